What follows belongs to an exercise in optimizing a design on an open flow for small area, a short achievable clock period and few clock cycles; a production flow would make more cautious choices.
Function was checked by simulation only, so behaviour that the tests miss may differ from the original.
Runs are listed by start time; runs that overlapped did not see each other's results, and the first one shown may already differ from the original design.
The series may have gaps, and a smaller design here may also do less where the tests do not look.
Power figures rest on the tool's default switching activity, not on a simulated workload.

===== design/flow/config.mk =====
export PLATFORM = sky130hd
export DESIGN_NAME = gpu_block
export DESIGN_NICKNAME = gpu_block
export VERILOG_FILES = /design/flow/design.v
export SDC_FILE = /design/flow/constraint.sdc
export NUM_CORES = 4
export LEC_CHECK = 0
export CAP_MARGIN = 20
export CORE_MARGIN = 2
export CORE_UTILIZATION = 40
export PLACE_DENSITY = 0.6
export SLEW_MARGIN = 20

===== design/flow/run.sh =====
#!/bin/bash
# synth_recipe.tcl (not shown) runs the flow's synth.tcl, then flattens the netlist and writes it again
# the make line also repeats each setting of config.mk as NAME=value (left out here)
make -C /OpenROAD-flow-scripts/flow DESIGN_CONFIG=/design/flow/config.mk WORK_HOME=/design/flow/orfs CLKGATE_MAP_FILE= SYNTH_SCRIPT=/design/flow/synth_recipe.tcl finish

===== design/flow/constraint.sdc =====
create_clock -name core_clock -period 9.5 [get_ports {clk}]
set_input_delay 1.9000 -clock core_clock [delete_from_list [all_inputs] [get_ports {clk}]]
set_output_delay 1.9000 -clock core_clock [all_outputs]
set_load 0.01 [all_outputs]

===== design/flow/design.v =====
module gpu_storage_register (
    input  wire         clk,
    input  wire         rst,
    input  wire         read_frame,
    input  wire [2:0]   control_in,
    input  wire [23:0]  color_in,
    input  wire [767:0] vertices_in,
    input  wire [7:0]   num_vertices_in,
    output wire [2:0]   control,
    output wire [23:0]  color,
    output wire [767:0] vertices,
    output wire [7:0]   num_vertices
);
    reg [2:0]   control_reg;
    reg [23:0]  color_reg;
    reg [767:0] vertices_reg;
    reg [7:0]   num_vertices_reg;
    always @(posedge clk or posedge rst) begin
        if (rst) begin
            control_reg      <= 3'b0;
            color_reg        <= 24'b0;
            vertices_reg     <= 768'b0;
            num_vertices_reg <= 8'b0;
        end else if (read_frame) begin
            control_reg      <= control_in;
            color_reg        <= color_in;
            vertices_reg     <= vertices_in;
            num_vertices_reg <= num_vertices_in;
        end
    end
    assign control      = control_reg;
    assign color        = color_reg;
    assign vertices     = vertices_reg;
    assign num_vertices = num_vertices_reg;
endmodule
module gpu_controller (
    input  wire       clk,
    input  wire       rst,
    input  wire       read_frame,
    input  wire [2:0] control,
    input  wire       pixel_ready,
    input  wire       data_read,
    input  wire       valid,
    input  wire       done1,
    input  wire       done2,
    output reg        start,
    output reg        data_ready,
    output reg        computation_done,
    output reg        next_pixel,
    output reg        strobe_fill,
    output reg        read_input,
    output reg        new_data,
    output reg        mode
);
    localparam IDLE      = 4'd0,
               READ      = 4'd1,
               BRANCH    = 4'd2,
               DRLN      = 4'd3,
               CHKERRL   = 4'd4,
               TR        = 4'd5,
               WAI1      = 4'd6,
               PIXELFILL = 4'd7,
               STROBE    = 4'd8,
               WAITERR   = 4'd9,
               CHKERR    = 4'd10,
               WAI2      = 4'd11,
               MWAI2     = 4'd12;
    reg [3:0] state, nextstate;
    always @(posedge clk or posedge rst) begin
        if (rst) state <= IDLE;
        else     state <= nextstate;
    end
    always @(*) begin
        nextstate = state;
        case (state)
            IDLE:      if (read_frame) nextstate = READ;
            READ:      nextstate = BRANCH;
            BRANCH:    if (control == 3'b001)      nextstate = DRLN;
                       else if (control == 3'b100) nextstate = STROBE;
                       else                        nextstate = PIXELFILL;
            DRLN:      if (done1)            nextstate = IDLE;
                       else if (pixel_ready) nextstate = CHKERRL;
            CHKERRL:   nextstate = valid ? TR : DRLN;
            TR:        if (data_read) nextstate = WAI1;
            WAI1:      nextstate = done1 ? IDLE : DRLN;
            PIXELFILL: nextstate = STROBE;
            STROBE:    nextstate = WAITERR;
            WAITERR:   nextstate = CHKERR;
            CHKERR:    nextstate = valid ? WAI2 : STROBE;
            WAI2:      if (data_read) nextstate = MWAI2;
            MWAI2:     if (done2 || control == 3'b011 || control == 3'b100) nextstate = IDLE;
                       else                                                  nextstate = STROBE;
            default:   nextstate = IDLE;
        endcase
    end
    always @(*) begin
        start            = 1'b0;
        data_ready       = 1'b0;
        computation_done = 1'b0;
        next_pixel       = 1'b0;
        strobe_fill      = 1'b0;
        read_input       = 1'b0;
        new_data         = 1'b0;
        mode             = 1'b0;
        case (state)
            IDLE:      computation_done = 1'b1;
            READ:      read_input = 1'b1;
            BRANCH:    start = (control == 3'b001);
            DRLN:      next_pixel = 1'b1;
            TR:        data_ready = 1'b1;
            PIXELFILL: begin new_data = 1'b1; mode = 1'b1; end
            STROBE:    begin strobe_fill = 1'b1; mode = 1'b1; end
            WAITERR:   mode = 1'b1;
            CHKERR:    mode = 1'b1;
            WAI2:      begin data_ready = 1'b1; mode = 1'b1; end
            MWAI2:     mode = 1'b1;
            default:   ;
        endcase
    end
endmodule
module sequencer (
    input  wire        clk,
    input  wire        rst,
    input  wire        start,
    input  wire        continue_in,
    input  wire        line_drawn,
    input  wire [7:0]  num_vertices,
    input  wire [15:0] connection,
    output reg         next_line,
    output reg         sequence_drawn,
    output wire [3:0]  addr
);
    localparam IDLE = 3'd0, FIND = 3'd1, FINDDONE = 3'd2, NLINE = 3'd3, DRAW = 3'd4, DONE = 3'd5;
    reg [2:0]  state, nextstate;
    reg [4:0]  count_reg;
    reg [15:0] mask_reg;
    reg        count_enable;
    wire       match_found;
    always @(posedge clk or posedge rst) begin
        if (rst) begin
            count_reg <= 5'b0;
            state     <= IDLE;
            mask_reg  <= 16'b0;
        end else begin
            state <= nextstate;
            if (start || continue_in) begin
                count_reg <= 5'b0;
                mask_reg  <= 16'h0001;
            end else if (count_enable) begin
                count_reg <= count_reg + 5'd1;
                mask_reg  <= {mask_reg[14:0], 1'b0};
            end
        end
    end
    always @(*) begin
        nextstate = state;
        case (state)
            IDLE:     if (start || continue_in) nextstate = FIND;
            FIND:     if (count_reg == num_vertices[4:0]) nextstate = DONE;
                      else if (match_found)               nextstate = NLINE;
                      else                                nextstate = FINDDONE;
            FINDDONE: nextstate = FIND;
            NLINE:    nextstate = DRAW;
            DRAW:     if (line_drawn) nextstate = FINDDONE;
            DONE:     nextstate = IDLE;
            default:  nextstate = IDLE;
        endcase
    end
    always @(*) begin
        next_line      = (state == NLINE);
        sequence_drawn = (state == DONE);
        count_enable   = (state == FINDDONE);
    end
    assign addr = count_reg[3:0];
    assign match_found = |(connection[7:0] & mask_reg[7:0]);
endmodule
module gpu_timer (
    input  wire       clk,
    input  wire       rst,
    input  wire       start,
    input  wire       sequence_drawn,
    input  wire [7:0] num_vertices,
    output reg        continue_out,
    output wire       done1,
    output wire [3:0] count
);
    reg  [4:0] count_reg;
    wire [4:0] count_inc = count_reg + 5'd1;
    always @(posedge clk or posedge rst) begin
        if (rst) begin
            count_reg    <= 5'b0;
            continue_out <= 1'b0;
        end else begin
            continue_out <= 1'b0;
            if (start)
                count_reg <= 5'b0;
            else if (count_reg == num_vertices[4:0])
                count_reg <= 5'b0;
            else if (sequence_drawn) begin
                count_reg <= count_inc;
                continue_out <= (count_inc != num_vertices[4:0]);
            end
        end
    end
    assign count = count_reg[3:0];
    assign done1 = (count_reg == num_vertices[4:0]);
endmodule
module coord_selector (
    input  wire         clk,
    input  wire         rst,
    input  wire         start,
    input  wire         continue_in,
    input  wire         line_drawn,
    input  wire [3:0]   count,
    input  wire [7:0]   num_vertices,
    input  wire [767:0] vertices,
    output wire [63:0]  two_points,
    output wire         next_line,
    output wire         sequence_drawn
);
    wire [3:0]  addr;
    wire [47:0] vtx [0:15];
    genvar k;
    generate
        for (k = 0; k < 16; k = k + 1) begin : g_vtx
            assign vtx[k] = vertices[767-48*k -: 48];
        end
    endgenerate
    wire [15:0] connection = vtx[count][47:32];
    wire [31:0] coord1     = vtx[count][31:0];
    wire [31:0] coord2     = vtx[addr][31:0];
    sequencer seq1 (
        .clk            (clk),
        .rst            (rst),
        .start          (start),
        .continue_in    (continue_in),
        .line_drawn     (line_drawn),
        .num_vertices   (num_vertices),
        .connection     (connection),
        .next_line      (next_line),
        .sequence_drawn (sequence_drawn),
        .addr           (addr)
    );
    assign two_points = {coord1, coord2};
endmodule
module line_alg_controller (
    input  wire       clk,
    input  wire       rst,
    input  wire       small_slope,
    input  wire       positive_slope,
    input  wire       next_line,
    input  wire       next_pixel,
    input  wire [7:0] status,
    output reg        load,
    output reg        strobe,
    output reg        read_data,
    output reg        line_drawn,
    output reg        pixel_ready,
    output reg  [3:0] enable
);
    localparam RSTIDLE = 5'd0,  LDRAWN = 5'd1,  IDLE = 5'd2,  IDLE2 = 5'd3,
               READ    = 5'd4,  READ2  = 5'd5,  BRANCH = 5'd6,
               NEL     = 5'd7,  NLP    = 5'd8,  NLW  = 5'd9,
               NES     = 5'd10, NSP    = 5'd11, NSW  = 5'd12,
               POL     = 5'd13, PLP    = 5'd14, PLW  = 5'd15,
               POS     = 5'd16, PSP    = 5'd17, PSW  = 5'd18;
    wire pos_small_pixel_rdy = status[0];
    wire pos_small_line_done = status[1];
    wire pos_large_pixel_rdy = status[2];
    wire pos_large_line_done = status[3];
    wire neg_small_pixel_rdy = status[4];
    wire neg_small_line_done = status[5];
    wire neg_large_pixel_rdy = status[6];
    wire neg_large_line_done = status[7];
    reg [4:0] state, nextstate;
    always @(posedge clk or posedge rst) begin
        if (rst) state <= RSTIDLE;
        else     state <= nextstate;
    end
    always @(*) begin
        nextstate = state;
        case (state)
            RSTIDLE: if (next_line) nextstate = IDLE2;
            LDRAWN:  nextstate = IDLE;
            IDLE:    if (next_line) nextstate = IDLE2;
            IDLE2:   nextstate = READ;
            READ:    nextstate = READ2;
            READ2:   nextstate = BRANCH;
            BRANCH:  if (positive_slope) nextstate = small_slope ? PSP : PLP;
                     else                nextstate = small_slope ? NSP : NLP;
            POS:     if (next_pixel) nextstate = pos_small_line_done ? LDRAWN : PSP;
            PSP:     if (pos_small_pixel_rdy) nextstate = PSW;
            PSW:     nextstate = POS;
            POL:     if (next_pixel) nextstate = pos_large_line_done ? LDRAWN : PLP;
            PLP:     if (pos_large_pixel_rdy) nextstate = PLW;
            PLW:     nextstate = POL;
            NES:     if (next_pixel) nextstate = neg_small_line_done ? LDRAWN : NSP;
            NSP:     if (neg_small_pixel_rdy) nextstate = NSW;
            NSW:     nextstate = NES;
            NEL:     if (next_pixel) nextstate = neg_large_line_done ? LDRAWN : NLP;
            NLP:     if (neg_large_pixel_rdy) nextstate = NLW;
            NLW:     nextstate = NEL;
            default: nextstate = RSTIDLE;
        endcase
    end
    always @(*) begin
        line_drawn  = 1'b0;
        pixel_ready = 1'b0;
        load        = 1'b0;
        strobe      = 1'b0;
        enable      = 4'b0000;
        read_data   = 1'b0;
        case (state)
            LDRAWN: line_drawn = 1'b1;
            READ:   read_data = 1'b1;
            READ2:  read_data = 1'b1;
            BRANCH: load = 1'b1;
            POS:    enable = 4'b0001;
            PSP:    begin strobe = 1'b1; enable = 4'b0001; end
            PSW:    begin pixel_ready = 1'b1; enable = 4'b0001; end
            POL:    enable = 4'b0010;
            PLP:    begin strobe = 1'b1; enable = 4'b0010; end
            PLW:    begin pixel_ready = 1'b1; enable = 4'b0010; end
            NES:    enable = 4'b0100;
            NSP:    begin strobe = 1'b1; enable = 4'b0100; end
            NSW:    begin pixel_ready = 1'b1; enable = 4'b0100; end
            NEL:    enable = 4'b1000;
            NLP:    begin strobe = 1'b1; enable = 4'b1000; end
            NLW:    begin pixel_ready = 1'b1; enable = 4'b1000; end
            default: ;
        endcase
    end
endmodule
module initial_calc (
    input  wire        clk,
    input  wire        rst,
    input  wire        read_data,
    input  wire [15:0] x1,
    input  wire [15:0] x2,
    input  wire [15:0] y1,
    input  wire [15:0] y2,
    output wire [15:0] xi,
    output wire [15:0] xf,
    output wire [15:0] yi,
    output wire [15:0] yf,
    output wire [15:0] dx,
    output wire [15:0] dy,
    output wire        positive_slope,
    output wire        small_slope
);
    reg [15:0] dx_reg, dy_reg, xi_reg, xf_reg, yi_reg, yf_reg;
    reg        small_slope_reg, positive_slope_reg;
    reg [15:0] dx_nxt, dy_nxt, xi_nxt, xf_nxt, yi_nxt, yf_nxt;
    reg        small_slope_nxt;
    wire       positive_slope_nxt;
    wire y1equaly2   = (y1 == y2);
    wire x1equalx2   = (x1 == x2);
    wire y1lessy2    = ($signed(y1) < $signed(y2));
    wire x1lessx2    = ($signed(x1) < $signed(x2));
    wire y1greatery2 = !y1lessy2 && !y1equaly2;
    wire x1greaterx2 = !x1lessx2 && !x1equalx2;
    wire x2greaterx1 = x1lessx2 && !x1equalx2;
    wire [15:0] absdx = dx_reg[15] ? (16'd0 - dx_reg) : dx_reg;
    wire [15:0] absdy = dy_reg[15] ? (16'd0 - dy_reg) : dy_reg;
    wire absdxgreaterabsdy = ($signed(absdx) >= $signed(absdy));
    assign positive_slope_nxt = (($signed(dx_reg) > 0) && ($signed(dy_reg) > 0)) ||
                                (($signed(dx_reg) < 0) && ($signed(dy_reg) < 0));
    always @(posedge clk or posedge rst) begin
        if (rst) begin
            dx_reg <= 16'b0;
            dy_reg <= 16'b0;
            xi_reg <= 16'b0;
            xf_reg <= 16'b0;
            yi_reg <= 16'b0;
            yf_reg <= 16'b0;
            positive_slope_reg <= 1'b0;
            small_slope_reg    <= 1'b0;
        end else begin
            dx_reg <= dx_nxt;
            dy_reg <= dy_nxt;
            xi_reg <= xi_nxt;
            xf_reg <= xf_nxt;
            yi_reg <= yi_nxt;
            yf_reg <= yf_nxt;
            positive_slope_reg <= positive_slope_nxt;
            small_slope_reg    <= small_slope_nxt;
        end
    end
    always @(*) begin
        xi_nxt = xi_reg;
        xf_nxt = xf_reg;
        yi_nxt = yi_reg;
        yf_nxt = yf_reg;
        small_slope_nxt = small_slope_reg;
        if (read_data) begin
            if (x1lessx2) begin xi_nxt = x1; xf_nxt = x2; end
            else          begin xi_nxt = x2; xf_nxt = x1; end
            if (y1lessy2) begin yi_nxt = y1; yf_nxt = y2; end
            else          begin yi_nxt = y2; yf_nxt = y1; end
            if (!positive_slope_nxt) begin
                if (absdxgreaterabsdy) begin
                    if (y1greatery2) begin yi_nxt = y1; yf_nxt = y2; end
                    else             begin yi_nxt = y2; yf_nxt = y1; end
                end else begin
                    if (x1greaterx2) begin xi_nxt = x1; xf_nxt = x2; end
                    else             begin xi_nxt = x2; xf_nxt = x1; end
                end
            end
            small_slope_nxt = absdxgreaterabsdy;
        end
    end
    always @(*) begin
        dx_nxt = dx_reg;
        dy_nxt = dy_reg;
        if (read_data) begin
            if (x2greaterx1 || (x1equalx2 && y1greatery2)) begin
                dx_nxt = x2 - x1;
                dy_nxt = y2 - y1;
            end else begin
                dx_nxt = x1 - x2;
                dy_nxt = y1 - y2;
            end
        end
    end
    assign positive_slope = positive_slope_reg;
    assign small_slope    = small_slope_reg;
    assign xi = xi_reg;
    assign xf = xf_reg;
    assign yi = yi_reg;
    assign yf = yf_reg;
    assign dx = dx_reg;
    assign dy = dy_reg;
endmodule
module positive_small_slope (
    input  wire        clk,
    input  wire        rst,
    input  wire        strobe,
    input  wire        load,
    input  wire        enable,
    input  wire [15:0] dx,
    input  wire [15:0] dy,
    input  wire [15:0] xi,
    input  wire [15:0] xf,
    input  wire [15:0] yi,
    input  wire [15:0] yf,
    output wire        pixel_done,
    output wire        line_done,
    output wire [15:0] x,
    output wire [15:0] y
);
    reg  [15:0] x_reg, y_reg, eps_reg, eps_plus_dy_reg;
    reg         wait_load_reg;
    reg  [15:0] x_nxt, y_nxt, eps_nxt, eps_plus_dy_nxt;
    wire        enstrobe = enable && strobe;
    wire [15:0] epsdy_min_dx     = eps_plus_dy_reg - dx;
    wire [15:0] epsdy_shift_left = {eps_plus_dy_reg[14:0], 1'b0};
    always @(posedge clk or posedge rst) begin
        if (rst) begin
            x_reg           <= 16'b0;
            y_reg           <= 16'b0;
            eps_reg         <= 16'b0;
            eps_plus_dy_reg <= 16'b0;
            wait_load_reg   <= 1'b0;
        end else begin
            x_reg           <= x_nxt;
            y_reg           <= y_nxt;
            eps_reg         <= eps_nxt;
            eps_plus_dy_reg <= eps_plus_dy_nxt;
            if (load)          wait_load_reg <= 1'b1;
            else if (enstrobe) wait_load_reg <= !wait_load_reg;
        end
    end
    always @(*) begin
        eps_plus_dy_nxt = eps_plus_dy_reg;
        if (!wait_load_reg) eps_plus_dy_nxt = eps_reg + dy;
        if (load)           eps_plus_dy_nxt = dy;
    end
    always @(*) begin
        x_nxt   = x_reg;
        y_nxt   = y_reg;
        eps_nxt = eps_reg;
        if (enstrobe) begin
            if (!wait_load_reg && (x_reg < xf))
                x_nxt = x_reg + 16'd1;
            if ((epsdy_shift_left >= dx) && !eps_plus_dy_reg[15]) begin
                eps_nxt = epsdy_min_dx;
                if (!wait_load_reg) y_nxt = y_reg + 16'd1;
            end else begin
                eps_nxt = eps_plus_dy_reg;
            end
        end
        if (load) begin
            x_nxt   = xi;
            y_nxt   = yi;
            eps_nxt = 16'b0;
        end
    end
    assign line_done  = (x_reg == xf);
    assign pixel_done = !wait_load_reg;
    assign x = x_reg;
    assign y = y_reg;
endmodule
module negative_small_slope (
    input  wire        clk,
    input  wire        rst,
    input  wire        strobe,
    input  wire        load,
    input  wire        enable,
    input  wire [15:0] dx,
    input  wire [15:0] dy,
    input  wire [15:0] xi,
    input  wire [15:0] xf,
    input  wire [15:0] yi,
    input  wire [15:0] yf,
    output wire        pixel_done,
    output wire        line_done,
    output wire [15:0] x,
    output wire [15:0] y
);
    reg  [15:0] x_reg, y_reg, eps_reg, eps_plus_dy_reg;
    reg         wait_load_reg;
    reg  [15:0] x_nxt, y_nxt, eps_nxt, eps_plus_dy_nxt;
    wire        enstrobe = enable && strobe;
    wire [15:0] epsdy_plus_dx    = eps_plus_dy_reg + dx;
    wire [15:0] epsdy_shift_left = {eps_plus_dy_reg[14:0], 1'b0};
    wire [15:0] neg_dx           = 16'd0 - dx;
    always @(posedge clk or posedge rst) begin
        if (rst) begin
            x_reg           <= 16'b0;
            y_reg           <= 16'b0;
            eps_reg         <= 16'b0;
            eps_plus_dy_reg <= 16'b0;
            wait_load_reg   <= 1'b0;
        end else begin
            x_reg           <= x_nxt;
            y_reg           <= y_nxt;
            eps_reg         <= eps_nxt;
            eps_plus_dy_reg <= eps_plus_dy_nxt;
            if (load)          wait_load_reg <= 1'b1;
            else if (enstrobe) wait_load_reg <= !wait_load_reg;
        end
    end
    always @(*) begin
        eps_plus_dy_nxt = eps_plus_dy_reg;
        if (!wait_load_reg) eps_plus_dy_nxt = eps_reg + dy;
        if (load)           eps_plus_dy_nxt = dy;
    end
    always @(*) begin
        x_nxt   = x_reg;
        y_nxt   = y_reg;
        eps_nxt = eps_reg;
        if (enstrobe) begin
            if (!wait_load_reg && ($signed(x_reg) < $signed(xf)))
                x_nxt = x_reg + 16'd1;
            if ($signed(epsdy_shift_left) <= $signed(neg_dx)) begin
                eps_nxt = epsdy_plus_dx;
                if (!wait_load_reg) y_nxt = y_reg - 16'd1;
            end else begin
                eps_nxt = eps_plus_dy_reg;
            end
        end
        if (load) begin
            x_nxt   = xi;
            y_nxt   = yi;
            eps_nxt = 16'b0;
        end
    end
    assign line_done  = (x_reg == xf);
    assign pixel_done = !wait_load_reg;
    assign x = x_reg;
    assign y = y_reg;
endmodule
module line_draw_algorithm (
    input  wire        clk,
    input  wire        rst,
    input  wire        next_line,
    input  wire        next_pixel,
    input  wire [63:0] twopoints,
    output wire        pixel_ready,
    output wire        line_drawn,
    output wire [31:0] line_coord
);
    wire [15:0] xps, xpl, xns, xnl, yps, ypl, yns, ynl;
    wire [3:0]  enable;
    wire [7:0]  status;
    wire        read_data, strobe, load;
    wire [15:0] xi, xf, yi, yf, dx, dy;
    wire        positive_slope, small_slope;
    wire [15:0] x1 = twopoints[63:48];
    wire [15:0] y1 = twopoints[47:32];
    wire [15:0] x2 = twopoints[31:16];
    wire [15:0] y2 = twopoints[15:0];
    wire [15:0] negdx = 16'd0 - dx;
    wire [15:0] negdy = 16'd0 - dy;
    positive_small_slope pos_small_slope (
        .clk(clk), .rst(rst), .strobe(strobe), .load(load), .enable(enable[0]),
        .dx(dx), .dy(dy), .xi(xi), .xf(xf), .yi(yi), .yf(yf),
        .pixel_done(status[0]), .line_done(status[1]), .x(xps), .y(yps)
    );
    positive_small_slope pos_large_slope (
        .clk(clk), .rst(rst), .strobe(strobe), .load(load), .enable(enable[1]),
        .dx(dy), .dy(dx), .xi(yi), .xf(yf), .yi(xi), .yf(xf),
        .pixel_done(status[2]), .line_done(status[3]), .x(ypl), .y(xpl)
    );
    negative_small_slope neg_small_slope (
        .clk(clk), .rst(rst), .strobe(strobe), .load(load), .enable(enable[2]),
        .dx(dx), .dy(dy), .xi(xi), .xf(xf), .yi(yi), .yf(yf),
        .pixel_done(status[4]), .line_done(status[5]), .x(xns), .y(yns)
    );
    negative_small_slope neg_large_slope (
        .clk(clk), .rst(rst), .strobe(strobe), .load(load), .enable(enable[3]),
        .dx(negdy), .dy(negdx), .xi(yi), .xf(yf), .yi(xi), .yf(xf),
        .pixel_done(status[6]), .line_done(status[7]), .x(ynl), .y(xnl)
    );
    line_alg_controller line_alg_cntr (
        .clk(clk), .rst(rst),
        .small_slope(small_slope), .positive_slope(positive_slope),
        .next_line(next_line), .next_pixel(next_pixel), .status(status),
        .load(load), .strobe(strobe), .read_data(read_data),
        .line_drawn(line_drawn), .pixel_ready(pixel_ready), .enable(enable)
    );
    initial_calc init_calc (
        .clk(clk), .rst(rst), .read_data(read_data),
        .x1(x1), .x2(x2), .y1(y1), .y2(y2),
        .xi(xi), .xf(xf), .yi(yi), .yf(yf), .dx(dx), .dy(dy),
        .positive_slope(positive_slope), .small_slope(small_slope)
    );
    wire [15:0] x_l = (enable == 4'b0001) ? xps :
                      (enable == 4'b0010) ? xpl :
                      (enable == 4'b0100) ? xns :
                      (enable == 4'b1000) ? xnl : 16'b0;
    wire [15:0] y_l = (enable == 4'b0001) ? yps :
                      (enable == 4'b0010) ? ypl :
                      (enable == 4'b0100) ? yns :
                      (enable == 4'b1000) ? ynl : 16'b0;
    assign line_coord = {x_l, y_l};
endmodule
module pixel_fill (
    input  wire        clk,
    input  wire        rst,
    input  wire        strobe_fill,
    input  wire        new_data,
    input  wire [15:0] xi,
    input  wire [15:0] yi,
    input  wire [15:0] w,
    input  wire [15:0] h,
    output wire        done2,
    output wire [15:0] x,
    output wire [15:0] y
);
    reg [15:0] countx_reg, county_reg;
    reg        strobe_d;
    wire       y_pulse = (countx_reg == w) && strobe_d;
    always @(posedge clk or posedge rst) begin
        if (rst) begin
            countx_reg <= 16'b0;
            county_reg <= 16'b0;
            strobe_d   <= 1'b0;
        end else begin
            strobe_d <= strobe_fill;
            if (new_data)         countx_reg <= xi;
            else if (strobe_fill) countx_reg <= countx_reg + 16'd1;
            else if (y_pulse)     countx_reg <= 16'b0;
            if (new_data)         county_reg <= yi;
            else if (y_pulse)     county_reg <= county_reg + 16'd1;
        end
    end
    assign x     = countx_reg;
    assign y     = county_reg;
    assign done2 = (county_reg == h);
endmodule
module coord_to_address (
    input  wire [31:0] fill_coord,
    input  wire [31:0] line_coord,
    input  wire        mode,
    output wire        valid_address,
    output wire [19:0] address
);
    wire [15:0] x_fill = fill_coord[31:16];
    wire [15:0] y_fill = fill_coord[15:0];
    wire [15:0] x_line = line_coord[31:16];
    wire [15:0] y_line = line_coord[15:0];
    wire x_fill_valid = !x_fill[15] && ($signed(x_fill) <= $signed(16'h02D0));
    wire y_fill_valid = !y_fill[15] && ($signed(y_fill) <= $signed(16'h01E0));
    wire x_line_valid = !x_line[15] && ($signed(x_line) <= $signed(16'h02D0));
    wire y_line_valid = !y_line[15] && ($signed(y_line) <= $signed(16'h01E0));
    wire [19:0] fill_addr = y_fill[15:0] * 20'd480 + {{4{x_fill[15]}}, x_fill};
    wire [19:0] line_addr = y_line[15:0] * 20'd480 + {{4{x_line[15]}}, x_line};
    assign valid_address = mode ? (x_fill_valid && y_fill_valid) : (x_line_valid && y_line_valid);
    assign address       = mode ? fill_addr : line_addr;
endmodule
module drawlogic_block (
    input  wire         clk,
    input  wire         rst,
    input  wire         start,
    input  wire         new_data,
    input  wire         strobe_fill,
    input  wire         next_pixel,
    input  wire [7:0]   num_vertices,
    input  wire [767:0] vertices,
    output wire         done1,
    output wire         done2,
    output wire         pixel_ready,
    output wire [31:0]  fill_coord,
    output wire [31:0]  line_coord
);
    wire [15:0] xi = vertices[767:752];
    wire [15:0] yi = vertices[751:736];
    wire [15:0] w  = vertices[735:720];
    wire [15:0] h  = vertices[719:704];
    wire [15:0] x, y;
    wire        sequence_drawn, line_drawn, next_line, continue_sig;
    wire [3:0]  count;
    wire [63:0] two_points;
    pixel_fill drw_pixel_fill (
        .clk(clk), .rst(rst), .strobe_fill(strobe_fill), .new_data(new_data),
        .xi(xi), .yi(yi), .w(w), .h(h), .done2(done2), .x(x), .y(y)
    );
    gpu_timer drw_gpu_timer (
        .clk(clk), .rst(rst), .start(start), .sequence_drawn(sequence_drawn),
        .num_vertices(num_vertices), .continue_out(continue_sig), .done1(done1), .count(count)
    );
    line_draw_algorithm drw_line_draw_algorithm (
        .clk(clk), .rst(rst), .next_line(next_line), .next_pixel(next_pixel),
        .twopoints(two_points), .pixel_ready(pixel_ready), .line_drawn(line_drawn),
        .line_coord(line_coord)
    );
    coord_selector drw_coord_selector (
        .clk(clk), .rst(rst), .start(start), .continue_in(continue_sig),
        .line_drawn(line_drawn), .count(count), .num_vertices(num_vertices),
        .vertices(vertices), .two_points(two_points), .next_line(next_line),
        .sequence_drawn(sequence_drawn)
    );
    assign fill_coord = {x, y};
endmodule
module gpu_block (
    input  wire         clk,
    input  wire         rst,
    input  wire         read_frame,
    input  wire         pixel_done,
    input  wire [2:0]   control_in,
    input  wire [7:0]   num_vertices_in,
    input  wire [23:0]  color_in,
    input  wire [767:0] vertices_in,
    output wire         computation_done,
    output wire         pixel_ready,
    output wire [23:0]  data_in,
    output wire [19:0]  address_in
);
    wire [2:0]   control;
    wire [23:0]  color;
    wire [767:0] vertices;
    wire [7:0]   num_vertices;
    wire         valid, done1, done2, start, data_ready, next_pixel;
    wire         strobe_fill, read_input, new_data, mode;
    wire [31:0]  fill_coord, line_coord;
    wire [19:0]  address;
    gpu_storage_register COMstorage_register (
        .clk(clk), .rst(rst), .read_frame(read_frame),
        .control_in(control_in), .color_in(color_in), .vertices_in(vertices_in),
        .num_vertices_in(num_vertices_in),
        .control(control), .color(color), .vertices(vertices), .num_vertices(num_vertices)
    );
    gpu_controller COMgpu_controller (
        .clk(clk), .rst(rst), .read_frame(read_frame), .control(control),
        .pixel_ready(data_ready), .data_read(pixel_done), .valid(valid),
        .done1(done1), .done2(done2),
        .start(start), .data_ready(pixel_ready), .computation_done(computation_done),
        .next_pixel(next_pixel), .strobe_fill(strobe_fill), .read_input(read_input),
        .new_data(new_data), .mode(mode)
    );
    drawlogic_block COMdrawlogic_block (
        .clk(clk), .rst(rst), .start(start), .new_data(new_data),
        .strobe_fill(strobe_fill), .next_pixel(next_pixel),
        .num_vertices(num_vertices), .vertices(vertices),
        .done1(done1), .done2(done2), .pixel_ready(data_ready),
        .fill_coord(fill_coord), .line_coord(line_coord)
    );
    coord_to_address COMcoord_to_address (
        .fill_coord(fill_coord), .line_coord(line_coord), .mode(mode),
        .valid_address(valid), .address(address)
    );
    assign data_in    = color;
    assign address_in = address;
endmodule

==> impl_metrics.env, run 1 <==
export IMPL_grt_use_total_pct=32.8
export IMPL_grt_pass1_vias=62900
export IMPL_synth_cell_area_um2=71700
export IMPL_period_needed_ps=9020
export IMPL_timing_critical_path_max_delay_family="compound AO/OA/AOI/OAI gates"
export IMPL_worst_path_max_delay_cell="sky130_fd_sc_hd__clkdlybuf4s50_1"
export IMPL_multi_input_comb_area_um2=41200
export IMPL_die_width_um=427
export IMPL_tritoncts_clock_tree="yes"
export IMPL_crit_fanout=17
export IMPL_layout_cell_area_non_filler_um2=86300
export IMPL_floorplan_io_pins=853
export IMPL_floorplan_die_area_um2=183000
export IMPL_finish_net_count=9094
export IMPL_cap_viol_max_count=0
export IMPL_post_route_cells_drive_above_1_share_pct=14.7
export IMPL_detailroute_via_count=64400
export IMPL_cts_reportedPaths_clkPinSlew_ps=60
export IMPL_critPathBufInv=4
export IMPL_placement_rows=155
export IMPL_synth_enable_flop_cells=0
export IMPL_start_kind="register"
export IMPL_post_drt_via_cell_ratio=6.24
export IMPL_worstSetupPathType="reg -> out"
export IMPL_skew_final_ps=45.8
export IMPL_power_static_leakage_nw=36.6
export IMPL_synth_async_sr_flop_share_pct=100
export IMPL_synth_area_per_cell_um2=9.91
export IMPL_achievable_frequency_mhz=111
export IMPL_weighted_congestion_at_the_end_of_routability_driven_global_placement=0.980
export IMPL_synthCells=7239
export IMPL_post_route_drc_count=0
export IMPL_placement_cell_area_um2=81500
export IMPL_cts_buffers=133
export IMPL_number_of_antenna_violations_at_the_first_check_in_global_routing=114
export IMPL_crit_path_cell_trace="ha_2, nor4bb_4, buf_4, or2_1, buf_4, a221o_2, xor2_1, xnor2_1, fa_1, inv_1, ha_1, nor2b_1, o31a_1, o211ai_1, a21oi_1, a2111o_1, xor2_1, ha_1, a21o_1, a31o_2, xnor2_1, mux2i_1, clkdlybuf4s50_1"
export IMPL_clk_latency_ps=830
export IMPL_yosysTopAreaCellShare_pct=38.6
export IMPL_worst_setup_path_end_kind="output pin"
export IMPL_slowest_delay_ps=610
export IMPL_timing_critical_path_arrival_ps=7120
export IMPL_min_path_type="reg -> reg"
export IMPL_floorplan_initialDensity_pct=40.2
export IMPL_maximum_number_of_pins_on_one_net_before_global_route_repair=188
export IMPL_tightestPinTransition_ps=1280
export IMPL_finalWorstSetupSlack_ps=475
export IMPL_clockRootBuffer="sky130_fd_sc_hd__clkbuf_16"
export IMPL_worst_slew_margin_rel_pct=14.7
export IMPL_clock_path_buffers=3
export IMPL_pre_cts_ws_ps=712
export IMPL_h_tree_depth=4
export IMPL_final_min_period_over_clock_period_pct=95.0
export IMPL_ys_warn_count=10
export IMPL_yosys_top_cells_area="sky130_fd_sc_hd__dfrtp_1 (39%), sky130_fd_sc_hd__mux2_2 (11%), sky130_fd_sc_hd__ha_1 (7.4%)"
export IMPL_cts_sinks=1106
export IMPL_dr_pass1_iters=10
export IMPL_syn_to_final_growth_pct=20.3
export IMPL_run_status="timing/DRC/antenna clean"
export IMPL_hold_worst_slack_ps=472
export IMPL_post_drt_wl_per_cell_um=29.7
export IMPL_finalSetupViolations=0
export IMPL_synth_most_common_cell="sky130_fd_sc_hd__dfrtp_1"
export IMPL_synth_sequential_area_ratio_pct=38.6
export IMPL_antenna_violating_nets_post_route=0
export IMPL_vdd_drop_max_uv=496
export IMPL_floorplan_core_area_um2=178000
export IMPL_initialDrtViolationCount=7917
export IMPL_finalWirelength_um=307000
export IMPL_fillers=16500
export IMPL_netlist_top_cell_by_area="sky130_fd_sc_hd__dfrtp_1"
export IMPL_unique_masters_post_synth=115
export IMPL_timing_max_transition_violations_final=0
export IMPL_p_per_area_nw_per_um2=417
export IMPL_ys_ff_latch=1106
export IMPL_hpwlAfterDp_um=229000
export IMPL_grt_pass1_wl_um=439000
export IMPL_critical_path_required_ps=7600
export IMPL_io_buffer_count=737
export IMPL_area_sequential_um2=27700
export IMPL_final_hold_violation_count=0
export IMPL_synth_top_cells_by_count="sky130_fd_sc_hd__dfrtp_1 (1106), sky130_fd_sc_hd__mux2_2 (701), sky130_fd_sc_hd__nor2_1 (434)"
export IMPL_grt_remaining_overflow=0
export IMPL_postCtsHoldBufs=0
export IMPL_die_h_um=427
export IMPL_postSynth_topFlopCell="sky130_fd_sc_hd__dfrtp_1"
==> report_power, final <==
part	internal (W)	total, W	switching, W
registers	0.00576	0.00735	0.00159
clock network	0.00305	0.00532	0.00227
logic	0.00937	0.0233	0.0140
==> kinds of logic (layout without fill, tap and decap cells) <==
logic type                 after synthesis  count (layout)  synth area share, %
AOI/OAI and AO/OA                     1880            1880                 18.2
xor gates and xnor gates               355             355                 4.34
adders and majority gates              485             485                 9.04
buffers and inverters                  754            1425                 4.15
DFF                                   1106            1106                 38.6
muxes                                  808             808                 12.5
other                                    0              65                    0
and+or+nand+nor                       1851            1851                 13.2
==> routing by layer <==
layer	vias to the layer above	share of wire [%]	wire length, µm	global-route usage, %
met5	-	0.14	431	0
li1	28100	-	-	-
met3	897	10	30900	9.19
met2	3501	45	137000	50.8
met1	31800	39	118000	41.2
met4	56	6.4	19600	18.2
==> layout make-up <==
| cell class | instances | share of cell area [%] |
|---|---|---|
| tap | 2355 | 3.42 |
| multi-input combinational | 5379 | 47.8 |
| sequential | 1106 | 32.1 |
| antenna | 65 | 0.189 |
| clock buffer | 191 | 4.36 |
| clock inverter | 50 | 0.851 |
| inverter | 314 | 1.37 |
| timing repair buffer | 870 | 9.94 |
==> worst paths after layout <==
path	slack, ps	start	to	cells after the start
worst min-delay path	470	COMstorage_register.vertices_reg[763]	COMdrawlogic_block.drw_pixel_fill.countx_reg[11]	2
worst min register to register	470	COMstorage_register.vertices_reg[763]	COMdrawlogic_block.drw_pixel_fill.countx_reg[11]	2
worst max register to register	2220	COMdrawlogic_block.drw_gpu_timer.count_reg[2]	register	18
worst max-delay path	480	register	address_in[18]	23
max in group asynchronous	6070	rst	COMstorage_register.vertices_reg[505]	5
min in group asynchronous	1540	rst	COMstorage_register.vertices_reg[389]	2
==> layout by cell type, fill, tap and decap left out, drive strengths merged, types with 33 or more instances in the layout <==
| master | n |
|---|---|
| nand3 | 212 |
| buf | 134 |
| nand4 | 125 |
| clkdlybuf4s50 | 734 |
| mux2 | 703 |
| o31ai | 39 |
| ha | 427 |
| nand2 | 401 |
| xnor2 | 249 |
| xor2 | 106 |
| inv | 318 |
| diode | 65 |
| a221o | 42 |
| a22oi | 270 |
| nor2b | 56 |
| o21a | 50 |
| nor2 | 439 |
| a21oi | 387 |
| clkbuf | 191 |
| a222oi | 65 |
| a211oi | 64 |
| and3 | 142 |
| o21ai | 357 |
| mux2i | 105 |
| o211ai | 33 |
| clkinv | 35 |
| a21o | 104 |
| dfrtp | 1106 |
| nor3 | 163 |
| fa | 56 |
| a221oi | 96 |
| a22o | 96 |
| nand2b | 42 |
| or3 | 65 |
| a31oi | 59 |
==> per-stage QoR <==
step | std cells | power, W | setup TNS, ps | util [%]
floorplan | 7239 | 0.0233 | -8472970 | -
global placement | 10000 | 0.0299 | 0 | 45.7
detailed placement | 10000 | 0.0302 | 0 | 45.7
CTS | 10300 | 0.0357 | 0 | 48.2
global route | 10300 | 0.0385 | -8.55 | 48.4
finish | 10300 | 0.0360 | 0 | 48.4
==> worst reg2reg max path: cells and delay by family (launching register included) <==
| kind | cells | cell delay [ps] |
|---|---|---|
| multiplexers | 1 | 510 |
| flip-flops | 1 | 380 |
| buffers and inverters | 3 | 940 |
| adder cells (fa/ha/maj) | 1 | 420 |
| AO/OA/AOI/OAI | 8 | 2280 |
| AND/OR/NAND/NOR | 5 | 2630 |
==> what timing repair did <==
action,CTS,global route
resized for setup,8,7
setup endpoints to repair,2,5
pin swaps,1,0
setup buffers,1,4
Testbench counts, summed over its fixed seeds: cycles 861,451.
==> run 2: changes to the inputs <==
==> design/flow/design.v (replaced) <==
module gpu_block (
    input  wire         clk,
    input  wire         rst,
    input  wire         read_frame,
    input  wire         pixel_done,
    input  wire [2:0]   control_in,
    input  wire [7:0]   num_vertices_in,
    input  wire [23:0]  color_in,
    input  wire [767:0] vertices_in,
    output wire         computation_done,
    output wire         pixel_ready,
    output wire [23:0]  data_in,
    output wire [19:0]  address_in
);
    localparam S_IDLE  = 4'd0,
               S_START = 4'd1,
               S_VTX   = 4'd2,
               S_L1    = 4'd3,
               S_L2    = 4'd4,
               S_L3    = 4'd5,
               S_L4    = 4'd6,
               S_STEP  = 4'd7,
               S_FSTEP = 4'd8,
               S_FIN   = 4'd9;
    reg [3:0] state;
    reg [175:0] vxs, vys;      
    reg [127:0] vcs;           
    reg [1:0]   v0c_hi;        
    reg         v1c_hi;        
    reg [23:0]  color;
    reg [2:0]   ctl;
    reg [4:0]   nv;
    integer k;
    always @(posedge clk) begin
        if (state == S_IDLE) begin
            for (k = 0; k < 16; k = k + 1) begin
                vcs[8*k +: 8]  <= vertices_in[752-48*k +: 8];
                vxs[11*k +: 11] <= vertices_in[736-48*k +: 11];
                vys[11*k +: 11] <= vertices_in[720-48*k +: 11];
            end
            v0c_hi <= vertices_in[761:760];
            v1c_hi <= vertices_in[712];
            color  <= color_in;
            ctl    <= control_in;
            nv     <= num_vertices_in[4:0];
        end
    end
    wire        lmode      = (ctl == 3'b001);
    wire        first_only = (ctl == 3'b011) || (ctl == 3'b100);
    wire [9:0]  f_xi = {v0c_hi, vcs[7:0]};
    wire [8:0]  f_yi = vxs[8:0];
    wire [9:0]  f_w  = vys[9:0];
    wire [8:0]  f_h  = {v1c_hi, vcs[15:8]};
    reg  [4:0]  i;             
    reg  [7:0]  rem;           
    reg  [2:0]  jreg;          
    reg  [10:0] x1, y1;        
    wire [3:0]  sel  = (state == S_VTX) ? i[3:0] : {1'b0, jreg};
    wire [10:0] sx   = vxs[11*sel +: 11];
    wire [10:0] sy   = vys[11*sel +: 11];
    wire [7:0]  sc   = vcs[8*sel +: 8];
    wire [7:0]  jmask;
    genvar g;
    generate
        for (g = 0; g < 8; g = g + 1) begin : g_jm
            assign jmask[g] = (nv > g);
        end
    endgenerate
    function [2:0] lowbit;
        input [7:0] m;
        begin
            casez (m)
                8'b???????1: lowbit = 3'd0;
                8'b??????10: lowbit = 3'd1;
                8'b?????100: lowbit = 3'd2;
                8'b????1000: lowbit = 3'd3;
                8'b???10000: lowbit = 3'd4;
                8'b??100000: lowbit = 3'd5;
                8'b?1000000: lowbit = 3'd6;
                default:     lowbit = 3'd7;
            endcase
        end
    endfunction
    wire [7:0]  vtx_m    = sc & jmask;
    wire [7:0]  rem_next = rem & ~(8'd1 << jreg);
    wire [4:0]  i_inc    = i + 5'd1;
    wire        last_i   = (i_inc == nv);
    reg  signed [11:0] lx, ly;     
    reg  signed [11:0] u;          
    reg  [10:0] k1;                
    reg  signed [11:0] k2;         
    reg  [10:0] r;                 
    reg  [10:0] tdx, tdy;          
    reg         negx, negy, zx, zy;
    reg         sm, s, minc, cand;
    wire signed [11:0] ddx = {1'b0, lx[10:0]} - {1'b0, x1};
    wire signed [11:0] ddy = {1'b0, ly[10:0]} - {1'b0, y1};
    wire [11:0] adx = ddx[11] ? -ddx : ddx;
    wire [11:0] ady = ddy[11] ? -ddy : ddy;
    wire        is_small  = (tdx >= tdy);
    wire        pos    = !zx && !zy && (negx == negy);
    wire [10:0] xmin   = negx ? lx[10:0] : x1;
    wire [10:0] xmax   = negx ? x1 : lx[10:0];
    wire [10:0] ymin   = negy ? ly[10:0] : y1;
    wire [10:0] ymax   = negy ? y1 : ly[10:0];
    wire [10:0] dmaj   = sm ? tdx : tdy;
    wire        c      = !u[11];
    reg  [9:0]  fx;
    reg  [8:0]  fy;
    wire [9:0]  fx1    = fx + 10'd1;
    wire        fvalid = (fx <= 10'd720) && (fy <= 9'd480);
    wire        lvalid = !lx[11] && !ly[11] && (lx <= 12'sd720) && (ly <= 12'sd480);
    wire        fterm  = cand && fvalid && (first_only || (fy == f_h));
    reg         out_valid;
    reg  [17:0] out_addr;
    wire        adv = !out_valid || pixel_done;
    wire [9:0]  ax = lmode ? lx[9:0] : fx;
    wire [8:0]  ay = lmode ? ly[8:0] : fy;
    wire [12:0] ahi = {ay, 4'b0} - {4'b0, ay} + {8'b0, ax[9:5]};
    wire [17:0] addr_calc = {ahi, ax[4:0]};
    always @(posedge clk or posedge rst) begin
        if (rst) begin
            out_valid <= 1'b0;
        end else if (adv) begin
            out_valid <= cand && (((state == S_STEP) && lvalid) ||
                                  ((state == S_FSTEP) && fvalid));
        end
    end
    always @(posedge clk) begin
        if (adv) out_addr <= addr_calc;
    end
    always @(posedge clk or posedge rst) begin
        if (rst) begin
            state <= S_IDLE;
            cand  <= 1'b0;
            fx    <= 10'd0;
            fy    <= 9'd0;
        end else begin
            case (state)
                S_IDLE: if (read_frame) state <= S_START;
                S_START: begin
                    cand <= 1'b0;
                    if (lmode) begin
                        state <= (nv == 5'd0) ? S_FIN : S_VTX;
                    end else begin
                        if (ctl != 3'b100) begin
                            fx <= f_xi;
                            fy <= f_yi;
                        end
                        state <= S_FSTEP;
                    end
                end
                S_VTX: begin
                    if (vtx_m != 8'd0)  state <= S_L1;
                    else if (last_i)    state <= S_FIN;
                end
                S_L1: state <= S_L2;
                S_L2: state <= S_L3;
                S_L3: state <= S_L4;
                S_L4: state <= S_STEP;
                S_STEP: if (adv) begin
                    if (r != 11'd0) begin
                        cand <= 1'b1;
                    end else begin
                        cand <= 1'b0;
                        if (rem != 8'd0)  state <= S_L1;
                        else if (last_i)  state <= S_FIN;
                        else              state <= S_VTX;
                    end
                end
                S_FSTEP: if (adv) begin
                    if (fterm) begin
                        state <= S_FIN;
                    end else begin
                        cand <= 1'b1;
                        if (fx1 == f_w) begin
                            fx <= 10'd0;
                            fy <= fy + 9'd1;
                        end else begin
                            fx <= fx1;
                        end
                    end
                end
                S_FIN: if (adv) state <= S_IDLE;
                default: state <= S_IDLE;
            endcase
        end
    end
    always @(posedge clk) begin
        case (state)
            S_START: i <= 5'd0;
            S_VTX: begin
                x1   <= sx;
                y1   <= sy;
                rem  <= vtx_m;
                jreg <= lowbit(vtx_m);
                if (vtx_m == 8'd0) i <= i_inc;
            end
            S_L1: begin
                lx   <= {1'b0, sx};
                ly   <= {1'b0, sy};
                rem  <= rem_next;
                jreg <= lowbit(rem_next);
            end
            S_L2: begin
                tdx  <= adx[10:0];
                tdy  <= ady[10:0];
                negx <= ddx[11];
                negy <= ddy[11];
                zx   <= (ddx == 12'sd0);
                zy   <= (ddy == 12'sd0);
            end
            S_L3: begin
                sm   <= is_small;
                s    <= pos;
                minc <= is_small ? (tdx != 11'd0) : (tdy != 11'd0);
                k1   <= is_small ? tdy : tdx;
                k2   <= is_small ? ({1'b0, tdy} - {1'b0, tdx}) : ({1'b0, tdx} - {1'b0, tdy});
                r    <= is_small ? ((tdx == 11'd0) ? 11'd1 : tdx) : tdy;
                lx   <= {1'b0, (is_small || pos) ? xmin : xmax};
                ly   <= {1'b0, (!is_small || pos) ? ymin : ymax};
            end
            S_L4: begin
                u    <= {1'b0, k1} - {2'b0, dmaj[10:1]} - {11'b0, dmaj[0]};
            end
            S_STEP: if (adv && (r != 11'd0)) begin
                r <= r - 11'd1;
                u <= u + (c ? k2 : {1'b0, k1});
                if (sm) begin
                    if (minc) lx <= lx + 12'sd1;
                    if (c)    ly <= s ? ly + 12'sd1 : ly - 12'sd1;
                end else begin
                    if (minc) ly <= ly + 12'sd1;
                    if (c)    lx <= s ? lx + 12'sd1 : lx - 12'sd1;
                end
            end
            S_FIN: ;
            default: ;
        endcase
        if (state == S_STEP && adv && r == 11'd0) begin
            if (rem == 8'd0 && !last_i) i <= i_inc;
        end
    end
    assign computation_done = (state == S_IDLE);
    assign pixel_ready      = out_valid;
    assign data_in          = color;
    assign address_in       = {2'b00, out_addr};
endmodule
==> impl_metrics.env, run 2 <==
export IMPL_antenna_violating_nets_post_route=0
export IMPL_unique_masters_post_synth=74
export IMPL_post_synth_xor_area_fraction_pct=3.28
export IMPL_h_tree_depth=3
export IMPL_synth_most_common_cell="sky130_fd_sc_hd__edfxtp_1"
export IMPL_clock_path_buffers=3
export IMPL_placed_cells=4439
export IMPL_pre_cts_ws_ps=4070
export IMPL_floorplan_initialDensity_pct=40.2
export IMPL_post_route_drc_count=0
export IMPL_clk_latency_ps=670
export IMPL_worst_slew_margin_rel_pct=30.9
export IMPL_postCtsHoldBufs=0
export IMPL_grt_use_total_pct=25.7
export IMPL_worst_setup_path_end_kind="register"
export IMPL_synthesized_area_fraction_occupied_by_ao_oa_aoi_and_oai_cells_pct=8.32
export IMPL_largest_registers="vxs: 176 flops, vys: 176 flops, vcs: 128 flops"
export IMPL_min_to="s"
export IMPL_cts_reportedPaths_clkPinSlew_ps=60
export IMPL_synthCells=2910
export IMPL_final_hold_violation_count=0
export IMPL_cts_sinks=695
export IMPL_run_status="timing/DRC/antenna clean"
export IMPL_detailroute_via_count=24700
export IMPL_maximum_number_of_pins_on_one_net_before_global_route_repair=155
export IMPL_finalWorstSetupSlack_ps=4200
export IMPL_post_drt_wl_per_cell_um=24.3
export IMPL_clockRootBuffer="sky130_fd_sc_hd__clkbuf_16"
export IMPL_post_layout_nonfiller_instances=4612
export IMPL_hpwlAfterDp_um=83800
export IMPL_post_route_cells_drive_above_1_share_pct=5.54
export IMPL_post_drt_via_cell_ratio=5.36
export IMPL_io_buffer_count=562
export IMPL_initialDrtViolationCount=2397
export IMPL_synth_async_sr_flop_share_pct=3.60
export IMPL_grt_remaining_overflow=0
export IMPL_netlist_top_cell_by_area="sky130_fd_sc_hd__edfxtp_1"
export IMPL_syn_to_final_growth_pct=28.2
export IMPL_die_h_um=293
export IMPL_vdd_drop_max_uv=262
export IMPL_tightestPinTransition_ps=1040
export IMPL_r2r_cells=13
export IMPL_achievable_frequency_mhz=189
export IMPL_synth_area_per_cell_um2=11.5
export IMPL_die_width_um=293
export IMPL_floorplan_core_area_um2=83200
export IMPL_min_path_type="reg -> reg"
export IMPL_postSynth_topFlopCell="sky130_fd_sc_hd__edfxtp_1"
export IMPL_worstHoldStart="zx"
export IMPL_synth_sequential_area_ratio_pct=61.9
export IMPL_skew_final_ps=42.8
export IMPL_timing_max_transition_violations_final=0
export IMPL_period_needed_ps=5300
export IMPL_critical_path_required_ps=10020
export IMPL_p_per_area_nw_per_um2=344
export IMPL_reg2reg_from="state[1]"
export IMPL_finalSetupViolations=0
export IMPL_floorplan_die_area_um2=85900
export IMPL_utilization_pct=51.5
export IMPL_dr_pass1_iters=5
export IMPL_weighted_congestion_at_the_end_of_routability_driven_global_placement=0.870
export IMPL_synth_top_family_by_area="simple AND/OR/NAND/NOR gates"
export IMPL_finalWirelength_um=112000
export IMPL_grt_setup_unrepaired="no"
export IMPL_number_of_antenna_violations_at_the_first_check_in_global_routing=48
export IMPL_worstSetupPathType="reg -> reg"
export IMPL_post_synth_fa_ha_maj_area_fraction_pct=4.54
export IMPL_tritoncts_clock_tree="yes"
export IMPL_power_static_leakage_nw=15.8
export IMPL_mostFrequentLayoutCell="sky130_fd_sc_hd__edfxtp_1"
export IMPL_yosys_top_cells_area="sky130_fd_sc_hd__edfxtp_1 (60%), sky130_fd_sc_hd__nand2_1 (6.6%), sky130_fd_sc_hd__ha_1 (4.0%)"
export IMPL_ys_ff_latch=695
export IMPL_synth_cell_area_um2=33400
export IMPL_cap_viol_max_count=0
export IMPL_grt_pass1_vias=23900
export IMPL_final_min_period_over_clock_period_pct=55.8
export IMPL_synth_simple_gate_area_share_pct=15.6
export IMPL_grt_pass1_wl_um=160000
export IMPL_floorplan_io_pins=853
export IMPL_rr_endpoint="i[1]"
export IMPL_ys_warn_count=1
export IMPL_cts_buffers=79
export IMPL_timing_critical_path_arrival_ps=5820
export IMPL_total_power_w=0.0148
export IMPL_layout_cells_most_common_list="sky130_fd_sc_hd__edfxtp_1 (665), sky130_fd_sc_hd__nand2_1 (588), sky130_fd_sc_hd__clkdlybuf4s50_1 (562), sky130_fd_sc_hd__nand3_1 (231), sky130_fd_sc_hd__inv_1 (139)"
export IMPL_yosysTopAreaCellShare_pct=59.7
export IMPL_cts_post_setup_buffers_inserted=0
export IMPL_worst_hold_path_num_cells=1
export IMPL_synth_enable_flop_cells=665
export IMPL_placement_rows=106
export IMPL_finish_net_count=4363
export IMPL_reg2reg_slack_ps=4200
export IMPL_cts_resized=0
export IMPL_synth_mux_area_share_pct=3.01
export IMPL_crit_fanout=57
export IMPL_synth_top_cells_by_count="sky130_fd_sc_hd__edfxtp_1 (665), sky130_fd_sc_hd__nand2_1 (590), sky130_fd_sc_hd__nand3_1 (231)"
export IMPL_start_kind="register"
-- run 2: cell count changes after synthesis, sizes merged, moves of 174 or more --
cell,previous run,this run
dfrtp,1106,25
mux2,703,24
edfxtp,0,665
ha,427,107
nor2,439,122
a21oi,387,92
a22oi,270,0
o21ai,357,132
clkbuf,332,108
nand2,401,590
inv,313,139
-- run 2: critical path: stages (launching register included) --
cell and delay [ps]:
sky130_fd_sc_hd__dfrtp_2 340, sky130_fd_sc_hd__buf_4 490, sky130_fd_sc_hd__nor4b_4 310, sky130_fd_sc_hd__buf_4 540
sky130_fd_sc_hd__mux2i_4 800, sky130_fd_sc_hd__buf_4 680, sky130_fd_sc_hd__nor2_2 300, sky130_fd_sc_hd__a32oi_1 340
sky130_fd_sc_hd__a31oi_1 120, sky130_fd_sc_hd__nor2_1 300, sky130_fd_sc_hd__o21ai_0 280, sky130_fd_sc_hd__nand4_2 290
sky130_fd_sc_hd__nand2_1 130, sky130_fd_sc_hd__a21bo_1 200
-- run 2: worst max path at each step --
stage	start	end
floorplan	state[2]	computation_done
global placement	state[1]	i[1]
detailed placement	state[1]	i[1]
CTS	state[1]	i[1]
global route	state[1]	i[1]
finish	state[1]	i[1]
-- run 2: layout make-up --
type,count,area (µm²)
fillers,7297,40300
multi-input cells,1929,11700
inverters,140,526
flip-flops and latches,695,20700
repair buffers,595,5920
clock inverters,39,468
diodes,29,72.6
well taps,1080,1350
clock buffers,105,2090
-- run 2: power by group --
group          internal (W)  leakage (nW)  switching [W]  total (W)
combinational       0.00225          8.00        0.00397    0.00623
clock               0.00171          1.22        0.00130    0.00302
sequential          0.00490          6.53       0.000611    0.00551
total               0.00887          15.8        0.00589     0.0148
-- run 2: kinds of logic (layout without fill, tap and decap cells) --
family / Yosys count / after routing
mux: 92 / 92
fa+ha+maj: 116 / 116
xor+xnor: 125 / 125
simple gates: 1157 / 1157
other cells: 1 / 31
buf+inv: 287 / 879
compound gates: 437 / 437
flops: 695 / 695
-- run 2: per-layer routing --
metal	wire length [µm]	track usage (%)
met5	207	0
met4	3560	8.81
met3	9660	6.34
met2	51500	40.2
met1	47000	34.9
-- run 2: stage by stage --
| step | cell area [µm²] | hold WS [ps] | TNS (ps) |
|---|---|---|---|
| 6_report | 42800 | 568 | 0 |
| 2_1_floorplan | 33400 | 485 | -2048460 |
| 3_3_place_gp | 40200 | 548 | 0 |
| 5_1_grt | 42800 | 579 | 0 |
| 4_1_cts | 42800 | 564 | 0 |
| 3_5_place_dp | 40200 | 559 | 0 |
Testbench counts for the RTL of run 2, summed over its fixed seeds: cycles 148,238.
==> run 3: changes to the inputs <==
--- a/design/flow/design.v
+++ b/design/flow/design.v
@@ -17,10 +17,12 @@
                S_VTX   = 4'd2,
-               S_L1    = 4'd3,
-               S_L2    = 4'd4,
-               S_L3    = 4'd5,
-               S_L4    = 4'd6,
-               S_STEP  = 4'd7,
-               S_FSTEP = 4'd8,
-               S_FIN   = 4'd9;
+               S_VTX2  = 4'd3,
+               S_L1    = 4'd4,
+               S_L2    = 4'd5,
+               S_L3    = 4'd6,
+               S_L4    = 4'd7,
+               S_STEP  = 4'd8,
+               S_FSTEP = 4'd9,
+               S_FIN   = 4'd10;
     reg [3:0] state;
+    reg       idle;            
     reg [175:0] vxs, vys;      
@@ -34,3 +36,3 @@
     always @(posedge clk) begin
-        if (state == S_IDLE) begin
+        if (idle) begin
             for (k = 0; k < 16; k = k + 1) begin
@@ -55,5 +57,4 @@
     reg  [7:0]  rem;           
-    reg  [2:0]  jreg;          
+    reg  [3:0]  sel;           
     reg  [10:0] x1, y1;        
-    wire [3:0]  sel  = (state == S_VTX) ? i[3:0] : {1'b0, jreg};
     wire [10:0] sx   = vxs[11*sel +: 11];
@@ -83,4 +84,4 @@
     endfunction
-    wire [7:0]  vtx_m    = sc & jmask;
-    wire [7:0]  rem_next = rem & ~(8'd1 << jreg);
+    wire [2:0]  jnext    = lowbit(rem);
+    wire [7:0]  rem_next = rem & ~(8'd1 << jnext);
     wire [4:0]  i_inc    = i + 5'd1;
@@ -95,7 +96,9 @@
     reg         sm, s, minc, cand;
-    wire signed [11:0] ddx = {1'b0, lx[10:0]} - {1'b0, x1};
-    wire signed [11:0] ddy = {1'b0, ly[10:0]} - {1'b0, y1};
-    wire [11:0] adx = ddx[11] ? -ddx : ddx;
-    wire [11:0] ady = ddy[11] ? -ddy : ddy;
-    wire        is_small  = (tdx >= tdy);
+    wire [11:0] pdx = {1'b0, lx[10:0]} - {1'b0, x1};
+    wire [11:0] ndx = {1'b0, x1} - {1'b0, lx[10:0]};
+    wire [11:0] pdy = {1'b0, ly[10:0]} - {1'b0, y1};
+    wire [11:0] ndy = {1'b0, y1} - {1'b0, ly[10:0]};
+    wire [11:0] dxy = {1'b0, tdx} - {1'b0, tdy};
+    wire [11:0] dyx = {1'b0, tdy} - {1'b0, tdx};
+    wire        is_small = !dxy[11];
     wire        pos    = !zx && !zy && (negx == negy);
@@ -107,2 +110,8 @@
     wire        c      = !u[11];
+    wire signed [11:0] u_k1 = u + {1'b0, k1};
+    wire signed [11:0] u_k2 = u + k2;
+    wire signed [11:0] lx_inc = lx + 12'sd1;
+    wire signed [11:0] ly_inc = ly + 12'sd1;
+    wire signed [11:0] lx_min = s ? lx_inc : lx - 12'sd1;
+    wire signed [11:0] ly_min = s ? ly_inc : ly - 12'sd1;
     reg  [9:0]  fx;
@@ -134,2 +143,3 @@
             state <= S_IDLE;
+            idle  <= 1'b1;
             cand  <= 1'b0;
@@ -139,3 +149,6 @@
             case (state)
-                S_IDLE: if (read_frame) state <= S_START;
+                S_IDLE: if (read_frame) begin
+                    state <= S_START;
+                    idle  <= 1'b0;
+                end
                 S_START: begin
@@ -152,5 +165,7 @@
                 end
-                S_VTX: begin
-                    if (vtx_m != 8'd0)  state <= S_L1;
-                    else if (last_i)    state <= S_FIN;
+                S_VTX: state <= S_VTX2;
+                S_VTX2: begin
+                    if (rem != 8'd0)  state <= S_L1;
+                    else if (last_i)  state <= S_FIN;
+                    else              state <= S_VTX;
                 end
@@ -165,5 +180,3 @@
                         cand <= 1'b0;
-                        if (rem != 8'd0)  state <= S_L1;
-                        else if (last_i)  state <= S_FIN;
-                        else              state <= S_VTX;
+                        state <= S_VTX2;
                     end
@@ -183,4 +196,10 @@
                 end
-                S_FIN: if (adv) state <= S_IDLE;
-                default: state <= S_IDLE;
+                S_FIN: if (adv) begin
+                    state <= S_IDLE;
+                    idle  <= 1'b1;
+                end
+                default: begin
+                    state <= S_IDLE;
+                    idle  <= 1'b1;
+                end
             endcase
@@ -190,9 +209,19 @@
         case (state)
-            S_START: i <= 5'd0;
+            S_START: begin
+                i   <= 5'd0;
+                sel <= 4'd0;
+            end
             S_VTX: begin
-                x1   <= sx;
-                y1   <= sy;
-                rem  <= vtx_m;
-                jreg <= lowbit(vtx_m);
-                if (vtx_m == 8'd0) i <= i_inc;
+                x1  <= sx;
+                y1  <= sy;
+                rem <= sc & jmask;
+            end
+            S_VTX2: begin
+                if (rem != 8'd0) begin
+                    sel <= {1'b0, jnext};
+                    rem <= rem_next;
+                end else begin
+                    i   <= i_inc;
+                    sel <= i_inc[3:0];
+                end
             end
@@ -201,12 +230,10 @@
                 ly   <= {1'b0, sy};
-                rem  <= rem_next;
-                jreg <= lowbit(rem_next);
             end
             S_L2: begin
-                tdx  <= adx[10:0];
-                tdy  <= ady[10:0];
-                negx <= ddx[11];
-                negy <= ddy[11];
-                zx   <= (ddx == 12'sd0);
-                zy   <= (ddy == 12'sd0);
+                negx <= pdx[11];
+                negy <= pdy[11];
+                tdx  <= pdx[11] ? ndx[10:0] : pdx[10:0];
+                tdy  <= pdy[11] ? ndy[10:0] : pdy[10:0];
+                zx   <= (lx[10:0] == x1);
+                zy   <= (ly[10:0] == y1);
             end
@@ -215,5 +242,5 @@
                 s    <= pos;
-                minc <= is_small ? (tdx != 11'd0) : (tdy != 11'd0);
+                minc <= is_small ? (tdx != 11'd0) : 1'b1;
                 k1   <= is_small ? tdy : tdx;
-                k2   <= is_small ? ({1'b0, tdy} - {1'b0, tdx}) : ({1'b0, tdx} - {1'b0, tdy});
+                k2   <= is_small ? dyx : dxy;
                 r    <= is_small ? ((tdx == 11'd0) ? 11'd1 : tdx) : tdy;
@@ -227,19 +254,15 @@
                 r <= r - 11'd1;
-                u <= u + (c ? k2 : {1'b0, k1});
+                u <= c ? u_k2 : u_k1;
                 if (sm) begin
-                    if (minc) lx <= lx + 12'sd1;
-                    if (c)    ly <= s ? ly + 12'sd1 : ly - 12'sd1;
+                    if (minc) lx <= lx_inc;
+                    if (c)    ly <= ly_min;
                 end else begin
-                    if (minc) ly <= ly + 12'sd1;
-                    if (c)    lx <= s ? lx + 12'sd1 : lx - 12'sd1;
-                end
-            end
-            S_FIN: ;
+                    ly <= ly_inc;
+                    if (c)    lx <= lx_min;
+                end
+            end
             default: ;
         endcase
-        if (state == S_STEP && adv && r == 11'd0) begin
-            if (rem == 8'd0 && !last_i) i <= i_inc;
-        end
-    end
-    assign computation_done = (state == S_IDLE);
+    end
+    assign computation_done = idle;
     assign pixel_ready      = out_valid;
==> impl_metrics.env, run 3 <==
export IMPL_critical_path_required_ps=7600
export IMPL_clockRootBuffer="sky130_fd_sc_hd__clkbuf_16"
export IMPL_run_status="timing/DRC/antenna clean"
export IMPL_synth_most_common_cell="sky130_fd_sc_hd__edfxtp_1"
export IMPL_share_clk_of_total_power_pct=22.1
export IMPL_clock_path_buffers=3
export IMPL_weighted_congestion_at_the_end_of_routability_driven_global_placement=0.889
export IMPL_power_share_switching_pct=35.9
export IMPL_tightestPinTransition_ps=1080
export IMPL_global_routing_met3_resource_utilization_pct=5.80
export IMPL_share_comb_of_total_power_pct=37.6
export IMPL_ys_warn_count=1
export IMPL_setup_tns_ps=0
export IMPL_finalWirelength_um=106000
export IMPL_floorplan_io_pins=853
export IMPL_io_buffer_count=562
export IMPL_initialDrtViolationCount=1850
export IMPL_dr_pass1_iters=7
export IMPL_grt_busiest_layer="met2"
export IMPL_worst_setup_path_end_kind="output pin"
export IMPL_final_hold_violation_count=0
export IMPL_grt_pass1_vias=22400
export IMPL_worst_slew_margin_rel_pct=27.8
export IMPL_p_per_area_nw_per_um2=328
export IMPL_crit_path_cell_trace="clkdlybuf4s50_1"
export IMPL_timing_critical_path_max_delay_family="flip-flops"
export IMPL_synth_area_per_cell_um2=14.8
export IMPL_mostFrequentLayoutCell="sky130_fd_sc_hd__edfxtp_1"
export IMPL_floorplan_core_area_um2=82200
export IMPL_synth_sequential_area_ratio_pct=62.5
export IMPL_timing_max_transition_violations_final=0
export IMPL_maximum_number_of_pins_on_one_net_before_global_route_repair=184
export IMPL_postSynth_topFlopCell="sky130_fd_sc_hd__edfxtp_1"
export IMPL_cts_resized=0
export IMPL_cell_internal_power_w=0.00900
export IMPL_hold_worst_slack_ps=580
export IMPL_unique_masters_post_synth=82
export IMPL_net_switching_power_of_the_design_w=0.00503
export IMPL_number_of_antenna_violations_at_the_first_check_in_global_routing=43
export IMPL_globalRouteMet2Util_pct=39.9
export IMPL_post_route_drc_count=0
export IMPL_floorplan_initialDensity_pct=40.5
export IMPL_synth_top_cells_by_count="sky130_fd_sc_hd__edfxtp_1 (671), sky130_fd_sc_hd__mux4_2 (149), sky130_fd_sc_hd__inv_1 (140)"
export IMPL_worstSetupPathType="reg -> out"
export IMPL_layout_cells_most_common_list="sky130_fd_sc_hd__edfxtp_1 (671), sky130_fd_sc_hd__clkdlybuf4s50_1 (562), sky130_fd_sc_hd__mux4_2 (149), sky130_fd_sc_hd__inv_1 (139), sky130_fd_sc_hd__ha_1 (135)"
export IMPL_timing_critical_path_arrival_ps=2350
export IMPL_h_tree_depth=3
export IMPL_synthCells=2252
export IMPL_finish_net_count=3777
export IMPL_ys_ff_latch=697
export IMPL_cts_reportedPaths_clkPinSlew_ps=60
export IMPL_cts_sinks=697
export IMPL_skew_final_ps=52.6
export IMPL_grt_met1_usage_pct=32.9
export IMPL_syn_to_final_growth_pct=28.6
export IMPL_critPathBufInv=1
export IMPL_synth_async_sr_flop_share_pct=3.73
export IMPL_yosysTopAreaCellShare_pct=60.6
export IMPL_netlist_top_cell_by_area="sky130_fd_sc_hd__edfxtp_1"
export IMPL_placed_cells=3811
export IMPL_postCtsHoldBufs=0
export IMPL_yosys_top_cells_area="sky130_fd_sc_hd__edfxtp_1 (61%), sky130_fd_sc_hd__mux4_2 (10%), sky130_fd_sc_hd__ha_1 (5.1%)"
export IMPL_cts_buffers=80
export IMPL_die_h_um=292
export IMPL_period_needed_ps=4250
export IMPL_slowest_delay_ps=1040
export IMPL_worst_path_max_delay_cell="sky130_fd_sc_hd__dfstp_4"
export IMPL_floorplan_die_area_um2=85500
export IMPL_vdd_drop_max_uv=262
export IMPL_largest_registers="vxs: 176 flops, vys: 176 flops, vcs: 128 flops"
export IMPL_achievable_frequency_mhz=235
export IMPL_post_layout_nonfiller_instances=3974
export IMPL_crit_fanout=40
export IMPL_min_path_type="reg -> reg"
export IMPL_post_drt_via_cell_ratio=5.53
export IMPL_synth_enable_flop_cells=671
export IMPL_cts_post_setup_buffers_inserted=0
export IMPL_hpwlAfterDp_um=81300
export IMPL_grt_setup_unrepaired="no"
export IMPL_tritoncts_clock_tree="yes"
export IMPL_start_kind="register"
export IMPL_grt_use_total_pct=24.6
export IMPL_antenna_violating_nets_post_route=0
export IMPL_final_min_period_over_clock_period_pct=44.7
export IMPL_detailroute_via_count=22000
export IMPL_post_drt_wl_per_cell_um=26.7
export IMPL_share_seq_of_total_power_pct=40.3
export IMPL_die_width_um=292
export IMPL_clk_latency_ps=670
export IMPL_grt_pass1_wl_um=151000
export IMPL_post_route_cells_drive_above_1_share_pct=11.1
export IMPL_synth_cell_area_um2=33300
export IMPL_grt_remaining_overflow=0
export IMPL_placement_rows=105
export IMPL_cap_viol_max_count=0
export IMPL_power_static_leakage_nw=15.4
export IMPL_finalSetupViolations=0
run 3: cell count changes after synthesis, moves of 17 or more:
cell                       before  now
sky130_fd_sc_hd__a22oi_1        0   17
sky130_fd_sc_hd__a311oi_1      46    2
sky130_fd_sc_hd__a31oi_1       47   17
sky130_fd_sc_hd__and3_1        38   10
sky130_fd_sc_hd__clkbuf_1     108   64
sky130_fd_sc_hd__ha_1         107  135
sky130_fd_sc_hd__mux2i_1       63   33
sky130_fd_sc_hd__mux4_2         4  149
sky130_fd_sc_hd__nand2_1      590  112
sky130_fd_sc_hd__nand3_1      231   31
run 3: power groups by stage:
stage	logic [W]	clock network (W)	registers, W
CTS	0.00532	0.00316	0.00565
global route	0.00578	0.00327	0.00574
global placement	0.00519	0	0.00566
floorplan	0.00341	0	0.00578
finish	0.00528	0.00310	0.00565
detailed placement	0.00530	0	0.00569
run 3: routing by layer:
layer	up-vias	wire, µm
met5	-	186
li1	9876	-
met4	30	3190
met1	10900	43400
met3	199	9140
met2	916	50200
run 3: cell families (layout without fill, tap and decap cells):
family	count (synthesis)	after routing	share of synthesized area [%]
adder cells (fa/ha/maj)	147	147	5.80
AND/OR/NAND/NOR	448	448	6.53
buffers and inverters	238	871	2.79
other	1	20	0.0113
flip-flops	697	697	62.5
XOR/XNOR	122	122	3.21
multiplexers	190	190	11.3
AO/OA/AOI/OAI	409	409	7.79
run 3: worst min-delay path, cell delays in order (launching register included):
cell	delay, ps
sky130_fd_sc_hd__edfxtp_1	410
sky130_fd_sc_hd__nand2_1	80
sky130_fd_sc_hd__nand3_1	80
run 3: worst paths after layout:
kind	from	end	slack, ps	cells after the start
max	idle	computation_done	5250	1
min reg2reg	vxs[8]	fy[8]	580	2
min in group asynchronous	rst	out_valid	1630	2
max in group asynchronous	rst	state[2]	7420	2
min	vxs[8]	fy[8]	580	2
max reg2reg	ctl[2]	out_addr[16]	5480	16
run 3: layout make-up:
cell class,count,area (µm²)
Antenna cell,18,45.0
Clock buffer,102,2150
Clock inverter,43,482
Fill cell,6808,39500
Inverter,141,529
Multi-Input combinational cell,1318,11600
Sequential cell,697,20800
Tap cell,1070,1340
Timing Repair Buffer,585,5840
run 3: through the flow:
step                      setup WS (ps)  power (W)  cell area (µm²)  util, %
after global placement             5080     0.0109            40100     48.8
after global routing               5170     0.0148            42700     52.0
after detailed placement           5050     0.0110            40100     48.8
after CTS                          5180     0.0141            42700     52.0
final                              5250     0.0140            42800     52.0
after floorplan                    1240    0.00918            33300        -
Testbench counts for the RTL of run 3, summed over its fixed seeds: cycles 149,243.
==> run 4: changes to the inputs <==
==> design/flow/flow/run.sh (new file) <==
#!/bin/bash
# Standard layout, but with the smallest plain buffer as every port's buffer
# instead of the delay-buffer cell buffer_ports picks by default.
set -euo pipefail
export BUFFER_PORTS_ARGS="-buffer_cell sky130_fd_sc_hd__buf_1"
bash standard.sh > standard.log 2>&1
==> design/flow/standard.sh (new file) <==
#!/bin/bash
# synth_recipe.tcl (not shown) runs the flow's synth.tcl, then flattens the netlist and writes it again
# the make line also repeats each setting of config.mk as NAME=value (left out here)
make -C /OpenROAD-flow-scripts/flow DESIGN_CONFIG=/design/flow/config.mk WORK_HOME=/design/flow/orfs CLKGATE_MAP_FILE= SYNTH_SCRIPT=/design/flow/synth_recipe.tcl "${@:-finish}"
removed: design/flow/run.sh
==> impl_metrics.env, run 4 <==
export IMPL_post_synth_xor_area_fraction_pct=3.21
export IMPL_weighted_congestion_at_the_end_of_routability_driven_global_placement=0.926
export IMPL_tritoncts_clock_tree="yes"
export IMPL_achievable_frequency_mhz=243
export IMPL_die_h_um=292
export IMPL_synth_area_per_cell_um2=14.8
export IMPL_dr_pass1_iters=8
export IMPL_tightestPinTransition_ps=1020
export IMPL_largest_registers="vxs: 176 flops, vys: 176 flops, vcs: 128 flops"
export IMPL_synthCells=2252
export IMPL_skew_final_ps=51.6
export IMPL_p_per_area_nw_per_um2=351
export IMPL_synth_simple_gate_area_share_pct=6.53
export IMPL_timing_max_transition_violations_final=0
export IMPL_setup_tns_ps=0
export IMPL_cts_sinks=697
export IMPL_utilization_pct=47.8
export IMPL_antenna_violating_nets_post_route=0
export IMPL_grt_use_total_pct=23.7
export IMPL_maximum_number_of_pins_on_one_net_before_global_route_repair=213
export IMPL_ys_warn_count=1
export IMPL_pre_cts_ws_ps=5270
export IMPL_crit_fanout=31
export IMPL_hpwlAfterDp_um=78600
export IMPL_syn_to_final_growth_pct=18.2
export IMPL_post_drt_wl_per_cell_um=25.7
export IMPL_mostFrequentLayoutCell="sky130_fd_sc_hd__edfxtp_1"
export IMPL_period_needed_ps=4120
export IMPL_start_kind="register"
export IMPL_cts_buffers=77
export IMPL_initialDrtViolationCount=1979
export IMPL_floorplan_io_pins=853
export IMPL_cap_viol_max_count=0
export IMPL_grt_pass1_vias=22000
export IMPL_worstHoldStart="fx[1]"
export IMPL_yosysTopAreaCellShare_pct=60.6
export IMPL_synth_enable_flop_cells=671
export IMPL_synth_async_sr_flop_share_pct=3.73
export IMPL_clk_latency_ps=650
export IMPL_yosys_top_cells_area="sky130_fd_sc_hd__edfxtp_1 (61%), sky130_fd_sc_hd__mux4_2 (10%), sky130_fd_sc_hd__ha_1 (5.1%)"
export IMPL_finalWirelength_um=102000
export IMPL_clockRootBuffer="sky130_fd_sc_hd__clkbuf_16"
export IMPL_synth_most_common_cell="sky130_fd_sc_hd__edfxtp_1"
export IMPL_post_drt_via_cell_ratio=5.49
export IMPL_floorplan_initialDensity_pct=40.5
export IMPL_synth_top_family_by_area="multiplexers"
export IMPL_floorplan_die_area_um2=85500
export IMPL_reg2reg_from="ctl[2]"
export IMPL_placement_rows=105
export IMPL_critical_path_required_ps=9850
export IMPL_finish_net_count=3777
export IMPL_synthesized_area_fraction_occupied_by_ao_oa_aoi_and_oai_cells_pct=7.79
export IMPL_post_route_drc_count=0
export IMPL_cts_reportedPaths_clkPinSlew_ps=60
export IMPL_startpoint="ctl[2]"
export IMPL_layout_cells_most_common_list="sky130_fd_sc_hd__edfxtp_1 (671), sky130_fd_sc_hd__buf_1 (562), sky130_fd_sc_hd__mux4_2 (149), sky130_fd_sc_hd__inv_1 (139), sky130_fd_sc_hd__ha_1 (135)"
export IMPL_postSynth_topFlopCell="sky130_fd_sc_hd__edfxtp_1"
export IMPL_final_hold_violation_count=0
export IMPL_cts_resized=0
export IMPL_layout_cell_area_non_filler_um2=39300
export IMPL_floorplan_core_area_um2=82200
export IMPL_timing_critical_path_arrival_ps=4470
export IMPL_synth_sequential_area_ratio_pct=62.5
export IMPL_unique_masters_post_synth=82
export IMPL_grt_pass1_wl_um=147000
export IMPL_postCtsHoldBufs=0
export IMPL_synth_cell_area_um2=33300
export IMPL_finalSetupViolations=0
export IMPL_h_tree_depth=3
export IMPL_worst_setup_path_end_kind="register"
export IMPL_number_of_antenna_violations_at_the_first_check_in_global_routing=40
export IMPL_grt_remaining_overflow=0
export IMPL_cts_post_setup_buffers_inserted=0
export IMPL_post_route_cells_drive_above_1_share_pct=11.5
export IMPL_io_buffer_count=562
export IMPL_post_synth_fa_ha_maj_area_fraction_pct=5.80
export IMPL_power_static_leakage_nw=14.0
export IMPL_worst_slew_margin_rel_pct=31.8
export IMPL_synth_top_cells_by_count="sky130_fd_sc_hd__edfxtp_1 (671), sky130_fd_sc_hd__mux4_2 (149), sky130_fd_sc_hd__inv_1 (140)"
export IMPL_die_width_um=292
export IMPL_finalWorstSetupSlack_ps=5380
export IMPL_grt_setup_unrepaired="no"
export IMPL_run_status="timing/DRC/antenna clean"
export IMPL_worstSetupPathType="reg -> reg"
export IMPL_detailroute_via_count=21800
export IMPL_placement_cell_area_um2=36600
export IMPL_ys_ff_latch=697
export IMPL_min_path_type="reg -> reg"
export IMPL_synth_mux_area_share_pct=11.3
export IMPL_clock_path_buffers=3
export IMPL_final_min_period_over_clock_period_pct=43.4
export IMPL_vdd_drop_max_uv=207
export IMPL_netlist_top_cell_by_area="sky130_fd_sc_hd__edfxtp_1"
==> run 4: cell counts after synthesis <==
No cell type changed its count.
==> run 4: worst paths after layout <==
path	to	slack [ps]	depth (start not counted)
worst max-delay path	out_addr[16]	5380	16
worst min-delay path	fx[1]	560	2
worst max register to register	out_addr[16]	5380	16
worst min register to register	fx[1]	560	2
max in group asynchronous	state[0]	7740	2
min in group asynchronous	fy[3]	1310	2
==> run 4: worst max-delay path, stage by stage (launching register included) <==
cell and delay [ps]:
sky130_fd_sc_hd__edfxtp_1 430, sky130_fd_sc_hd__nor2_1 150, sky130_fd_sc_hd__and2_1 140, sky130_fd_sc_hd__buf_4 340
sky130_fd_sc_hd__nand2_1 100, sky130_fd_sc_hd__o21ai_0 250, sky130_fd_sc_hd__ha_1 350, sky130_fd_sc_hd__ha_1 220
sky130_fd_sc_hd__fa_1 400, sky130_fd_sc_hd__a21o_1 200, sky130_fd_sc_hd__a21oi_1 240, sky130_fd_sc_hd__o21bai_1 90
sky130_fd_sc_hd__a21oi_1 230, sky130_fd_sc_hd__o21ai_0 180, sky130_fd_sc_hd__a21o_1 210, sky130_fd_sc_hd__a21oi_1 190
sky130_fd_sc_hd__xnor2_1 90
==> run 4: final cells by class <==
| type | instances | area, µm² |
|---|---|---|
| clock buffers | 88 | 2000 |
| diodes | 16 | 40.0 |
| flip-flops and latches | 697 | 20800 |
| repair buffers | 588 | 2360 |
| well taps | 1070 | 1340 |
| fillers | 7204 | 42900 |
| inverters | 141 | 529 |
| multi-input cells | 1318 | 11600 |
| clock inverters | 55 | 666 |
==> run 4: report_power, final <==
part / leakage (nW) / internal [W] / switching, W / total (W)
logic: 5.80 / 0.00212 / 0.00290 / 0.00501
registers: 6.84 / 0.00486 / 0.000820 / 0.00568
clock network: 1.31 / 0.00181 / 0.00130 / 0.00312
==> run 4: kinds of logic (layout without fill, tap and decap cells) <==
| group | Yosys count | count (layout) |
|---|---|---|
| XOR/XNOR | 122 | 122 |
| buffers and inverters | 238 | 872 |
| flip-flops | 697 | 697 |
| other | 1 | 18 |
| AND/OR/NAND/NOR | 448 | 448 |
| AO/OA/AOI/OAI | 409 | 409 |
| multiplexers | 190 | 190 |
| adder cells (fa/ha/maj) | 147 | 147 |
==> run 4: per-layer routing <==
layer / vias up / global-route usage, % / wire (µm)
li1: 9863 / - / -
met1: 10900 / 32.3 / 43400
met2: 922 / 37.7 / 48000
met3: 166 / 5.71 / 7770
met4: 24 / 7.12 / 2890
met5: - / 0 / 152
==> run 4: stage by stage <==
| step | std cells | total power, W | hold slack, ps |
|---|---|---|---|
| 2_1_floorplan | 2253 | 0.00918 | 446 |
| 6_report | 3973 | 0.0138 | 564 |
| 5_1_grt | 3964 | 0.0146 | 585 |
| 3_3_place_gp | 3813 | 0.0106 | 549 |
| 3_5_place_dp | 3813 | 0.0107 | 552 |
| 4_1_cts | 3956 | 0.0139 | 565 |
==> run 5: changes to the inputs <==
--- a/design/flow/design.v
+++ b/design/flow/design.v
@@ -27,2 +27,3 @@
     reg       idle;            
+    reg       cdone;           
     reg [175:0] vxs, vys;      
@@ -33,2 +34,3 @@
     reg [2:0]   ctl;
+    reg         lmode, first_only, is_cont;
     reg [4:0]   nv;
@@ -46,2 +48,5 @@
             ctl    <= control_in;
+            lmode  <= (control_in == 3'b001);
+            first_only <= (control_in == 3'b011) || (control_in == 3'b100);
+            is_cont <= (control_in == 3'b100);
             nv     <= num_vertices_in[4:0];
@@ -49,4 +54,2 @@
     end
-    wire        lmode      = (ctl == 3'b001);
-    wire        first_only = (ctl == 3'b011) || (ctl == 3'b100);
     wire [9:0]  f_xi = {v0c_hi, vcs[7:0]};
@@ -144,2 +147,3 @@
             idle  <= 1'b1;
+            cdone <= 1'b1;
             cand  <= 1'b0;
@@ -152,2 +156,3 @@
                     idle  <= 1'b0;
+                    cdone <= 1'b0;
                 end
@@ -158,3 +163,3 @@
                     end else begin
-                        if (ctl != 3'b100) begin
+                        if (!is_cont) begin
                             fx <= f_xi;
@@ -199,2 +204,3 @@
                     idle  <= 1'b1;
+                    cdone <= 1'b1;
                 end
@@ -203,2 +209,3 @@
                     idle  <= 1'b1;
+                    cdone <= 1'b1;
                 end
@@ -266,3 +273,3 @@
     end
-    assign computation_done = idle;
+    assign computation_done = cdone;
     assign pixel_ready      = out_valid;
--- a/design/flow/config.mk
+++ b/design/flow/config.mk
@@ -10,2 +10,3 @@
 export CORE_UTILIZATION = 40
+export CTS_BUF_LIST = sky130_fd_sc_hd__clkbuf_8
 export PLACE_DENSITY = 0.6
==> impl_metrics.env, run 5 <==
export IMPL_run_status="timing/DRC/antenna clean"
export IMPL_cts_buffers=117
export IMPL_synth_top_cells_by_count="sky130_fd_sc_hd__edfxtp_1 (671), sky130_fd_sc_hd__mux4_2 (146), sky130_fd_sc_hd__inv_1 (145)"
export IMPL_vdd_drop_max_uv=249
export IMPL_die_width_um=293
export IMPL_synth_most_common_cell="sky130_fd_sc_hd__edfxtp_1"
export IMPL_clk_latency_ps=800
export IMPL_tritoncts_clock_tree="yes"
export IMPL_hpwlAfterDp_um=82000
export IMPL_antenna_violating_nets_post_route=0
export IMPL_initialDrtViolationCount=2074
export IMPL_synth_cell_area_um2=33300
export IMPL_layout_cells_most_common_list="sky130_fd_sc_hd__edfxtp_1 (671), sky130_fd_sc_hd__buf_1 (562), sky130_fd_sc_hd__inv_1 (178), sky130_fd_sc_hd__mux4_2 (146), sky130_fd_sc_hd__ha_1 (136)"
export IMPL_yosys_top_cells_area="sky130_fd_sc_hd__edfxtp_1 (60%), sky130_fd_sc_hd__mux4_2 (9.9%), sky130_fd_sc_hd__ha_1 (5.1%)"
export IMPL_synthCells=2254
export IMPL_ys_ff_latch=697
export IMPL_worstHoldStart="v0c_hi[1]"
export IMPL_finalWirelength_um=107000
export IMPL_final_hold_violation_count=0
export IMPL_fillers=7334
export IMPL_achievable_frequency_mhz=246
export IMPL_setup_tns_ps=0
export IMPL_worst_hold_path_num_cells=2
export IMPL_io_buffer_count=562
export IMPL_finalSetupViolations=0
export IMPL_cts_sinks=697
export IMPL_grt_use_total_pct=24.8
export IMPL_detailroute_via_count=22500
export IMPL_rr_endpoint="vys[58]"
export IMPL_largest_registers="vxs: 176 flops, vys: 176 flops, vcs: 128 flops"
export IMPL_floorplan_initialDensity_pct=40.5
export IMPL_worst_setup_path_end_kind="register"
export IMPL_synth_sequential_area_ratio_pct=62.4
export IMPL_min_to="fx[9]"
export IMPL_weighted_congestion_at_the_end_of_routability_driven_global_placement=0.910
export IMPL_period_needed_ps=4060
export IMPL_cts_reportedPaths_clkPinSlew_ps=70
export IMPL_floorplan_io_pins=853
export IMPL_skew_final_ps=79.6
export IMPL_crit_fanout=157
export IMPL_synth_enable_flop_cells=671
export IMPL_unique_masters_post_synth=80
export IMPL_post_drt_wl_per_cell_um=26.5
export IMPL_grt_pass1_vias=22500
export IMPL_netlist_top_cell_by_area="sky130_fd_sc_hd__edfxtp_1"
export IMPL_grt_pass1_wl_um=153000
export IMPL_yosysTopAreaCellShare_pct=60.4
export IMPL_dr_pass1_iters=6
export IMPL_postSynth_topFlopCell="sky130_fd_sc_hd__edfxtp_1"
export IMPL_p_per_area_nw_per_um2=341
export IMPL_grt_remaining_overflow=0
export IMPL_min_path_type="reg -> reg"
export IMPL_start_kind="register"
export IMPL_synth_async_sr_flop_share_pct=3.73
export IMPL_cts_resized=0
export IMPL_r2r_cells=3
export IMPL_placed_cells=3810
export IMPL_postCtsHoldBufs=0
export IMPL_synth_area_per_cell_um2=14.8
export IMPL_post_layout_nonfiller_instances=4037
export IMPL_clock_path_buffers=3
export IMPL_post_route_cells_drive_above_1_share_pct=11.9
export IMPL_power_static_leakage_nw=13.9
export IMPL_floorplan_core_area_um2=82200
export IMPL_final_min_period_over_clock_period_pct=42.7
export IMPL_post_drt_via_cell_ratio=5.58
export IMPL_syn_to_final_growth_pct=16.4
export IMPL_clockRootBuffer="sky130_fd_sc_hd__clkbuf_8"
export IMPL_timing_max_transition_violations_final=0
export IMPL_mostFrequentLayoutCell="sky130_fd_sc_hd__edfxtp_1"
export IMPL_reg2reg_from="cdone"
export IMPL_grt_setup_unrepaired="no"
export IMPL_die_h_um=293
export IMPL_worst_slew_margin_rel_pct=27.0
export IMPL_placement_rows=105
export IMPL_number_of_antenna_violations_at_the_first_check_in_global_routing=36
export IMPL_timing_critical_path_arrival_ps=4410
export IMPL_critical_path_required_ps=9850
export IMPL_h_tree_depth=3
export IMPL_post_route_drc_count=0
export IMPL_ys_warn_count=1
export IMPL_reg2reg_slack_ps=5440
export IMPL_tightestPinTransition_ps=1090
export IMPL_cap_viol_max_count=0
export IMPL_cts_post_setup_buffers_inserted=0
export IMPL_worstSetupPathType="reg -> reg"
export IMPL_floorplan_die_area_um2=85700
export IMPL_maximum_number_of_pins_on_one_net_before_global_route_repair=158
export IMPL_finish_net_count=3815
run 5: worst max-delay path by stage:
stage	startpoint	end
after detailed placement	pixel_done	ly[8]
after CTS	cdone	vys[58]
after floorplan	cdone	computation_done
final	cdone	vys[58]
after global placement	pixel_done	ly[8]
after global routing	cdone	vxs[59]
run 5: final cells by class:
class                   count  area (µm²)  area share, %
clock buffers             117        1610           4.15
flip-flops and latches    697       20800           53.6
clock inverters            92         579           1.49
well taps                1070        1340           3.45
repair buffers            586        2310           5.96
diodes                     17        42.5          0.110
multi-input cells        1312       11600           29.8
inverters                 146         548           1.41
run 5: logic make-up after synthesis:
kind of cell	Yosys count	synth area share, %
flops	697	62.4
buf+inv	246	3.00
other cells	1	0.0112
simple gates	401	5.74
mux	193	11.3
compound gates	439	8.34
fa+ha+maj	148	5.82
xor+xnor	129	3.39
run 5: power breakdown:
group | total [W] | switching (W) | leakage [nW] | internal (W)
logic | 0.00505 | 0.00299 | 5.84 | 0.00206
registers | 0.00563 | 0.000770 | 6.83 | 0.00486
clock network | 0.00257 | 0.00127 | 1.25 | 0.00130
run 5: worst max-delay path, stage by stage, from the launching register on:
cell and delay, ps:
sky130_fd_sc_hd__dfstp_4 980, sky130_fd_sc_hd__buf_12 690, sky130_fd_sc_hd__buf_4 880, sky130_fd_sc_hd__buf_4 880
run 5: metal layers:
layer | track usage (%) | vias up | routed length (µm)
li1 | - | 9946 | -
met1 | 36.2 | 11300 | 47500
met2 | 36.3 | 1110 | 46500
met3 | 7.11 | 169 | 10300
met4 | 6.94 | 22 | 2650
met5 | 0 | - | 147
run 5: through the flow:
| step | utilization, % | worst slack, ps | instance area [µm²] | power [W] | hold WS (ps) |
|---|---|---|---|---|---|
| 2_1_floorplan | - | 1240 | 33300 | 0.00914 | 522 |
| 5_1_grt | 47.2 | 5170 | 38800 | 0.0140 | 630 |
| 3_5_place_dp | 44.5 | 5030 | 36600 | 0.0107 | 562 |
| 4_1_cts | 47.1 | 5380 | 38800 | 0.0133 | 575 |
| 3_3_place_gp | 44.5 | 5100 | 36600 | 0.0106 | 575 |
| 6_report | 47.2 | 5440 | 38800 | 0.0132 | 580 |
Testbench counts for the RTL of run 5, summed over its fixed seeds: cycles 149,243.
==> run 6: changes to the inputs <==
==> design/flow/flow/run.sh (replaced) <==
#!/bin/bash
set -euo pipefail
export BUFFER_PORTS_ARGS="-buffer_cell sky130_fd_sc_hd__buf_1"
export SETUP_SLACK_MARGIN=6.0
bash standard.sh > standard.log 2>&1
--- a/design/flow/config.mk
+++ b/design/flow/config.mk
@@ -7,2 +7,3 @@
 export LEC_CHECK = 0
+export ABC_CLOCK_PERIOD_IN_PS = 3500
 export CAP_MARGIN = 20
==> impl_metrics.env, run 6 <==
export IMPL_min_path_type="reg -> reg"
export IMPL_synth_most_common_cell="sky130_fd_sc_hd__edfxtp_1"
export IMPL_hold_worst_slack_ps=608
export IMPL_hpwlAfterDp_um=82100
export IMPL_mostFrequentLayoutCell="sky130_fd_sc_hd__edfxtp_1"
export IMPL_io_buffer_count=562
export IMPL_die_h_um=293
export IMPL_share_comb_of_total_power_pct=38.4
export IMPL_worst_setup_path_end_kind="output pin"
export IMPL_timing_critical_path_arrival_ps=1580
export IMPL_setup_tns_ps=0
export IMPL_finalSetupViolations=0
export IMPL_post_drt_via_cell_ratio=5.53
export IMPL_r2r_cells=15
export IMPL_syn_to_final_growth_pct=18.4
export IMPL_final_hold_violation_count=0
export IMPL_floorplan_io_pins=853
export IMPL_ys_warn_count=1
export IMPL_achievable_frequency_mhz=287
export IMPL_floorplan_initialDensity_pct=40.5
export IMPL_synth_top_cells_by_count="sky130_fd_sc_hd__edfxtp_1 (671), sky130_fd_sc_hd__mux4_2 (146), sky130_fd_sc_hd__inv_1 (145)"
export IMPL_maximum_number_of_pins_on_one_net_before_global_route_repair=193
export IMPL_share_clk_of_total_power_pct=20.7
export IMPL_worst_hold_path_num_cells=2
export IMPL_h_tree_depth=3
export IMPL_placement_cell_area_um2=36600
export IMPL_rr_endpoint="out_addr[16]"
export IMPL_antenna_violating_nets_post_route=0
export IMPL_run_status="timing/DRC/antenna clean"
export IMPL_detailroute_via_count=22500
export IMPL_tightestPinTransition_ps=1090
export IMPL_vdd_drop_max_uv=338
export IMPL_synth_enable_flop_cells=671
export IMPL_grt_remaining_overflow=0
export IMPL_finalWirelength_um=109000
export IMPL_grt_pass1_wl_um=154000
export IMPL_critical_path_required_ps=7600
export IMPL_share_seq_of_total_power_pct=41.0
export IMPL_layout_cell_area_non_filler_um2=39500
export IMPL_cap_viol_max_count=0
export IMPL_net_switching_power_of_the_design_w=0.00514
export IMPL_initialDrtViolationCount=2105
export IMPL_worstSetupPathType="reg -> out"
export IMPL_timing_max_transition_violations_final=0
export IMPL_final_min_period_over_clock_period_pct=36.7
export IMPL_grt_use_total_pct=25.0
export IMPL_power_share_switching_pct=37.5
export IMPL_reg2reg_from="lmode"
export IMPL_post_drt_wl_per_cell_um=26.8
export IMPL_largest_registers="vxs: 176 flops, vys: 176 flops, vcs: 128 flops"
export IMPL_tritoncts_clock_tree="yes"
export IMPL_floorplan_die_area_um2=85700
export IMPL_critPathBufInv=1
export IMPL_p_per_area_nw_per_um2=347
export IMPL_postCtsHoldBufs=0
export IMPL_synth_cell_area_um2=33300
export IMPL_yosysTopAreaCellShare_pct=60.4
export IMPL_crit_path_cell_trace="buf_6"
export IMPL_placement_rows=105
export IMPL_weighted_congestion_at_the_end_of_routability_driven_global_placement=0.946
export IMPL_netlist_top_cell_by_area="sky130_fd_sc_hd__edfxtp_1"
export IMPL_cts_reportedPaths_clkPinSlew_ps=60
export IMPL_worst_slew_margin_rel_pct=27.2
export IMPL_layout_cells_most_common_list="sky130_fd_sc_hd__edfxtp_1 (671), sky130_fd_sc_hd__buf_1 (561), sky130_fd_sc_hd__inv_1 (170), sky130_fd_sc_hd__mux4_2 (146), sky130_fd_sc_hd__ha_1 (133)"
export IMPL_cts_sinks=697
export IMPL_slowest_delay_ps=660
export IMPL_synth_sequential_area_ratio_pct=62.4
export IMPL_clockRootBuffer="sky130_fd_sc_hd__clkbuf_8"
export IMPL_reg2reg_slack_ps=6070
export IMPL_grt_setup_unrepaired="yes"
export IMPL_die_width_um=293
export IMPL_postSynth_topFlopCell="sky130_fd_sc_hd__edfxtp_1"
export IMPL_yosys_top_cells_area="sky130_fd_sc_hd__edfxtp_1 (60%), sky130_fd_sc_hd__mux4_2 (9.9%), sky130_fd_sc_hd__ha_1 (5.1%)"
export IMPL_cts_buffers=115
export IMPL_skew_final_ps=50.9
export IMPL_clock_path_buffers=3
export IMPL_crit_fanout=3
export IMPL_synth_async_sr_flop_share_pct=3.73
export IMPL_worstHoldStart="fx[9]"
export IMPL_start_kind="register"
export IMPL_synth_area_per_cell_um2=14.8
export IMPL_finish_net_count=3839
export IMPL_period_needed_ps=3480
export IMPL_post_route_cells_drive_above_1_share_pct=13.6
export IMPL_worst_path_max_delay_cell="sky130_fd_sc_hd__dfstp_4"
export IMPL_utilization_pct=48.0
export IMPL_post_route_drc_count=0
export IMPL_grt_pass1_vias=22800
export IMPL_floorplan_core_area_um2=82200
export IMPL_min_to="fx[9]"
export IMPL_clk_latency_ps=790
export IMPL_unique_masters_post_synth=80
export IMPL_dr_pass1_iters=7
export IMPL_number_of_antenna_violations_at_the_first_check_in_global_routing=36
export IMPL_timing_critical_path_max_delay_family="flip-flops"
export IMPL_synthCells=2254
export IMPL_ys_ff_latch=697
export IMPL_cell_internal_power_w=0.00857
export IMPL_power_static_leakage_nw=14.2
## run 6: changes by cell type in the layout (fill, tap and decap cells not counted), sizes merged
cell	before	now
buf	586	609
bufinv	5	14
clkbuf	117	119
clkinv	45	52
clkinvlp	3	2
diode	17	15
inv	185	178
## run 6: cells by family (layout without fill, tap and decap cells)
logic type | Yosys count | after routing | synth area share (%)
flops | 697 | 697 | 62.4
fa+ha+maj | 148 | 148 | 5.82
buf+inv | 246 | 974 | 3.00
xor+xnor | 129 | 129 | 3.39
compound gates | 439 | 439 | 8.34
other cells | 1 | 17 | 0.0112
simple gates | 401 | 401 | 5.74
mux | 193 | 193 | 11.3
## run 6: worst max path at each step
stage	slack (ps)	end	startpoint	cells after the start
CTS	5950	computation_done	cdone	1
floorplan	4060	computation_done	cdone	0
global route	5900	k2[10]	tdx[9]	11
global placement	5470	ly[1]	pixel_done	7
finish	6020	computation_done	cdone	1
detailed placement	5380	ly[0]	pixel_done	7
## run 6: per-layer routing
metal	vias up	track usage [%]	part of all wire, %
li1	10000	-	-
met1	11200	35.2	43
met2	1002	36.7	43
met3	212	8.26	9.7
met4	32	7.58	3.2
met5	-	0	0.20
## run 6: metrics by stage
step | cells | power, W | worst slack (ps)
after floorplan | 2255 | 0.00900 | 4060
after global placement | 3811 | 0.0106 | 5470
after detailed placement | 3811 | 0.0107 | 5380
after CTS | 4037 | 0.0137 | 5950
after global routing | 4061 | 0.0145 | 5900
final | 4068 | 0.0137 | 6020
## run 6: what timing repair did
item                       in CTS  in global routing
gates resized for setup        20                 17
pin swaps                       1                  5
buffers inserted               10                 13
cloned                          0                  3
setup endpoints to repair      91                102
## run 6: power by group through the flow
| stage | logic, W | registers, W | clock network, W |
|---|---|---|---|
| 2_1_floorplan | 0.00338 | 0.00562 | 0 |
| 3_3_place_gp | 0.00491 | 0.00567 | 0 |
| 3_5_place_dp | 0.00499 | 0.00570 | 0 |
| 4_1_cts | 0.00515 | 0.00561 | 0.00289 |
| 5_1_grt | 0.00575 | 0.00569 | 0.00302 |
| 6_report | 0.00526 | 0.00562 | 0.00283 |
## run 6: final cells by class
type / count / area (µm²)
Multi-Input combinational cell: 1312 / 11700
Antenna cell: 15 / 37.5
Clock buffer: 116 / 1600
Timing Repair Buffer: 612 / 2630
Clock inverter: 100 / 851
Inverter: 146 / 548
Sequential cell: 697 / 20800
Fill cell: 7296 / 42800
Tap cell: 1070 / 1340
==> run 7: changes to the inputs <==
--- a/design/flow/design.v
+++ b/design/flow/design.v
@@ -16,5 +16,3 @@
                S_START = 4'd1,
-               S_VTX   = 4'd2,
-               S_VTX2  = 4'd3,
-               S_L1    = 4'd4,
+               S_LWAIT = 4'd2,
                S_L2    = 4'd5,
@@ -28,4 +26,3 @@
     reg       cdone;           
-    reg [175:0] vxs, vys;      
-    reg [127:0] vcs;           
+    reg [29:0]  ring [0:15];
     reg [1:0]   v0c_hi;        
@@ -38,8 +35,10 @@
     always @(posedge clk) begin
+        for (k = 0; k < 16; k = k + 1) begin
+            if (idle)
+                ring[k] <= {vertices_in[752-48*k +: 8], vertices_in[736-48*k +: 11],
+                            vertices_in[720-48*k +: 11]};
+            else
+                ring[k] <= ring[(k+1) % 16];
+        end
         if (idle) begin
-            for (k = 0; k < 16; k = k + 1) begin
-                vcs[8*k +: 8]  <= vertices_in[752-48*k +: 8];
-                vxs[11*k +: 11] <= vertices_in[736-48*k +: 11];
-                vys[11*k +: 11] <= vertices_in[720-48*k +: 11];
-            end
             v0c_hi <= vertices_in[761:760];
@@ -54,13 +53,17 @@
     end
-    wire [9:0]  f_xi = {v0c_hi, vcs[7:0]};
-    wire [8:0]  f_yi = vxs[8:0];
-    wire [9:0]  f_w  = vys[9:0];
-    wire [8:0]  f_h  = {v1c_hi, vcs[15:8]};
+    wire [29:0] ring0 = ring[0];
+    wire [29:0] ring1 = ring[1];
+    wire [9:0]  f_xi = {v0c_hi, ring0[29:22]};
+    wire [8:0]  f_yi = ring0[19:11];
+    wire [9:0]  f_w_in = ring0[9:0];
+    wire [8:0]  f_h_in = {v1c_hi, ring1[29:22]};
     reg  [4:0]  i;             
     reg  [7:0]  rem;           
-    reg  [3:0]  sel;           
     reg  [10:0] x1, y1;        
-    wire [10:0] sx   = vxs[11*sel +: 11];
-    wire [10:0] sy   = vys[11*sel +: 11];
-    wire [7:0]  sc   = vcs[8*sel +: 8];
+    reg  [3:0]  tv;            
+    reg         havev;         
+    reg         havej;         
+    reg         fin_l;         
+    wire [29:0] tap15 = ring[15];
+    wire [29:0] tap7  = ring[7];
     wire [7:0]  jmask;
@@ -91,2 +94,11 @@
     wire        last_i   = (i_inc == nv);
+    wire [3:0]  want  = havev ? {1'b0, jnext} : i[3:0];
+    wire        avail = (tv[2:0] == want[2:0]);
+    wire [29:0] tap   = (tv[3] == want[3]) ? tap15 : tap7;
+    wire [10:0] sx    = tap[21:11];
+    wire [10:0] sy    = tap[10:0];
+    wire [7:0]  vtx_m = tap[29:22] & jmask;
+    wire        fe    = (state == S_LWAIT) || (state == S_STEP);
+    wire        fetch_v = fe && !havev && !havej && !fin_l && avail;
+    wire        fetch_j = fe && havev && !havej && avail;
     reg  signed [11:0] lx, ly;     
@@ -99,6 +111,6 @@
     reg         sm, s, minc, cand;
-    wire [11:0] pdx = {1'b0, lx[10:0]} - {1'b0, x1};
-    wire [11:0] ndx = {1'b0, x1} - {1'b0, lx[10:0]};
-    wire [11:0] pdy = {1'b0, ly[10:0]} - {1'b0, y1};
-    wire [11:0] ndy = {1'b0, y1} - {1'b0, ly[10:0]};
+    wire [11:0] pdx = {1'b0, tdx} - {1'b0, x1};
+    wire [11:0] ndx = {1'b0, x1} - {1'b0, tdx};
+    wire [11:0] pdy = {1'b0, tdy} - {1'b0, y1};
+    wire [11:0] ndy = {1'b0, y1} - {1'b0, tdy};
     wire [11:0] dxy = {1'b0, tdx} - {1'b0, tdy};
@@ -124,2 +136,4 @@
     wire        lvalid = !lx[11] && !ly[11] && (lx <= 12'sd720) && (ly <= 12'sd480);
+    wire [9:0]  f_w    = k1[9:0];
+    wire [8:0]  f_h    = r[8:0];
     wire        fterm  = cand && fvalid && (first_only || (fy == f_h));
@@ -161,3 +175,3 @@
                     if (lmode) begin
-                        state <= (nv == 5'd0) ? S_FIN : S_VTX;
+                        state <= (nv == 5'd0) ? S_FIN : S_LWAIT;
                     end else begin
@@ -170,9 +184,6 @@
                 end
-                S_VTX: state <= S_VTX2;
-                S_VTX2: begin
-                    if (rem != 8'd0)  state <= S_L1;
-                    else if (last_i)  state <= S_FIN;
-                    else              state <= S_VTX;
-                end
-                S_L1: state <= S_L2;
+                S_LWAIT: begin
+                    if (havej)       state <= S_L2;
+                    else if (fin_l)  state <= S_FIN;
+                end
                 S_L2: state <= S_L3;
@@ -185,3 +196,5 @@
                         cand <= 1'b0;
-                        state <= S_VTX2;
+                        if (havej)       state <= S_L2;
+                        else if (fin_l)  state <= S_FIN;
+                        else             state <= S_LWAIT;
                     end
@@ -217,30 +230,12 @@
             S_START: begin
-                i   <= 5'd0;
-                sel <= 4'd0;
-            end
-            S_VTX: begin
-                x1  <= sx;
-                y1  <= sy;
-                rem <= sc & jmask;
-            end
-            S_VTX2: begin
-                if (rem != 8'd0) begin
-                    sel <= {1'b0, jnext};
-                    rem <= rem_next;
-                end else begin
-                    i   <= i_inc;
-                    sel <= i_inc[3:0];
-                end
-            end
-            S_L1: begin
-                lx   <= {1'b0, sx};
-                ly   <= {1'b0, sy};
+                k1[9:0] <= f_w_in;
+                r[8:0]  <= f_h_in;
             end
             S_L2: begin
+                lx   <= {1'b0, tdx};
+                ly   <= {1'b0, tdy};
                 negx <= pdx[11];
                 negy <= pdy[11];
-                tdx  <= pdx[11] ? ndx[10:0] : pdx[10:0];
-                tdy  <= pdy[11] ? ndy[10:0] : pdy[10:0];
-                zx   <= (lx[10:0] == x1);
-                zy   <= (ly[10:0] == y1);
+                zx   <= (tdx == x1);
+                zy   <= (tdy == y1);
             end
@@ -273,2 +268,32 @@
     end
+    always @(posedge clk) begin
+        tv <= idle ? 4'd15 : tv + 4'd1;
+        if (state == S_START) begin
+            i     <= 5'd0;
+            havev <= 1'b0;
+            havej <= 1'b0;
+            fin_l <= 1'b0;
+        end else if (state == S_L2) begin
+            havej <= 1'b0;
+            tdx   <= pdx[11] ? ndx[10:0] : pdx[10:0];
+            tdy   <= pdy[11] ? ndy[10:0] : pdy[10:0];
+        end else if (fetch_v) begin
+            x1 <= sx;
+            y1 <= sy;
+            rem <= vtx_m;
+            if (vtx_m != 8'd0) havev <= 1'b1;
+            else if (last_i)   fin_l <= 1'b1;
+            else               i <= i_inc;
+        end else if (fetch_j) begin
+            tdx   <= sx;
+            tdy   <= sy;
+            rem   <= rem_next;
+            havej <= 1'b1;
+            if (rem_next == 8'd0) begin
+                havev <= 1'b0;
+                if (last_i) fin_l <= 1'b1;
+                else        i <= i_inc;
+            end
+        end
+    end
     assign computation_done = cdone;
==> impl_metrics.env, run 7 <==
export IMPL_ys_ff_latch=700
export IMPL_grt_use_total_pct=23.6
export IMPL_post_route_drc_count=0
export IMPL_critPathBufInv=1
export IMPL_post_drt_via_cell_ratio=5.25
export IMPL_tritoncts_clock_tree="yes"
export IMPL_hpwlAfterDp_um=79700
export IMPL_synth_most_common_cell="sky130_fd_sc_hd__mux2_2"
export IMPL_skew_final_ps=87.0
export IMPL_tightestPinTransition_ps=1020
export IMPL_placement_rows=104
export IMPL_initialDrtViolationCount=1986
export IMPL_yosys_top_cells_area="sky130_fd_sc_hd__dfxtp_1 (30%), sky130_fd_sc_hd__mux2_2 (18%), sky130_fd_sc_hd__edfxtp_1 (17%)"
export IMPL_largest_registers="ring: 480 flops, color: 24 flops, out_addr: 18 flops"
export IMPL_startpoint="cdone"
export IMPL_finalWirelength_um=102000
export IMPL_die_h_um=289
export IMPL_synth_async_sr_flop_share_pct=3.71
export IMPL_pre_cts_ws_ps=5150
export IMPL_worst_slew_margin_rel_pct=32.0
export IMPL_registers_top_by_ff_count="ring"
export IMPL_share_seq_of_total_power_pct=44.2
export IMPL_floorplan_io_pins=853
export IMPL_io_buffer_count=562
export IMPL_grt_setup_unrepaired="no"
export IMPL_final_min_period_over_clock_period_pct=35.9
export IMPL_share_comb_of_total_power_pct=33.9
export IMPL_floorplan_core_area_um2=80500
export IMPL_cell_internal_power_w=0.00809
export IMPL_vdd_drop_max_uv=242
export IMPL_final_hold_violation_count=0
export IMPL_synth_cell_area_um2=32500
export IMPL_crit_path_depth=1
export IMPL_floorplan_initialDensity_pct=40.4
export IMPL_synthCells=2897
export IMPL_reg2reg_from="sm"
export IMPL_unique_masters_post_synth=95
export IMPL_start_kind="register"
export IMPL_post_route_cells_drive_above_1_share_pct=22.0
export IMPL_finish_net_count=4422
export IMPL_achievable_frequency_mhz=293
export IMPL_slowest_delay_ps=620
export IMPL_antenna_violating_nets_post_route=0
export IMPL_syn_to_final_growth_pct=17.8
export IMPL_p_per_area_nw_per_um2=320
export IMPL_weighted_congestion_at_the_end_of_routability_driven_global_placement=0.937
export IMPL_finalSetupViolations=0
export IMPL_min_path_type="reg -> reg"
export IMPL_synth_area_per_cell_um2=11.2
export IMPL_number_of_antenna_violations_at_the_first_check_in_global_routing=55
export IMPL_worst_setup_path_end_kind="output pin"
export IMPL_worstSetupEndpoint="computation_done"
export IMPL_worst_path_max_delay_cell="sky130_fd_sc_hd__dfstp_4"
export IMPL_mostFrequentLayoutCell="sky130_fd_sc_hd__buf_1"
export IMPL_crit_path_cell_trace="buf_4"
export IMPL_synth_top_cells_by_count="sky130_fd_sc_hd__mux2_2 (517), sky130_fd_sc_hd__dfxtp_1 (492), sky130_fd_sc_hd__edfxtp_1 (182)"
export IMPL_layout_cells_most_common_list="sky130_fd_sc_hd__buf_1 (561), sky130_fd_sc_hd__mux2_2 (517), sky130_fd_sc_hd__dfxtp_1 (492), sky130_fd_sc_hd__edfxtp_1 (182), sky130_fd_sc_hd__inv_1 (168)"
export IMPL_grt_remaining_overflow=0
export IMPL_r2r_cells=12
export IMPL_finalWorstSetupSlack_ps=6090
export IMPL_post_layout_nonfiller_instances=4645
export IMPL_netlist_top_cell_by_area="sky130_fd_sc_hd__dfxtp_1"
export IMPL_clk_latency_ps=770
export IMPL_reg2reg_slack_ps=6130
export IMPL_critical_path_required_ps=7600
export IMPL_placed_cells=4386
export IMPL_crit_fanout=2
export IMPL_timing_max_transition_violations_final=0
export IMPL_cts_buffers=116
export IMPL_fillers=7543
export IMPL_rr_endpoint="u[10]"
export IMPL_die_width_um=289
export IMPL_h_tree_depth=3
export IMPL_clock_path_buffers=3
export IMPL_synth_enable_flop_cells=182
export IMPL_run_status="timing/DRC/antenna clean"
export IMPL_share_clk_of_total_power_pct=22.0
export IMPL_grt_pass1_wl_um=146000
export IMPL_power_share_switching_pct=34.1
export IMPL_worstSetupPathType="reg -> out"
export IMPL_yosysTopAreaCellShare_pct=30.3
export IMPL_post_drt_wl_per_cell_um=22.1
export IMPL_maximum_number_of_pins_on_one_net_before_global_route_repair=185
export IMPL_dr_pass1_iters=6
export IMPL_utilization_pct=47.6
export IMPL_number_of_flip_flops_in_the_largest_register=480
export IMPL_ys_warn_count=2
export IMPL_timing_critical_path_arrival_ps=1510
export IMPL_period_needed_ps=3410
export IMPL_setup_tns_ps=0
export IMPL_grt_pass1_vias=22800
export IMPL_postCtsHoldBufs=0
export IMPL_net_switching_power_of_the_design_w=0.00419
export IMPL_cap_viol_max_count=0
export IMPL_clockRootBuffer="sky130_fd_sc_hd__clkbuf_8"
export IMPL_cts_sinks=700
export IMPL_detailroute_via_count=24400
export IMPL_postSynth_topFlopCell="sky130_fd_sc_hd__dfxtp_1"
export IMPL_floorplan_die_area_um2=83700
export IMPL_timing_critical_path_max_delay_family="flip-flops"
export IMPL_synth_sequential_area_ratio_pct=49.1
export IMPL_cts_reportedPaths_clkPinSlew_ps=70
export IMPL_power_static_leakage_nw=15.1
export IMPL_total_power_w=0.0123
## run 7: cell count changes after synthesis, moves of 24 or more
| cell | delta |
|---|---|
| sky130_fd_sc_hd__mux2_2 | +510 |
| sky130_fd_sc_hd__dfxtp_1 | +492 |
| sky130_fd_sc_hd__edfxtp_1 | -489 |
| sky130_fd_sc_hd__mux4_2 | -146 |
| sky130_fd_sc_hd__clkbuf_1 | +62 |
| sky130_fd_sc_hd__nor2_1 | +38 |
| sky130_fd_sc_hd__nand2_1 | +36 |
| sky130_fd_sc_hd__xnor2_1 | -24 |
## run 7: power by group through the flow
stage	logic, W	clock network, W	registers [W]
6_report	0.00416	0.00270	0.00542
4_1_cts	0.00415	0.00276	0.00542
3_3_place_gp	0.00395	0	0.00551
5_1_grt	0.00459	0.00289	0.00554
3_5_place_dp	0.00400	0	0.00552
2_1_floorplan	0.00328	0	0.00495
## run 7: metal layers
layer  track usage (%)  share of wire [%]  vias up
li1                  -                  -    11600
met1              33.7                 45    11500
met2              33.5                 42     1000
met3              7.02                9.9      172
met4              8.52                2.8       28
met5                 0               0.19        -
## run 7: stage by stage
step	area (µm²)	hold slack, ps
detailed placement	35600	440
global route	38300	452
floorplan	32600	433
global placement	35600	435
CTS	38100	434
finish	38300	422
## run 7: worst min-delay path by stage
stage                               to  slack [ps]  cells after the start    startpoint
final                      ring[7][21]         420                      1   ring[8][21]
after global routing      ring[11][20]         450                      1  ring[12][20]
after CTS                  ring[7][21]         430                      1   ring[8][21]
after detailed placement   ring[7][17]         440                      1   ring[8][17]
after global placement     ring[3][29]         440                      1   ring[4][29]
after floorplan                  tv[0]         430                      1         tv[0]
## run 7: cell type report
class                           instances  area, µm²  share of cell area [%]
Multi-Input combinational cell       1919      15600                    40.7
Sequential cell                       700      16000                    41.7
Clock buffer                          134       1840                    4.81
Inverter                              124        474                    1.24
Timing Repair Buffer                  604       2520                    6.57
Antenna cell                           24       60.1                   0.157
Clock inverter                         80        537                    1.40
Tap cell                             1060       1330                    3.46
## run 7: cells by family after synthesis
kind of cell | share of synthesized area, %
flip-flops | 49.1
AND/OR/NAND/NOR | 8.79
multiplexers | 19.6
AO/OA/AOI/OAI | 9.93
buffers and inverters | 3.36
adder cells (fa/ha/maj) | 6.11
XOR/XNOR | 3.16
other | 0.0115
## run 7: repair_timing
item / 4_1_cts / 5_1_grt
resized for setup: 14 / 18
endpoints found under the setup margin: 184 / 127
setup buffers: 11 / 10
pin swaps: 0 / 1
cloned: 0 / 0
Testbench counts for the RTL of run 7, summed over its fixed seeds: cycles 148,045.
==> run 8: changes to the inputs <==
--- a/design/flow/design.v
+++ b/design/flow/design.v
@@ -26,2 +26,3 @@
     reg       cdone;           
+    reg       ld;              
     reg [29:0]  ring [0:15];
@@ -36,3 +37,3 @@
         for (k = 0; k < 16; k = k + 1) begin
-            if (idle)
+            if (ld)
                 ring[k] <= {vertices_in[752-48*k +: 8], vertices_in[736-48*k +: 11],
@@ -162,2 +163,3 @@
             cdone <= 1'b1;
+            ld    <= 1'b1;
             cand  <= 1'b0;
@@ -171,2 +173,3 @@
                     cdone <= 1'b0;
+                    ld    <= 1'b0;
                 end
@@ -176,2 +179,3 @@
                         state <= (nv == 5'd0) ? S_FIN : S_LWAIT;
+                        ld    <= (nv == 5'd0);
                     end else begin
@@ -186,3 +190,6 @@
                     if (havej)       state <= S_L2;
-                    else if (fin_l)  state <= S_FIN;
+                    else if (fin_l) begin
+                        state <= S_FIN;
+                        ld    <= 1'b1;
+                    end
                 end
@@ -197,4 +204,6 @@
                         if (havej)       state <= S_L2;
-                        else if (fin_l)  state <= S_FIN;
-                        else             state <= S_LWAIT;
+                        else if (fin_l) begin
+                            state <= S_FIN;
+                            ld    <= 1'b1;
+                        end else         state <= S_LWAIT;
                     end
@@ -204,2 +213,3 @@
                         state <= S_FIN;
+                        ld    <= 1'b1;
                     end else begin
@@ -223,2 +233,3 @@
                     cdone <= 1'b1;
+                    ld    <= 1'b1;
                 end
==> design/flow/flow/run.sh (replaced) <==
#!/bin/bash
set -euo pipefail
export BUFFER_PORTS_ARGS="-buffer_cell sky130_fd_sc_hd__buf_1"
export SETUP_SLACK_MARGIN=6.3
bash standard.sh > standard.log 2>&1
==> impl_metrics.env, run 8 <==
export IMPL_p_per_area_nw_per_um2=331
export IMPL_post_synth_xor_area_fraction_pct=3.56
export IMPL_dr_pass1_iters=5
export IMPL_placement_rows=103
export IMPL_floorplan_core_area_um2=79000
export IMPL_timing_critical_path_max_delay_family="flip-flops"
export IMPL_h_tree_depth=3
export IMPL_synthCells=2807
export IMPL_syn_to_final_growth_pct=20.6
export IMPL_yosysTopAreaCellShare_pct=30.8
export IMPL_final_min_period_over_clock_period_pct=35.4
export IMPL_run_status="timing/DRC/antenna clean"
export IMPL_rr_endpoint="k2[10]"
export IMPL_crit_path_depth=1
export IMPL_post_drt_via_cell_ratio=5.24
export IMPL_postSynth_topFlopCell="sky130_fd_sc_hd__dfxtp_1"
export IMPL_worst_slew_margin_rel_pct=30.6
export IMPL_cts_buffers=119
export IMPL_cap_viol_max_count=0
export IMPL_clockRootBuffer="sky130_fd_sc_hd__clkbuf_8"
export IMPL_start_kind="register"
export IMPL_yosys_top_cells_area="sky130_fd_sc_hd__dfxtp_1 (31%), sky130_fd_sc_hd__mux2_2 (18%), sky130_fd_sc_hd__edfxtp_1 (17%)"
export IMPL_startpoint="cdone"
export IMPL_synth_async_sr_flop_share_pct=3.85
export IMPL_worstSetupEndpoint="computation_done"
export IMPL_layout_cells_most_common_list="sky130_fd_sc_hd__buf_1 (535), sky130_fd_sc_hd__mux2_2 (515), sky130_fd_sc_hd__dfxtp_1 (492), sky130_fd_sc_hd__edfxtp_1 (182), sky130_fd_sc_hd__inv_1 (160)"
export IMPL_dr_wl_met2_um=43700
export IMPL_registers_top_by_ff_count="ring"
export IMPL_synth_simple_gate_area_share_pct=7.67
export IMPL_die_h_um=287
export IMPL_number_of_antenna_violations_at_the_first_check_in_global_routing=47
export IMPL_timing_critical_path_arrival_ps=1460
export IMPL_period_needed_ps=3360
export IMPL_post_route_drc_count=0
export IMPL_synth_cell_area_um2=32000
export IMPL_synth_most_common_cell="sky130_fd_sc_hd__mux2_2"
export IMPL_antenna_violating_nets_post_route=0
export IMPL_post_drt_wl_per_cell_um=22.9
export IMPL_post_synth_fa_ha_maj_area_fraction_pct=6.15
export IMPL_mostFrequentLayoutCell="sky130_fd_sc_hd__buf_1"
export IMPL_highest_metal_layer_with_signal_wires="met5"
export IMPL_unique_masters_post_synth=91
export IMPL_finalWirelength_um=105000
export IMPL_layout_cell_area_non_filler_um2=38500
export IMPL_setup_tns_ps=0
export IMPL_post_route_cells_drive_above_1_share_pct=25.0
export IMPL_worstSetupPathType="reg -> out"
export IMPL_die_width_um=287
export IMPL_placed_cells=4298
export IMPL_skew_final_ps=85.3
export IMPL_grt_pass1_vias=23400
export IMPL_slowest_delay_ps=630
export IMPL_final_hold_violation_count=0
export IMPL_achievable_frequency_mhz=297
export IMPL_tritoncts_clock_tree="yes"
export IMPL_grt_remaining_overflow=0
export IMPL_finalWorstSetupSlack_ps=6140
export IMPL_synth_mux_area_share_pct=19.3
export IMPL_fillers=7391
export IMPL_pre_cts_ws_ps=5140
export IMPL_min_path_type="reg -> reg"
export IMPL_vdd_drop_max_uv=243
export IMPL_power_static_leakage_nw=15.1
export IMPL_r2r_cells=12
export IMPL_critical_path_required_ps=7600
export IMPL_hpwlAfterDp_um=80000
export IMPL_ys_warn_count=2
export IMPL_synth_top_cells_by_count="sky130_fd_sc_hd__mux2_2 (515), sky130_fd_sc_hd__dfxtp_1 (492), sky130_fd_sc_hd__edfxtp_1 (182)"
export IMPL_floorplan_initialDensity_pct=40.5
export IMPL_initialDrtViolationCount=1794
export IMPL_worst_path_max_delay_cell="sky130_fd_sc_hd__dfstp_4"
export IMPL_synth_enable_flop_cells=182
export IMPL_worst_setup_path_end_kind="output pin"
export IMPL_placement_cell_area_um2=35100
export IMPL_finish_net_count=4376
export IMPL_finalSetupViolations=0
export IMPL_ys_ff_latch=701
export IMPL_largest_registers="ring: 480 flops, color: 24 flops, out_addr: 18 flops"
export IMPL_floorplan_io_pins=853
export IMPL_cts_sinks=701
export IMPL_weighted_congestion_at_the_end_of_routability_driven_global_placement=0.922
export IMPL_reg2reg_from="tdx[1]"
export IMPL_m1WireLength_um=47000
export IMPL_crit_path_cell_trace="buf_6"
export IMPL_crit_fanout=2
export IMPL_grt_use_total_pct=24.6
export IMPL_grt_pass1_wl_um=149000
export IMPL_post_layout_nonfiller_instances=4574
export IMPL_tightestPinTransition_ps=1040
export IMPL_number_of_flip_flops_in_the_largest_register=480
export IMPL_synthesized_area_fraction_occupied_by_ao_oa_aoi_and_oai_cells_pct=9.96
export IMPL_clk_latency_ps=790
export IMPL_clock_path_buffers=3
export IMPL_met3WireLength_um=11600
export IMPL_critPathBufInv=1
export IMPL_io_buffer_count=562
export IMPL_synth_sequential_area_ratio_pct=50.0
export IMPL_synth_top_family_by_area="multiplexers"
export IMPL_floorplan_die_area_um2=82200
export IMPL_netlist_top_cell_by_area="sky130_fd_sc_hd__dfxtp_1"
export IMPL_timing_max_transition_violations_final=0
export IMPL_detailroute_via_count=24000
export IMPL_grt_setup_unrepaired="yes"
export IMPL_reg2reg_slack_ps=6370
export IMPL_cts_reportedPaths_clkPinSlew_ps=60
export IMPL_maximum_number_of_pins_on_one_net_before_global_route_repair=181
export IMPL_synth_area_per_cell_um2=11.4
==> run 8: cells by family (layout without fill, tap and decap cells) <==
kind of cell,count (synthesis),in the layout
flip-flops,701,701
AO/OA/AOI/OAI,509,509
XOR/XNOR,129,129
buffers and inverters,269,973
adder cells (fa/ha/maj),150,150
multiplexers,553,553
AND/OR/NAND/NOR,495,496
other,1,13
==> run 8: routing by layer <==
layer	GRT usage, %	vias to the layer above
met4	6.19	30
met5	0	-
met3	8.57	185
met1	34.6	11400
met2	35.8	1034
li1	-	11300
==> run 8: cell type report <==
| class | count | area [µm²] | share of cell area (%) |
|---|---|---|---|
| Antenna cell | 11 | 27.5 | 0.0714 |
| Clock buffer | 142 | 1950 | 5.07 |
| Clock inverter | 73 | 627 | 1.63 |
| Inverter | 134 | 507 | 1.31 |
| Multi-Input combinational cell | 1839 | 15300 | 39.7 |
| Sequential cell | 701 | 16000 | 41.5 |
| Tap cell | 1050 | 1310 | 3.41 |
| Timing Repair Buffer | 624 | 2790 | 7.24 |
==> run 8: through the flow <==
| stage | util [%] | power, W | hold slack [ps] |
|---|---|---|---|
| 2_1_floorplan | - | 0.00822 | 433 |
| 3_3_place_gp | 44.4 | 0.00956 | 437 |
| 3_5_place_dp | 44.4 | 0.00960 | 441 |
| 4_1_cts | 48.1 | 0.0126 | 423 |
| 5_1_grt | 48.8 | 0.0135 | 440 |
| 6_report | 48.8 | 0.0128 | 426 |
==> run 8: worst min path at each step <==
stage                            from          end  slack, ps  depth (start not counted)
after floorplan                 tv[0]        tv[0]        430                          1
after global placement    ring[11][1]  ring[10][1]        440                          1
after detailed placement  ring[9][28]  ring[8][28]        440                          1
after CTS                 ring[1][18]  ring[0][18]        420                          1
after global routing      ring[1][18]  ring[0][18]        440                          1
final                     ring[1][18]  ring[0][18]        430                          1
==> run 8: timing repair <==
action                     4_1_cts  5_1_grt
gates resized for setup         24       90
setup buffers                   26       21
pin swaps                        3       16
gates cloned                     1        2
hold buffers                     0        0
setup endpoints to repair      179      142
==> run 8: report_power, final <==
part / internal (W) / switching (W)
clock: 0.00157 / 0.00132
combinational: 0.00225 / 0.00204
sequential: 0.00455 / 0.00102
Testbench counts for the RTL of run 8, summed over its fixed seeds: cycles 148,045.
==> run 9: changes to the inputs <==
--- a/design/flow/config.mk
+++ b/design/flow/config.mk
@@ -11,3 +11,2 @@
 export CORE_UTILIZATION = 40
-export CTS_BUF_LIST = sky130_fd_sc_hd__clkbuf_8
 export PLACE_DENSITY = 0.6
==> impl_metrics.env, run 9 <==
export IMPL_run_status="timing/DRC/antenna clean"
export IMPL_vdd_drop_max_uv=240
export IMPL_slowest_delay_ps=650
export IMPL_grt_setup_unrepaired="yes"
export IMPL_maximum_number_of_pins_on_one_net_before_global_route_repair=181
export IMPL_period_needed_ps=3290
export IMPL_critPathBufInv=1
export IMPL_registers_top_by_ff_count="ring"
export IMPL_share_seq_of_total_power_pct=42.8
export IMPL_worstHoldStart="ring[11][28]"
export IMPL_initialDrtViolationCount=1811
export IMPL_grt_remaining_overflow=0
export IMPL_antenna_violating_nets_post_route=0
export IMPL_finalSetupViolations=0
export IMPL_h_tree_depth=3
export IMPL_number_of_antenna_violations_at_the_first_check_in_global_routing=44
export IMPL_clk_latency_ps=670
export IMPL_cap_viol_max_count=0
export IMPL_dr_pass1_iters=5
export IMPL_hpwlAfterDp_um=80000
export IMPL_clock_path_buffers=3
export IMPL_grt_use_total_pct=24.5
export IMPL_die_width_um=287
export IMPL_timing_critical_path_max_delay_family="flip-flops"
export IMPL_cts_sinks=701
export IMPL_p_per_area_nw_per_um2=337
export IMPL_finalWirelength_um=104000
export IMPL_floorplan_io_pins=853
export IMPL_synthCells=2807
export IMPL_finish_net_count=4334
export IMPL_worst_path_max_delay_cell="sky130_fd_sc_hd__dfstp_4"
export IMPL_dr_wl_met2_um=43000
export IMPL_synth_sequential_area_ratio_pct=50.0
export IMPL_final_min_period_over_clock_period_pct=34.6
export IMPL_yosysTopAreaCellShare_pct=30.8
export IMPL_mostFrequentLayoutCell="sky130_fd_sc_hd__buf_1"
export IMPL_power_static_leakage_nw=14.9
export IMPL_io_buffer_count=562
export IMPL_die_h_um=287
export IMPL_number_of_flip_flops_in_the_largest_register=480
export IMPL_post_drt_via_cell_ratio=5.25
export IMPL_post_drt_wl_per_cell_um=23.0
export IMPL_met3WireLength_um=12200
export IMPL_grt_pass1_vias=23100
export IMPL_reg2reg_from="tdy[7]"
export IMPL_postSynth_topFlopCell="sky130_fd_sc_hd__dfxtp_1"
export IMPL_synth_async_sr_flop_share_pct=3.85
export IMPL_placement_cell_area_um2=35100
export IMPL_crit_fanout=5
export IMPL_ys_warn_count=2
export IMPL_share_comb_of_total_power_pct=33.0
export IMPL_critical_path_required_ps=7600
export IMPL_highest_metal_layer_with_signal_wires="met5"
export IMPL_cts_reportedPaths_clkPinSlew_ps=60
export IMPL_timing_critical_path_arrival_ps=1390
export IMPL_layout_cell_area_non_filler_um2=38600
export IMPL_synth_top_cells_by_count="sky130_fd_sc_hd__mux2_2 (515), sky130_fd_sc_hd__dfxtp_1 (492), sky130_fd_sc_hd__edfxtp_1 (182)"
export IMPL_clockRootBuffer="sky130_fd_sc_hd__clkbuf_16"
export IMPL_largest_registers="ring: 480 flops, color: 24 flops, out_addr: 18 flops"
export IMPL_unique_masters_post_synth=91
export IMPL_achievable_frequency_mhz=304
export IMPL_power_share_switching_pct=33.8
export IMPL_detailroute_via_count=23700
export IMPL_synth_area_per_cell_um2=11.4
export IMPL_weighted_congestion_at_the_end_of_routability_driven_global_placement=0.922
export IMPL_setup_tns_ps=0
export IMPL_tightestPinTransition_ps=1080
export IMPL_layout_cells_most_common_list="sky130_fd_sc_hd__buf_1 (561), sky130_fd_sc_hd__mux2_2 (515), sky130_fd_sc_hd__dfxtp_1 (492), sky130_fd_sc_hd__edfxtp_1 (182), sky130_fd_sc_hd__nor2_1 (147)"
export IMPL_total_power_w=0.0130
export IMPL_cell_internal_power_w=0.00861
export IMPL_start_kind="register"
export IMPL_ys_ff_latch=701
export IMPL_floorplan_initialDensity_pct=40.5
export IMPL_synth_enable_flop_cells=182
export IMPL_net_switching_power_of_the_design_w=0.00439
export IMPL_tritoncts_clock_tree="yes"
export IMPL_worstSetupPathType="reg -> out"
export IMPL_yosys_top_cells_area="sky130_fd_sc_hd__dfxtp_1 (31%), sky130_fd_sc_hd__mux2_2 (18%), sky130_fd_sc_hd__edfxtp_1 (17%)"
export IMPL_grt_pass1_wl_um=149000
export IMPL_skew_final_ps=70.6
export IMPL_worst_setup_path_end_kind="output pin"
export IMPL_m1WireLength_um=45900
export IMPL_timing_max_transition_violations_final=0
export IMPL_post_route_drc_count=0
export IMPL_floorplan_die_area_um2=82200
export IMPL_syn_to_final_growth_pct=20.8
export IMPL_floorplan_core_area_um2=79000
export IMPL_cts_buffers=79
export IMPL_startpoint="cdone"
export IMPL_crit_path_cell_trace="buf_6"
export IMPL_placement_rows=103
export IMPL_synth_most_common_cell="sky130_fd_sc_hd__mux2_2"
export IMPL_final_hold_violation_count=0
export IMPL_synth_cell_area_um2=32000
export IMPL_netlist_top_cell_by_area="sky130_fd_sc_hd__dfxtp_1"
export IMPL_post_route_cells_drive_above_1_share_pct=23.3
export IMPL_worst_slew_margin_rel_pct=27.8
export IMPL_min_path_type="reg -> reg"
export IMPL_share_clk_of_total_power_pct=24.2
-- run 9: cell counts after synthesis --
No cell type changed its count.
-- run 9: path summary, 6_finish.rpt --
path | endpoint | slack, ps | cells after the start
max | computation_done | 6210 | 1
min | ring[10][28] | 440 | 1
max reg2reg | k2[10] | 6340 | 11
min reg2reg | ring[10][28] | 440 | 1
max in group asynchronous | ld | 7840 | 3
min in group asynchronous | fx[9] | 1310 | 3
-- run 9: final cells by class --
cell class / count / area [µm²]
fill: 7357 / 40400
sequential: 701 / 16000
multi-input combinational: 1838 / 15300
timing repair buffer: 623 / 2730
clock buffer: 115 / 2280
tap: 1050 / 1310
inverter: 134 / 507
clock inverter: 33 / 438
antenna: 15 / 37.5
-- run 9: metrics by stage --
| step | hold slack (ps) | instances | utilization (%) | setup slack [ps] |
|---|---|---|---|---|
| after floorplan | 433 | 2808 | - | 6320 |
| after global placement | 437 | 4298 | 44.4 | 5150 |
| after detailed placement | 441 | 4298 | 44.4 | 5140 |
| after CTS | 438 | 4470 | 48.2 | 5910 |
| after global routing | 453 | 4497 | 48.8 | 6170 |
| final | 440 | 4509 | 48.9 | 6210 |
-- run 9: worst register-to-register path, stage by stage, from the launching register on --
cell	delay [ps]
sky130_fd_sc_hd__edfxtp_1	470
sky130_fd_sc_hd__buf_4	190
sky130_fd_sc_hd__ha_2	400
sky130_fd_sc_hd__nand4_1	170
sky130_fd_sc_hd__a21oi_1	170
sky130_fd_sc_hd__o21ai_1	120
sky130_fd_sc_hd__nand2b_4	220
sky130_fd_sc_hd__buf_12	270
sky130_fd_sc_hd__mux2_2	370
sky130_fd_sc_hd__a21oi_1	250
sky130_fd_sc_hd__o21ai_1	120
sky130_fd_sc_hd__xor2_1	150
-- run 9: timing repair --
item                                    4_1_cts  5_1_grt
setup buffers                                23       23
hold buffers                                  0        0
endpoints found under the setup margin      153       79
endpoints found under the hold margin         0        0
resized for setup                            25       63
pin swaps                                     3       14
cloned                                        1        0
-- run 9: power by group through the flow --
stage,logic (W),clock network (W),registers (W)
after global placement,0.00392,0,0.00563
after detailed placement,0.00396,0,0.00564
after floorplan,0.00325,0,0.00497
after CTS,0.00407,0.00321,0.00559
after global routing,0.00469,0.00333,0.00570
final,0.00428,0.00315,0.00557
-- run 9: metal layers --
metal  vias to the layer above  GRT usage [%]
met2                       992           35.5
li1                      11300              -
met1                     11300           35.1
met3                       168           8.24
met5                         -              0
met4                        28           5.64
-- run 9: kinds of logic (layout without fill, tap and decap cells) --
family,Yosys count,after routing,synth area share (%)
and+or+nand+nor,495,495,7.67
AOI/OAI and AO/OA,509,509,9.96
other,1,17,0.0117
buffers and inverters,269,905,3.27
xor gates and xnor gates,129,129,3.56
muxes,553,553,19.3
adders and majority gates,150,150,6.15
DFF,701,701,50.0
==> run 10: changes to the inputs <==
--- a/design/flow/design.v
+++ b/design/flow/design.v
@@ -25,4 +25,5 @@
     reg       idle;            
-    reg       cdone;           
+    reg       busy;            
     reg       ld;              
+    reg       ld_n;            
     reg [29:0]  ring [0:15];
@@ -37,7 +38,5 @@
         for (k = 0; k < 16; k = k + 1) begin
-            if (ld)
-                ring[k] <= {vertices_in[752-48*k +: 8], vertices_in[736-48*k +: 11],
-                            vertices_in[720-48*k +: 11]};
-            else
-                ring[k] <= ring[(k+1) % 16];
+            ring[k] <= ~(({vertices_in[752-48*k +: 8], vertices_in[736-48*k +: 11],
+                           vertices_in[720-48*k +: 11]} & {30{ld}}) |
+                         (ring[(k+1) % 16] & {30{ld_n}}));
         end
@@ -54,4 +53,4 @@
     end
-    wire [29:0] ring0 = ring[0];
-    wire [29:0] ring1 = ring[1];
+    wire [29:0] ring0 = ~ring[0];      
+    wire [29:0] ring1 = ~ring[1];
     wire [9:0]  f_xi = {v0c_hi, ring0[29:22]};
@@ -97,3 +96,3 @@
     wire        avail = (tv[2:0] == want[2:0]);
-    wire [29:0] tap   = (tv[3] == want[3]) ? tap15 : tap7;
+    wire [29:0] tap   = ((tv[3] == want[3]) ? tap15 : tap7) ^ {30{tv[0]}};
     wire [10:0] sx    = tap[21:11];
@@ -162,4 +161,5 @@
             idle  <= 1'b1;
-            cdone <= 1'b1;
+            busy  <= 1'b0;
             ld    <= 1'b1;
+            ld_n  <= 1'b0;
             cand  <= 1'b0;
@@ -172,4 +172,5 @@
                     idle  <= 1'b0;
-                    cdone <= 1'b0;
+                    busy  <= 1'b1;
                     ld    <= 1'b0;
+                    ld_n  <= 1'b1;
                 end
@@ -180,2 +181,3 @@
                         ld    <= (nv == 5'd0);
+                        ld_n  <= !((nv == 5'd0));
                     end else begin
@@ -193,2 +195,3 @@
                         ld    <= 1'b1;
+                        ld_n  <= 1'b0;
                     end
@@ -207,2 +210,3 @@
                             ld    <= 1'b1;
+                            ld_n  <= 1'b0;
                         end else         state <= S_LWAIT;
@@ -214,2 +218,3 @@
                         ld    <= 1'b1;
+                        ld_n  <= 1'b0;
                     end else begin
@@ -227,3 +232,3 @@
                     idle  <= 1'b1;
-                    cdone <= 1'b1;
+                    busy  <= 1'b0;
                 end
@@ -232,4 +237,5 @@
                     idle  <= 1'b1;
-                    cdone <= 1'b1;
+                    busy  <= 1'b0;
                     ld    <= 1'b1;
+                    ld_n  <= 1'b0;
                 end
@@ -309,3 +315,3 @@
     end
-    assign computation_done = cdone;
+    assign computation_done = !busy;
     assign pixel_ready      = out_valid;
==> design/flow/flow/run.sh (replaced) <==
#!/bin/bash
set -euo pipefail
export BUFFER_PORTS_ARGS="-buffer_cell sky130_fd_sc_hd__buf_1"
export SETUP_SLACK_MARGIN=6.45
bash standard.sh > standard.log 2>&1
==> impl_metrics.env, run 10 <==
export IMPL_run_status="timing/DRC/antenna clean"
export IMPL_reg2reg_from="tdx[1]"
export IMPL_timing_max_transition_violations_final=0
export IMPL_final_min_period_over_clock_period_pct=33.4
export IMPL_vdd_drop_max_uv=276
export IMPL_grt_pass1_wl_um=164000
export IMPL_placement_rows=101
export IMPL_synth_enable_flop_cells=182
export IMPL_floorplan_die_area_um2=79000
export IMPL_postSynth_topFlopCell="sky130_fd_sc_hd__dfxtp_1"
export IMPL_clk_latency_ps=670
export IMPL_tritoncts_clock_tree="yes"
export IMPL_cts_buffers=76
export IMPL_start_kind="register"
export IMPL_yosys_top_cells_area="sky130_fd_sc_hd__dfxtp_1 (32%), sky130_fd_sc_hd__edfxtp_1 (18%), sky130_fd_sc_hd__a22oi_1 (12%)"
export IMPL_cts_sinks=703
export IMPL_grt_pass1_vias=24300
export IMPL_power_share_switching_pct=38.6
export IMPL_ys_warn_count=2
export IMPL_tightestPinTransition_ps=1050
export IMPL_period_needed_ps=3170
export IMPL_synth_top_cells_by_count="sky130_fd_sc_hd__a22oi_1 (504), sky130_fd_sc_hd__dfxtp_1 (492), sky130_fd_sc_hd__edfxtp_1 (182)"
export IMPL_skew_final_ps=58.3
export IMPL_io_buffer_count=562
export IMPL_achievable_frequency_mhz=315
export IMPL_unique_masters_post_synth=89
export IMPL_finalSetupViolations=0
export IMPL_synth_cell_area_um2=30700
export IMPL_share_clk_of_total_power_pct=22.9
export IMPL_worst_setup_path_end_kind="register"
export IMPL_synth_sequential_area_ratio_pct=52.2
export IMPL_cell_internal_power_w=0.00815
export IMPL_pre_cts_ws_ps=5320
export IMPL_grt_remaining_overflow=0
export IMPL_synth_most_common_cell="sky130_fd_sc_hd__a22oi_1"
export IMPL_netlist_top_cell_by_area="sky130_fd_sc_hd__dfxtp_1"
export IMPL_r2r_cells=12
export IMPL_power_static_leakage_nw=14.8
export IMPL_maximum_number_of_pins_on_one_net_before_global_route_repair=187
export IMPL_finish_net_count=4444
export IMPL_min_path_type="reg -> reg"
export IMPL_dr_pass1_iters=6
export IMPL_registers_top_by_ff_count="ring"
export IMPL_hold_worst_slack_ps=400
export IMPL_worstSetupPathType="reg -> reg"
export IMPL_die_h_um=281
export IMPL_finalWorstSetupSlack_ps=6330
export IMPL_h_tree_depth=3
export IMPL_timing_critical_path_arrival_ps=3560
export IMPL_yosysTopAreaCellShare_pct=32.1
export IMPL_final_hold_violation_count=0
export IMPL_largest_registers="ring: 480 flops, color: 24 flops, out_addr: 18 flops"
export IMPL_critical_path_required_ps=9890
export IMPL_worst_slew_margin_rel_pct=30.1
export IMPL_setup_tns_ps=0
export IMPL_hpwlAfterDp_um=87300
export IMPL_detailroute_via_count=26000
export IMPL_post_drt_via_cell_ratio=5.66
export IMPL_clockRootBuffer="sky130_fd_sc_hd__clkbuf_16"
export IMPL_startpoint="tdx[1]"
export IMPL_crit_fanout=6
export IMPL_grt_use_total_pct=28.6
export IMPL_clock_path_buffers=3
export IMPL_synth_async_sr_flop_share_pct=4.13
export IMPL_floorplan_initialDensity_pct=40.4
export IMPL_share_seq_of_total_power_pct=44.2
export IMPL_net_switching_power_of_the_design_w=0.00513
export IMPL_synth_area_per_cell_um2=10.5
export IMPL_antenna_violating_nets_post_route=0
export IMPL_number_of_antenna_violations_at_the_first_check_in_global_routing=35
export IMPL_mostFrequentLayoutCell="sky130_fd_sc_hd__buf_1"
export IMPL_number_of_flip_flops_in_the_largest_register=480
export IMPL_finalWirelength_um=118000
export IMPL_initialDrtViolationCount=2705
export IMPL_post_route_drc_count=0
export IMPL_die_width_um=281
export IMPL_weighted_congestion_at_the_end_of_routability_driven_global_placement=0.962
export IMPL_post_route_cells_drive_above_1_share_pct=12.3
export IMPL_cap_viol_max_count=0
export IMPL_worst_hold_path_num_cells=1
export IMPL_floorplan_io_pins=853
export IMPL_worstHoldStart="ring[14][10]"
export IMPL_post_drt_wl_per_cell_um=25.8
export IMPL_layout_cells_most_common_list="sky130_fd_sc_hd__buf_1 (523), sky130_fd_sc_hd__a22oi_1 (503), sky130_fd_sc_hd__dfxtp_1 (489), sky130_fd_sc_hd__edfxtp_1 (182), sky130_fd_sc_hd__nand2_1 (167)"
export IMPL_floorplan_core_area_um2=75900
export IMPL_ys_ff_latch=703
export IMPL_cts_reportedPaths_clkPinSlew_ps=60
export IMPL_share_comb_of_total_power_pct=32.9
export IMPL_syn_to_final_growth_pct=23.8
export IMPL_grt_setup_unrepaired="yes"
export IMPL_p_per_area_nw_per_um2=349
export IMPL_synthCells=2922
==> run 10: cell count changes after synthesis, moves of 23 or more <==
cell	change
sky130_fd_sc_hd__nand2_1	+45
sky130_fd_sc_hd__mux2_2	-498
sky130_fd_sc_hd__mux2i_1	+23
sky130_fd_sc_hd__nor2_1	-37
sky130_fd_sc_hd__clkbuf_1	+56
sky130_fd_sc_hd__a22oi_1	+477
==> run 10: cell type report <==
| type | instances | area [µm²] |
|---|---|---|
| fillers | 7016 | 37900 |
| flip-flops and latches | 703 | 16100 |
| multi-input cells | 1889 | 14100 |
| repair buffers | 677 | 3330 |
| clock buffers | 107 | 2260 |
| well taps | 1030 | 1290 |
| inverters | 139 | 549 |
| clock inverters | 32 | 354 |
| diodes | 17 | 42.5 |
| repair inverters | 1 | 8.76 |
==> run 10: final timing paths <==
check	endpoint	slack [ps]
min reg2reg	ring[13][10]	400
max	tdx[3]	6330
min	ring[13][10]	400
max reg2reg	tdx[3]	6330
max in group asynchronous	fx[0]	7790
min in group asynchronous	state[0]	1350
==> run 10: repair_timing <==
item,in CTS,in global routing
pin swaps,24,35
hold buffers,0,0
gates cloned,4,5
endpoints found under the setup margin,323,178
setup buffers,54,30
resized for setup,109,93
==> run 10: logic make-up after synthesis <==
| kind of cell | share of synthesized area, % |
|---|---|
| other | 0.0122 |
| DFF | 52.2 |
| buffers and inverters | 4.15 |
| and+or+nand+nor | 8.01 |
| xor gates and xnor gates | 4.39 |
| adders and majority gates | 6.50 |
| AOI/OAI and AO/OA | 22.1 |
| muxes | 2.58 |
==> run 10: power by group through the flow <==
stage | Clock (W) | Combinational (W) | Sequential, W
finish | 0.00304 | 0.00438 | 0.00587
detailed placement | 0 | 0.00386 | 0.00589
global route | 0.00320 | 0.00483 | 0.00593
floorplan | 0 | 0.00306 | 0.00503
CTS | 0.00308 | 0.00420 | 0.00582
global placement | 0 | 0.00380 | 0.00590
==> run 10: worst max-delay path: stages (launching register included) <==
cell                       delay [ps]
sky130_fd_sc_hd__edfxtp_1         410
sky130_fd_sc_hd__buf_6            160
sky130_fd_sc_hd__ha_4             210
sky130_fd_sc_hd__nor2b_4          130
sky130_fd_sc_hd__o31a_1           250
sky130_fd_sc_hd__o41a_1           340
sky130_fd_sc_hd__o31a_1           330
sky130_fd_sc_hd__o41ai_4          250
sky130_fd_sc_hd__buf_4            180
sky130_fd_sc_hd__buf_12           140
sky130_fd_sc_hd__mux2i_2          240
sky130_fd_sc_hd__xor2_1           190
sky130_fd_sc_hd__o21ai_0           90
==> run 10: stage by stage <==
stage | cells | cell area [µm²] | total power [W] | utilization, %
floorplan | 2923 | 30900 | 0.00809 | -
global placement | 4346 | 33700 | 0.00970 | 44.4
detailed placement | 4346 | 33700 | 0.00975 | 44.4
CTS | 4543 | 37400 | 0.0131 | 49.2
global route | 4585 | 38000 | 0.0140 | 50.0
finish | 4595 | 38000 | 0.0133 | 50.1
==> run 10: per-layer routing <==
metal  vias up  GRT usage (%)  wire length, µm
met2      1214           43.6            52200
met1     12600           39.6            50200
met4        20           8.61             3590
met5         -              0              136
li1      12000              -                -
met3       221           7.76            12400
Testbench counts for the RTL of run 10, summed over its fixed seeds: cycles 148,045.
==> run 11: changes to the inputs <==
==> design/flow/flow/run.sh (replaced) <==
#!/bin/bash
set -euo pipefail
export BUFFER_PORTS_ARGS="-buffer_cell sky130_fd_sc_hd__buf_1"
export SETUP_SLACK_MARGIN=6.7
bash standard.sh > standard.log 2>&1
==> impl_metrics.env, run 11 <==
export IMPL_run_status="timing/DRC/antenna clean"
export IMPL_setup_tns_ps=0
export IMPL_final_hold_violation_count=0
export IMPL_timing_critical_path_arrival_ps=3480
export IMPL_finish_net_count=4522
export IMPL_synth_enable_flop_cells=182
export IMPL_dr_pass1_iters=6
export IMPL_worst_setup_path_end_kind="register"
export IMPL_grt_pass1_vias=24700
export IMPL_io_buffer_count=562
export IMPL_critPathBufInv=3
export IMPL_final_min_period_over_clock_period_pct=32.7
export IMPL_syn_to_final_growth_pct=28.4
export IMPL_cts_buffers=78
export IMPL_initialDrtViolationCount=2631
export IMPL_unique_masters_post_synth=89
export IMPL_min_path_type="reg -> reg"
export IMPL_p_per_area_nw_per_um2=345
export IMPL_ys_ff_latch=703
export IMPL_achievable_frequency_mhz=322
export IMPL_crit_path_cell_trace="inv_2, ha_4, nor2b_4, o31a_1, o41a_1, o31a_1, o41ai_4, buf_12, buf_4, mux2i_1, xnor2_1, o21ai_1"
export IMPL_cell_seen_most_often_among_critical_path_stages="sky130_fd_sc_hd__o31a_1"
export IMPL_hpwlAfterDp_um=88100
export IMPL_synth_top_family_by_area="compound AO/OA/AOI/OAI gates"
export IMPL_tightestPinTransition_ps=1030
export IMPL_mostFrequentLayoutCell="sky130_fd_sc_hd__buf_1"
export IMPL_grt_setup_unrepaired="yes"
export IMPL_post_synth_xor_area_fraction_pct=4.39
export IMPL_crit_fanout=11
export IMPL_grt_pass1_wl_um=167000
export IMPL_number_of_flip_flops_in_the_largest_register=480
export IMPL_worstSetupPathType="reg -> reg"
export IMPL_synth_simple_gate_area_share_pct=8.01
export IMPL_floorplan_initialDensity_pct=40.4
export IMPL_die_width_um=281
export IMPL_clock_path_buffers=3
export IMPL_critical_path_required_ps=9880
export IMPL_number_of_antenna_violations_at_the_first_check_in_global_routing=31
export IMPL_fillers=7005
export IMPL_synth_cell_area_um2=30700
export IMPL_timing_max_transition_violations_final=0
export IMPL_largest_registers="ring: 480 flops, color: 24 flops, out_addr: 18 flops"
export IMPL_skew_final_ps=54.1
export IMPL_post_route_drc_count=0
export IMPL_post_drt_via_cell_ratio=5.69
export IMPL_power_static_leakage_nw=15.4
export IMPL_die_h_um=281
export IMPL_tritoncts_clock_tree="yes"
export IMPL_finalSetupViolations=0
export IMPL_finalWirelength_um=120000
export IMPL_synth_top_cells_by_count="sky130_fd_sc_hd__a22oi_1 (504), sky130_fd_sc_hd__dfxtp_1 (492), sky130_fd_sc_hd__edfxtp_1 (182)"
export IMPL_synth_area_per_cell_um2=10.5
export IMPL_timing_critical_path_max_delay_family="compound AO/OA/AOI/OAI gates"
export IMPL_grt_remaining_overflow=0
export IMPL_post_drt_wl_per_cell_um=25.8
export IMPL_synthCells=2922
export IMPL_clk_latency_ps=660
export IMPL_cts_sinks=703
export IMPL_registers_top_by_ff_count="ring"
export IMPL_synth_async_sr_flop_share_pct=4.13
export IMPL_postCtsHoldBufs=0
export IMPL_synth_mux_area_share_pct=2.58
export IMPL_vdd_drop_max_uv=212
export IMPL_weighted_congestion_at_the_end_of_routability_driven_global_placement=0.971
export IMPL_h_tree_depth=3
export IMPL_layout_cells_most_common_list="sky130_fd_sc_hd__buf_1 (519), sky130_fd_sc_hd__a22oi_1 (503), sky130_fd_sc_hd__dfxtp_1 (489), sky130_fd_sc_hd__edfxtp_1 (182), sky130_fd_sc_hd__nand2_1 (164)"
export IMPL_yosys_top_cells_area="sky130_fd_sc_hd__dfxtp_1 (32%), sky130_fd_sc_hd__edfxtp_1 (18%), sky130_fd_sc_hd__a22oi_1 (12%)"
export IMPL_yosysTopAreaCellShare_pct=32.1
export IMPL_slowest_delay_ps=440
export IMPL_cts_reportedPaths_clkPinSlew_ps=70
export IMPL_netlist_top_cell_by_area="sky130_fd_sc_hd__dfxtp_1"
export IMPL_postSynth_topFlopCell="sky130_fd_sc_hd__dfxtp_1"
export IMPL_synth_most_common_cell="sky130_fd_sc_hd__a22oi_1"
export IMPL_worst_path_max_delay_cell="sky130_fd_sc_hd__edfxtp_1"
export IMPL_floorplan_die_area_um2=79000
export IMPL_synth_sequential_area_ratio_pct=52.2
export IMPL_clockRootBuffer="sky130_fd_sc_hd__clkbuf_16"
export IMPL_post_synth_fa_ha_maj_area_fraction_pct=6.50
export IMPL_floorplan_io_pins=853
export IMPL_hold_worst_slack_ps=393
export IMPL_period_needed_ps=3100
export IMPL_grt_use_total_pct=29.0
export IMPL_placement_rows=101
export IMPL_antenna_violating_nets_post_route=0
export IMPL_detailroute_via_count=26600
export IMPL_ys_warn_count=2
export IMPL_post_route_cells_drive_above_1_share_pct=16.9
export IMPL_worst_slew_margin_rel_pct=30.6
export IMPL_start_kind="register"
export IMPL_maximum_number_of_pins_on_one_net_before_global_route_repair=211
export IMPL_synthesized_area_fraction_occupied_by_ao_oa_aoi_and_oai_cells_pct=22.1
export IMPL_cap_viol_max_count=0
export IMPL_floorplan_core_area_um2=75900
==> run 11: cell types whose count changed in the layout (fill, tap and decap cells not counted), moves of 8 or more <==
cell | previous run | this run
sky130_fd_sc_hd__diode_2 | 17 | 8
sky130_fd_sc_hd__buf_4 | 88 | 134
sky130_fd_sc_hd__a21oi_1 | 113 | 95
sky130_fd_sc_hd__clkbuf_2 | 28 | 36
sky130_fd_sc_hd__a21oi_2 | 14 | 28
sky130_fd_sc_hd__ha_4 | 8 | 21
sky130_fd_sc_hd__buf_6 | 9 | 35
sky130_fd_sc_hd__ha_1 | 122 | 110
sky130_fd_sc_hd__inv_2 | 3 | 13
sky130_fd_sc_hd__o21ai_0 | 128 | 117
sky130_fd_sc_hd__inv_1 | 130 | 119
==> run 11: area by class of cell <==
cell class                      count  area [µm²]  area share (%)
Multi-Input combinational cell   1889       14700            37.3
Clock inverter                     35         402            1.02
Timing Repair inverter              1        11.3          0.0286
Antenna cell                        8        20.0          0.0508
Timing Repair Buffer              753        4080            10.4
Clock buffer                      109        2290            5.82
Tap cell                         1030        1290            3.27
Sequential cell                   703       16100            40.8
Inverter                          139         551            1.40
==> run 11: repair_timing <==
action / in CTS / in global routing
cloned: 8 / 5
setup endpoints to repair: 429 / 210
gates resized for setup: 173 / 183
buffers inserted: 95 / 57
pin swaps: 50 / 74
==> run 11: layer usage <==
layer,track usage (%),wire [µm],vias up
li1,-,-,12100
met1,40.3,50800,13000
met2,44.6,53600,1220
met3,7.08,12000,208
met4,8.19,3800,28
met5,0,181,-
==> run 11: logic make-up (layout without fill, tap and decap cells) <==
family | count (synthesis) | in the layout
xor+xnor | 153 | 153
other cells | 1 | 10
compound gates | 983 | 984
fa+ha+maj | 153 | 153
buf+inv | 333 | 1037
simple gates | 519 | 520
mux | 77 | 77
flops | 703 | 703
==> run 11: worst paths after layout <==
| check | start | slack [ps] | cells past startpoint | endpoint |
|---|---|---|---|---|
| worst max-delay path | x1[1] | 6400 | 12 | tdx[6] |
| worst min-delay path | ring[12][14] | 390 | 1 | ring[11][14] |
| worst max register to register | x1[1] | 6400 | 12 | tdx[6] |
| worst min register to register | ring[12][14] | 390 | 1 | ring[11][14] |
| max in group asynchronous | rst | 7770 | 3 | fx[0] |
| min in group asynchronous | rst | 1330 | 3 | busy |
==> run 11: where the power goes <==
group	leakage [nW]	internal (W)	switching, W
Clock	1.33	0.00180	0.00134
Combinational	7.87	0.00202	0.00256
Sequential	6.21	0.00459	0.00129
==> run 11: stage by stage <==
step	total power (W)	worst slack, ps	instance area (µm²)	instances	utilization, %
after floorplan	0.00812	6300	31000	2923	-
after detailed placement	0.00977	5430	33800	4350	44.5
final	0.0136	6400	39400	4667	51.9
after global routing	0.0143	6310	39400	4663	51.9
after CTS	0.0133	6390	38200	4597	50.3
after global placement	0.00972	5450	33800	4350	44.5
==> run 12: changes to the inputs <==
==> design/flow/flow/run.sh (replaced) <==
#!/bin/bash
set -euo pipefail
export BUFFER_PORTS_ARGS="-buffer_cell sky130_fd_sc_hd__buf_1"
export SETUP_SLACK_MARGIN=6.45
bash standard.sh > standard.log 2>&1
--- a/design/flow/config.mk
+++ b/design/flow/config.mk
@@ -11,2 +11,4 @@
 export CORE_UTILIZATION = 40
+export CTS_CLUSTER_DIAMETER = 120
+export CTS_CLUSTER_SIZE = 25
 export PLACE_DENSITY = 0.6
==> impl_metrics.env, run 12 <==
export IMPL_number_of_antenna_violations_at_the_first_check_in_global_routing=38
export IMPL_finalWirelength_um=118000
export IMPL_share_seq_of_total_power_pct=48.5
export IMPL_yosys_top_cells_area="sky130_fd_sc_hd__dfxtp_1 (32%), sky130_fd_sc_hd__edfxtp_1 (18%), sky130_fd_sc_hd__a22oi_1 (12%)"
export IMPL_finish_net_count=4405
export IMPL_floorplan_die_area_um2=79000
export IMPL_synth_most_common_cell="sky130_fd_sc_hd__a22oi_1"
export IMPL_worst_slew_margin_rel_pct=32.6
export IMPL_ys_ff_latch=703
export IMPL_post_drt_via_cell_ratio=5.69
export IMPL_postCtsHoldBufs=0
export IMPL_post_drt_wl_per_cell_um=26.1
export IMPL_cts_sinks=703
export IMPL_synth_cell_area_um2=30700
export IMPL_tightestPinTransition_ps=1010
export IMPL_synth_sequential_area_ratio_pct=52.2
export IMPL_postSynth_topFlopCell="sky130_fd_sc_hd__dfxtp_1"
export IMPL_ys_warn_count=2
export IMPL_floorplan_initialDensity_pct=40.4
export IMPL_tritoncts_clock_tree="yes"
export IMPL_hpwlAfterDp_um=87300
export IMPL_vdd_drop_max_uv=206
export IMPL_min_path_type="reg -> reg"
export IMPL_placed_cells=4346
export IMPL_skew_final_ps=40.6
export IMPL_mostFrequentLayoutCell="sky130_fd_sc_hd__buf_1"
export IMPL_die_width_um=281
export IMPL_post_layout_nonfiller_instances=4515
export IMPL_netlist_top_cell_by_area="sky130_fd_sc_hd__dfxtp_1"
export IMPL_antenna_violating_nets_post_route=0
export IMPL_power_static_leakage_nw=14.1
export IMPL_cap_viol_max_count=0
export IMPL_clk_latency_ps=630
export IMPL_post_route_drc_count=0
export IMPL_achievable_frequency_mhz=314
export IMPL_synthCells=2922
export IMPL_fillers=7157
export IMPL_number_of_flip_flops_in_the_largest_register=480
export IMPL_p_per_area_nw_per_um2=330
export IMPL_cts_reportedPaths_clkPinSlew_ps=110
export IMPL_registers_top_by_ff_count="ring"
export IMPL_clockRootBuffer="sky130_fd_sc_hd__clkbuf_16"
export IMPL_synth_top_cells_by_count="sky130_fd_sc_hd__a22oi_1 (504), sky130_fd_sc_hd__dfxtp_1 (492), sky130_fd_sc_hd__edfxtp_1 (182)"
export IMPL_cts_buffers=35
export IMPL_share_clk_of_total_power_pct=15.2
export IMPL_post_route_cells_drive_above_1_share_pct=10.5
export IMPL_final_hold_violation_count=0
export IMPL_crit_fanout=6
export IMPL_worst_setup_path_end_kind="register"
export IMPL_hold_worst_slack_ps=394
export IMPL_weighted_congestion_at_the_end_of_routability_driven_global_placement=0.962
export IMPL_placement_rows=101
export IMPL_synth_enable_flop_cells=182
export IMPL_grt_use_total_pct=28.3
export IMPL_grt_remaining_overflow=0
export IMPL_detailroute_via_count=25700
export IMPL_grt_setup_unrepaired="yes"
export IMPL_layout_cells_most_common_list="sky130_fd_sc_hd__buf_1 (524), sky130_fd_sc_hd__a22oi_1 (503), sky130_fd_sc_hd__dfxtp_1 (489), sky130_fd_sc_hd__edfxtp_1 (182), sky130_fd_sc_hd__nand2_1 (167)"
export IMPL_clock_path_buffers=3
export IMPL_io_buffer_count=562
export IMPL_worstSetupPathType="reg -> reg"
export IMPL_synth_area_per_cell_um2=10.5
export IMPL_syn_to_final_growth_pct=19.3
export IMPL_finalSetupViolations=0
export IMPL_net_switching_power_of_the_design_w=0.00485
export IMPL_start_kind="register"
export IMPL_setup_tns_ps=0
export IMPL_largest_registers="ring: 480 flops, color: 24 flops, out_addr: 18 flops"
export IMPL_area_sequential_um2=16100
export IMPL_synth_async_sr_flop_share_pct=4.13
export IMPL_maximum_number_of_pins_on_one_net_before_global_route_repair=187
export IMPL_period_needed_ps=3190
export IMPL_timing_critical_path_arrival_ps=3550
export IMPL_floorplan_core_area_um2=75900
export IMPL_grt_pass1_vias=23700
export IMPL_total_power_w=0.0121
export IMPL_dr_pass1_iters=5
export IMPL_h_tree_depth=2
export IMPL_run_status="timing/DRC/antenna clean"
export IMPL_yosysTopAreaCellShare_pct=32.1
export IMPL_critical_path_required_ps=9860
export IMPL_floorplan_io_pins=853
export IMPL_die_h_um=281
export IMPL_multi_input_comb_area_um2=14200
export IMPL_timing_max_transition_violations_final=0
export IMPL_grt_pass1_wl_um=162000
export IMPL_initialDrtViolationCount=2629
export IMPL_final_min_period_over_clock_period_pct=33.6
export IMPL_share_comb_of_total_power_pct=36.3
export IMPL_unique_masters_post_synth=89
export IMPL_utilization_pct=48.2
export IMPL_power_share_switching_pct=40.1
export IMPL_cell_internal_power_w=0.00724
## run 12: cell types whose count changed in the layout (fill, tap and decap cells not counted), sizes merged, moves of 2 or more
| cell | before | now |
|---|---|---|
| clkinv | 23 | 1 |
| clkbuf | 148 | 80 |
| diode | 8 | 19 |
| inv | 145 | 142 |
| buf | 712 | 645 |
| clkinvlp | 4 | 2 |
| bufinv | 3 | 1 |
## run 12: worst paths after layout
path                                    end  slack [ps]         from  cells after the start
worst max-delay path                 tdx[7]        6310       tdx[1]                     13
max in group asynchronous             fx[0]        7740          rst                      3
worst min-delay path            ring[1][10]         390  ring[2][10]                      1
worst max register to register       tdx[7]        6310       tdx[1]                     13
worst min register to register  ring[1][10]         390  ring[2][10]                      1
min in group asynchronous          state[0]        1370          rst                      3
## run 12: layout make-up
class / count / area share (%)
diodes: 19 / 0.130
flip-flops and latches: 703 / 43.9
repair buffers: 679 / 9.14
clock buffers: 49 / 2.74
multi-input cells: 1889 / 38.8
inverters: 139 / 1.49
well taps: 1030 / 3.52
repair inverters: 1 / 0.0239
clock inverters: 6 / 0.301
## run 12: kinds of logic (layout without fill, tap and decap cells)
family	count (synthesis)	count (layout)	synth area share, %
buffers and inverters	333	874	4.15
other	1	21	0.0122
flip-flops	703	703	52.2
AND/OR/NAND/NOR	519	520	8.01
adder cells (fa/ha/maj)	153	153	6.50
AO/OA/AOI/OAI	983	984	22.1
XOR/XNOR	153	153	4.39
multiplexers	77	77	2.58
## run 12: what timing repair did
| item | in CTS | in global routing |
|---|---|---|
| endpoints found under the hold margin | 0 | 0 |
| gates cloned | 4 | 3 |
| pin swaps | 26 | 39 |
| setup buffers | 54 | 34 |
| setup endpoints to repair | 322 | 174 |
| gates resized for setup | 96 | 119 |
## run 12: worst max-delay path, stage by stage (launching register included)
cell and delay, ps:
sky130_fd_sc_hd__edfxtp_1 420, sky130_fd_sc_hd__buf_6 150, sky130_fd_sc_hd__ha_4 210, sky130_fd_sc_hd__nor2b_4 120, sky130_fd_sc_hd__o31a_1 250, sky130_fd_sc_hd__o41a_1 340
sky130_fd_sc_hd__o31a_1 320, sky130_fd_sc_hd__o41ai_4 250, sky130_fd_sc_hd__buf_4 180, sky130_fd_sc_hd__buf_12 140, sky130_fd_sc_hd__buf_12 110, sky130_fd_sc_hd__mux2i_4 210
sky130_fd_sc_hd__xnor2_1 140, sky130_fd_sc_hd__o21ai_1 70
## run 12: per-stage QoR
step           instance area, µm²  setup slack (ps)
6_report                    36600              6310
5_1_grt                     36600              6190
4_1_cts                     35800              6280
3_5_place_dp                33700              5320
3_3_place_gp                33700              5350
2_1_floorplan               30900              6300
## run 12: power groups by stage
stage               registers [W]  clock network, W  logic [W]
floorplan                 0.00503                 0    0.00306
global placement          0.00590                 0    0.00380
detailed placement        0.00589                 0    0.00386
CTS                       0.00581           0.00186    0.00417
global route              0.00592           0.00197    0.00484
finish                    0.00586           0.00184    0.00439
## run 12: routing by layer
metal	wire length [µm]	track usage, %	vias up	part of all wire, %
met1	50800	39.9	12500	43
met3	11800	7.09	157	10
met2	52100	43.0	1116	44
li1	-	-	11900	-
met5	171	0	-	0.15
met4	2970	7.43	22	2.5
==> run 13: changes to the inputs <==
--- a/design/flow/design.v
+++ b/design/flow/design.v
@@ -111,2 +111,3 @@
     reg         sm, s, minc, cand;
+    reg         dead_r;        
     wire [11:0] pdx = {1'b0, tdx} - {1'b0, x1};
@@ -136,2 +137,6 @@
     wire        lvalid = !lx[11] && !ly[11] && (lx <= 12'sd720) && (ly <= 12'sd480);
+    wire        x_hi   = (lx > 12'sd720);
+    wire        y_hi   = (ly > 12'sd480);
+    wire        dead   = (x_hi && (sm || s)) || (y_hi && (!sm || s));
+    wire        more   = (r != 11'd0) && !dead_r;
     wire [9:0]  f_w    = k1[9:0];
@@ -202,3 +207,3 @@
                 S_STEP: if (adv) begin
-                    if (r != 11'd0) begin
+                    if (more) begin
                         cand <= 1'b1;
@@ -271,3 +276,3 @@
             end
-            S_STEP: if (adv && (r != 11'd0)) begin
+            S_STEP: if (adv && more) begin
                 r <= r - 11'd1;
@@ -286,2 +291,3 @@
     always @(posedge clk) begin
+        dead_r <= dead;
         tv <= idle ? 4'd15 : tv + 4'd1;
==> impl_metrics.env, run 13 <==
export IMPL_min_path_type="reg -> reg"
export IMPL_crit_path_cell_trace="buf_4, ha_4, nand4_1, nor2_2, a221oi_4, buf_12, a311oi_1, a31oi_1, a311oi_4, o21ai_1, a221oi_2, xnor2_1"
export IMPL_placement_rows=101
export IMPL_layout_cells_most_common_list="sky130_fd_sc_hd__buf_1 (537), sky130_fd_sc_hd__a22oi_1 (496), sky130_fd_sc_hd__dfxtp_1 (490), sky130_fd_sc_hd__edfxtp_1 (182), sky130_fd_sc_hd__nand2_1 (156)"
export IMPL_tritoncts_clock_tree="yes"
export IMPL_netlist_top_cell_by_area="sky130_fd_sc_hd__dfxtp_1"
export IMPL_number_of_antenna_violations_at_the_first_check_in_global_routing=42
export IMPL_worst_slew_margin_rel_pct=38.7
export IMPL_power_static_leakage_nw=14.1
export IMPL_initialDrtViolationCount=2660
export IMPL_die_width_um=280
export IMPL_power_share_switching_pct=39.0
export IMPL_unique_masters_post_synth=89
export IMPL_synth_top_cells_by_count="sky130_fd_sc_hd__a22oi_1 (496), sky130_fd_sc_hd__dfxtp_1 (493), sky130_fd_sc_hd__edfxtp_1 (182)"
export IMPL_cts_reportedPaths_clkPinSlew_ps=110
export IMPL_critical_path_required_ps=9850
export IMPL_yosysTopAreaCellShare_pct=32.4
export IMPL_pre_cts_ws_ps=5360
export IMPL_reg2reg_slack_ps=6350
export IMPL_placement_cell_area_um2=33300
export IMPL_crit_fanout=7
export IMPL_cts_sinks=704
export IMPL_final_hold_violation_count=0
export IMPL_share_comb_of_total_power_pct=36.0
export IMPL_post_layout_nonfiller_instances=4391
export IMPL_min_to="ring[13][29]"
export IMPL_grt_remaining_overflow=0
export IMPL_registers_top_by_ff_count="ring"
export IMPL_syn_to_final_growth_pct=19.0
export IMPL_post_drt_wl_per_cell_um=26.6
export IMPL_achievable_frequency_mhz=318
export IMPL_share_seq_of_total_power_pct=48.9
export IMPL_tightestPinTransition_ps=919
export IMPL_synth_sequential_area_ratio_pct=52.8
export IMPL_worst_setup_path_end_kind="register"
export IMPL_period_needed_ps=3150
export IMPL_skew_final_ps=38.8
export IMPL_synth_enable_flop_cells=182
export IMPL_synth_async_sr_flop_share_pct=4.12
export IMPL_floorplan_io_pins=853
export IMPL_layout_cell_area_non_filler_um2=36200
export IMPL_dr_pass1_iters=6
export IMPL_share_clk_of_total_power_pct=15.1
export IMPL_timing_max_transition_violations_final=0
export IMPL_ys_warn_count=2
export IMPL_io_buffer_count=562
export IMPL_r2r_cells=12
export IMPL_largest_registers="ring: 480 flops, color: 24 flops, out_addr: 18 flops"
export IMPL_postCtsHoldBufs=0
export IMPL_maximum_number_of_pins_on_one_net_before_global_route_repair=219
export IMPL_final_min_period_over_clock_period_pct=33.1
export IMPL_critPathBufInv=2
export IMPL_clk_latency_ps=600
export IMPL_cell_internal_power_w=0.00711
export IMPL_placed_cells=4203
export IMPL_clockRootBuffer="sky130_fd_sc_hd__clkbuf_16"
export IMPL_postSynth_topFlopCell="sky130_fd_sc_hd__dfxtp_1"
export IMPL_p_per_area_nw_per_um2=322
export IMPL_clock_path_buffers=3
export IMPL_floorplan_die_area_um2=78300
export IMPL_ys_ff_latch=704
export IMPL_synth_cell_area_um2=30400
export IMPL_net_switching_power_of_the_design_w=0.00454
export IMPL_worstSetupPathType="reg -> reg"
export IMPL_antenna_violating_nets_post_route=0
export IMPL_worstHoldStart="ring[14][29]"
export IMPL_finish_net_count=4329
export IMPL_reg2reg_from="tdy[8]"
export IMPL_post_route_drc_count=0
export IMPL_synth_most_common_cell="sky130_fd_sc_hd__a22oi_1"
export IMPL_finalSetupViolations=0
export IMPL_finalWorstSetupSlack_ps=6350
export IMPL_hpwlAfterDp_um=86400
export IMPL_floorplan_initialDensity_pct=40.3
export IMPL_post_drt_via_cell_ratio=5.71
export IMPL_grt_use_total_pct=28.2
export IMPL_h_tree_depth=2
export IMPL_timing_critical_path_max_delay_family="compound AO/OA/AOI/OAI gates"
export IMPL_cts_buffers=35
export IMPL_setup_tns_ps=0
export IMPL_grt_pass1_vias=23200
export IMPL_number_of_flip_flops_in_the_largest_register=480
export IMPL_synthCells=2840
export IMPL_post_route_cells_drive_above_1_share_pct=10.9
export IMPL_die_h_um=280
export IMPL_hold_worst_slack_ps=393
export IMPL_worst_hold_path_num_cells=1
export IMPL_timing_critical_path_arrival_ps=3490
export IMPL_floorplan_core_area_um2=75600
export IMPL_cap_viol_max_count=0
export IMPL_finalWirelength_um=117000
export IMPL_grt_pass1_wl_um=160000
export IMPL_weighted_congestion_at_the_end_of_routability_driven_global_placement=0.927
export IMPL_grt_setup_unrepaired="yes"
export IMPL_vdd_drop_max_uv=205
export IMPL_rr_endpoint="k2[10]"
export IMPL_mostFrequentLayoutCell="sky130_fd_sc_hd__buf_1"
export IMPL_start_kind="register"
export IMPL_detailroute_via_count=25100
export IMPL_worst_path_max_delay_cell="sky130_fd_sc_hd__edfxtp_1"
export IMPL_synth_area_per_cell_um2=10.7
export IMPL_yosys_top_cells_area="sky130_fd_sc_hd__dfxtp_1 (32%), sky130_fd_sc_hd__edfxtp_1 (18%), sky130_fd_sc_hd__a22oi_1 (12%)"
export IMPL_run_status="timing/DRC/antenna clean"
export IMPL_slowest_delay_ps=470
run 13: changes by cell type after synthesis, sizes merged, moves of 8 or more:
| cell | previous run | this run |
|---|---|---|
| xnor2 | 91 | 112 |
| buf | 20 | 38 |
| inv | 137 | 119 |
| nor3 | 51 | 34 |
| a21oi | 131 | 115 |
| clkbuf | 174 | 161 |
| nand2 | 174 | 162 |
| xor2 | 62 | 50 |
| o21a | 13 | 4 |
| o221ai | 12 | 21 |
| a22oi | 504 | 496 |
run 13: cell type report:
class | count | area (µm²)
Fill cell | 7163 | 39400
Sequential cell | 704 | 16100
Multi-Input combinational cell | 1820 | 13800
Timing Repair Buffer | 691 | 3510
Tap cell | 978 | 1220
Clock buffer | 46 | 938
Inverter | 120 | 463
Clock inverter | 7 | 93.8
Antenna cell | 25 | 62.6
run 13: worst max-delay path by stage:
| stage | start | endpoint | cells after the start |
|---|---|---|---|
| after floorplan | pixel_done | ld_n | 7 |
| after global placement | pixel_done | fy[5] | 7 |
| after detailed placement | pixel_done | fy[5] | 7 |
| after CTS | lmode | out_addr[16] | 13 |
| after global routing | tdy[8] | k2[10] | 12 |
| final | tdy[8] | k2[10] | 12 |
run 13: layer usage:
layer	wire length [µm]	GRT usage (%)	up-vias	part of all wire (%)
met5	180	0	-	0.15
met4	4560	10.1	30	3.9
met3	11600	8.50	207	9.9
met2	53200	44.3	1072	46
met1	47400	36.6	12200	41
li1	-	-	11600	-
run 13: repair_timing:
action,in CTS,in global routing
gates resized for setup,70,137
setup buffers,39,58
pin swaps,16,45
setup endpoints to repair,217,127
gates cloned,9,4
run 13: logic make-up (layout without fill, tap and decap cells):
logic type	count (synthesis)	in the layout	share of synthesized area [%]
fa+ha+maj	152	152	6.53
other cells	1	27	0.0123
buf+inv	319	864	4.12
xor+xnor	162	162	4.75
compound gates	943	943	21.4
simple gates	479	481	7.67
flops	704	704	52.8
mux	80	80	2.74
run 13: through the flow:
step | utilization (%) | power (W)
floorplan | - | 0.00793
global placement | 44.0 | 0.00936
detailed placement | 44.0 | 0.00940
CTS | 46.4 | 0.0113
global route | 47.9 | 0.0122
finish | 47.9 | 0.0116
run 13: power by group through the flow:
stage | sequential (W) | combinational, W | clock [W]
6_report | 0.00570 | 0.00419 | 0.00175
5_1_grt | 0.00577 | 0.00460 | 0.00188
4_1_cts | 0.00567 | 0.00386 | 0.00178
3_5_place_dp | 0.00571 | 0.00369 | 0
3_3_place_gp | 0.00572 | 0.00364 | 0
2_1_floorplan | 0.00500 | 0.00293 | 0
Testbench counts for the RTL of run 13, summed over its fixed seeds: cycles 142,640.
==> run 14: changes to the inputs <==
--- a/design/flow/config.mk
+++ b/design/flow/config.mk
@@ -11,4 +11,4 @@
 export CORE_UTILIZATION = 40
-export CTS_CLUSTER_DIAMETER = 120
-export CTS_CLUSTER_SIZE = 25
+export CTS_CLUSTER_DIAMETER = 100
+export CTS_CLUSTER_SIZE = 20
 export PLACE_DENSITY = 0.6
==> impl_metrics.env, run 14 <==
export IMPL_worstSetupPathType="reg -> reg"
export IMPL_critPathBufInv=2
export IMPL_clk_latency_ps=630
export IMPL_finish_net_count=4323
export IMPL_ys_warn_count=2
export IMPL_synth_most_common_cell="sky130_fd_sc_hd__a22oi_1"
export IMPL_post_drt_wl_per_cell_um=26.3
export IMPL_period_needed_ps=3200
export IMPL_mostFrequentLayoutCell="sky130_fd_sc_hd__buf_1"
export IMPL_postSynth_topFlopCell="sky130_fd_sc_hd__dfxtp_1"
export IMPL_synth_top_cells_by_count="sky130_fd_sc_hd__a22oi_1 (496), sky130_fd_sc_hd__dfxtp_1 (493), sky130_fd_sc_hd__edfxtp_1 (182)"
export IMPL_number_of_antenna_violations_at_the_first_check_in_global_routing=42
export IMPL_grt_pass1_vias=23300
export IMPL_floorplan_io_pins=853
export IMPL_run_status="timing/DRC/antenna clean"
export IMPL_grt_setup_unrepaired="yes"
export IMPL_cts_buffers=44
export IMPL_crit_path_cell_trace="buf_4, ha_2, nand4_1, nor2_2, a221oi_4, buf_12, a311oi_1, a31oi_1, a311oi_2, o21ai_1, a221oi_2, xnor2_1"
export IMPL_yosys_top_cells_area="sky130_fd_sc_hd__dfxtp_1 (32%), sky130_fd_sc_hd__edfxtp_1 (18%), sky130_fd_sc_hd__a22oi_1 (12%)"
export IMPL_die_h_um=280
export IMPL_initialDrtViolationCount=2628
export IMPL_cts_reportedPaths_clkPinSlew_ps=90
export IMPL_synthCells=2840
export IMPL_post_layout_nonfiller_instances=4389
export IMPL_dr_pass1_iters=6
export IMPL_crit_fanout=7
export IMPL_vdd_drop_max_uv=227
export IMPL_worst_slew_margin_rel_pct=30.1
export IMPL_start_kind="register"
export IMPL_timing_critical_path_max_delay_family="compound AO/OA/AOI/OAI gates"
export IMPL_final_hold_violation_count=0
export IMPL_maximum_number_of_pins_on_one_net_before_global_route_repair=219
export IMPL_number_of_flip_flops_in_the_largest_register=480
export IMPL_final_min_period_over_clock_period_pct=33.7
export IMPL_p_per_area_nw_per_um2=325
export IMPL_post_drt_via_cell_ratio=5.71
export IMPL_synth_enable_flop_cells=182
export IMPL_slowest_delay_ps=500
export IMPL_io_buffer_count=562
export IMPL_worst_setup_path_end_kind="register"
export IMPL_critical_path_required_ps=9870
export IMPL_grt_use_total_pct=28.1
export IMPL_floorplan_core_area_um2=75600
export IMPL_placement_rows=101
export IMPL_worst_path_max_delay_cell="sky130_fd_sc_hd__edfxtp_1"
export IMPL_hpwlAfterDp_um=86400
export IMPL_timing_critical_path_arrival_ps=3570
export IMPL_weighted_congestion_at_the_end_of_routability_driven_global_placement=0.927
export IMPL_floorplan_initialDensity_pct=40.3
export IMPL_registers_top_by_ff_count="ring"
export IMPL_syn_to_final_growth_pct=19.0
export IMPL_yosysTopAreaCellShare_pct=32.4
export IMPL_grt_remaining_overflow=0
export IMPL_tightestPinTransition_ps=1050
export IMPL_cap_viol_max_count=0
export IMPL_grt_pass1_wl_um=160000
export IMPL_synth_cell_area_um2=30400
export IMPL_ys_ff_latch=704
export IMPL_clock_path_buffers=3
export IMPL_layout_cells_most_common_list="sky130_fd_sc_hd__buf_1 (530), sky130_fd_sc_hd__a22oi_1 (496), sky130_fd_sc_hd__dfxtp_1 (491), sky130_fd_sc_hd__edfxtp_1 (182), sky130_fd_sc_hd__nand2_1 (156)"
export IMPL_achievable_frequency_mhz=313
export IMPL_finalSetupViolations=0
export IMPL_die_width_um=280
export IMPL_area_sequential_um2=16100
export IMPL_finalWirelength_um=115000
export IMPL_post_route_cells_drive_above_1_share_pct=10.7
export IMPL_min_path_type="reg -> reg"
export IMPL_h_tree_depth=2
export IMPL_unique_masters_post_synth=89
export IMPL_skew_final_ps=33.8
export IMPL_antenna_violating_nets_post_route=0
export IMPL_clockRootBuffer="sky130_fd_sc_hd__clkbuf_16"
export IMPL_post_route_drc_count=0
export IMPL_largest_registers="ring: 480 flops, color: 24 flops, out_addr: 18 flops"
export IMPL_synth_area_per_cell_um2=10.7
export IMPL_cts_sinks=704
export IMPL_tritoncts_clock_tree="yes"
export IMPL_setup_tns_ps=0
export IMPL_floorplan_die_area_um2=78300
export IMPL_timing_max_transition_violations_final=0
export IMPL_postCtsHoldBufs=0
export IMPL_synth_async_sr_flop_share_pct=4.12
export IMPL_netlist_top_cell_by_area="sky130_fd_sc_hd__dfxtp_1"
export IMPL_power_static_leakage_nw=14.1
export IMPL_placed_cells=4203
export IMPL_multi_input_comb_area_um2=13700
export IMPL_detailroute_via_count=25100
export IMPL_fillers=7144
export IMPL_synth_sequential_area_ratio_pct=52.8
==> run 14: changes by cell type in the layout (fill, tap and decap cells not counted), sizes merged <==
cell      previous run  this run
bufinv               1         0
clkbuf              68        79
inv                122       124
diode               25        26
buf                662       644
clkinvlp             2         1
clkinv               2         8
bufbuf               7         5
==> run 14: kinds of logic (layout without fill, tap and decap cells) <==
family | after synthesis | count (layout) | synth area share [%]
muxes | 80 | 80 | 2.74
adders and majority gates | 152 | 152 | 6.53
xor gates and xnor gates | 162 | 162 | 4.75
DFF | 704 | 704 | 52.8
other | 1 | 28 | 0.0123
and+or+nand+nor | 479 | 481 | 7.67
AOI/OAI and AO/OA | 943 | 943 | 21.4
buffers and inverters | 319 | 861 | 4.12
==> run 14: layer usage <==
layer  vias up  wire (µm)  global-route usage, %  part of all wire, %
met1     12100      46500                   36.2                   40
met3       225      11700                   8.75                   10
met2      1094      52100                   44.0                   45
li1      11600          -                      -                    -
met4        30       4990                   11.1                  4.3
met5         -        186                      0                 0.16
==> run 14: repair_timing <==
item | CTS | global route
cloned | 7 | 3
gates resized for setup | 86 | 106
endpoints found under the setup margin | 210 | 173
pin swaps | 25 | 44
setup buffers | 42 | 43
==> run 14: layout make-up <==
type                            count  share of cell area (%)
Antenna cell                       26                   0.180
Clock buffer                       52                    3.12
Clock inverter                     13                   0.477
Inverter                          120                    1.26
Multi-Input combinational cell   1820                    38.0
Sequential cell                   704                    44.4
Tap cell                          978                    3.38
Timing Repair Buffer              676                    9.19
==> run 14: where the power goes <==
part / total (W) / internal, W / leakage [nW] / switching, W
Sequential: 0.00569 / 0.00456 / 6.24 / 0.00113
Clock: 0.00197 / 0.000875 / 0.631 / 0.00109
Combinational: 0.00410 / 0.00177 / 7.25 / 0.00233
Total: 0.0118 / 0.00721 / 14.1 / 0.00455
==> run 14: metrics by stage <==
step           cell area, µm²  hold WS (ps)  setup WS [ps]  total power [W]  util, %
5_1_grt                 36200           415           6220           0.0124     47.9
4_1_cts                 35500           398           6350           0.0116     46.9
6_report                36200           400           6300           0.0118     47.9
2_1_floorplan           30600           390           6350          0.00793        -
3_3_place_gp            33300           392           5390          0.00936     44.0
3_5_place_dp            33300           396           5360          0.00940     44.0
==> run 14: final timing paths <==
check / startpoint / to / slack [ps] / cells past startpoint
min: ring[9][19] / ring[8][19] / 400 / 1
min in group asynchronous: rst / ld_n / 1360 / 3
min reg2reg: ring[9][19] / ring[8][19] / 400 / 1
max: tdy[7] / k2[10] / 6300 / 12
max reg2reg: tdy[7] / k2[10] / 6300 / 12
max in group asynchronous: rst / state[3] / 7790 / 3
==> run 15: changes to the inputs <==
--- a/design/flow/design.v
+++ b/design/flow/design.v
@@ -268,3 +268,2 @@
                 k1   <= is_small ? tdy : tdx;
-                k2   <= is_small ? dyx : dxy;
                 r    <= is_small ? ((tdx == 11'd0) ? 11'd1 : tdx) : tdy;
@@ -275,2 +274,3 @@
                 u    <= {1'b0, k1} - {2'b0, dmaj[10:1]} - {11'b0, dmaj[0]};
+                k2   <= sm ? dyx : dxy;
             end
--- a/design/flow/config.mk
+++ b/design/flow/config.mk
@@ -11,4 +11,4 @@
 export CORE_UTILIZATION = 40
-export CTS_CLUSTER_DIAMETER = 100
-export CTS_CLUSTER_SIZE = 20
+export CTS_CLUSTER_DIAMETER = 120
+export CTS_CLUSTER_SIZE = 25
 export PLACE_DENSITY = 0.6
==> impl_metrics.env, run 15 <==
export IMPL_vdd_drop_max_uv=309
export IMPL_cts_sinks=704
export IMPL_finalSetupViolations=0
export IMPL_finish_net_count=4342
export IMPL_initialDrtViolationCount=2691
export IMPL_synth_cell_area_um2=30500
export IMPL_synth_most_common_cell="sky130_fd_sc_hd__dfxtp_1"
export IMPL_maximum_number_of_pins_on_one_net_before_global_route_repair=222
export IMPL_crit_fanout=8
export IMPL_postSynth_topFlopCell="sky130_fd_sc_hd__dfxtp_1"
export IMPL_weighted_congestion_at_the_end_of_routability_driven_global_placement=0.939
export IMPL_share_clk_of_total_power_pct=14.7
export IMPL_antenna_violating_nets_post_route=0
export IMPL_grt_setup_unrepaired="yes"
export IMPL_grt_pass1_vias=23400
export IMPL_post_drt_via_cell_ratio=5.68
export IMPL_hold_worst_slack_ps=389
export IMPL_tightestPinTransition_ps=1060
export IMPL_die_h_um=280
export IMPL_start_kind="register"
export IMPL_net_switching_power_of_the_design_w=0.00445
export IMPL_cts_reportedPaths_clkPinSlew_ps=110
export IMPL_clock_path_buffers=3
export IMPL_floorplan_initialDensity_pct=40.3
export IMPL_post_layout_nonfiller_instances=4411
export IMPL_worst_slew_margin_rel_pct=29.6
export IMPL_placed_cells=4223
export IMPL_skew_final_ps=31.4
export IMPL_worstSetupPathType="reg -> reg"
export IMPL_critical_path_required_ps=9850
export IMPL_synth_enable_flop_cells=182
export IMPL_finalWirelength_um=114000
export IMPL_clk_latency_ps=590
export IMPL_synth_sequential_area_ratio_pct=52.6
export IMPL_number_of_flip_flops_in_the_largest_register=480
export IMPL_setup_tns_ps=0
export IMPL_detailroute_via_count=25100
export IMPL_post_drt_wl_per_cell_um=25.8
export IMPL_io_buffer_count=562
export IMPL_netlist_top_cell_by_area="sky130_fd_sc_hd__dfxtp_1"
export IMPL_placement_rows=101
export IMPL_layout_cells_most_common_list="sky130_fd_sc_hd__buf_1 (529), sky130_fd_sc_hd__dfxtp_1 (490), sky130_fd_sc_hd__a22oi_1 (489), sky130_fd_sc_hd__edfxtp_1 (182), sky130_fd_sc_hd__nand2_1 (141)"
export IMPL_timing_critical_path_arrival_ps=3790
export IMPL_cell_internal_power_w=0.00712
export IMPL_yosysTopAreaCellShare_pct=32.3
export IMPL_final_hold_violation_count=0
export IMPL_synth_top_cells_by_count="sky130_fd_sc_hd__dfxtp_1 (493), sky130_fd_sc_hd__a22oi_1 (489), sky130_fd_sc_hd__edfxtp_1 (182)"
export IMPL_reg2reg_slack_ps=6060
export IMPL_grt_use_total_pct=27.8
export IMPL_cts_buffers=34
export IMPL_ys_ff_latch=704
export IMPL_dr_pass1_iters=6
export IMPL_r2r_cells=12
export IMPL_unique_masters_post_synth=79
export IMPL_registers_top_by_ff_count="ring"
export IMPL_tritoncts_clock_tree="yes"
export IMPL_timing_max_transition_violations_final=0
export IMPL_postCtsHoldBufs=0
export IMPL_pre_cts_ws_ps=5560
export IMPL_min_path_type="reg -> reg"
export IMPL_power_share_switching_pct=38.5
export IMPL_post_route_drc_count=0
export IMPL_share_comb_of_total_power_pct=36.3
export IMPL_final_min_period_over_clock_period_pct=36.2
export IMPL_hpwlAfterDp_um=85900
export IMPL_synth_area_per_cell_um2=10.7
export IMPL_total_power_w=0.0116
export IMPL_yosys_top_cells_area="sky130_fd_sc_hd__dfxtp_1 (32%), sky130_fd_sc_hd__edfxtp_1 (18%), sky130_fd_sc_hd__a22oi_1 (12%)"
export IMPL_worst_setup_path_end_kind="register"
export IMPL_grt_pass1_wl_um=159000
export IMPL_grt_remaining_overflow=0
export IMPL_worst_hold_path_num_cells=1
export IMPL_worstHoldStart="ring[8][24]"
export IMPL_reg2reg_from="lmode"
export IMPL_p_per_area_nw_per_um2=319
export IMPL_min_to="ring[7][24]"
export IMPL_achievable_frequency_mhz=291
export IMPL_h_tree_depth=2
export IMPL_ys_warn_count=2
export IMPL_power_static_leakage_nw=14.0
export IMPL_clockRootBuffer="sky130_fd_sc_hd__clkbuf_16"
export IMPL_number_of_antenna_violations_at_the_first_check_in_global_routing=56
export IMPL_syn_to_final_growth_pct=18.9
export IMPL_floorplan_die_area_um2=78600
export IMPL_floorplan_core_area_um2=75800
export IMPL_rr_endpoint="out_addr[17]"
export IMPL_period_needed_ps=3440
export IMPL_synthCells=2852
export IMPL_largest_registers="ring: 480 flops, color: 24 flops, out_addr: 18 flops"
export IMPL_cap_viol_max_count=0
export IMPL_post_route_cells_drive_above_1_share_pct=10.5
export IMPL_floorplan_io_pins=853
export IMPL_share_seq_of_total_power_pct=49.1
export IMPL_mostFrequentLayoutCell="sky130_fd_sc_hd__buf_1"
export IMPL_run_status="timing/DRC/antenna clean"
export IMPL_synth_async_sr_flop_share_pct=4.12
export IMPL_finalWorstSetupSlack_ps=6060
export IMPL_die_width_um=280
## run 15: cell types whose count changed after synthesis, sizes merged, moves of 7 or more
cell,change
inv,+11
a22oi,-7
nor3,+19
o21a,+9
a221oi,+7
buf,-8
mux2i,-11
nor2,+15
nand3,-7
o21ai,-29
a21oi,-8
nand2,-15
## run 15: what timing repair did
action	CTS	global route
pin swaps	24	28
endpoints found under the setup margin	279	236
gates resized for setup	106	85
cloned	6	4
buffers inserted	62	31
## run 15: final cells by class
class | instances | area (µm²)
clock buffer | 49 | 928
sequential | 704 | 16100
multi-input combinational | 1822 | 13900
clock inverter | 4 | 56.3
fill | 7267 | 39500
inverter | 130 | 510
tap | 978 | 1220
timing repair buffer | 691 | 3470
timing repair inverter | 2 | 16.3
antenna | 31 | 77.6
## run 15: cell families after synthesis
kind of cell / share of synthesized area [%]
AO/OA/AOI/OAI: 21.9
XOR/XNOR: 4.74
adder cells (fa/ha/maj): 6.51
buffers and inverters: 4.12
flip-flops: 52.6
multiplexers: 2.47
other: 0.0123
AND/OR/NAND/NOR: 7.65
## run 15: how the worst max path moves through the flow
stage                from            to  slack (ps)  depth (start not counted)
2_1_floorplan       lmode  out_addr[17]        6150                         12
4_1_cts             lmode  out_addr[17]        6090                         12
5_1_grt             lmode  out_addr[17]        5980                         13
3_3_place_gp   pixel_done         fy[5]        5540                          9
6_report            lmode  out_addr[17]        6060                         12
3_5_place_dp   pixel_done         fy[7]        5560                          9
## run 15: metal layers
metal  GRT usage [%]  up-vias  routed length [µm]
met5               0        -                 218
met4            9.76       34                4160
met3            7.34      192               11800
met2            42.9     1011               51400
met1            37.5    12100               46200
li1                -    11700                   -
## run 15: through the flow
step / util (%) / cell area [µm²]
final: 47.9 / 36300
after global placement: 44.2 / 33500
after global routing: 47.8 / 36200
after floorplan: - / 30800
after CTS: 47.1 / 35700
after detailed placement: 44.2 / 33500
## run 15: power groups by stage
stage / Clock, W / Combinational, W / Sequential [W]
after CTS: 0.00173 / 0.00407 / 0.00565
after detailed placement: 0 / 0.00380 / 0.00570
final: 0.00170 / 0.00419 / 0.00568
after global placement: 0 / 0.00375 / 0.00570
after global routing: 0.00182 / 0.00463 / 0.00576
after floorplan: 0 / 0.00301 / 0.00503
## run 15: worst max-delay path: stages, from the launching register on
cell and delay (ps):
sky130_fd_sc_hd__edfxtp_1 450, sky130_fd_sc_hd__buf_12 180, sky130_fd_sc_hd__buf_12 130, sky130_fd_sc_hd__mux2i_4 190, sky130_fd_sc_hd__fa_1 570, sky130_fd_sc_hd__ha_4 210, sky130_fd_sc_hd__nor2b_2 160, sky130_fd_sc_hd__or4_4 440
sky130_fd_sc_hd__a31oi_4 160, sky130_fd_sc_hd__nor2b_1 60, sky130_fd_sc_hd__o21a_1 180, sky130_fd_sc_hd__o41a_1 330, sky130_fd_sc_hd__xnor2_1 130
Testbench counts for the RTL of run 15, summed over its fixed seeds: cycles 142,640.
==> run 16: changes to the inputs <==
--- a/design/flow/design.v
+++ b/design/flow/design.v
@@ -268,2 +268,3 @@
                 k1   <= is_small ? tdy : tdx;
+                k2   <= is_small ? dyx : dxy;
                 r    <= is_small ? ((tdx == 11'd0) ? 11'd1 : tdx) : tdy;
@@ -274,3 +275,2 @@
                 u    <= {1'b0, k1} - {2'b0, dmaj[10:1]} - {11'b0, dmaj[0]};
-                k2   <= sm ? dyx : dxy;
             end
--- a/design/flow/config.mk
+++ b/design/flow/config.mk
@@ -10,6 +10,6 @@
 export CORE_MARGIN = 2
-export CORE_UTILIZATION = 40
+export CORE_UTILIZATION = 55
 export CTS_CLUSTER_DIAMETER = 120
 export CTS_CLUSTER_SIZE = 25
-export PLACE_DENSITY = 0.6
+export PLACE_DENSITY = 0.7
 export SLEW_MARGIN = 20
==> impl_metrics.env, run 16 <==
export IMPL_p_per_area_nw_per_um2=328
export IMPL_skew_final_ps=30.4
export IMPL_ys_ff_latch=704
export IMPL_final_hold_violation_count=0
export IMPL_start_kind="register"
export IMPL_yosysTopAreaCellShare_pct=32.4
export IMPL_grt_pass1_vias=23500
export IMPL_grt_remaining_overflow=0
export IMPL_floorplan_io_pins=853
export IMPL_ys_warn_count=2
export IMPL_detailroute_via_count=25400
export IMPL_registers_top_by_ff_count="ring"
export IMPL_synth_top_cells_by_count="sky130_fd_sc_hd__a22oi_1 (496), sky130_fd_sc_hd__dfxtp_1 (493), sky130_fd_sc_hd__edfxtp_1 (182)"
export IMPL_hpwlAfterDp_um=83400
export IMPL_floorplan_initialDensity_pct=55.4
export IMPL_mostFrequentLayoutCell="sky130_fd_sc_hd__buf_1"
export IMPL_unique_masters_post_synth=89
export IMPL_synth_async_sr_flop_share_pct=4.12
export IMPL_reg2reg_from="tdy[9]"
export IMPL_finish_net_count=4311
export IMPL_synthCells=2840
export IMPL_io_buffer_count=562
export IMPL_clock_path_buffers=3
export IMPL_cts_reportedPaths_clkPinSlew_ps=110
export IMPL_grt_use_total_pct=37.1
export IMPL_reg2reg_slack_ps=6300
export IMPL_post_route_cells_drive_above_1_share_pct=10.1
export IMPL_synth_sequential_area_ratio_pct=52.8
export IMPL_startpoint="tdy[9]"
export IMPL_vdd_drop_max_uv=274
export IMPL_antenna_violating_nets_post_route=0
export IMPL_r2r_cells=11
export IMPL_finalWirelength_um=111000
export IMPL_achievable_frequency_mhz=312
export IMPL_grt_setup_unrepaired="yes"
export IMPL_setup_tns_ps=0
export IMPL_grt_pass1_wl_um=154000
export IMPL_timing_max_transition_violations_final=0
export IMPL_h_tree_depth=2
export IMPL_weighted_congestion_at_the_end_of_routability_driven_global_placement=0.973
export IMPL_timing_critical_path_arrival_ps=3560
export IMPL_synth_cell_area_um2=30400
export IMPL_rr_endpoint="k2[10]"
export IMPL_finalSetupViolations=0
export IMPL_synth_enable_flop_cells=182
export IMPL_worstSetupEndpoint="k2[10]"
export IMPL_number_of_flip_flops_in_the_largest_register=480
export IMPL_layout_cells_most_common_list="sky130_fd_sc_hd__buf_1 (536), sky130_fd_sc_hd__a22oi_1 (496), sky130_fd_sc_hd__dfxtp_1 (491), sky130_fd_sc_hd__edfxtp_1 (182), sky130_fd_sc_hd__nand2_1 (155)"
export IMPL_cap_viol_max_count=0
export IMPL_largest_registers="ring: 480 flops, color: 24 flops, out_addr: 18 flops"
export IMPL_hold_worst_slack_ps=377
export IMPL_die_width_um=239
export IMPL_number_of_antenna_violations_at_the_first_check_in_global_routing=13
export IMPL_worstHoldStart="ring[13][16]"
export IMPL_clockRootBuffer="sky130_fd_sc_hd__clkbuf_16"
export IMPL_syn_to_final_growth_pct=16.6
export IMPL_critical_path_required_ps=9850
export IMPL_total_power_w=0.0116
export IMPL_tritoncts_clock_tree="yes"
export IMPL_worst_slew_margin_rel_pct=25.9
export IMPL_fillers=4525
export IMPL_crit_fanout=4
export IMPL_run_status="timing/DRC/antenna clean"
export IMPL_synth_area_per_cell_um2=10.7
export IMPL_worst_setup_path_end_kind="register"
export IMPL_floorplan_core_area_um2=54900
export IMPL_dr_pass1_iters=6
export IMPL_die_h_um=239
export IMPL_multi_input_comb_area_um2=13800
export IMPL_tightestPinTransition_ps=1110
export IMPL_worstSetupPathType="reg -> reg"
export IMPL_cts_buffers=34
export IMPL_period_needed_ps=3200
export IMPL_yosys_top_cells_area="sky130_fd_sc_hd__dfxtp_1 (32%), sky130_fd_sc_hd__edfxtp_1 (18%), sky130_fd_sc_hd__a22oi_1 (12%)"
export IMPL_netlist_top_cell_by_area="sky130_fd_sc_hd__dfxtp_1"
export IMPL_initialDrtViolationCount=2661
export IMPL_postCtsHoldBufs=0
export IMPL_final_min_period_over_clock_period_pct=33.7
export IMPL_post_drt_wl_per_cell_um=27.2
export IMPL_min_path_type="reg -> reg"
export IMPL_cts_sinks=704
export IMPL_area_sequential_um2=16100
export IMPL_post_route_drc_count=0
export IMPL_placement_rows=86
export IMPL_clk_latency_ps=610
export IMPL_floorplan_die_area_um2=57200
export IMPL_power_static_leakage_nw=13.9
export IMPL_synth_most_common_cell="sky130_fd_sc_hd__a22oi_1"
export IMPL_maximum_number_of_pins_on_one_net_before_global_route_repair=267
export IMPL_postSynth_topFlopCell="sky130_fd_sc_hd__dfxtp_1"
export IMPL_post_drt_via_cell_ratio=6.21
run 16: cell families after synthesis:
kind of cell               count (synthesis)  synth area share (%)
muxes                                     80                  2.74
and+or+nand+nor                          479                  7.67
xor gates and xnor gates                 162                  4.75
DFF                                      704                  52.8
buffers and inverters                    319                  4.12
adders and majority gates                152                  6.53
other                                      1                0.0123
AOI/OAI and AO/OA                        943                  21.4
run 16: metal layers:
layer,wire length [µm],global-route usage [%]
met2,50800,58.1
met1,44900,50.5
met3,10700,8.09
met4,4790,14.1
met5,46,0
run 16: worst min path at each step:
stage,endpoint,cells after the start
after floorplan,ring[0][0],1
after detailed placement,ring[2][9],1
after global routing,ring[7][18],1
after CTS,ring[12][16],1
final,ring[12][16],1
after global placement,ring[1][1],1
run 16: power by group:
part	switching, W	leakage [nW]	internal, W	total (W)
logic	0.00239	7.20	0.00183	0.00422
clock network	0.000992	0.475	0.000703	0.00169
registers	0.00117	6.24	0.00456	0.00572
total	0.00455	13.9	0.00709	0.0116
run 16: metrics by stage:
step | instances | setup slack [ps] | instance area, µm² | util (%)
6_report | 4083 | 6300 | 35500 | 64.6
4_1_cts | 4030 | 6180 | 34600 | 63.1
5_1_grt | 4082 | 6240 | 35500 | 64.6
2_1_floorplan | 2841 | 6350 | 30600 | -
3_3_place_gp | 3927 | 5450 | 32900 | 60.0
3_5_place_dp | 3927 | 5410 | 32900 | 60.0
run 16: repair_timing:
item	CTS	global route
cloned	6	3
buffers inserted	44	41
pin swaps	23	49
resized for setup	68	114
endpoints found under the setup margin	280	145
run 16: worst max-delay path, cell delays in order (launching register included):
cell,delay [ps]
sky130_fd_sc_hd__edfxtp_1,500
sky130_fd_sc_hd__inv_1,210
sky130_fd_sc_hd__ha_1,290
sky130_fd_sc_hd__o21ai_0,210
sky130_fd_sc_hd__o21bai_2,130
sky130_fd_sc_hd__a221oi_4,330
sky130_fd_sc_hd__buf_6,170
sky130_fd_sc_hd__mux2_2,350
sky130_fd_sc_hd__a311oi_2,300
sky130_fd_sc_hd__o21ai_1,120
sky130_fd_sc_hd__a221oi_2,250
sky130_fd_sc_hd__xnor2_1,100
run 16: final cells by class:
cell class | count | share of cell area, %
Sequential cell | 704 | 45.3
Timing Repair inverter | 1 | 0.0212
Tap cell | 704 | 2.48
Clock buffer | 50 | 2.63
Antenna cell | 8 | 0.0564
Multi-Input combinational cell | 1820 | 39.0
Inverter | 120 | 1.28
Timing Repair Buffer | 673 | 9.07
Clock inverter | 3 | 0.166
Testbench counts for the RTL of run 16, summed over its fixed seeds: cycles 142,640.
==> run 17: changes to the inputs <==
==> design/flow/flow/run.sh (replaced) <==
#!/bin/bash
set -euo pipefail
export BUFFER_PORTS_ARGS="-buffer_cell sky130_fd_sc_hd__buf_1"
export SETUP_SLACK_MARGIN=6.3
bash standard.sh > standard.log 2>&1
--- a/design/flow/config.mk
+++ b/design/flow/config.mk
@@ -10,6 +10,6 @@
 export CORE_MARGIN = 2
-export CORE_UTILIZATION = 55
+export CORE_UTILIZATION = 40
 export CTS_CLUSTER_DIAMETER = 120
 export CTS_CLUSTER_SIZE = 25
-export PLACE_DENSITY = 0.7
+export PLACE_DENSITY = 0.6
 export SLEW_MARGIN = 20
==> impl_metrics.env, run 17 <==
export IMPL_run_status="timing/DRC/antenna clean"
export IMPL_floorplan_initialDensity_pct=40.3
export IMPL_hpwlAfterDp_um=88300
export IMPL_hold_worst_slack_ps=387
export IMPL_floorplan_core_area_um2=75600
export IMPL_grt_pass1_wl_um=161000
export IMPL_h_tree_depth=2
export IMPL_post_route_drc_count=0
export IMPL_reg2reg_slack_ps=6260
export IMPL_fillers=7343
export IMPL_grt_use_total_pct=28.4
export IMPL_timing_max_transition_violations_final=0
export IMPL_timing_critical_path_max_delay_family="compound AO/OA/AOI/OAI gates"
export IMPL_cap_viol_max_count=0
export IMPL_r2r_cells=11
export IMPL_ys_warn_count=2
export IMPL_final_min_period_over_clock_period_pct=34.1
export IMPL_tritoncts_clock_tree="yes"
export IMPL_synthCells=2840
export IMPL_detailroute_via_count=24900
export IMPL_largest_registers="ring: 480 flops, color: 24 flops, out_addr: 18 flops"
export IMPL_synth_enable_flop_cells=182
export IMPL_cts_reportedPaths_clkPinSlew_ps=110
export IMPL_reg2reg_from="tdx[8]"
export IMPL_rr_endpoint="k2[10]"
export IMPL_number_of_antenna_violations_at_the_first_check_in_global_routing=51
export IMPL_post_route_cells_drive_above_1_share_pct=7.37
export IMPL_weighted_congestion_at_the_end_of_routability_driven_global_placement=0.970
export IMPL_skew_final_ps=37.8
export IMPL_clk_latency_ps=610
export IMPL_synth_most_common_cell="sky130_fd_sc_hd__a22oi_1"
export IMPL_grt_pass1_vias=23100
export IMPL_crit_path_cell_trace="buf_4, ha_1, a211oi_2, o21bai_2, a221oi_4, buf_12, mux2_2, a311oi_2, o21ai_1, a221oi_2, xnor2_1"
export IMPL_utilization_pct=46.8
export IMPL_setup_tns_ps=0
export IMPL_yosys_top_cells_area="sky130_fd_sc_hd__dfxtp_1 (32%), sky130_fd_sc_hd__edfxtp_1 (18%), sky130_fd_sc_hd__a22oi_1 (12%)"
export IMPL_tightestPinTransition_ps=964
export IMPL_power_static_leakage_nw=13.7
export IMPL_layout_cells_most_common_list="sky130_fd_sc_hd__buf_1 (561), sky130_fd_sc_hd__a22oi_1 (496), sky130_fd_sc_hd__dfxtp_1 (491), sky130_fd_sc_hd__edfxtp_1 (182), sky130_fd_sc_hd__nand2_1 (156)"
export IMPL_synth_sequential_area_ratio_pct=52.8
export IMPL_worst_slew_margin_rel_pct=35.7
export IMPL_registers_top_by_ff_count="ring"
export IMPL_critical_path_required_ps=9860
export IMPL_worst_hold_path_num_cells=1
export IMPL_finalWirelength_um=117000
export IMPL_worst_setup_path_end_kind="register"
export IMPL_timing_critical_path_arrival_ps=3600
export IMPL_antenna_violating_nets_post_route=0
export IMPL_placement_rows=101
export IMPL_vdd_drop_max_uv=256
export IMPL_achievable_frequency_mhz=308
export IMPL_floorplan_io_pins=853
export IMPL_post_drt_via_cell_ratio=5.73
export IMPL_clock_path_buffers=3
export IMPL_synth_area_per_cell_um2=10.7
export IMPL_die_h_um=280
export IMPL_ys_ff_latch=704
export IMPL_finalWorstSetupSlack_ps=6260
export IMPL_cts_sinks=704
export IMPL_post_drt_wl_per_cell_um=26.8
export IMPL_finalSetupViolations=0
export IMPL_worstSetupPathType="reg -> reg"
export IMPL_floorplan_die_area_um2=78300
export IMPL_unique_masters_post_synth=89
export IMPL_grt_setup_unrepaired="yes"
export IMPL_worst_path_max_delay_cell="sky130_fd_sc_hd__edfxtp_1"
export IMPL_synth_top_cells_by_count="sky130_fd_sc_hd__a22oi_1 (496), sky130_fd_sc_hd__dfxtp_1 (493), sky130_fd_sc_hd__edfxtp_1 (182)"
export IMPL_p_per_area_nw_per_um2=322
export IMPL_final_hold_violation_count=0
export IMPL_critPathBufInv=2
export IMPL_die_width_um=280
export IMPL_synth_cell_area_um2=30400
export IMPL_start_kind="register"
export IMPL_io_buffer_count=562
export IMPL_mostFrequentLayoutCell="sky130_fd_sc_hd__buf_1"
export IMPL_worstHoldStart="ring[8][24]"
export IMPL_synth_async_sr_flop_share_pct=4.12
export IMPL_period_needed_ps=3240
export IMPL_postSynth_topFlopCell="sky130_fd_sc_hd__dfxtp_1"
export IMPL_dr_pass1_iters=6
export IMPL_maximum_number_of_pins_on_one_net_before_global_route_repair=176
export IMPL_number_of_flip_flops_in_the_largest_register=480
export IMPL_netlist_top_cell_by_area="sky130_fd_sc_hd__dfxtp_1"
export IMPL_grt_remaining_overflow=0
export IMPL_cts_buffers=34
export IMPL_pre_cts_ws_ps=4920
export IMPL_initialDrtViolationCount=2759
export IMPL_min_path_type="reg -> reg"
export IMPL_syn_to_final_growth_pct=16.1
export IMPL_total_power_w=0.0114
export IMPL_slowest_delay_ps=490
export IMPL_finish_net_count=4292
export IMPL_min_to="ring[7][24]"
export IMPL_yosysTopAreaCellShare_pct=32.4
export IMPL_clockRootBuffer="sky130_fd_sc_hd__clkbuf_16"
export IMPL_crit_fanout=8
## run 17: cell families (layout without fill, tap and decap cells)
logic type / Yosys count / after routing / synth area share (%)
simple gates: 479 / 479 / 7.67
buf+inv: 319 / 828 / 4.12
xor+xnor: 162 / 162 / 4.75
flops: 704 / 704 / 52.8
other cells: 1 / 23 / 0.0123
mux: 80 / 80 / 2.74
fa+ha+maj: 152 / 152 / 6.53
compound gates: 943 / 943 / 21.4
## run 17: cell type report
class / instances / area (µm²) / area share (%)
antenna: 21 / 52.6 / 0.149
clock buffer: 47 / 921 / 2.61
clock inverter: 4 / 51.3 / 0.145
inverter: 120 / 454 / 1.29
multi-input combinational: 1818 / 13500 / 38.2
sequential: 704 / 16100 / 45.5
tap: 978 / 1220 / 3.46
timing repair buffer: 657 / 3070 / 8.69
## run 17: layer usage
metal  track usage (%)  share of wire, %  vias to the layer above
met5                 0              0.23                        -
met1              37.2                41                    12100
met3              8.01               9.9                      174
met2              45.4                46                     1112
li1                  -                 -                    11500
met4              8.72               3.2                       42
## run 17: worst max-delay path by stage
stage               cells past startpoint       start  endpoint
finish                                 11      tdx[8]    k2[10]
global route                           11      tdy[8]    k2[10]
CTS                                    11      tdx[8]    k2[10]
detailed placement                     11      tdx[4]    k2[10]
global placement                       11      tdx[4]    k2[10]
floorplan                               7  pixel_done      ld_n
## run 17: power by group
group          switching (W)  internal, W  total [W]
clock network        0.00100     0.000698    0.00170
registers            0.00114      0.00455    0.00569
logic                0.00230      0.00169    0.00399
total                0.00444      0.00694     0.0114
## run 17: through the flow
step | area (µm²) | cells
finish | 35300 | 4349
global route | 35300 | 4337
CTS | 34700 | 4283
detailed placement | 33300 | 4206
global placement | 33300 | 4206
floorplan | 30500 | 2841
## run 17: what timing repair did
item,in CTS,in global routing
setup endpoints to repair,112,55
setup buffers,23,43
resized for setup,38,60
gates cloned,3,2
pin swaps,5,29
hold buffers,0,0
==> run 18: changes to the inputs <==
==> design/flow/flow/run.sh (replaced) <==
#!/bin/bash
set -euo pipefail
export BUFFER_PORTS_ARGS="-buffer_cell sky130_fd_sc_hd__buf_1"
export SETUP_SLACK_MARGIN=6.45
bash standard.sh > standard.log 2>&1
--- a/design/flow/config.mk
+++ b/design/flow/config.mk
@@ -7,3 +7,3 @@
 export LEC_CHECK = 0
-export ABC_CLOCK_PERIOD_IN_PS = 3500
+export ABC_CLOCK_PERIOD_IN_PS = 3000
 export CAP_MARGIN = 20
==> impl_metrics.env, run 18 <==
export IMPL_setup_tns_ps=0
export IMPL_grt_pass1_vias=23200
export IMPL_share_comb_of_total_power_pct=36.0
export IMPL_start_kind="register"
export IMPL_synth_most_common_cell="sky130_fd_sc_hd__a22oi_1"
export IMPL_tightestPinTransition_ps=919
export IMPL_io_buffer_count=562
export IMPL_post_layout_nonfiller_instances=4391
export IMPL_largest_registers="ring: 480 flops, color: 24 flops, out_addr: 18 flops"
export IMPL_floorplan_core_area_um2=75600
export IMPL_synth_async_sr_flop_share_pct=4.12
export IMPL_skew_final_ps=38.8
export IMPL_syn_to_final_growth_pct=19.0
export IMPL_worstSetupEndpoint="k2[10]"
export IMPL_maximum_number_of_pins_on_one_net_before_global_route_repair=219
export IMPL_share_seq_of_total_power_pct=48.9
export IMPL_post_drt_via_cell_ratio=5.71
export IMPL_floorplan_io_pins=853
export IMPL_final_min_period_over_clock_period_pct=33.1
export IMPL_antenna_violating_nets_post_route=0
export IMPL_mostFrequentLayoutCell="sky130_fd_sc_hd__buf_1"
export IMPL_unique_masters_post_synth=89
export IMPL_timing_critical_path_arrival_ps=3490
export IMPL_number_of_antenna_violations_at_the_first_check_in_global_routing=42
export IMPL_reg2reg_from="tdy[8]"
export IMPL_ys_warn_count=2
export IMPL_critical_path_required_ps=9850
export IMPL_postSynth_topFlopCell="sky130_fd_sc_hd__dfxtp_1"
export IMPL_power_static_leakage_nw=14.1
export IMPL_crit_fanout=7
export IMPL_hpwlAfterDp_um=86400
export IMPL_clk_latency_ps=600
export IMPL_synth_top_cells_by_count="sky130_fd_sc_hd__a22oi_1 (496), sky130_fd_sc_hd__dfxtp_1 (493), sky130_fd_sc_hd__edfxtp_1 (182)"
export IMPL_floorplan_initialDensity_pct=40.3
export IMPL_placement_rows=101
export IMPL_weighted_congestion_at_the_end_of_routability_driven_global_placement=0.927
export IMPL_cts_buffers=35
export IMPL_synth_sequential_area_ratio_pct=52.8
export IMPL_grt_setup_unrepaired="yes"
export IMPL_achievable_frequency_mhz=318
export IMPL_min_path_type="reg -> reg"
export IMPL_post_drt_wl_per_cell_um=26.6
export IMPL_cts_sinks=704
export IMPL_number_of_flip_flops_in_the_largest_register=480
export IMPL_finish_net_count=4329
export IMPL_timing_max_transition_violations_final=0
export IMPL_post_route_drc_count=0
export IMPL_die_width_um=280
export IMPL_grt_pass1_wl_um=160000
export IMPL_die_h_um=280
export IMPL_synthCells=2840
export IMPL_dr_pass1_iters=6
export IMPL_run_status="timing/DRC/antenna clean"
export IMPL_tritoncts_clock_tree="yes"
export IMPL_h_tree_depth=2
export IMPL_cell_internal_power_w=0.00711
export IMPL_p_per_area_nw_per_um2=322
export IMPL_r2r_cells=12
export IMPL_worstSetupPathType="reg -> reg"
export IMPL_period_needed_ps=3150
export IMPL_yosys_top_cells_area="sky130_fd_sc_hd__dfxtp_1 (32%), sky130_fd_sc_hd__edfxtp_1 (18%), sky130_fd_sc_hd__a22oi_1 (12%)"
export IMPL_ys_ff_latch=704
export IMPL_rr_endpoint="k2[10]"
export IMPL_initialDrtViolationCount=2660
export IMPL_clockRootBuffer="sky130_fd_sc_hd__clkbuf_16"
export IMPL_worst_slew_margin_rel_pct=38.7
export IMPL_net_switching_power_of_the_design_w=0.00454
export IMPL_vdd_drop_max_uv=205
export IMPL_grt_remaining_overflow=0
export IMPL_clock_path_buffers=3
export IMPL_cap_viol_max_count=0
export IMPL_finalWirelength_um=117000
export IMPL_worst_setup_path_end_kind="register"
export IMPL_share_clk_of_total_power_pct=15.1
export IMPL_netlist_top_cell_by_area="sky130_fd_sc_hd__dfxtp_1"
export IMPL_startpoint="tdy[8]"
export IMPL_layout_cells_most_common_list="sky130_fd_sc_hd__buf_1 (537), sky130_fd_sc_hd__a22oi_1 (496), sky130_fd_sc_hd__dfxtp_1 (490), sky130_fd_sc_hd__edfxtp_1 (182), sky130_fd_sc_hd__nand2_1 (156)"
export IMPL_detailroute_via_count=25100
export IMPL_final_hold_violation_count=0
export IMPL_registers_top_by_ff_count="ring"
export IMPL_grt_use_total_pct=28.2
export IMPL_cts_reportedPaths_clkPinSlew_ps=110
export IMPL_fillers=7163
export IMPL_placed_cells=4203
export IMPL_synth_area_per_cell_um2=10.7
export IMPL_reg2reg_slack_ps=6350
export IMPL_multi_input_comb_area_um2=13800
export IMPL_yosysTopAreaCellShare_pct=32.4
export IMPL_floorplan_die_area_um2=78300
export IMPL_synth_cell_area_um2=30400
export IMPL_utilization_pct=47.9
export IMPL_synth_enable_flop_cells=182
export IMPL_finalSetupViolations=0
export IMPL_area_sequential_um2=16100
export IMPL_post_route_cells_drive_above_1_share_pct=10.9
export IMPL_power_share_switching_pct=39.0
export IMPL_postCtsHoldBufs=0
-- run 18: worst max-delay path: stages, from the launching register on --
cell and delay [ps]:
sky130_fd_sc_hd__edfxtp_1 470, sky130_fd_sc_hd__buf_4 190, sky130_fd_sc_hd__ha_4 320, sky130_fd_sc_hd__nand4_1 200
sky130_fd_sc_hd__nor2_2 180, sky130_fd_sc_hd__a221oi_4 100, sky130_fd_sc_hd__buf_12 150, sky130_fd_sc_hd__a311oi_1 250
sky130_fd_sc_hd__a31oi_1 150, sky130_fd_sc_hd__a311oi_4 380, sky130_fd_sc_hd__o21ai_1 110, sky130_fd_sc_hd__a221oi_2 280
sky130_fd_sc_hd__xnor2_1 100
-- run 18: cell families (layout without fill, tap and decap cells) --
kind of cell / Yosys count / count (layout) / synth area share, %
AOI/OAI and AO/OA: 943 / 943 / 21.4
xor gates and xnor gates: 162 / 162 / 4.75
adders and majority gates: 152 / 152 / 6.53
buffers and inverters: 319 / 864 / 4.12
DFF: 704 / 704 / 52.8
muxes: 80 / 80 / 2.74
other: 1 / 27 / 0.0123
and+or+nand+nor: 479 / 481 / 7.67
-- run 18: what timing repair did --
item,CTS,global route
endpoints found under the setup margin,217,127
resized for setup,70,137
buffers inserted,39,58
gates cloned,9,4
pin swaps,16,45
-- run 18: per-layer routing --
metal / track usage [%] / wire, µm
met5: 0 / 180
met4: 10.1 / 4560
met3: 8.50 / 11600
met2: 44.3 / 53200
met1: 36.6 / 47400
-- run 18: how the worst min path moves through the flow --
| stage | start | end | cells past startpoint |
|---|---|---|---|
| 2_1_floorplan | ring[1][0] | ring[0][0] | 1 |
| 3_3_place_gp | ring[5][6] | ring[4][6] | 1 |
| 3_5_place_dp | ring[3][16] | ring[2][16] | 1 |
| 4_1_cts | ring[14][29] | ring[13][29] | 1 |
| 5_1_grt | ring[14][29] | ring[13][29] | 1 |
| 6_report | ring[14][29] | ring[13][29] | 1 |
-- run 18: layout make-up --
| type | instances | area share (%) |
|---|---|---|
| diodes | 25 | 0.173 |
| inverters | 120 | 1.28 |
| well taps | 978 | 3.38 |
| clock inverters | 7 | 0.259 |
| repair buffers | 691 | 9.68 |
| flip-flops and latches | 704 | 44.4 |
| multi-input cells | 1820 | 38.2 |
| clock buffers | 46 | 2.59 |
-- run 18: per-stage QoR --
step / total power, W / worst slack [ps] / area, µm² / hold WS (ps)
floorplan: 0.00793 / 6350 / 30600 / 390
global route: 0.0122 / 6230 / 36200 / 411
global placement: 0.00936 / 5390 / 33300 / 392
CTS: 0.0113 / 6330 / 35100 / 395
finish: 0.0116 / 6350 / 36200 / 393
detailed placement: 0.00940 / 5360 / 33300 / 396
-- run 18: power groups by stage --
stage | logic, W | clock network [W] | registers (W)
after floorplan | 0.00293 | 0 | 0.00500
after global placement | 0.00364 | 0 | 0.00572
after detailed placement | 0.00369 | 0 | 0.00571
after CTS | 0.00386 | 0.00178 | 0.00567
after global routing | 0.00460 | 0.00188 | 0.00577
final | 0.00419 | 0.00175 | 0.00570
==> run 19: changes to the inputs <==
--- a/design/flow/design.v
+++ b/design/flow/design.v
@@ -147,4 +147,5 @@
     wire        adv = !out_valid || pixel_done;
-    wire [9:0]  ax = lmode ? lx[9:0] : fx;
-    wire [8:0]  ay = lmode ? ly[8:0] : fy;
+    reg         amode;         
+    wire [9:0]  ax = amode ? lx[9:0] : fx;
+    wire [8:0]  ay = amode ? ly[8:0] : fy;
     wire [12:0] ahi = {ay, 4'b0} - {4'b0, ay} + {8'b0, ax[9:5]};
@@ -252,2 +253,3 @@
             S_START: begin
+                amode   <= lmode;
                 k1[9:0] <= f_w_in;
--- a/design/flow/config.mk
+++ b/design/flow/config.mk
@@ -7,3 +7,3 @@
 export LEC_CHECK = 0
-export ABC_CLOCK_PERIOD_IN_PS = 3000
+export ABC_CLOCK_PERIOD_IN_PS = 3500
 export CAP_MARGIN = 20
==> impl_metrics.env, run 19 <==
export IMPL_run_status="timing/DRC/antenna clean"
export IMPL_number_of_antenna_violations_at_the_first_check_in_global_routing=34
export IMPL_clk_latency_ps=620
export IMPL_die_width_um=283
export IMPL_postCtsHoldBufs=0
export IMPL_critical_path_required_ps=7600
export IMPL_placement_rows=102
export IMPL_placed_cells=4453
export IMPL_cts_sinks=705
export IMPL_timing_critical_path_arrival_ps=1170
export IMPL_detailroute_via_count=26600
export IMPL_clock_path_buffers=3
export IMPL_crit_path_cell_trace="clkbuf_2"
export IMPL_synthCells=3038
export IMPL_synth_area_per_cell_um2=10.3
export IMPL_p_per_area_nw_per_um2=302
export IMPL_grt_pass1_wl_um=167000
export IMPL_post_route_cells_drive_above_1_share_pct=9.43
export IMPL_ys_ff_latch=705
export IMPL_grt_use_total_pct=28.2
export IMPL_yosysTopAreaCellShare_pct=31.6
export IMPL_initialDrtViolationCount=3005
export IMPL_weighted_congestion_at_the_end_of_routability_driven_global_placement=0.949
export IMPL_syn_to_final_growth_pct=18.0
export IMPL_tritoncts_clock_tree="yes"
export IMPL_grt_setup_unrepaired="yes"
export IMPL_cap_viol_max_count=0
export IMPL_floorplan_io_pins=853
export IMPL_finalSetupViolations=0
export IMPL_post_drt_wl_per_cell_um=25.8
export IMPL_synth_most_common_cell="sky130_fd_sc_hd__a22oi_1"
export IMPL_final_hold_violation_count=0
export IMPL_mostFrequentLayoutCell="sky130_fd_sc_hd__buf_1"
export IMPL_number_of_flip_flops_in_the_largest_register=480
export IMPL_final_min_period_over_clock_period_pct=32.4
export IMPL_power_static_leakage_nw=14.4
export IMPL_floorplan_core_area_um2=77300
export IMPL_timing_max_transition_violations_final=0
export IMPL_registers_top_by_ff_count="ring"
export IMPL_cts_reportedPaths_clkPinSlew_ps=110
export IMPL_slowest_delay_ps=410
export IMPL_min_to="ring[8][11]"
export IMPL_synth_enable_flop_cells=183
export IMPL_timing_critical_path_max_delay_family="flip-flops"
export IMPL_yosys_top_cells_area="sky130_fd_sc_hd__dfxtp_1 (32%), sky130_fd_sc_hd__edfxtp_1 (18%), sky130_fd_sc_hd__a22oi_1 (12%)"
export IMPL_post_route_drc_count=0
export IMPL_h_tree_depth=2
export IMPL_worst_setup_path_end_kind="output pin"
export IMPL_rr_endpoint="out_addr[17]"
export IMPL_post_drt_via_cell_ratio=5.76
export IMPL_layout_cells_most_common_list="sky130_fd_sc_hd__buf_1 (538), sky130_fd_sc_hd__a22oi_1 (503), sky130_fd_sc_hd__dfxtp_1 (490), sky130_fd_sc_hd__nand2_1 (200), sky130_fd_sc_hd__edfxtp_1 (183)"
export IMPL_tightestPinTransition_ps=1090
export IMPL_placement_cell_area_um2=34200
export IMPL_post_layout_nonfiller_instances=4624
export IMPL_floorplan_die_area_um2=80300
export IMPL_netlist_top_cell_by_area="sky130_fd_sc_hd__dfxtp_1"
export IMPL_achievable_frequency_mhz=325
export IMPL_cts_buffers=36
export IMPL_maximum_number_of_pins_on_one_net_before_global_route_repair=224
export IMPL_grt_pass1_vias=24600
export IMPL_vdd_drop_max_uv=185
export IMPL_skew_final_ps=50.1
export IMPL_min_path_type="reg -> reg"
export IMPL_io_buffer_count=562
export IMPL_worst_hold_path_num_cells=1
export IMPL_hpwlAfterDp_um=89600
export IMPL_worst_slew_margin_rel_pct=27.5
export IMPL_largest_registers="ring: 480 flops, color: 24 flops, out_addr: 18 flops"
export IMPL_die_h_um=283
export IMPL_dr_pass1_iters=6
export IMPL_ys_warn_count=2
export IMPL_floorplan_initialDensity_pct=40.4
export IMPL_grt_remaining_overflow=0
export IMPL_worst_path_max_delay_cell="sky130_fd_sc_hd__edfxtp_1"
export IMPL_critPathBufInv=1
export IMPL_r2r_cells=12
export IMPL_utilization_pct=47.6
export IMPL_synth_top_cells_by_count="sky130_fd_sc_hd__a22oi_1 (503), sky130_fd_sc_hd__dfxtp_1 (493), sky130_fd_sc_hd__nand2_1 (205)"
export IMPL_reg2reg_slack_ps=6440
export IMPL_period_needed_ps=3070
export IMPL_crit_fanout=1
export IMPL_reg2reg_from="amode"
export IMPL_synth_async_sr_flop_share_pct=4.11
export IMPL_synth_sequential_area_ratio_pct=51.5
export IMPL_finalWirelength_um=119000
export IMPL_unique_masters_post_synth=80
export IMPL_clockRootBuffer="sky130_fd_sc_hd__clkbuf_16"
export IMPL_synth_cell_area_um2=31200
export IMPL_setup_tns_ps=0
export IMPL_layout_cell_area_non_filler_um2=36900
export IMPL_worstSetupPathType="reg -> out"
export IMPL_worstHoldStart="ring[9][11]"
export IMPL_finish_net_count=4500
export IMPL_antenna_violating_nets_post_route=0
export IMPL_start_kind="register"
export IMPL_postSynth_topFlopCell="sky130_fd_sc_hd__dfxtp_1"
## run 19: changes by cell type after synthesis, moves of 18 or more
cell / change
sky130_fd_sc_hd__nand2_1: +46
sky130_fd_sc_hd__nor2_1: +43
sky130_fd_sc_hd__inv_1: +30
sky130_fd_sc_hd__xnor2_1: -24
sky130_fd_sc_hd__a21oi_1: +22
sky130_fd_sc_hd__clkbuf_1: +19
sky130_fd_sc_hd__nor3_1: +18
## run 19: logic make-up (layout without fill, tap and decap cells)
kind of cell	after synthesis	after routing	synth area share [%]
AOI/OAI and AO/OA	1002	1002	22.4
other	1	24	0.0120
adders and majority gates	151	151	6.33
xor gates and xnor gates	139	139	3.90
DFF	705	705	51.5
and+or+nand+nor	615	616	9.31
buffers and inverters	361	883	4.44
muxes	64	64	2.08
## run 19: cell type report
cell class	count	area [µm²]
Inverter	148	563
Clock buffer	49	971
Multi-Input combinational cell	1974	14400
Antenna cell	22	55.1
Sequential cell	705	16100
Fill cell	7429	40500
Timing Repair Buffer	679	3320
Tap cell	1040	1300
Clock inverter	7	105
## run 19: worst max-delay path by stage
stage / start / endpoint / slack, ps / cells past startpoint
2_1_floorplan: pixel_done / state[3] / 6260 / 8
3_3_place_gp: pixel_done / fy[8] / 5500 / 8
6_report: out_addr[11] / address_in[11] / 6430 / 1
3_5_place_dp: pixel_done / fy[8] / 5470 / 8
4_1_cts: amode / out_addr[17] / 6340 / 12
5_1_grt: amode / out_addr[17] / 6290 / 12
## run 19: power breakdown
group          total (W)  internal [W]  leakage, nW  switching [W]
combinational    0.00391       0.00163         7.60        0.00228
sequential       0.00542       0.00443         6.24       0.000987
clock            0.00180      0.000748        0.521        0.00105
total             0.0111       0.00681         14.4        0.00432
## run 19: through the flow
step	hold WS (ps)	power, W	setup WS [ps]
2_1_floorplan	390	0.00763	6260
3_3_place_gp	391	0.00897	5500
3_5_place_dp	397	0.00901	5470
4_1_cts	408	0.0110	6340
5_1_grt	417	0.0117	6290
6_report	408	0.0111	6430
## run 19: layer usage
| layer | vias up | GRT usage [%] | share of wire, % |
|---|---|---|---|
| li1 | 12200 | - | - |
| met1 | 12900 | 38.5 | 41 |
| met2 | 1271 | 42.7 | 44 |
| met3 | 182 | 8.30 | 11 |
| met4 | 28 | 9.56 | 3.6 |
| met5 | - | 0 | 0.14 |
## run 19: timing repair
item	4_1_cts	5_1_grt
setup buffers	53	32
pin swaps	17	26
gates resized for setup	86	106
gates cloned	5	3
endpoints found under the setup margin	263	140
Testbench counts for the RTL of run 19, summed over its fixed seeds: cycles 142,640.
==> run 20: changes to the inputs <==
==> design/flow/flow/run.sh (replaced) <==
#!/bin/bash
set -euo pipefail
export BUFFER_PORTS_ARGS="-buffer_cell sky130_fd_sc_hd__buf_1"
export SETUP_SLACK_MARGIN=6.3
bash standard.sh > standard.log 2>&1
==> impl_metrics.env, run 20 <==
export IMPL_pre_cts_ws_ps=5540
export IMPL_detailroute_via_count=26600
export IMPL_total_power_w=0.0109
export IMPL_post_drt_wl_per_cell_um=26.0
export IMPL_startpoint="amode"
export IMPL_weighted_congestion_at_the_end_of_routability_driven_global_placement=0.953
export IMPL_floorplan_die_area_um2=80300
export IMPL_synth_async_sr_flop_share_pct=4.11
export IMPL_skew_final_ps=27.6
export IMPL_cts_reportedPaths_clkPinSlew_ps=120
export IMPL_timing_max_transition_violations_final=0
export IMPL_largest_registers="ring: 480 flops, color: 24 flops, out_addr: 18 flops"
export IMPL_post_route_cells_drive_above_1_share_pct=6.64
export IMPL_maximum_number_of_pins_on_one_net_before_global_route_repair=246
export IMPL_die_h_um=283
export IMPL_floorplan_io_pins=853
export IMPL_antenna_violating_nets_post_route=0
export IMPL_unique_masters_post_synth=80
export IMPL_synth_area_per_cell_um2=10.3
export IMPL_reg2reg_from="amode"
export IMPL_tightestPinTransition_ps=1110
export IMPL_h_tree_depth=2
export IMPL_start_kind="register"
export IMPL_grt_setup_unrepaired="yes"
export IMPL_yosysTopAreaCellShare_pct=31.6
export IMPL_layout_cells_most_common_list="sky130_fd_sc_hd__buf_1 (561), sky130_fd_sc_hd__a22oi_1 (503), sky130_fd_sc_hd__dfxtp_1 (492), sky130_fd_sc_hd__nand2_1 (201), sky130_fd_sc_hd__edfxtp_1 (183)"
export IMPL_period_needed_ps=3200
export IMPL_ys_warn_count=2
export IMPL_vdd_drop_max_uv=246
export IMPL_die_width_um=283
export IMPL_synthCells=3038
export IMPL_tritoncts_clock_tree="yes"
export IMPL_synth_top_cells_by_count="sky130_fd_sc_hd__a22oi_1 (503), sky130_fd_sc_hd__dfxtp_1 (493), sky130_fd_sc_hd__nand2_1 (205)"
export IMPL_final_min_period_over_clock_period_pct=33.7
export IMPL_grt_pass1_vias=24500
export IMPL_achievable_frequency_mhz=313
export IMPL_timing_critical_path_arrival_ps=3570
export IMPL_finalWirelength_um=119000
export IMPL_dr_pass1_iters=8
export IMPL_utilization_pct=46.6
export IMPL_hpwlAfterDp_um=90200
export IMPL_grt_remaining_overflow=0
export IMPL_critical_path_required_ps=9870
export IMPL_initialDrtViolationCount=3029
export IMPL_placement_cell_area_um2=34100
export IMPL_number_of_antenna_violations_at_the_first_check_in_global_routing=18
export IMPL_yosys_top_cells_area="sky130_fd_sc_hd__dfxtp_1 (32%), sky130_fd_sc_hd__edfxtp_1 (18%), sky130_fd_sc_hd__a22oi_1 (12%)"
export IMPL_finalSetupViolations=0
export IMPL_final_hold_violation_count=0
export IMPL_post_drt_via_cell_ratio=5.81
export IMPL_worstSetupPathType="reg -> reg"
export IMPL_cts_buffers=34
export IMPL_grt_pass1_wl_um=167000
export IMPL_synth_most_common_cell="sky130_fd_sc_hd__a22oi_1"
export IMPL_cts_sinks=705
export IMPL_synth_cell_area_um2=31200
export IMPL_synth_sequential_area_ratio_pct=51.5
export IMPL_setup_tns_ps=0
export IMPL_syn_to_final_growth_pct=15.3
export IMPL_finalWorstSetupSlack_ps=6300
export IMPL_number_of_flip_flops_in_the_largest_register=480
export IMPL_ys_ff_latch=705
export IMPL_io_buffer_count=562
export IMPL_grt_use_total_pct=28.1
export IMPL_post_route_drc_count=0
export IMPL_registers_top_by_ff_count="ring"
export IMPL_postSynth_topFlopCell="sky130_fd_sc_hd__dfxtp_1"
export IMPL_cap_viol_max_count=0
export IMPL_floorplan_core_area_um2=77300
export IMPL_clk_latency_ps=620
export IMPL_min_path_type="reg -> reg"
export IMPL_crit_fanout=15
export IMPL_netlist_top_cell_by_area="sky130_fd_sc_hd__dfxtp_1"
export IMPL_worst_slew_margin_rel_pct=25.7
export IMPL_finish_net_count=4465
export IMPL_mostFrequentLayoutCell="sky130_fd_sc_hd__buf_1"
export IMPL_worst_setup_path_end_kind="register"
export IMPL_layout_cell_area_non_filler_um2=36000
export IMPL_placement_rows=102
export IMPL_run_status="timing/DRC/antenna clean"
export IMPL_power_static_leakage_nw=14.0
export IMPL_p_per_area_nw_per_um2=303
export IMPL_clockRootBuffer="sky130_fd_sc_hd__clkbuf_16"
export IMPL_synth_enable_flop_cells=183
export IMPL_floorplan_initialDensity_pct=40.4
export IMPL_worstHoldStart="ring[8][13]"
export IMPL_clock_path_buffers=3
## run 20: cells by family (layout without fill, tap and decap cells)
logic type / Yosys count / count (layout) / share of synthesized area (%)
AO/OA/AOI/OAI: 1002 / 1002 / 22.4
XOR/XNOR: 139 / 139 / 3.90
adder cells (fa/ha/maj): 151 / 151 / 6.33
buffers and inverters: 361 / 845 / 4.44
flip-flops: 705 / 705 / 51.5
multiplexers: 64 / 64 / 2.08
other: 1 / 12 / 0.0120
AND/OR/NAND/NOR: 615 / 616 / 9.31
## run 20: cell type report
cell class | instances | area (µm²)
clock buffers | 46 | 948
multi-input cells | 1974 | 14100
flip-flops and latches | 705 | 16100
well taps | 1040 | 1300
fillers | 7518 | 41300
clock inverters | 5 | 47.5
inverters | 148 | 563
diodes | 10 | 25.0
repair buffers | 646 | 2880
## run 20: report_power, final
part	internal, W	leakage (nW)	total, W	switching (W)
registers	0.00443	6.24	0.00540	0.000968
logic	0.00150	7.27	0.00377	0.00227
clock network	0.000717	0.489	0.00174	0.00102
total	0.00664	14.0	0.0109	0.00426
## run 20: critical path, stage by stage, from the launching register on
cell	delay [ps]
sky130_fd_sc_hd__edfxtp_1	430
sky130_fd_sc_hd__buf_4	170
sky130_fd_sc_hd__buf_16	150
sky130_fd_sc_hd__nand2_1	70
sky130_fd_sc_hd__o21ai_2	120
sky130_fd_sc_hd__ha_1	180
sky130_fd_sc_hd__inv_1	40
sky130_fd_sc_hd__ha_1	240
sky130_fd_sc_hd__fa_2	410
sky130_fd_sc_hd__a21o_1	180
sky130_fd_sc_hd__a21oi_2	180
sky130_fd_sc_hd__o21bai_1	100
sky130_fd_sc_hd__a21oi_2	190
sky130_fd_sc_hd__o21ai_2	100
sky130_fd_sc_hd__a21o_1	190
sky130_fd_sc_hd__a21oi_2	140
sky130_fd_sc_hd__xnor2_1	70
## run 20: what timing repair did
item | CTS | global route
gates resized for setup | 42 | 52
buffers inserted | 28 | 29
hold endpoints to repair | 0 | 0
hold buffers | 0 | 0
endpoints found under the setup margin | 107 | 108
pin swaps | 4 | 19
gates cloned | 2 | 2
## run 20: final timing paths
| kind | to | slack (ps) | cells past startpoint |
|---|---|---|---|
| max | out_addr[16] | 6300 | 16 |
| min | ring[7][13] | 400 | 1 |
| max reg2reg | out_addr[16] | 6300 | 16 |
| min reg2reg | ring[7][13] | 400 | 1 |
| max in group asynchronous | ld_n | 7750 | 3 |
| min in group asynchronous | busy | 1390 | 3 |
## run 20: through the flow
stage,cells,hold WS [ps]
2_1_floorplan,3039,390
3_3_place_gp,4452,392
3_5_place_dp,4452,396
4_1_cts,4533,401
5_1_grt,4572,408
6_report,4574,397
## run 20: layer usage
layer / global-route usage [%] / vias up / part of all wire, %
li1: - / 12200 / -
met1: 38.8 / 12900 / 42
met2: 42.7 / 1350 / 44
met3: 8.11 / 165 / 11
met4: 8.15 / 10 / 3.2
met5: 0 / - / 0.056

[static timing again, ports no longer ideal]
How much do the figures lean on ideal ports? The routed layouts below were timed once more, with nothing changed but the port constraints.
Step 1 assumes that a clkbuf_16 drives the clock port and a buf_2 every other input.
Step 2, shift: input delay + t, output delay - t, t = (earliest + latest rising clock arrival at the registers) / 2. This alone moves slack from input paths to output paths.
Three values: ideal ports, drivers, drivers and shift; two values: the first two.
| run | t, ns | setup WS [ns] | clock arrival spread, ns | worst register clock-pin slew, ns | pins driven straight from the clock port |
|---|---|---|---|---|---|
| run 1 | 0.901 | 0.475 / 0.376 / 1.277 | 0.057 / 0.057 | 0.07 / 0.07 | 1 |
| run 2 | 0.714 | 4.197 / 4.197 / 4.197 | 0.049 / 0.049 | 0.06 / 0.06 | 1 |
| run 3 | 0.714 | 5.253 / 5.179 / 5.022 | 0.056 / 0.055 | 0.07 / 0.07 | 1 |
| run 4 | 0.707 | 5.379 / 5.379 / 5.274 | 0.052 / 0.052 | 0.07 / 0.07 | 1 |
| run 5 | 0.839 | 5.443 / 5.443 / 4.855 | 0.081 / 0.081 | 0.08 / 0.08 | 1 |
| run 6 | 0.836 | 6.018 / 5.948 / 5.336 | 0.051 / 0.051 | 0.07 / 0.07 | 1 |
| run 7 | 0.794 | 6.087 / 6.016 / 5.504 | 0.087 / 0.087 | 0.07 / 0.07 | 1 |
| run 8 | 0.812 | 6.138 / 6.073 / 5.657 | 0.090 / 0.089 | 0.07 / 0.07 | 1 |
| run 9 | 0.698 | 6.211 / 6.146 / 5.749 | 0.073 / 0.073 | 0.06 / 0.06 | 1 |
| run 10 | 0.708 | 6.327 / 6.293 / 5.877 | 0.062 / 0.062 | 0.07 / 0.07 | 1 |
| run 11 | 0.702 | 6.397 / 6.355 / 5.947 | 0.055 / 0.056 | 0.07 / 0.07 | 1 |
| run 12 | 0.676 | 6.310 / 6.308 / 5.892 | 0.042 / 0.042 | 0.12 / 0.12 | 1 |
| run 13 | 0.655 | 6.353 / 6.339 / 5.956 | 0.043 / 0.042 | 0.11 / 0.11 | 1 |
| run 14 | 0.689 | 6.300 / 6.300 / 5.941 | 0.036 / 0.036 | 0.09 / 0.09 | 1 |
| run 15 | 0.648 | 6.061 / 6.061 / 5.884 | 0.045 / 0.044 | 0.12 / 0.12 | 1 |
| run 16 | 0.649 | 6.297 / 6.297 / 5.946 | 0.044 / 0.045 | 0.11 / 0.11 | 1 |
| run 17 | 0.659 | 6.257 / 6.257 / 5.829 | 0.041 / 0.041 | 0.12 / 0.12 | 1 |
| run 18 | 0.655 | 6.353 / 6.339 / 5.956 | 0.043 / 0.042 | 0.11 / 0.11 | 1 |
| run 19 | 0.661 | 6.426 / 6.355 / 5.925 | 0.051 / 0.051 | 0.11 / 0.11 | 1 |
| run 20 | 0.667 | 6.302 / 6.245 / 5.728 | 0.034 / 0.033 | 0.12 / 0.12 | 1 |
After both steps setup and hold are still met in every run listed. For run 6, which loses most, drivers alone change the setup slack by -0.070 ns; drivers and shift together by -0.682 ns.
